Background: an optimization exercise with open tools, aiming at small area, a short achievable clock period and few clock cycles per item. Do not read the settings as production practice.
In this exercise RTL edits were held to simulation tests only and were not proved equivalent to the original.
Runs are listed by start time; runs that overlapped did not see each other's results, and the first one shown may already differ from the original design.
Some runs may be left out. An edit can pass the tests and still lose a function that they never use.

==> design/flow/design.v <==
`timescale 1ns / 10ps
module flex_counter #(
    parameter SIZE = 8
) (
    input logic clk,
    input logic n_rst,
    input logic clear,
    input logic count_enable,
    input logic [SIZE-1:0] rollover_val,
    output logic [SIZE-1:0] count_out,
    output logic rollover_flag
);
    logic [SIZE-1:0] count_next;
    logic rollover_next;
    always_comb begin
        if (clear) begin
            count_next = '0;
        end else if (count_enable) begin
            if (count_out >= rollover_val) begin
                count_next = '0; count_next[0] = 1'b1;
            end else begin
                count_next = count_out + 1;
            end
        end else begin
            count_next = count_out;
        end
    end
    always_comb begin
        rollover_next = 1'b0;
        if (!clear) begin
            rollover_next = (count_next >= rollover_val);
        end
    end
    always_ff @(posedge clk or negedge n_rst) begin
        if (!n_rst) begin
            count_out <= '0;
            rollover_flag <= 1'b0;
        end else begin
            count_out <= count_next;
            rollover_flag <= rollover_next;
        end
    end
endmodule
`timescale 1ns / 10ps
module sync #(
    parameter logic RST_VAL = 1'b0
) (
    input logic clk,
    input logic n_rst,
    input logic async_in,
    output logic sync_out
);
    logic stage1;
    always_ff @( posedge clk, negedge n_rst ) begin : sync_ff
        if(!n_rst) begin
            stage1 <= RST_VAL;
            sync_out <= RST_VAL;
        end
        else begin
            stage1 <= async_in;
            sync_out <= stage1;
        end
    end
endmodule
`timescale 1ns / 10ps
module counter (
    input logic clk,
    input logic n_rst,
    input logic cnt_up,
    input logic clear,
    output logic one_k_samples
);
    logic [9:0] count_out;
    logic [9:0] unused;
    flex_counter #(.SIZE(10)) counter (
        .clk(clk),
        .n_rst(n_rst),
        .clear(clear),
        .count_enable(cnt_up),
        .rollover_val(10'd1000),
        .count_out(count_out),
        .rollover_flag(one_k_samples)
    );
    assign unused = count_out;
endmodule
`timescale 1ns / 10ps
module magnitude (
  input  logic [16:0] in,
  output logic [15:0] out
);
  logic [16:0] in_temp;
  always_comb begin
    if (in[16] == 1'b1) begin
      in_temp = (~in) + 1'b1;
    end else begin
      in_temp = in;
    end
    out = in_temp[15:0];
  end
endmodule
`timescale 1ns / 10ps
module datapath (
    input  logic        clk,
    input  logic        n_reset,
    input  logic [2:0]  op,
    input  logic [3:0]  src1,
    input  logic [3:0]  src2,
    input  logic [3:0]  dest,
    input  logic [15:0] ext_data1,
    input  logic [15:0] ext_data2,
    output logic [16:0] outreg_data,
    output logic        overflow
);
    logic [16*17-1:0] regs;
    logic [16:0] src1_data;
    logic [16:0] src2_data;
    logic [16:0] wdata;
    logic        wen;
    logic [17:0] sum;
    logic [33:0] prod;
    assign src1_data = regs[src1*17 +: 17];
    assign src2_data = regs[src2*17 +: 17];
    assign outreg_data = regs[16:0];
    always_comb begin
        wen = 1'b1;
        wdata = '0;
        overflow = 1'b0;
        sum = '0;
        prod = '0;
        case (op)
            3'd1: wdata = src1_data;
            3'd2: wdata = {1'b0, ext_data1};
            3'd3: wdata = {1'b0, ext_data2};
            3'd4: begin
                sum = {src1_data[16], src1_data} + {src2_data[16], src2_data};
                wdata = sum[16:0];
                overflow = sum[17] ^ sum[16];
            end
            3'd5: begin
                sum = {src1_data[16], src1_data} - {src2_data[16], src2_data};
                wdata = sum[16:0];
                overflow = sum[17] ^ sum[16];
            end
            3'd6: begin
                prod = $signed(src1_data) * $signed(src2_data);
                wdata = prod[31:15];
                overflow = !((prod[33:31] == 3'b000) || (prod[33:31] == 3'b111));
            end
            default: wen = 1'b0;
        endcase
    end
    genvar i;
    generate
        for (i = 0; i < 16; i++) begin : g_reg
            always_ff @(posedge clk or negedge n_reset) begin
                if (!n_reset) begin
                    regs[i*17 +: 17] <= '0;
                end else if (wen && (dest == i)) begin
                    regs[i*17 +: 17] <= wdata;
                end
            end
        end
    endgenerate
endmodule
`timescale 1ns / 10ps
module controller (
    input logic clk,
    input logic n_rst,
    input logic dr,
    input logic lc,
    input logic overflow,
    output logic cnt_up,
    output logic clear,
    output logic modwait,
    output logic [2:0] op,
    output logic [3:0] src1,
    output logic [3:0] src2,
    output logic [3:0] dest,
    output logic err
);
    logic busy_modwait_next;
    typedef enum logic [4:0] {
        IDLE = 5'd0,
        CHECK_DR = 5'd1,
        SHIFT4_3 = 5'd2,
        SHIFT3_2 = 5'd3,
        SHIFT2_1 = 5'd4,
        SHIFT1_0 = 5'd5,
        CLR_ACC = 5'd6,
        MUL_0 = 5'd7,
        ACC_0 = 5'd8,
        MUL_1 = 5'd9,
        ACC_1 = 5'd10,
        MUL_2 = 5'd11,
        ACC_2 = 5'd12,
        MUL_3 = 5'd13,
        ACC_3 = 5'd14,
        DONE = 5'd15,
        LOAD_F0 = 5'd16,
        LOAD_F1 = 5'd17,
        LOAD_F2 = 5'd18,
        LOAD_F3 = 5'd19,
        DR_ERROR = 5'd20,
        OVERFLOW = 5'd21,
        LOAD_F0_WAIT = 5'd22,
        LOAD_F1_WAIT = 5'd23,
        LOAD_F2_WAIT = 5'd24,
        LOAD_F3_WAIT = 5'd25,
        CHECK_DR_ERR = 5'd26
    } state_t;
    state_t state, state_next;
    always_ff @(posedge clk or negedge n_rst) begin
        if (!n_rst) begin
            state <= IDLE;
        end else begin
            state <= state_next;
        end
    end
    always_comb begin
        busy_modwait_next = !(state_next == IDLE || 
                              state_next == LOAD_F0_WAIT || 
                              state_next == LOAD_F1_WAIT || 
                              state_next == LOAD_F2_WAIT || 
                              state_next == LOAD_F3_WAIT || 
                              state_next == DONE || 
                              state_next == DR_ERROR || 
                              state_next == CHECK_DR_ERR ||
                              state_next == OVERFLOW);
    end
    always_ff @(posedge clk or negedge n_rst) begin
        if (!n_rst) begin
            modwait <= 1'b0;
        end else begin
            modwait <= busy_modwait_next;
        end
    end
    always_comb begin
        state_next = state;
        unique case (state)
            IDLE: begin
                if (lc) begin
                    state_next = LOAD_F0;
                end
                else if (dr) begin
                    state_next = CHECK_DR;
                end
            end
            CHECK_DR: begin
                if (!dr) begin
                    state_next = DR_ERROR;
                end else begin
                    state_next = SHIFT4_3;
                end
            end
            DR_ERROR: begin
                if (lc) begin
                    state_next = LOAD_F0;
                end
                else if (dr) begin
                    state_next = CHECK_DR;
                end
            end
            CHECK_DR_ERR: begin
                if (dr) begin
                    state_next = SHIFT4_3;
                end
            end
            SHIFT4_3: begin
                state_next = SHIFT3_2;
            end
            SHIFT3_2: begin
                state_next = SHIFT2_1;
            end
            SHIFT2_1: begin
                state_next = SHIFT1_0;
            end
            SHIFT1_0: begin
                state_next = CLR_ACC;
            end
            CLR_ACC: begin
                state_next = MUL_0;
            end
            MUL_0: begin
                if (!overflow) begin
                    state_next = ACC_0;
                end else begin
                    state_next = OVERFLOW;
                end
            end
            ACC_0: begin
                if (!overflow) begin
                    state_next = MUL_1;
                end else begin
                    state_next = OVERFLOW;
                end
            end
            MUL_1: begin
                if (!overflow) begin
                    state_next = ACC_1;
                end else begin
                    state_next = OVERFLOW;
                end
            end
            ACC_1: begin
                if (!overflow) begin
                    state_next = MUL_2;
                end else begin
                    state_next = OVERFLOW;
                end
            end
            MUL_2: begin
                if (!overflow) begin
                    state_next = ACC_2;
                end else begin
                    state_next = OVERFLOW;
                end
            end
            ACC_2: begin
                if (!overflow) begin
                    state_next = MUL_3;
                end else begin
                    state_next = OVERFLOW;
                end
            end
            MUL_3: begin
                if (!overflow) begin
                    state_next = ACC_3;
                end else begin
                    state_next = OVERFLOW;
                end
            end
            ACC_3: begin
                if (!overflow) begin
                    state_next = DONE;
                end else begin
                    state_next = OVERFLOW;
                end
            end
            DONE: begin
                state_next = IDLE;
            end
            LOAD_F0: begin
                state_next = LOAD_F0_WAIT;
            end
            LOAD_F0_WAIT: begin
                if (lc) begin
                    state_next = LOAD_F1;
                end
            end
            LOAD_F1: begin
                state_next = LOAD_F1_WAIT;
            end
            LOAD_F1_WAIT: begin
                if (lc) begin
                state_next = LOAD_F2;
                end
            end
            LOAD_F2: begin
                state_next = LOAD_F2_WAIT;
            end
            LOAD_F2_WAIT: begin
                if (lc) begin
                state_next = LOAD_F3;
                end
            end
            LOAD_F3: begin
                state_next = LOAD_F3_WAIT;
            end
            LOAD_F3_WAIT: begin
                state_next = IDLE;
            end
            OVERFLOW: begin
                if (lc) begin
                    state_next = LOAD_F0;
                end else if (dr) begin
                    state_next = CHECK_DR;
                end
            end
            default: state_next = IDLE;
        endcase
    end
    always_comb begin
        clear = 1'd0;
        cnt_up = 1'd0;
        op = 3'd0;
        src1 = 4'd0;
        src2 = 4'd0;
        dest = 4'd0;
        err = 1'd0;
        unique case (state)
            IDLE: begin
            end
            CHECK_DR: begin
                err = 1'd0;
            end
            DR_ERROR: begin
                err = 1'd1;
            end
            CHECK_DR_ERR: begin
                err = 1'd1;
            end
            SHIFT4_3: begin
                op = 3'd1;
                src1 = 4'd3;
                dest = 4'd4;
            end
            SHIFT3_2: begin
                op = 3'd1;
                src1 = 4'd2;
                dest = 4'd3;
            end
            SHIFT2_1: begin 
                op = 3'd1;
                src1 = 4'd1;
                dest = 4'd2;
            end
            SHIFT1_0: begin
                op = 3'd2;
                src1 = 4'd0;
                dest = 4'd1;
            end
            CLR_ACC: begin
                op   = 3'd5;  
                src1 = 4'd0;
                src2 = 4'd0;
                dest = 4'd0;
            end
            MUL_0: begin
                op = 3'd6;
                src1 = 4'd1;
                src2 = 4'd5;
                dest = 4'd9;
                cnt_up = 1'd1;
            end
            ACC_0: begin
                op = 3'd4;
                src1 = 4'd0;
                src2 = 4'd9;
                dest = 4'd0;
            end
            MUL_1: begin
                op = 3'd6;
                src1 = 4'd2;
                src2 = 4'd6;
                dest = 4'd9;
            end
            ACC_1: begin
                op = 3'd5;
                src1 = 4'd0;
                src2 = 4'd9;
                dest = 4'd0;
            end
            MUL_2: begin
                op = 3'd6;
                src1 = 4'd3;
                src2 = 4'd7;
                dest = 4'd9;
            end
            ACC_2: begin
                op = 3'd4;
                src1 = 4'd0;
                src2 = 4'd9;
                dest = 4'd0;
            end
            MUL_3: begin
                op = 3'd6;
                src1 = 4'd4;
                src2 = 4'd8;
                dest = 4'd9;
            end
            ACC_3: begin
                op = 3'd5;
                src1 = 4'd0;
                src2 = 4'd9;
                dest = 4'd0;
            end
            DONE: begin
            end
            LOAD_F0: begin
                op = 3'd3;
                dest = 4'd5;
                clear = 1'd1;
            end
            LOAD_F0_WAIT: begin
            end
            LOAD_F1: begin
                op = 3'd3;
                dest = 4'd6;
            end
            LOAD_F1_WAIT: begin
            end
            LOAD_F2: begin
                op = 3'd3;
                dest = 4'd7;
            end
            LOAD_F2_WAIT: begin
            end
            LOAD_F3: begin
                op = 3'd3;
                dest = 4'd8;
            end
            LOAD_F3_WAIT: begin
            end
            OVERFLOW: begin
                err = 1'd1;
            end
        endcase
    end
endmodule
`timescale 1ns / 10ps
module fir_filter (
    input logic clk,
    input logic n_rst,
    input logic [15:0] sample_data,
    input logic [15:0] fir_coefficient,
    input logic load_coeff,
    input logic data_ready,
    output logic one_k_samples,
    output logic modwait,
    output logic [15:0] fir_out,
    output logic err
);
    logic cnt_up;
    logic clear;
    logic overflow;
    logic [2:0] op;
    logic [3:0] src1;
    logic [3:0] src2;
    logic [3:0] dest;
    logic [16:0] outreg_data;
    logic lc;
    logic dr;
    counter counter (
        .clk(clk),
        .n_rst(n_rst),
        .cnt_up(cnt_up),
        .clear(clear),
        .one_k_samples(one_k_samples)
    );
    controller FIR_controller (
        .clk(clk),
        .n_rst(n_rst),
        .dr(dr),
        .lc(lc),
        .overflow(overflow),
        .cnt_up(cnt_up),
        .clear(clear),
        .modwait(modwait),
        .op(op),
        .src1(src1),
        .src2(src2),
        .dest(dest),
        .err(err)
    );
    datapath datapath (
        .clk(clk),
        .n_reset(n_rst),
        .op(op),
        .src1(src1),
        .src2(src2),
        .dest(dest),
        .ext_data1(sample_data),
        .ext_data2(fir_coefficient),
        .outreg_data(outreg_data),
        .overflow(overflow)
    );
    magnitude magnitude (
        .in(outreg_data),
        .out(fir_out)
    );
    sync sync_lc (
        .clk(clk),
        .n_rst(n_rst),
        .async_in(load_coeff),
        .sync_out(lc)
    );
    sync sync_dr (
        .clk(clk),
        .n_rst(n_rst),
        .async_in(data_ready),
        .sync_out(dr)
    );
endmodule
==> design/flow/run.sh <==
#!/bin/bash
# synth_recipe.tcl (not shown) runs the flow's synth.tcl, then flattens the netlist and writes it again
# the make line also repeats each setting of config.mk as NAME=value (left out here)
make -C /OpenROAD-flow-scripts/flow DESIGN_CONFIG=/design/flow/config.mk WORK_HOME=/design/flow/orfs CLKGATE_MAP_FILE= SYNTH_SCRIPT=/design/flow/synth_recipe.tcl finish
==> design/flow/config.mk <==
export PLATFORM = sky130hd
export DESIGN_NAME = fir_filter
export DESIGN_NICKNAME = fir_filter
export VERILOG_FILES = /design/flow/design.v
export SDC_FILE = /design/flow/constraint.sdc
export NUM_CORES = 4
export LEC_CHECK = 0
export CAP_MARGIN = 20
export CORE_MARGIN = 2
export CORE_UTILIZATION = 40
export SLEW_MARGIN = 20
==> design/flow/constraint.sdc <==
create_clock -name core_clock -period 11.0 [get_ports {clk}]
set_input_delay 2.2000 -clock core_clock [delete_from_list [all_inputs] [get_ports {clk}]]
set_output_delay 2.2000 -clock core_clock [all_outputs]
set_load 0.01 [all_outputs]
==> flow_metrics.py, run 1 <==
metrics = {
    "logic_synthesis": {
        "synth_ff_type": "dfrtp_1",
        "syn_inst": 3084,
        "ys_ff_latch": 257,
        "synth_cell_types": 75,
        "syn_nets": 3542,
        "synth.avg_cell_area_sq_um": 8.392,
        "yosys_warnings": 5,
        "async_flop_share_pct": 100.0,
        "seq_area_frac_synth_pct": 24.85,
        "synth_area_sq_mm": 0.02588,
        "synth_edf_count": 0,
    },
    "sta": {
        "worst_slew_pin_slew_ns": 1.166,
        "timing.final.ws_setup_ns": 0.5524,
        "rsz0062_at_grt": "no",
        "setup_viol": 0,
        "fmax_mhz": 95.72,
        "period_minus_slack_ns": 10.45,
        "tns_ns": 0,
        "period_share_pct": 94.98,
        "maxSlewViolCount": 0,
        "hold_viol_final": 0,
        "slew_headroom_pct": 22.25,
        "clock_skew_ns": 0.01373,
    },
    "worst_setup_path": {
        "startpoint_type": "flip-flop",
        "crit_path_frequent_cell": "fa_1",
        "critPathTopFamily": "adder cells",
        "cpMaxStageDelayCell": "fa_1",
        "required_ns": 11.43,
        "worstSetupPathType": "reg2reg",
        "crit_arrival_ns": 10.88,
        "rrSetupSlack_ns": 0.55,
        "max_stage_delay_ns": 0.56,
        "worst-path-buf-inv": 9,
        "cp-end-kind": "flip-flop",
        "cp_max_fo": 17,
    },
    "clocking": {
        "clock-sinks": 257,
        "numCtsBuffers": 27,
        "h-tree-depth": 1,
        "cts.clk_slew.worst_paths_ns": 0.07,
        "ctsLongestPathBuffers": 3,
        "holdBufCountCts": 0,
        "root_buffer": "clkbuf_16",
        "post_cts_buffers": 0,
        "cts_tree": "built",
        "clk_latency_ns": 0.56,
    },
    "place": {
        "place_hpwl_um": 59990,
        "place_congestion": 0.9436,
        "place_worst_setup_slack_ns": 0.4841,
        "io_buffers": 54,
    },
    "run_status": {
        "status": "no timing/DRC/antenna violations",
    },
    "final_layout": {
        "reg_top3": "datapath.regs (236), counter.counter.count_out (10), FIR_controller.state (5)",
        "fin_util_pct": 45.15,
        "final_common_cell": "nand2_1",
        "nets": 3568,
        "diodes": 0,
        "drive_gt1_share_pct": 8.623,
        "top_register": "datapath.regs",
        "area_growth_syn_to_layout_pct": 12.05,
        "largest_register_ffs": 236,
        "final_cell_mix": "nand2_1, inv_1, nor2_1",
        "n_fill_cell": 6422,
    },
    "drt": {
        "drc_errors": 0,
        "num_vias": 21640,
        "wl_per_cell_um": 20.09,
        "dr.pass1.iters": 5,
        "drt_iter0_drc": 1776,
        "drt-total-wl_um": 80070,
        "viasPerCell": 5.429,
        "postRouteAntennaNets": 0,
    },
    "floorplan": {
        "die_h_um": 258.4,
        "die-area_sq_mm": 0.06675,
        "ios": 55,
        "die_w_um": 258.4,
        "coreArea_sq_mm": 0.06423,
        "initial_core_util_pct": 40.29,
        "rows": 93,
    },
    "grt": {
        "grt_pass1_vias": 21180,
        "grt_use_met3_pct": 3.678,
        "track_usage_pct": 24.34,
        "gr-total-overflow": 0,
        "grt_use_met2_pct": 37.85,
        "grt_max_degree": 130,
        "grt.busiest_layer": "met2",
        "grt.met1_usage_pct": 35.32,
        "antenna_found_initial": 1,
        "grt_pass1_wl_um": 125700,
    },
    "job": {
        "maxCapViolCount": 0,
    },
    "min_path": {
        "min_path_type": "reg2reg",
    },
}
final cells by class:
type	instances	area, sq um	share of cell area [%]
Inverter	365	1370	4.724
Timing Repair Buffer	177	1518	5.234
Clock inverter	15	286.5	0.9880
Clock buffer	35	745.7	2.572
Sequential cell	257	6432	22.18
Tap cell	855	1070	3.689
Multi-Input combinational cell	2282	17580	60.61
stage by stage:
stage | cells | hold slack [ns] | area [sq um]
after floorplan | 3084 | 0.3312 | 25880
after global placement | 3935 | 0.3445 | 27900
after detailed placement | 3935 | 0.3372 | 27910
after CTS | 3985 | 0.3628 | 28940
after global routing | 3986 | 0.3679 | 29000
final | 3986 | 0.3605 | 29000
final timing paths:
kind	cells past startpoint	startpoint	to
worst max-delay path	37	FIR_controller.state[0]	FIR_controller.modwait
worst min-delay path	0	sync_dr.stage1	sync_dr.sync_out
worst max register to register	37	FIR_controller.state[0]	FIR_controller.modwait
worst min register to register	0	sync_dr.stage1	sync_dr.sync_out
max in group asynchronous	3	n_rst	datapath.regs[37]
min in group asynchronous	1	n_rst	datapath.regs[268]
metal layers:
metal	vias up	share of wire (%)
li1	10090	-
met1	10720	45
met2	724	45
met3	115	7.3
met4	0	3.2
met5	-	0
repair_timing:
action	4_1_cts	5_1_grt
endpoints found under the hold margin	0	0
endpoints found under the setup margin	0	1
gates resized for setup	0	7
cell usage after synthesis (10+ instances only):
master,n,share of area (%)
inv_1,365,5.3
nor2b_1,25,0.60
o31ai_1,10,0.29
a211oi_1,11,0.32
a221o_1,18,0.70
or3_1,12,0.29
nand2b_1,14,0.34
a21oi_1,271,5.2
dfrtp_1,257,25
o21ai_0,120,2.3
o211ai_1,19,0.55
mux2i_1,27,1.0
a31oi_1,27,0.65
fa_1,297,23
mux2_2,30,1.3
ha_1,125,6.0
xor2_1,15,0.51
and3_1,25,0.60
a21o_1,28,0.81
xnor2_1,34,1.2
nand3_1,98,1.9
o221ai_1,14,0.47
nor2_1,329,4.8
nor3_1,20,0.39
a311oi_1,17,0.58
buf_1,12,0.17
o21a_1,11,0.32
clkbuf_1,161,2.3
or2_2,10,0.24
nand2_1,467,6.8
and2_1,114,2.8
logic make-up after synthesis:
group | Yosys count | share of synthesized area (%)
AND/OR/NAND/NOR | 1147 | 19.59
AO/OA/AOI/OAI | 606 | 14.47
buffers and inverters | 545 | 7.972
adder cells (fa/ha/maj) | 422 | 29.02
flip-flops | 257 | 24.85
multiplexers | 57 | 2.350
XOR/XNOR | 50 | 1.745
Testbench counts, summed over its fixed seeds: cycles 136,808, samples 8,040.
Power of run 1 is not shown: default switching activity piles up to over one toggle a cycle in this logic, so the estimate is an artifact.
==> run 2, diff against run 1 <==
==> design/flow/design.v (replaced) <==
`timescale 1ns / 10ps
module flex_counter #(
    parameter SIZE = 8
) (
    input logic clk,
    input logic n_rst,
    input logic clear,
    input logic count_enable,
    input logic [SIZE-1:0] rollover_val,
    output logic [SIZE-1:0] count_out,
    output logic rollover_flag
);
    logic [SIZE-1:0] count_next;
    logic rollover_next;
    always_comb begin
        if (clear) begin
            count_next = '0;
        end else if (count_enable) begin
            if (count_out >= rollover_val) begin
                count_next = '0; count_next[0] = 1'b1;
            end else begin
                count_next = count_out + 1;
            end
        end else begin
            count_next = count_out;
        end
    end
    always_comb begin
        rollover_next = 1'b0;
        if (!clear) begin
            rollover_next = (count_next >= rollover_val);
        end
    end
    always_ff @(posedge clk or negedge n_rst) begin
        if (!n_rst) begin
            count_out <= '0;
            rollover_flag <= 1'b0;
        end else begin
            count_out <= count_next;
            rollover_flag <= rollover_next;
        end
    end
endmodule
`timescale 1ns / 10ps
module sync #(
    parameter logic RST_VAL = 1'b0
) (
    input logic clk,
    input logic n_rst,
    input logic async_in,
    output logic sync_out
);
    logic stage1;
    always_ff @( posedge clk, negedge n_rst ) begin : sync_ff
        if(!n_rst) begin
            stage1 <= RST_VAL;
            sync_out <= RST_VAL;
        end
        else begin
            stage1 <= async_in;
            sync_out <= stage1;
        end
    end
endmodule
`timescale 1ns / 10ps
module counter (
    input logic clk,
    input logic n_rst,
    input logic cnt_up,
    input logic clear,
    output logic one_k_samples
);
    logic [9:0] count_out;
    logic [9:0] unused;
    flex_counter #(.SIZE(10)) counter (
        .clk(clk),
        .n_rst(n_rst),
        .clear(clear),
        .count_enable(cnt_up),
        .rollover_val(10'd1000),
        .count_out(count_out),
        .rollover_flag(one_k_samples)
    );
    assign unused = count_out;
endmodule
`timescale 1ns / 10ps
module magnitude (
  input  logic [16:0] in,
  output logic [15:0] out
);
  logic [16:0] in_temp;
  always_comb begin
    if (in[16] == 1'b1) begin
      in_temp = (~in) + 1'b1;
    end else begin
      in_temp = in;
    end
    out = in_temp[15:0];
  end
endmodule
`timescale 1ns / 10ps
module datapath (
    input  logic        clk,
    input  logic        n_reset,
    input  logic [15:0] sample_data,
    input  logic [15:0] fir_coefficient,
    input  logic [3:0]  f_we,         
    input  logic        shift,        
    input  logic        out_we,       
    input  logic        use_alt,      
    input  logic [1:0]  alt_a_sel,    
    input  logic [1:0]  alt_f_sel,    
    input  logic [2:0]  st2_op,       
    input  logic        st2_init,     
    input  logic        st2_neg_a,    
    input  logic        st2_neg_b,    
    output logic        ovf,          
    output logic [15:0] fir_out
);
    logic [15:0] f0, f1, f2, f3;
    logic [15:0] x0, x1, x2;
    always_ff @(posedge clk or negedge n_reset) begin
        if (!n_reset) begin
            f0 <= '0; f1 <= '0; f2 <= '0; f3 <= '0;
        end else begin
            if (f_we[0]) f0 <= fir_coefficient;
            if (f_we[1]) f1 <= fir_coefficient;
            if (f_we[2]) f2 <= fir_coefficient;
            if (f_we[3]) f3 <= fir_coefficient;
        end
    end
    always_ff @(posedge clk or negedge n_reset) begin
        if (!n_reset) begin
            x0 <= '0; x1 <= '0; x2 <= '0;
        end else if (shift) begin
            x0 <= sample_data;
            x1 <= x0;
            x2 <= x1;
        end
    end
    logic [15:0] xalt, falt;
    logic [17:0] f0x3, faltx3;
    logic [15:0] a_next;
    always_comb begin
        case (alt_a_sel)
            2'd1: xalt = x0;
            2'd2: xalt = x1;
            default: xalt = x2;
        endcase
        case (alt_f_sel)
            2'd0: falt = f0;
            2'd1: falt = f1;
            2'd2: falt = f2;
            default: falt = f3;
        endcase
    end
    assign f0x3   = {2'b0, f0} + {1'b0, f0, 1'b0};
    assign faltx3 = {2'b0, falt} + {1'b0, falt, 1'b0};
    assign a_next = use_alt ? xalt : sample_data;
    logic [7:0]  op_s1, op_s2, op_s3;
    logic [15:0] op_f;
    logic [17:0] op_f3;
    always_ff @(posedge clk) begin
        for (int j = 0; j < 8; j++) begin
            op_s1[j] <= a_next[2*j] & ~a_next[2*j+1];
            op_s2[j] <= ~a_next[2*j] & a_next[2*j+1];
            op_s3[j] <= a_next[2*j] & a_next[2*j+1];
        end
        op_f  <= use_alt ? falt : f0;
        op_f3 <= use_alt ? faltx3 : f0x3;
    end
    logic [31:0] rs, rc;
    mul_tree tree (.s1(op_s1), .s2(op_s2), .s3(op_s3), .f(op_f), .f3(op_f3), .rs(rs), .rc(rc));
    logic [31:0] ps, pc;
    always_ff @(posedge clk) begin
        ps <= rs;
        pc <= rc;
    end
    logic [15:0] lo;
    logic        c15;
    logic [31:0] full;
    logic        pov;                  
    logic [18:0] ph, qh;
    assign lo   = {1'b0, ps[14:0]} + {1'b0, pc[14:0]};
    assign c15  = lo[15];
    assign full = ps + pc;
    assign pov  = full[31];
    assign ph   = {2'b0, ps[31:15]};
    assign qh   = {2'b0, pc[31:15]};
    logic [18:0] bank_a, bank_b;       
    logic        bank_ov;
    logic        neg_a, neg_b, is_t3;
    assign neg_a = st2_neg_a;
    assign neg_b = st2_neg_b;
    assign is_t3 = (st2_op == 3'd3);
    logic [18:0] base_a, base_b, in_a, in_b, sa, ca, sb, cb;
    logic [18:0] sum_a, sum_b0, sum_b1, new_a, new_b;
    assign base_a = st2_init ? 19'd0 : bank_a;
    assign base_b = st2_init ? {19{1'b1}} : bank_b;
    assign in_a = base_a ^ {19{neg_a}};
    assign in_b = base_b ^ {19{neg_b}};
    assign sa = in_a ^ ph ^ qh;
    assign ca = (in_a & ph) | (in_a & qh) | (ph & qh);
    assign sb = in_b ^ ph ^ qh;
    assign cb = (in_b & ph) | (in_b & qh) | (ph & qh);
    assign sum_a  = sa + {ca[17:0], c15};
    assign sum_b0 = sb + {cb[17:0], c15};
    assign sum_b1 = sb + {cb[17:0], c15} + 19'd1;
    assign new_a = is_t3 ? base_a : (sum_a ^ {19{neg_a}});
    assign new_b = sum_b0 ^ {19{neg_b}};
    logic [18:0] acc2, acc3, acc3m1;
    assign acc2   = sum_a;
    assign acc3   = sum_b1;
    assign acc3m1 = sum_b0;
    assign ovf = pov | bank_ov
               | (!acc2[18] && (acc2[17] || acc2[16]))
               | (acc3[18] && !(acc3[17] && acc3[16]));
    always_ff @(posedge clk or negedge n_reset) begin
        if (!n_reset) fir_out <= '0;
        else if (out_we) fir_out <= acc3[18] ? ~acc3m1[15:0] : acc3[15:0];
    end
    always_ff @(posedge clk or negedge n_reset) begin
        if (!n_reset) begin
            bank_a <= '0;
            bank_b <= {19{1'b1}};
            bank_ov <= 1'b0;
        end else if (st2_op != 3'd0) begin
            bank_a <= new_a;
            bank_b <= new_b;
            bank_ov <= (st2_init ? 1'b0 : bank_ov) | pov;
        end
    end
endmodule
module mul_tree (
    input  logic [7:0]  s1,    
    input  logic [7:0]  s2,    
    input  logic [7:0]  s3,    
    input  logic [15:0] f,     
    input  logic [17:0] f3,    
    output logic [31:0] rs,    
    output logic [31:0] rc
);
    logic pp0_0, pp0_1, pp0_2, pp0_3, pp0_4, pp0_5, pp0_6, pp0_7, pp0_8, pp0_9, pp0_10, pp0_11, pp0_12, pp0_13, pp0_14, pp0_15, pp0_16, pp0_17, pp1_0, pp1_1, pp1_2, pp1_3, pp1_4, pp1_5, pp1_6, pp1_7, pp1_8, pp1_9, pp1_10, pp1_11, pp1_12, pp1_13, pp1_14, pp1_15, pp1_16, pp1_17, pp2_0, pp2_1, pp2_2, pp2_3, pp2_4, pp2_5, pp2_6, pp2_7, pp2_8, pp2_9, pp2_10, pp2_11, pp2_12, pp2_13, pp2_14, pp2_15, pp2_16, pp2_17, pp3_0, pp3_1, pp3_2, pp3_3, pp3_4, pp3_5, pp3_6, pp3_7, pp3_8, pp3_9, pp3_10, pp3_11, pp3_12, pp3_13, pp3_14, pp3_15, pp3_16, pp3_17, pp4_0, pp4_1, pp4_2, pp4_3, pp4_4, pp4_5, pp4_6, pp4_7, pp4_8, pp4_9, pp4_10, pp4_11, pp4_12, pp4_13, pp4_14, pp4_15, pp4_16, pp4_17, pp5_0, pp5_1, pp5_2, pp5_3, pp5_4, pp5_5, pp5_6, pp5_7, pp5_8, pp5_9, pp5_10, pp5_11, pp5_12, pp5_13, pp5_14, pp5_15, pp5_16, pp5_17, pp6_0, pp6_1, pp6_2, pp6_3, pp6_4, pp6_5, pp6_6, pp6_7, pp6_8, pp6_9, pp6_10, pp6_11, pp6_12, pp6_13, pp6_14, pp6_15, pp6_16, pp6_17, pp7_0, pp7_1, pp7_2, pp7_3, pp7_4, pp7_5, pp7_6, pp7_7, pp7_8, pp7_9, pp7_10, pp7_11, pp7_12, pp7_13, pp7_14, pp7_15, pp7_16, pp7_17, hs0, hc0, fs0, fc0, fs1, fc1, hs1, hc1, fs2, fc2, fs3, fc3, fs4, fc4, fs5, fc5, fs6, fc6, fs7, fc7, fs8, fc8, hs2, hc2, fs9, fc9, hs3, hc3, fs10, fc10, hs4, hc4, hs5, hc5, fs11, fc11, fs12, fc12, hs6, hc6, fs13, fc13, fs14, fc14, fs15, fc15, fs16, fc16, fs17, fc17, fs18, fc18, fs19, fc19, fs20, fc20, fs21, fc21, fs22, fc22, fs23, fc23, fs24, fc24, fs25, fc25, fs26, fc26, fs27, fc27, fs28, fc28, fs29, fc29, fs30, fc30, fs31, fc31, fs32, fc32, fs33, fc33, fs34, fc34, fs35, fc35, fs36, fc36, fs37, fc37, hs7, hc7, fs38, fc38, hs8, hc8, hs9, hc9, fs39, fc39, fs40, fc40, fs41, fc41, fs42, fc42, fs43, fc43, fs44, fc44, fs45, fc45, fs46, fc46, fs47, fc47, fs48, fc48, fs49, fc49, fs50, fc50, fs51, fc51, fs52, fc52, fs53, fc53, fs54, fc54, fs55, fc55, fs56, fc56, fs57, fc57, fs58, fc58, hs10, hc10, hs11, hc11, fs59, fc59, fs60, fc60, fs61, fc61, fs62, fc62, fs63, fc63, fs64, fc64, fs65, fc65, fs66, fc66, fs67, fc67, fs68, fc68, fs69, fc69, fs70, fc70, fs71, fc71, fs72, fc72, fs73, fc73, fs74, fc74, fs75, fc75, fs76, fc76, fs77, fc77, fs78, fc78, fs79, fc79, fs80, fc80, fs81, fc81, fs82, fc82, hs12, hc12;
    assign pp0_0 = (s1[0] & f[0]) | (s3[0] & f3[0]);
    assign pp0_1 = (s1[0] & f[1]) | (s2[0] & f[0]) | (s3[0] & f3[1]);
    assign pp0_2 = (s1[0] & f[2]) | (s2[0] & f[1]) | (s3[0] & f3[2]);
    assign pp0_3 = (s1[0] & f[3]) | (s2[0] & f[2]) | (s3[0] & f3[3]);
    assign pp0_4 = (s1[0] & f[4]) | (s2[0] & f[3]) | (s3[0] & f3[4]);
    assign pp0_5 = (s1[0] & f[5]) | (s2[0] & f[4]) | (s3[0] & f3[5]);
    assign pp0_6 = (s1[0] & f[6]) | (s2[0] & f[5]) | (s3[0] & f3[6]);
    assign pp0_7 = (s1[0] & f[7]) | (s2[0] & f[6]) | (s3[0] & f3[7]);
    assign pp0_8 = (s1[0] & f[8]) | (s2[0] & f[7]) | (s3[0] & f3[8]);
    assign pp0_9 = (s1[0] & f[9]) | (s2[0] & f[8]) | (s3[0] & f3[9]);
    assign pp0_10 = (s1[0] & f[10]) | (s2[0] & f[9]) | (s3[0] & f3[10]);
    assign pp0_11 = (s1[0] & f[11]) | (s2[0] & f[10]) | (s3[0] & f3[11]);
    assign pp0_12 = (s1[0] & f[12]) | (s2[0] & f[11]) | (s3[0] & f3[12]);
    assign pp0_13 = (s1[0] & f[13]) | (s2[0] & f[12]) | (s3[0] & f3[13]);
    assign pp0_14 = (s1[0] & f[14]) | (s2[0] & f[13]) | (s3[0] & f3[14]);
    assign pp0_15 = (s1[0] & f[15]) | (s2[0] & f[14]) | (s3[0] & f3[15]);
    assign pp0_16 = (s2[0] & f[15]) | (s3[0] & f3[16]);
    assign pp0_17 = (s3[0] & f3[17]);
    assign pp1_0 = (s1[1] & f[0]) | (s3[1] & f3[0]);
    assign pp1_1 = (s1[1] & f[1]) | (s2[1] & f[0]) | (s3[1] & f3[1]);
    assign pp1_2 = (s1[1] & f[2]) | (s2[1] & f[1]) | (s3[1] & f3[2]);
    assign pp1_3 = (s1[1] & f[3]) | (s2[1] & f[2]) | (s3[1] & f3[3]);
    assign pp1_4 = (s1[1] & f[4]) | (s2[1] & f[3]) | (s3[1] & f3[4]);
    assign pp1_5 = (s1[1] & f[5]) | (s2[1] & f[4]) | (s3[1] & f3[5]);
    assign pp1_6 = (s1[1] & f[6]) | (s2[1] & f[5]) | (s3[1] & f3[6]);
    assign pp1_7 = (s1[1] & f[7]) | (s2[1] & f[6]) | (s3[1] & f3[7]);
    assign pp1_8 = (s1[1] & f[8]) | (s2[1] & f[7]) | (s3[1] & f3[8]);
    assign pp1_9 = (s1[1] & f[9]) | (s2[1] & f[8]) | (s3[1] & f3[9]);
    assign pp1_10 = (s1[1] & f[10]) | (s2[1] & f[9]) | (s3[1] & f3[10]);
    assign pp1_11 = (s1[1] & f[11]) | (s2[1] & f[10]) | (s3[1] & f3[11]);
    assign pp1_12 = (s1[1] & f[12]) | (s2[1] & f[11]) | (s3[1] & f3[12]);
    assign pp1_13 = (s1[1] & f[13]) | (s2[1] & f[12]) | (s3[1] & f3[13]);
    assign pp1_14 = (s1[1] & f[14]) | (s2[1] & f[13]) | (s3[1] & f3[14]);
    assign pp1_15 = (s1[1] & f[15]) | (s2[1] & f[14]) | (s3[1] & f3[15]);
    assign pp1_16 = (s2[1] & f[15]) | (s3[1] & f3[16]);
    assign pp1_17 = (s3[1] & f3[17]);
    assign pp2_0 = (s1[2] & f[0]) | (s3[2] & f3[0]);
    assign pp2_1 = (s1[2] & f[1]) | (s2[2] & f[0]) | (s3[2] & f3[1]);
    assign pp2_2 = (s1[2] & f[2]) | (s2[2] & f[1]) | (s3[2] & f3[2]);
    assign pp2_3 = (s1[2] & f[3]) | (s2[2] & f[2]) | (s3[2] & f3[3]);
    assign pp2_4 = (s1[2] & f[4]) | (s2[2] & f[3]) | (s3[2] & f3[4]);
    assign pp2_5 = (s1[2] & f[5]) | (s2[2] & f[4]) | (s3[2] & f3[5]);
    assign pp2_6 = (s1[2] & f[6]) | (s2[2] & f[5]) | (s3[2] & f3[6]);
    assign pp2_7 = (s1[2] & f[7]) | (s2[2] & f[6]) | (s3[2] & f3[7]);
    assign pp2_8 = (s1[2] & f[8]) | (s2[2] & f[7]) | (s3[2] & f3[8]);
    assign pp2_9 = (s1[2] & f[9]) | (s2[2] & f[8]) | (s3[2] & f3[9]);
    assign pp2_10 = (s1[2] & f[10]) | (s2[2] & f[9]) | (s3[2] & f3[10]);
    assign pp2_11 = (s1[2] & f[11]) | (s2[2] & f[10]) | (s3[2] & f3[11]);
    assign pp2_12 = (s1[2] & f[12]) | (s2[2] & f[11]) | (s3[2] & f3[12]);
    assign pp2_13 = (s1[2] & f[13]) | (s2[2] & f[12]) | (s3[2] & f3[13]);
    assign pp2_14 = (s1[2] & f[14]) | (s2[2] & f[13]) | (s3[2] & f3[14]);
    assign pp2_15 = (s1[2] & f[15]) | (s2[2] & f[14]) | (s3[2] & f3[15]);
    assign pp2_16 = (s2[2] & f[15]) | (s3[2] & f3[16]);
    assign pp2_17 = (s3[2] & f3[17]);
    assign pp3_0 = (s1[3] & f[0]) | (s3[3] & f3[0]);
    assign pp3_1 = (s1[3] & f[1]) | (s2[3] & f[0]) | (s3[3] & f3[1]);
    assign pp3_2 = (s1[3] & f[2]) | (s2[3] & f[1]) | (s3[3] & f3[2]);
    assign pp3_3 = (s1[3] & f[3]) | (s2[3] & f[2]) | (s3[3] & f3[3]);
    assign pp3_4 = (s1[3] & f[4]) | (s2[3] & f[3]) | (s3[3] & f3[4]);
    assign pp3_5 = (s1[3] & f[5]) | (s2[3] & f[4]) | (s3[3] & f3[5]);
    assign pp3_6 = (s1[3] & f[6]) | (s2[3] & f[5]) | (s3[3] & f3[6]);
    assign pp3_7 = (s1[3] & f[7]) | (s2[3] & f[6]) | (s3[3] & f3[7]);
    assign pp3_8 = (s1[3] & f[8]) | (s2[3] & f[7]) | (s3[3] & f3[8]);
    assign pp3_9 = (s1[3] & f[9]) | (s2[3] & f[8]) | (s3[3] & f3[9]);
    assign pp3_10 = (s1[3] & f[10]) | (s2[3] & f[9]) | (s3[3] & f3[10]);
    assign pp3_11 = (s1[3] & f[11]) | (s2[3] & f[10]) | (s3[3] & f3[11]);
    assign pp3_12 = (s1[3] & f[12]) | (s2[3] & f[11]) | (s3[3] & f3[12]);
    assign pp3_13 = (s1[3] & f[13]) | (s2[3] & f[12]) | (s3[3] & f3[13]);
    assign pp3_14 = (s1[3] & f[14]) | (s2[3] & f[13]) | (s3[3] & f3[14]);
    assign pp3_15 = (s1[3] & f[15]) | (s2[3] & f[14]) | (s3[3] & f3[15]);
    assign pp3_16 = (s2[3] & f[15]) | (s3[3] & f3[16]);
    assign pp3_17 = (s3[3] & f3[17]);
    assign pp4_0 = (s1[4] & f[0]) | (s3[4] & f3[0]);
    assign pp4_1 = (s1[4] & f[1]) | (s2[4] & f[0]) | (s3[4] & f3[1]);
    assign pp4_2 = (s1[4] & f[2]) | (s2[4] & f[1]) | (s3[4] & f3[2]);
    assign pp4_3 = (s1[4] & f[3]) | (s2[4] & f[2]) | (s3[4] & f3[3]);
    assign pp4_4 = (s1[4] & f[4]) | (s2[4] & f[3]) | (s3[4] & f3[4]);
    assign pp4_5 = (s1[4] & f[5]) | (s2[4] & f[4]) | (s3[4] & f3[5]);
    assign pp4_6 = (s1[4] & f[6]) | (s2[4] & f[5]) | (s3[4] & f3[6]);
    assign pp4_7 = (s1[4] & f[7]) | (s2[4] & f[6]) | (s3[4] & f3[7]);
    assign pp4_8 = (s1[4] & f[8]) | (s2[4] & f[7]) | (s3[4] & f3[8]);
    assign pp4_9 = (s1[4] & f[9]) | (s2[4] & f[8]) | (s3[4] & f3[9]);
    assign pp4_10 = (s1[4] & f[10]) | (s2[4] & f[9]) | (s3[4] & f3[10]);
    assign pp4_11 = (s1[4] & f[11]) | (s2[4] & f[10]) | (s3[4] & f3[11]);
    assign pp4_12 = (s1[4] & f[12]) | (s2[4] & f[11]) | (s3[4] & f3[12]);
    assign pp4_13 = (s1[4] & f[13]) | (s2[4] & f[12]) | (s3[4] & f3[13]);
    assign pp4_14 = (s1[4] & f[14]) | (s2[4] & f[13]) | (s3[4] & f3[14]);
    assign pp4_15 = (s1[4] & f[15]) | (s2[4] & f[14]) | (s3[4] & f3[15]);
    assign pp4_16 = (s2[4] & f[15]) | (s3[4] & f3[16]);
    assign pp4_17 = (s3[4] & f3[17]);
    assign pp5_0 = (s1[5] & f[0]) | (s3[5] & f3[0]);
    assign pp5_1 = (s1[5] & f[1]) | (s2[5] & f[0]) | (s3[5] & f3[1]);
    assign pp5_2 = (s1[5] & f[2]) | (s2[5] & f[1]) | (s3[5] & f3[2]);
    assign pp5_3 = (s1[5] & f[3]) | (s2[5] & f[2]) | (s3[5] & f3[3]);
    assign pp5_4 = (s1[5] & f[4]) | (s2[5] & f[3]) | (s3[5] & f3[4]);
    assign pp5_5 = (s1[5] & f[5]) | (s2[5] & f[4]) | (s3[5] & f3[5]);
    assign pp5_6 = (s1[5] & f[6]) | (s2[5] & f[5]) | (s3[5] & f3[6]);
    assign pp5_7 = (s1[5] & f[7]) | (s2[5] & f[6]) | (s3[5] & f3[7]);
    assign pp5_8 = (s1[5] & f[8]) | (s2[5] & f[7]) | (s3[5] & f3[8]);
    assign pp5_9 = (s1[5] & f[9]) | (s2[5] & f[8]) | (s3[5] & f3[9]);
    assign pp5_10 = (s1[5] & f[10]) | (s2[5] & f[9]) | (s3[5] & f3[10]);
    assign pp5_11 = (s1[5] & f[11]) | (s2[5] & f[10]) | (s3[5] & f3[11]);
    assign pp5_12 = (s1[5] & f[12]) | (s2[5] & f[11]) | (s3[5] & f3[12]);
    assign pp5_13 = (s1[5] & f[13]) | (s2[5] & f[12]) | (s3[5] & f3[13]);
    assign pp5_14 = (s1[5] & f[14]) | (s2[5] & f[13]) | (s3[5] & f3[14]);
    assign pp5_15 = (s1[5] & f[15]) | (s2[5] & f[14]) | (s3[5] & f3[15]);
    assign pp5_16 = (s2[5] & f[15]) | (s3[5] & f3[16]);
    assign pp5_17 = (s3[5] & f3[17]);
    assign pp6_0 = (s1[6] & f[0]) | (s3[6] & f3[0]);
    assign pp6_1 = (s1[6] & f[1]) | (s2[6] & f[0]) | (s3[6] & f3[1]);
    assign pp6_2 = (s1[6] & f[2]) | (s2[6] & f[1]) | (s3[6] & f3[2]);
    assign pp6_3 = (s1[6] & f[3]) | (s2[6] & f[2]) | (s3[6] & f3[3]);
    assign pp6_4 = (s1[6] & f[4]) | (s2[6] & f[3]) | (s3[6] & f3[4]);
    assign pp6_5 = (s1[6] & f[5]) | (s2[6] & f[4]) | (s3[6] & f3[5]);
    assign pp6_6 = (s1[6] & f[6]) | (s2[6] & f[5]) | (s3[6] & f3[6]);
    assign pp6_7 = (s1[6] & f[7]) | (s2[6] & f[6]) | (s3[6] & f3[7]);
    assign pp6_8 = (s1[6] & f[8]) | (s2[6] & f[7]) | (s3[6] & f3[8]);
    assign pp6_9 = (s1[6] & f[9]) | (s2[6] & f[8]) | (s3[6] & f3[9]);
    assign pp6_10 = (s1[6] & f[10]) | (s2[6] & f[9]) | (s3[6] & f3[10]);
    assign pp6_11 = (s1[6] & f[11]) | (s2[6] & f[10]) | (s3[6] & f3[11]);
    assign pp6_12 = (s1[6] & f[12]) | (s2[6] & f[11]) | (s3[6] & f3[12]);
    assign pp6_13 = (s1[6] & f[13]) | (s2[6] & f[12]) | (s3[6] & f3[13]);
    assign pp6_14 = (s1[6] & f[14]) | (s2[6] & f[13]) | (s3[6] & f3[14]);
    assign pp6_15 = (s1[6] & f[15]) | (s2[6] & f[14]) | (s3[6] & f3[15]);
    assign pp6_16 = (s2[6] & f[15]) | (s3[6] & f3[16]);
    assign pp6_17 = (s3[6] & f3[17]);
    assign pp7_0 = (s1[7] & f[0]) | (s3[7] & f3[0]);
    assign pp7_1 = (s1[7] & f[1]) | (s2[7] & f[0]) | (s3[7] & f3[1]);
    assign pp7_2 = (s1[7] & f[2]) | (s2[7] & f[1]) | (s3[7] & f3[2]);
    assign pp7_3 = (s1[7] & f[3]) | (s2[7] & f[2]) | (s3[7] & f3[3]);
    assign pp7_4 = (s1[7] & f[4]) | (s2[7] & f[3]) | (s3[7] & f3[4]);
    assign pp7_5 = (s1[7] & f[5]) | (s2[7] & f[4]) | (s3[7] & f3[5]);
    assign pp7_6 = (s1[7] & f[6]) | (s2[7] & f[5]) | (s3[7] & f3[6]);
    assign pp7_7 = (s1[7] & f[7]) | (s2[7] & f[6]) | (s3[7] & f3[7]);
    assign pp7_8 = (s1[7] & f[8]) | (s2[7] & f[7]) | (s3[7] & f3[8]);
    assign pp7_9 = (s1[7] & f[9]) | (s2[7] & f[8]) | (s3[7] & f3[9]);
    assign pp7_10 = (s1[7] & f[10]) | (s2[7] & f[9]) | (s3[7] & f3[10]);
    assign pp7_11 = (s1[7] & f[11]) | (s2[7] & f[10]) | (s3[7] & f3[11]);
    assign pp7_12 = (s1[7] & f[12]) | (s2[7] & f[11]) | (s3[7] & f3[12]);
    assign pp7_13 = (s1[7] & f[13]) | (s2[7] & f[12]) | (s3[7] & f3[13]);
    assign pp7_14 = (s1[7] & f[14]) | (s2[7] & f[13]) | (s3[7] & f3[14]);
    assign pp7_15 = (s1[7] & f[15]) | (s2[7] & f[14]) | (s3[7] & f3[15]);
    assign pp7_16 = (s2[7] & f[15]) | (s3[7] & f3[16]);
    assign pp7_17 = (s3[7] & f3[17]);
    assign hs0 = pp0_12 ^ pp1_10;
    assign hc0 = pp0_12 & pp1_10;
    assign fs0 = pp0_13 ^ pp1_11 ^ pp2_9;
    assign fc0 = (pp0_13 & pp1_11) | (pp0_13 & pp2_9) | (pp1_11 & pp2_9);
    assign fs1 = pp0_14 ^ pp1_12 ^ pp2_10;
    assign fc1 = (pp0_14 & pp1_12) | (pp0_14 & pp2_10) | (pp1_12 & pp2_10);
    assign hs1 = pp3_8 ^ pp4_6;
    assign hc1 = pp3_8 & pp4_6;
    assign fs2 = pp0_15 ^ pp1_13 ^ pp2_11;
    assign fc2 = (pp0_15 & pp1_13) | (pp0_15 & pp2_11) | (pp1_13 & pp2_11);
    assign fs3 = pp3_9 ^ pp4_7 ^ pp5_5;
    assign fc3 = (pp3_9 & pp4_7) | (pp3_9 & pp5_5) | (pp4_7 & pp5_5);
    assign fs4 = pp0_16 ^ pp1_14 ^ pp2_12;
    assign fc4 = (pp0_16 & pp1_14) | (pp0_16 & pp2_12) | (pp1_14 & pp2_12);
    assign fs5 = pp3_10 ^ pp4_8 ^ pp5_6;
    assign fc5 = (pp3_10 & pp4_8) | (pp3_10 & pp5_6) | (pp4_8 & pp5_6);
    assign fs6 = pp0_17 ^ pp1_15 ^ pp2_13;
    assign fc6 = (pp0_17 & pp1_15) | (pp0_17 & pp2_13) | (pp1_15 & pp2_13);
    assign fs7 = pp3_11 ^ pp4_9 ^ pp5_7;
    assign fc7 = (pp3_11 & pp4_9) | (pp3_11 & pp5_7) | (pp4_9 & pp5_7);
    assign fs8 = pp1_16 ^ pp2_14 ^ pp3_12;
    assign fc8 = (pp1_16 & pp2_14) | (pp1_16 & pp3_12) | (pp2_14 & pp3_12);
    assign hs2 = pp4_10 ^ pp5_8;
    assign hc2 = pp4_10 & pp5_8;
    assign fs9 = pp1_17 ^ pp2_15 ^ pp3_13;
    assign fc9 = (pp1_17 & pp2_15) | (pp1_17 & pp3_13) | (pp2_15 & pp3_13);
    assign hs3 = pp4_11 ^ pp5_9;
    assign hc3 = pp4_11 & pp5_9;
    assign fs10 = pp2_16 ^ pp3_14 ^ pp4_12;
    assign fc10 = (pp2_16 & pp3_14) | (pp2_16 & pp4_12) | (pp3_14 & pp4_12);
    assign hs4 = pp2_17 ^ pp3_15;
    assign hc4 = pp2_17 & pp3_15;
    assign hs5 = pp0_8 ^ pp1_6;
    assign hc5 = pp0_8 & pp1_6;
    assign fs11 = pp0_9 ^ pp1_7 ^ pp2_5;
    assign fc11 = (pp0_9 & pp1_7) | (pp0_9 & pp2_5) | (pp1_7 & pp2_5);
    assign fs12 = pp0_10 ^ pp1_8 ^ pp2_6;
    assign fc12 = (pp0_10 & pp1_8) | (pp0_10 & pp2_6) | (pp1_8 & pp2_6);
    assign hs6 = pp3_4 ^ pp4_2;
    assign hc6 = pp3_4 & pp4_2;
    assign fs13 = pp0_11 ^ pp1_9 ^ pp2_7;
    assign fc13 = (pp0_11 & pp1_9) | (pp0_11 & pp2_7) | (pp1_9 & pp2_7);
    assign fs14 = pp3_5 ^ pp4_3 ^ pp5_1;
    assign fc14 = (pp3_5 & pp4_3) | (pp3_5 & pp5_1) | (pp4_3 & pp5_1);
    assign fs15 = hs0 ^ pp2_8 ^ pp3_6;
    assign fc15 = (hs0 & pp2_8) | (hs0 & pp3_6) | (pp2_8 & pp3_6);
    assign fs16 = pp4_4 ^ pp5_2 ^ pp6_0;
    assign fc16 = (pp4_4 & pp5_2) | (pp4_4 & pp6_0) | (pp5_2 & pp6_0);
    assign fs17 = hc0 ^ fs0 ^ pp3_7;
    assign fc17 = (hc0 & fs0) | (hc0 & pp3_7) | (fs0 & pp3_7);
    assign fs18 = pp4_5 ^ pp5_3 ^ pp6_1;
    assign fc18 = (pp4_5 & pp5_3) | (pp4_5 & pp6_1) | (pp5_3 & pp6_1);
    assign fs19 = fc0 ^ fs1 ^ hs1;
    assign fc19 = (fc0 & fs1) | (fc0 & hs1) | (fs1 & hs1);
    assign fs20 = pp5_4 ^ pp6_2 ^ pp7_0;
    assign fc20 = (pp5_4 & pp6_2) | (pp5_4 & pp7_0) | (pp6_2 & pp7_0);
    assign fs21 = fc1 ^ hc1 ^ fs2;
    assign fc21 = (fc1 & hc1) | (fc1 & fs2) | (hc1 & fs2);
    assign fs22 = fs3 ^ pp6_3 ^ pp7_1;
    assign fc22 = (fs3 & pp6_3) | (fs3 & pp7_1) | (pp6_3 & pp7_1);
    assign fs23 = fc2 ^ fc3 ^ fs4;
    assign fc23 = (fc2 & fc3) | (fc2 & fs4) | (fc3 & fs4);
    assign fs24 = fs5 ^ pp6_4 ^ pp7_2;
    assign fc24 = (fs5 & pp6_4) | (fs5 & pp7_2) | (pp6_4 & pp7_2);
    assign fs25 = fc4 ^ fc5 ^ fs6;
    assign fc25 = (fc4 & fc5) | (fc4 & fs6) | (fc5 & fs6);
    assign fs26 = fs7 ^ pp6_5 ^ pp7_3;
    assign fc26 = (fs7 & pp6_5) | (fs7 & pp7_3) | (pp6_5 & pp7_3);
    assign fs27 = fc6 ^ fc7 ^ fs8;
    assign fc27 = (fc6 & fc7) | (fc6 & fs8) | (fc7 & fs8);
    assign fs28 = hs2 ^ pp6_6 ^ pp7_4;
    assign fc28 = (hs2 & pp6_6) | (hs2 & pp7_4) | (pp6_6 & pp7_4);
    assign fs29 = fc8 ^ hc2 ^ fs9;
    assign fc29 = (fc8 & hc2) | (fc8 & fs9) | (hc2 & fs9);
    assign fs30 = hs3 ^ pp6_7 ^ pp7_5;
    assign fc30 = (hs3 & pp6_7) | (hs3 & pp7_5) | (pp6_7 & pp7_5);
    assign fs31 = fc9 ^ hc3 ^ fs10;
    assign fc31 = (fc9 & hc3) | (fc9 & fs10) | (hc3 & fs10);
    assign fs32 = pp5_10 ^ pp6_8 ^ pp7_6;
    assign fc32 = (pp5_10 & pp6_8) | (pp5_10 & pp7_6) | (pp6_8 & pp7_6);
    assign fs33 = fc10 ^ hs4 ^ pp4_13;
    assign fc33 = (fc10 & hs4) | (fc10 & pp4_13) | (hs4 & pp4_13);
    assign fs34 = pp5_11 ^ pp6_9 ^ pp7_7;
    assign fc34 = (pp5_11 & pp6_9) | (pp5_11 & pp7_7) | (pp6_9 & pp7_7);
    assign fs35 = hc4 ^ pp3_16 ^ pp4_14;
    assign fc35 = (hc4 & pp3_16) | (hc4 & pp4_14) | (pp3_16 & pp4_14);
    assign fs36 = pp5_12 ^ pp6_10 ^ pp7_8;
    assign fc36 = (pp5_12 & pp6_10) | (pp5_12 & pp7_8) | (pp6_10 & pp7_8);
    assign fs37 = pp3_17 ^ pp4_15 ^ pp5_13;
    assign fc37 = (pp3_17 & pp4_15) | (pp3_17 & pp5_13) | (pp4_15 & pp5_13);
    assign hs7 = pp6_11 ^ pp7_9;
    assign hc7 = pp6_11 & pp7_9;
    assign fs38 = pp4_16 ^ pp5_14 ^ pp6_12;
    assign fc38 = (pp4_16 & pp5_14) | (pp4_16 & pp6_12) | (pp5_14 & pp6_12);
    assign hs8 = pp4_17 ^ pp5_15;
    assign hc8 = pp4_17 & pp5_15;
    assign hs9 = pp0_6 ^ pp1_4;
    assign hc9 = pp0_6 & pp1_4;
    assign fs39 = pp0_7 ^ pp1_5 ^ pp2_3;
    assign fc39 = (pp0_7 & pp1_5) | (pp0_7 & pp2_3) | (pp1_5 & pp2_3);
    assign fs40 = hs5 ^ pp2_4 ^ pp3_2;
    assign fc40 = (hs5 & pp2_4) | (hs5 & pp3_2) | (pp2_4 & pp3_2);
    assign fs41 = hc5 ^ fs11 ^ pp3_3;
    assign fc41 = (hc5 & fs11) | (hc5 & pp3_3) | (fs11 & pp3_3);
    assign fs42 = fc11 ^ fs12 ^ hs6;
    assign fc42 = (fc11 & fs12) | (fc11 & hs6) | (fs12 & hs6);
    assign fs43 = fc12 ^ hc6 ^ fs13;
    assign fc43 = (fc12 & hc6) | (fc12 & fs13) | (hc6 & fs13);
    assign fs44 = fc13 ^ fc14 ^ fs15;
    assign fc44 = (fc13 & fc14) | (fc13 & fs15) | (fc14 & fs15);
    assign fs45 = fc15 ^ fc16 ^ fs17;
    assign fc45 = (fc15 & fc16) | (fc15 & fs17) | (fc16 & fs17);
    assign fs46 = fc17 ^ fc18 ^ fs19;
    assign fc46 = (fc17 & fc18) | (fc17 & fs19) | (fc18 & fs19);
    assign fs47 = fc19 ^ fc20 ^ fs21;
    assign fc47 = (fc19 & fc20) | (fc19 & fs21) | (fc20 & fs21);
    assign fs48 = fc21 ^ fc22 ^ fs23;
    assign fc48 = (fc21 & fc22) | (fc21 & fs23) | (fc22 & fs23);
    assign fs49 = fc23 ^ fc24 ^ fs25;
    assign fc49 = (fc23 & fc24) | (fc23 & fs25) | (fc24 & fs25);
    assign fs50 = fc25 ^ fc26 ^ fs27;
    assign fc50 = (fc25 & fc26) | (fc25 & fs27) | (fc26 & fs27);
    assign fs51 = fc27 ^ fc28 ^ fs29;
    assign fc51 = (fc27 & fc28) | (fc27 & fs29) | (fc28 & fs29);
    assign fs52 = fc29 ^ fc30 ^ fs31;
    assign fc52 = (fc29 & fc30) | (fc29 & fs31) | (fc30 & fs31);
    assign fs53 = fc31 ^ fc32 ^ fs33;
    assign fc53 = (fc31 & fc32) | (fc31 & fs33) | (fc32 & fs33);
    assign fs54 = fc33 ^ fc34 ^ fs35;
    assign fc54 = (fc33 & fc34) | (fc33 & fs35) | (fc34 & fs35);
    assign fs55 = fc35 ^ fc36 ^ fs37;
    assign fc55 = (fc35 & fc36) | (fc35 & fs37) | (fc36 & fs37);
    assign fs56 = fc37 ^ hc7 ^ fs38;
    assign fc56 = (fc37 & hc7) | (fc37 & fs38) | (hc7 & fs38);
    assign fs57 = fc38 ^ hs8 ^ pp6_13;
    assign fc57 = (fc38 & hs8) | (fc38 & pp6_13) | (hs8 & pp6_13);
    assign fs58 = hc8 ^ pp5_16 ^ pp6_14;
    assign fc58 = (hc8 & pp5_16) | (hc8 & pp6_14) | (pp5_16 & pp6_14);
    assign hs10 = pp5_17 ^ pp6_15;
    assign hc10 = pp5_17 & pp6_15;
    assign hs11 = pp0_4 ^ pp1_2;
    assign hc11 = pp0_4 & pp1_2;
    assign fs59 = pp0_5 ^ pp1_3 ^ pp2_1;
    assign fc59 = (pp0_5 & pp1_3) | (pp0_5 & pp2_1) | (pp1_3 & pp2_1);
    assign fs60 = hs9 ^ pp2_2 ^ pp3_0;
    assign fc60 = (hs9 & pp2_2) | (hs9 & pp3_0) | (pp2_2 & pp3_0);
    assign fs61 = hc9 ^ fs39 ^ pp3_1;
    assign fc61 = (hc9 & fs39) | (hc9 & pp3_1) | (fs39 & pp3_1);
    assign fs62 = fc39 ^ fs40 ^ pp4_0;
    assign fc62 = (fc39 & fs40) | (fc39 & pp4_0) | (fs40 & pp4_0);
    assign fs63 = fc40 ^ fs41 ^ pp4_1;
    assign fc63 = (fc40 & fs41) | (fc40 & pp4_1) | (fs41 & pp4_1);
    assign fs64 = fc41 ^ fs42 ^ pp5_0;
    assign fc64 = (fc41 & fs42) | (fc41 & pp5_0) | (fs42 & pp5_0);
    assign fs65 = fc42 ^ fs43 ^ fs14;
    assign fc65 = (fc42 & fs43) | (fc42 & fs14) | (fs43 & fs14);
    assign fs66 = fc43 ^ fs44 ^ fs16;
    assign fc66 = (fc43 & fs44) | (fc43 & fs16) | (fs44 & fs16);
    assign fs67 = fc44 ^ fs45 ^ fs18;
    assign fc67 = (fc44 & fs45) | (fc44 & fs18) | (fs45 & fs18);
    assign fs68 = fc45 ^ fs46 ^ fs20;
    assign fc68 = (fc45 & fs46) | (fc45 & fs20) | (fs46 & fs20);
    assign fs69 = fc46 ^ fs47 ^ fs22;
    assign fc69 = (fc46 & fs47) | (fc46 & fs22) | (fs47 & fs22);
    assign fs70 = fc47 ^ fs48 ^ fs24;
    assign fc70 = (fc47 & fs48) | (fc47 & fs24) | (fs48 & fs24);
    assign fs71 = fc48 ^ fs49 ^ fs26;
    assign fc71 = (fc48 & fs49) | (fc48 & fs26) | (fs49 & fs26);
    assign fs72 = fc49 ^ fs50 ^ fs28;
    assign fc72 = (fc49 & fs50) | (fc49 & fs28) | (fs50 & fs28);
    assign fs73 = fc50 ^ fs51 ^ fs30;
    assign fc73 = (fc50 & fs51) | (fc50 & fs30) | (fs51 & fs30);
    assign fs74 = fc51 ^ fs52 ^ fs32;
    assign fc74 = (fc51 & fs52) | (fc51 & fs32) | (fs52 & fs32);
    assign fs75 = fc52 ^ fs53 ^ fs34;
    assign fc75 = (fc52 & fs53) | (fc52 & fs34) | (fs53 & fs34);
    assign fs76 = fc53 ^ fs54 ^ fs36;
    assign fc76 = (fc53 & fs54) | (fc53 & fs36) | (fs54 & fs36);
    assign fs77 = fc54 ^ fs55 ^ hs7;
    assign fc77 = (fc54 & fs55) | (fc54 & hs7) | (fs55 & hs7);
    assign fs78 = fc55 ^ fs56 ^ pp7_10;
    assign fc78 = (fc55 & fs56) | (fc55 & pp7_10) | (fs56 & pp7_10);
    assign fs79 = fc56 ^ fs57 ^ pp7_11;
    assign fc79 = (fc56 & fs57) | (fc56 & pp7_11) | (fs57 & pp7_11);
    assign fs80 = fc57 ^ fs58 ^ pp7_12;
    assign fc80 = (fc57 & fs58) | (fc57 & pp7_12) | (fs58 & pp7_12);
    assign fs81 = fc58 ^ hs10 ^ pp7_13;
    assign fc81 = (fc58 & hs10) | (fc58 & pp7_13) | (hs10 & pp7_13);
    assign fs82 = hc10 ^ pp6_16 ^ pp7_14;
    assign fc82 = (hc10 & pp6_16) | (hc10 & pp7_14) | (pp6_16 & pp7_14);
    assign hs12 = pp6_17 ^ pp7_15;
    assign hc12 = pp6_17 & pp7_15;
    assign rs[0] = pp0_0;
    assign rc[0] = 1'b0;
    assign rs[1] = pp0_1;
    assign rc[1] = 1'b0;
    assign rs[2] = pp0_2;
    assign rc[2] = pp1_0;
    assign rs[3] = pp0_3;
    assign rc[3] = pp1_1;
    assign rs[4] = hs11;
    assign rc[4] = pp2_0;
    assign rs[5] = hc11;
    assign rc[5] = fs59;
    assign rs[6] = fc59;
    assign rc[6] = fs60;
    assign rs[7] = fc60;
    assign rc[7] = fs61;
    assign rs[8] = fc61;
    assign rc[8] = fs62;
    assign rs[9] = fc62;
    assign rc[9] = fs63;
    assign rs[10] = fc63;
    assign rc[10] = fs64;
    assign rs[11] = fc64;
    assign rc[11] = fs65;
    assign rs[12] = fc65;
    assign rc[12] = fs66;
    assign rs[13] = fc66;
    assign rc[13] = fs67;
    assign rs[14] = fc67;
    assign rc[14] = fs68;
    assign rs[15] = fc68;
    assign rc[15] = fs69;
    assign rs[16] = fc69;
    assign rc[16] = fs70;
    assign rs[17] = fc70;
    assign rc[17] = fs71;
    assign rs[18] = fc71;
    assign rc[18] = fs72;
    assign rs[19] = fc72;
    assign rc[19] = fs73;
    assign rs[20] = fc73;
    assign rc[20] = fs74;
    assign rs[21] = fc74;
    assign rc[21] = fs75;
    assign rs[22] = fc75;
    assign rc[22] = fs76;
    assign rs[23] = fc76;
    assign rc[23] = fs77;
    assign rs[24] = fc77;
    assign rc[24] = fs78;
    assign rs[25] = fc78;
    assign rc[25] = fs79;
    assign rs[26] = fc79;
    assign rc[26] = fs80;
    assign rs[27] = fc80;
    assign rc[27] = fs81;
    assign rs[28] = fc81;
    assign rc[28] = fs82;
    assign rs[29] = fc82;
    assign rc[29] = hs12;
    assign rs[30] = hc12;
    assign rc[30] = pp7_16;
    assign rs[31] = pp7_17;
    assign rc[31] = 1'b0;
endmodule
`timescale 1ns / 10ps
module controller (
    input  logic       clk,
    input  logic       n_rst,
    input  logic       dr,
    input  logic       lc,
    input  logic       ovf,
    output logic       cnt_up,
    output logic       clear,
    output logic       modwait,
    output logic       err,
    output logic [3:0] f_we,
    output logic       shift,
    output logic       out_we,
    output logic       use_alt,
    output logic [1:0] alt_a_sel,
    output logic [1:0] alt_f_sel,
    output logic [2:0] st2_op,
    output logic       st2_init,
    output logic       st2_neg_a,
    output logic       st2_neg_b
);
    typedef enum logic [1:0] {
        IDLE  = 2'd0,
        SAMP  = 2'd1,    
        LOAD  = 2'd2,    
        LWAIT = 2'd3     
    } state_t;
    state_t state, state_next;
    logic [1:0] k, k_next;           
    logic seen_samp, seen_load;
    logic post_commit, post_load;    
    logic [2:0] tag_op, tag_op_next, tag_st2_next;
    logic init_op, init_op_next, init_st2_next;
    always_comb begin
        state_next = state;
        k_next = k;
        seen_samp = 1'b0;
        seen_load = 1'b0;
        case (state)
            IDLE: begin
                if (lc) begin
                    state_next = LOAD;
                    k_next = 2'd0;
                    seen_load = 1'b1;
                end else if (dr) begin
                    state_next = SAMP;
                    seen_samp = 1'b1;
                end
            end
            SAMP: state_next = IDLE;
            LOAD: state_next = LWAIT;
            LWAIT: begin
                if (k == 2'd3) begin
                    state_next = IDLE;
                end else if (lc) begin
                    state_next = LOAD;
                    k_next = k + 2'd1;
                    seen_load = 1'b1;
                end
            end
            default: state_next = IDLE;
        endcase
    end
    assign shift  = (state == SAMP) && dr;
    assign out_we = shift;
    assign cnt_up = shift;
    assign clear  = (state == LOAD) && (k == 2'd0);
    always_comb begin
        f_we = 4'd0;
        if (seen_load) f_we[k_next] = 1'b1;
        if (state == LOAD) f_we[k] = 1'b1;
    end
    logic lw_load;                   
    logic [1:0] alt_a_next, alt_f_next;
    assign lw_load = (state == LWAIT) && lc && (k != 2'd3);
    always_comb begin
        use_alt = 1'b0;
        tag_op_next = 3'd0;
        init_op_next = 1'b0;
        if (seen_samp) begin
            use_alt = 1'b1; tag_op_next = 3'd3; init_op_next = 1'b1;
        end else if (lw_load) begin
            use_alt = 1'b1; init_op_next = 1'b1;
            tag_op_next = (k == 2'd2) ? 3'd1 : 3'd3;
        end else if (state == SAMP) begin
            use_alt = 1'b1;
            if (dr) tag_op_next = 3'd2;
        end else if ((state == LOAD) && (k != 2'd0)) begin
            use_alt = 1'b1;
            tag_op_next = (k == 2'd2) ? 3'd1 : 3'd2;
        end else if (post_commit) begin
            use_alt = 1'b1; tag_op_next = 3'd1;
        end else if (post_load && (k != 2'd0)) begin
            use_alt = 1'b1;
            tag_op_next = (k == 2'd2) ? 3'd2 : (k == 2'd3) ? 3'd3 : 3'd1;
        end
    end
    always_comb begin
        if (state == SAMP) begin
            alt_a_next = 2'd1; alt_f_next = 2'd1;                        
        end else if (state == LOAD) begin                                
            if (k == 2'd2) begin alt_a_next = 2'd2; alt_f_next = 2'd2; end
            else if (k == 2'd3) begin alt_a_next = 2'd3; alt_f_next = 2'd3; end
            else begin alt_a_next = 2'd1; alt_f_next = 2'd1; end
        end else if (state_next == SAMP) begin
            alt_a_next = 2'd1; alt_f_next = 2'd2;
        end else if (state_next == LOAD) begin
            if (k_next == 2'd2) begin alt_a_next = 2'd1; alt_f_next = 2'd1; end
            else begin alt_a_next = 2'd2; alt_f_next = 2'd2; end
        end else if (state_next == LWAIT) begin                          
            if (k_next == 2'd2) begin alt_a_next = 2'd1; alt_f_next = 2'd1; end
            else begin alt_a_next = 2'd3; alt_f_next = 2'd3; end
        end else begin                                                   
            alt_a_next = 2'd2; alt_f_next = 2'd3;
        end
    end
    always_comb begin
        tag_st2_next = tag_op;
        init_st2_next = init_op;
        if (seen_samp || ((state == SAMP) && !dr)) begin
            tag_st2_next = 3'd0;
        end
    end
    always_ff @(posedge clk or negedge n_rst) begin
        if (!n_rst) begin
            state <= IDLE;
            k <= 2'd0;
            modwait <= 1'b0;
            err <= 1'b0;
            post_commit <= 1'b0;
            post_load <= 1'b0;
            tag_op <= 3'd0;
            init_op <= 1'b0;
            st2_op <= 3'd0;
            st2_init <= 1'b0;
            st2_neg_a <= 1'b0;
            st2_neg_b <= 1'b0;
            alt_a_sel <= 2'd1;
            alt_f_sel <= 2'd1;
        end else begin
            state <= state_next;
            k <= k_next;
            modwait <= (state_next == SAMP) || (state_next == LOAD);
            if (state == SAMP) err <= dr ? ovf : 1'b1;
            else if (seen_load) err <= 1'b0;
            post_commit <= shift;
            post_load <= (state == LOAD);
            tag_op <= tag_op_next;
            init_op <= init_op_next;
            st2_op <= tag_st2_next;
            st2_init <= init_st2_next;
            st2_neg_a <= (tag_st2_next == 3'd1);
            st2_neg_b <= (tag_st2_next == 3'd1) || (tag_st2_next == 3'd3);
            alt_a_sel <= alt_a_next;
            alt_f_sel <= alt_f_next;
        end
    end
endmodule
`timescale 1ns / 10ps
module fir_filter (
    input logic clk,
    input logic n_rst,
    input logic [15:0] sample_data,
    input logic [15:0] fir_coefficient,
    input logic load_coeff,
    input logic data_ready,
    output logic one_k_samples,
    output logic modwait,
    output logic [15:0] fir_out,
    output logic err
);
    logic cnt_up;
    logic clear;
    logic ovf;
    logic lc;
    logic dr;
    logic [3:0] f_we;
    logic shift;
    logic out_we;
    logic use_alt;
    logic [1:0] alt_a_sel;
    logic [1:0] alt_f_sel;
    logic [2:0] st2_op;
    logic st2_init;
    logic st2_neg_a;
    logic st2_neg_b;
    counter counter (
        .clk(clk),
        .n_rst(n_rst),
        .cnt_up(cnt_up),
        .clear(clear),
        .one_k_samples(one_k_samples)
    );
    controller FIR_controller (
        .clk(clk),
        .n_rst(n_rst),
        .dr(dr),
        .lc(lc),
        .ovf(ovf),
        .cnt_up(cnt_up),
        .clear(clear),
        .modwait(modwait),
        .err(err),
        .f_we(f_we),
        .shift(shift),
        .out_we(out_we),
        .use_alt(use_alt),
        .alt_a_sel(alt_a_sel),
        .alt_f_sel(alt_f_sel),
        .st2_op(st2_op),
        .st2_init(st2_init),
        .st2_neg_a(st2_neg_a),
        .st2_neg_b(st2_neg_b)
    );
    datapath datapath (
        .clk(clk),
        .n_reset(n_rst),
        .sample_data(sample_data),
        .fir_coefficient(fir_coefficient),
        .f_we(f_we),
        .shift(shift),
        .out_we(out_we),
        .use_alt(use_alt),
        .alt_a_sel(alt_a_sel),
        .alt_f_sel(alt_f_sel),
        .st2_op(st2_op),
        .st2_init(st2_init),
        .st2_neg_a(st2_neg_a),
        .st2_neg_b(st2_neg_b),
        .ovf(ovf),
        .fir_out(fir_out)
    );
    sync sync_lc (
        .clk(clk),
        .n_rst(n_rst),
        .async_in(load_coeff),
        .sync_out(lc)
    );
    sync sync_dr (
        .clk(clk),
        .n_rst(n_rst),
        .async_in(data_ready),
        .sync_out(dr)
    );
endmodule
==> run 2 against run 1 <==
  * Still clean
  * Worst setup slack better by 5.2 ns
  * Register-to-register slack better by 5.2 ns
  * Via count is 24% lower
  * Largest cell class unchanged
  * Highest routed layer unchanged
==> flow_metrics.py, run 2 <==
metrics = {
    "run_status": {
        "status": "no timing/DRC/antenna violations",
    },
    "final_layout": {
        "area_growth_syn_to_layout_pct": 11.10,
        "n_fill_cell": 5013,
        "nets": 2505,
        "final_cell_mix": "inv_1, nand2_1, dfrtp_1",
        "diodes": 0,
        "seqCellArea_sq_mm": 0.007381,
        "multi_input_area_sq_mm": 0.01254,
        "reg_top3": "datapath.ps (30), datapath.pc (29)",
        "top_register": "datapath.ps",
        "drive_gt1_share_pct": 9.733,
        "final_common_cell": "inv_1",
        "largest_register_ffs": 30,
    },
    "floorplan": {
        "die-area_sq_mm": 0.05556,
        "ios": 55,
        "initial_core_util_pct": 40.62,
        "die_w_um": 235.7,
        "coreArea_sq_mm": 0.05287,
        "die_h_um": 235.7,
        "rows": 84,
    },
    "sta": {
        "rsz0062_at_grt": "no",
        "maxSlewViolCount": 0,
        "timing.final.ws_setup_ns": 5.705,
        "hold_viol_final": 0,
        "setup_viol": 0,
        "period_minus_slack_ns": 5.295,
        "tns_ns": 0,
        "clock_skew_ns": 0.02563,
        "worst_slew_pin_slew_ns": 1.077,
        "slew_headroom_pct": 28.23,
        "fmax_mhz": 188.9,
        "period_share_pct": 48.14,
    },
    "grt": {
        "grt_max_degree": 83,
        "track_usage_pct": 19.78,
        "gr-total-overflow": 0,
        "grt_pass1_wl_um": 89640,
        "antenna_found_initial": 0,
        "grt_pass1_vias": 16600,
    },
    "clocking": {
        "h-tree-depth": 2,
        "cts.clk_slew.worst_paths_ns": 0.06,
        "cts_resized": 0,
        "cts_tree": "built",
        "numCtsBuffers": 38,
        "root_buffer": "clkbuf_16",
        "clock-sinks": 317,
        "holdBufCountCts": 0,
        "clk_latency_ns": 0.57,
        "post_cts_buffers": 0,
        "ctsLongestPathBuffers": 3,
    },
    "logic_synthesis": {
        "synth.avg_cell_area_sq_um": 9.574,
        "synth_cell_types": 80,
        "yosys.area.top_type_share_pct": 20.97,
        "syn_nets": 2528,
        "yosysMostFrequentCell": "inv_1",
        "ys_top_cells_by_area": "dfrtp_1, fa_1, dfxtp_1",
        "synth_ff_type": "dfrtp_1",
        "syn_inst": 2243,
        "ys_ff_latch": 317,
        "seq_area_frac_synth_pct": 34.36,
        "yosys.area.top_type": "dfrtp_1",
        "synth_edf_count": 0,
        "synth_area_sq_mm": 0.02148,
        "async_flop_share_pct": 63.41,
        "ys_top_cells_by_count": "inv_1, nand2_1, dfrtp_1, ha_1, a21oi_1",
        "yosys_warnings": 4,
    },
    "place": {
        "io_buffers": 54,
        "place_hpwl_um": 39400,
        "place_worst_setup_slack_ns": 5.639,
        "place_congestion": 0.9116,
    },
    "drt": {
        "drt-total-wl_um": 55100,
        "dr.pass1.iters": 14,
        "num_vias": 16500,
        "drt_iter0_drc": 2048,
        "viasPerCell": 5.616,
        "postRouteAntennaNets": 0,
        "wl_per_cell_um": 18.76,
        "drc_errors": 0,
    },
    "worst_setup_path": {
        "cpMaxStageDelayCell": "fa_1",
        "worstSetupPathType": "reg2reg",
        "cp_cell_sequence": "buf_4 -> nor2_1 -> xor2_1 -> fa_1 -> inv_1 -> ha_1 -> fa_1 -> a211oi_2 -> o21bai_4 -> a2111o_1 -> o21ai_1 -> xnor2_1 -> nand3_1 -> nor4b_4 -> xnor2_2 -> or4_1 -> nand3_1",
        "startpoint_type": "flip-flop",
        "crit_arrival_ns": 5.79,
        "rr_endpoint": "datapath.fir_out[13]",
        "cp-end-kind": "flip-flop",
        "r2r_cells": 17,
        "critPathTopFamily": "simple AND/OR/NAND/NOR gates",
        "rr_startpoint": "FIR_controller.st2_init",
        "rrSetupSlack_ns": 5.71,
        "cp_max_fo": 39,
        "worst-path-buf-inv": 2,
        "required_ns": 11.49,
        "max_stage_delay_ns": 0.55,
    },
    "min_path": {
        "min_path_type": "reg2reg",
        "hold_depth": 0,
        "min_to": "sync_dr.sync_out",
        "hp-start": "sync_dr.stage1",
    },
    "job": {
        "maxCapViolCount": 0,
    },
}
## run 2: changes by cell type in the layout (fill, tap and decap cells not counted), moves of 116 or more
cell,change
a222oi_1,+119
dfxtp_1,+116
a21oi_1,-135
nand2_1,-240
fa_1,-178
nor2_1,-197
## run 2: through the flow
stage	hold WS [ns]	area [sq um]	util, %	instances
floorplan	0.3312	21480	-	2243
global placement	0.3402	22520	42.59	2868
detailed placement	0.3387	22520	42.59	2868
CTS	0.3525	23850	45.11	2938
global route	0.3561	23860	45.13	2938
finish	0.3509	23860	45.13	2938
## run 2: cell type report
type                            count  area share, %
Multi-Input combinational cell   1503          52.56
Sequential cell                   317          30.94
Clock buffer                       51          4.620
Inverter                          292          4.594
Tap cell                          688          3.608
Timing Repair Buffer               68          2.722
Clock inverter                     19         0.9597
## run 2: kinds of logic after synthesis
family	count (synthesis)	synth area share (%)
AO/OA/AOI/OAI	514	17.50
XOR/XNOR	124	5.092
adder cells (fa/ha/maj)	249	18.67
buffers and inverters	423	7.405
AND/OR/NAND/NOR	522	11.23
multiplexers	94	5.756
flip-flops	317	34.36
## run 2: metal layers
metal,global-route usage [%],share of wire [%],up-vias
met2,32.36,46,645
met1,26.50,44,7976
met5,0,0,-
met4,6.871,3.1,0
li1,-,-,7758
met3,3.342,6.7,122
## run 2: worst max-delay path by stage
stage | from | to | slack (ns) | depth (start not counted)
6_report | FIR_controller.st2_init | datapath.fir_out[13] | 5.71 | 17
3_5_place_dp | FIR_controller.st2_init | datapath.fir_out[13] | 5.64 | 17
5_1_grt | FIR_controller.st2_init | datapath.fir_out[13] | 5.36 | 17
2_1_floorplan | FIR_controller.st2_op[0] | datapath.fir_out[3] | 5.94 | 18
3_3_place_gp | FIR_controller.st2_init | datapath.fir_out[13] | 5.71 | 17
4_1_cts | FIR_controller.st2_init | datapath.fir_out[13] | 5.59 | 17
Testbench counts for the RTL of run 2, summed over its fixed seeds: cycles 32,288, samples 8,040.
Power of run 2 is left out for the same reason.
==> run 3, diff against run 2 <==
==> design/flow/flow/run.sh (new file) <==
#!/bin/bash
# The standard layout, with repair_timing asked to reach more setup slack
# than the design's clock period needs. Make's output goes to flow_make.log;
# each ORFS step keeps its own log under orfs/logs/.
set -euo pipefail
bash standard.sh SETUP_SLACK_MARGIN=7 finish > flow_make.log 2>&1
==> design/flow/standard.sh (new file) <==
#!/bin/bash
# synth_recipe.tcl (not shown) runs the flow's synth.tcl, then flattens the netlist and writes it again
# the make line also repeats each setting of config.mk as NAME=value (left out here)
make -C /OpenROAD-flow-scripts/flow DESIGN_CONFIG=/design/flow/config.mk WORK_HOME=/design/flow/orfs CLKGATE_MAP_FILE= SYNTH_SCRIPT=/design/flow/synth_recipe.tcl "${@:-finish}"
removed: design/flow/run.sh
==> run 3 against run 2 <==
  * Still clean on timing, DRC and antenna
  * Final cell count rose by 1.5%
  * Register-to-register slack improved by 0.97 ns
  * Final area rose by 4.3%
  * Synthesized cell count did not move
  * Clock skew rose by 0.019 ns
  * Count of clock-buffer cells in the layout rose by 5
  * Worst hold slack improved by 0.014 ns
  * Routed wire length rose by 3.8%
  * Die area did not move
  * Maximum frequency rose by 22%
  * Global-route usage rose by 0.96 points
  * Non-clock buffer count rose by 41
  * Critical path type unchanged
  * Largest cell class unchanged
  * Highest routed layer unchanged
==> flow_metrics.py, run 3 <==
metrics = {
    "run_status": {
        "status": "no timing/DRC/antenna violations",
    },
    "worst_setup_path": {
        "cp-end-kind": "flip-flop",
        "cp_max_fo": 7,
        "rr_endpoint": "datapath.fir_out[13]",
        "required_ns": 11.51,
        "critPathTopFamily": "simple AND/OR/NAND/NOR gates",
        "rr_startpoint": "FIR_controller.st2_op[0]",
        "worstSetupPathType": "reg2reg",
        "crit_arrival_ns": 4.84,
        "worst-path-buf-inv": 3,
        "cp_cell_sequence": "buf_8 -> xor2_1 -> fa_1 -> inv_1 -> ha_4 -> o21a_1 -> and4_1 -> a211oi_2 -> xnor2_2 -> o2111a_2 -> nand4_4 -> nor4b_4 -> buf_6 -> xnor2_4 -> or4_1 -> nand3_1",
        "r2r_cells": 16,
        "startpoint_type": "flip-flop",
        "cpMaxStageDelayCell": "fa_1",
        "rrSetupSlack_ns": 6.67,
        "max_stage_delay_ns": 0.56,
    },
    "final_layout": {
        "fin_util_pct": 47.07,
        "layout.cells.non_filler": 2983,
        "diodes": 0,
        "n_fill_cell": 4893,
        "fin_area_sq_mm": 0.02489,
        "largest_register_ffs": 30,
        "reg_top3": "datapath.ps (30), datapath.pc (29)",
        "drive_gt1_share_pct": 14.55,
        "area_growth_syn_to_layout_pct": 15.88,
        "final_cell_mix": "inv_1, nand2_1, dfrtp_1",
        "top_register": "datapath.ps",
        "final_common_cell": "inv_1",
        "nets": 2549,
    },
    "sta": {
        "worst_slew_pin_slew_ns": 1.076,
        "fmax_mhz": 231.2,
        "period_share_pct": 39.33,
        "clock_skew_ns": 0.04421,
        "rsz0062_at_grt": "yes",
        "tns_ns": 0,
        "setup_viol": 0,
        "period_minus_slack_ns": 4.326,
        "slew_headroom_pct": 28.25,
        "hold_viol_final": 0,
        "maxSlewViolCount": 0,
    },
    "clocking": {
        "h-tree-depth": 2,
        "ctsLongestPathBuffers": 3,
        "holdBufCountCts": 0,
        "cts_tree": "built",
        "clk_latency_ns": 0.59,
        "root_buffer": "clkbuf_16",
        "numCtsBuffers": 40,
        "cts.clk_slew.worst_paths_ns": 0.06,
        "clock-sinks": 317,
    },
    "place": {
        "dp.cells": 2868,
        "place_hpwl_um": 39740,
        "place_congestion": 0.8991,
        "io_buffers": 54,
        "dpl-instance-area_sq_mm": 0.02258,
    },
    "grt": {
        "antenna_found_initial": 0,
        "track_usage_pct": 20.74,
        "grt_pass1_vias": 17010,
        "grt_pass1_wl_um": 93430,
        "grt_max_degree": 100,
        "gr-total-overflow": 0,
    },
    "drt": {
        "wl_per_cell_um": 19.17,
        "dr.pass1.iters": 15,
        "num_vias": 16890,
        "postRouteAntennaNets": 0,
        "drt_iter0_drc": 2246,
        "drt-total-wl_um": 57200,
        "drc_errors": 0,
        "viasPerCell": 5.661,
    },
    "logic_synthesis": {
        "syn_nets": 2528,
        "yosys_warnings": 4,
        "synth_ff_type": "dfrtp_1",
        "synth_area_sq_mm": 0.02148,
        "ys_top_cells_by_count": "inv_1, nand2_1, dfrtp_1, ha_1, a21oi_1",
        "yosysMostFrequentCell": "inv_1",
        "yosys.area.top_type_share_pct": 20.97,
        "syn_inst": 2243,
        "ys_ff_latch": 317,
        "ys_top_cells_by_area": "dfrtp_1, fa_1, dfxtp_1",
        "synth.avg_cell_area_sq_um": 9.574,
        "yosys.area.top_type": "dfrtp_1",
        "seq_area_frac_synth_pct": 34.36,
        "async_flop_share_pct": 63.41,
        "synth_cell_types": 80,
        "synth_edf_count": 0,
    },
    "floorplan": {
        "die_h_um": 235.7,
        "die_w_um": 235.7,
        "rows": 84,
        "die-area_sq_mm": 0.05556,
        "ios": 55,
        "coreArea_sq_mm": 0.05287,
        "initial_core_util_pct": 40.62,
    },
    "min_path": {
        "hp-start": "sync_dr.stage1",
        "hold_depth": 0,
        "min_to": "sync_dr.sync_out",
        "min_path_type": "reg2reg",
    },
    "job": {
        "maxCapViolCount": 0,
    },
}
## run 3: changes by cell type in the layout (fill, tap and decap cells not counted), sizes merged
cell and change:
buf +40, clkbuf +5, inv +5, clkinv -3, bufinv -2, clkinvlp -2, bufbuf +1, xnor2 +1
## run 3: final cells by class
class	count	area (sq um)	area share (%)
timing repair buffer	109	1069	4.294
multi-input combinational	1504	13140	52.79
inverter	292	1100	4.419
clock inverter	17	185.2	0.7441
tap	688	860.8	3.459
sequential	317	7392	29.70
clock buffer	56	1144	4.595
## run 3: cells by family after synthesis
logic type | after synthesis | share of synthesized area [%]
muxes | 94 | 5.756
AOI/OAI and AO/OA | 514 | 17.50
adders and majority gates | 249 | 18.67
xor gates and xnor gates | 124 | 5.092
DFF | 317 | 34.36
and+or+nand+nor | 522 | 11.23
buffers and inverters | 423 | 7.405
## run 3: worst register-to-register path, stage by stage (launching register included)
cell	delay, ns
dfrtp_4	0.52
buf_8	0.16
xor2_1	0.18
fa_1	0.56
inv_1	0.07
ha_4	0.26
o21a_1	0.23
and4_1	0.23
a211oi_2	0.31
xnor2_2	0.17
o2111a_2	0.28
nand4_4	0.12
nor4b_4	0.29
buf_6	0.17
xnor2_4	0.11
or4_1	0.52
nand3_1	0.09
## run 3: what timing repair did
item                       CTS  global route
pin swaps                   45            13
setup endpoints to repair   21            87
buffers inserted            32             8
resized for setup          106            17
cloned                       2             0
## run 3: per-layer routing
layer	GRT usage, %	wire length, um
met1	28.37	25470
met2	33.34	26300
met3	3.389	3722
met4	7.180	1700
met5	0	0
## run 3: worst max-delay path by stage
| stage | end | depth (start not counted) | slack [ns] | start |
|---|---|---|---|---|
| 2_1_floorplan | datapath.fir_out[13] | 17 | 6.62 | FIR_controller.st2_op[0] |
| 3_3_place_gp | datapath.fir_out[13] | 17 | 6.05 | datapath.pc[4] |
| 3_5_place_dp | datapath.fir_out[13] | 17 | 5.85 | datapath.pc[13] |
| 4_1_cts | datapath.fir_out[13] | 17 | 6.74 | FIR_controller.st2_op[0] |
| 5_1_grt | datapath.fir_out[2] | 16 | 6.50 | FIR_controller.st2_op[0] |
| 6_report | datapath.fir_out[13] | 16 | 6.67 | FIR_controller.st2_op[0] |
## run 3: metrics by stage
step                setup slack [ns]  hold slack [ns]
floorplan                      6.623           0.3312
global placement               6.048           0.3603
detailed placement             5.851           0.3595
CTS                            6.744           0.3733
global route                   6.501           0.3704
finish                         6.674           0.3646
Power of run 3 is left out for the same reason.
==> run 4, diff against run 3 <==
--- a/design/flow/design.v
+++ b/design/flow/design.v
@@ -107,10 +107,11 @@
     input  logic [3:0]  f_we,         
     input  logic        shift,        
     input  logic        out_we,       
-    input  logic        use_alt,      
+    input  logic        a_use_x,      
     input  logic [1:0]  alt_a_sel,    
+    input  logic        f_use_alt,    
     input  logic [1:0]  alt_f_sel,    
-    input  logic [2:0]  st2_op,       
+    input  logic [1:0]  st2_op,       
     input  logic        st2_init,     
     input  logic        st2_neg_a,    
     input  logic        st2_neg_b,    
@@ -138,9 +139,8 @@
             x2 <= x1;
         end
     end
-    logic [15:0] xalt, falt;
-    logic [17:0] f0x3, faltx3;
-    logic [15:0] a_next;
+    logic [15:0] xalt, falt, fsel, a_next;
+    logic [17:0] fsel3;
     always_comb begin
         case (alt_a_sel)
             2'd1: xalt = x0;
@@ -148,15 +148,14 @@
             default: xalt = x2;
         endcase
         case (alt_f_sel)
-            2'd0: falt = f0;
             2'd1: falt = f1;
             2'd2: falt = f2;
             default: falt = f3;
         endcase
     end
-    assign f0x3   = {2'b0, f0} + {1'b0, f0, 1'b0};
-    assign faltx3 = {2'b0, falt} + {1'b0, falt, 1'b0};
-    assign a_next = use_alt ? xalt : sample_data;
+    assign fsel   = f_use_alt ? falt : f0;
+    assign fsel3  = {2'b0, fsel} + {1'b0, fsel, 1'b0};
+    assign a_next = a_use_x ? xalt : sample_data;
     logic [7:0]  op_s1, op_s2, op_s3;
     logic [15:0] op_f;
     logic [17:0] op_f3;
@@ -166,8 +165,8 @@
             op_s2[j] <= ~a_next[2*j] & a_next[2*j+1];
             op_s3[j] <= a_next[2*j] & a_next[2*j+1];
         end
-        op_f  <= use_alt ? falt : f0;
-        op_f3 <= use_alt ? faltx3 : f0x3;
+        op_f  <= fsel;
+        op_f3 <= fsel3;
     end
     logic [31:0] rs, rc;
     mul_tree tree (.s1(op_s1), .s2(op_s2), .s3(op_s3), .f(op_f), .f3(op_f3), .rs(rs), .rc(rc));
@@ -176,42 +175,42 @@
         ps <= rs;
         pc <= rc;
     end
-    logic [15:0] lo;
-    logic        c15;
-    logic [31:0] full;
-    logic        pov;                  
-    logic [18:0] ph, qh;
-    assign lo   = {1'b0, ps[14:0]} + {1'b0, pc[14:0]};
-    assign c15  = lo[15];
-    assign full = ps + pc;
-    assign pov  = full[31];
-    assign ph   = {2'b0, ps[31:15]};
-    assign qh   = {2'b0, pc[31:15]};
-    logic [18:0] bank_a, bank_b;       
+    logic [31:0] prod;
+    logic [16:0] p;
+    assign prod = ps + pc;
+    always_ff @(posedge clk) begin
+        p <= prod[31:15];
+    end
+    logic [18:0] pv;
+    logic        pov;
+    assign pv  = {3'b0, p[15:0]};
+    assign pov = p[16];
+    logic [17:0] bank_a, bank_b;       
     logic        bank_ov;
-    logic        neg_a, neg_b, is_t3;
-    assign neg_a = st2_neg_a;
-    assign neg_b = st2_neg_b;
-    assign is_t3 = (st2_op == 3'd3);
-    logic [18:0] base_a, base_b, in_a, in_b, sa, ca, sb, cb;
-    logic [18:0] sum_a, sum_b0, sum_b1, new_a, new_b;
-    assign base_a = st2_init ? 19'd0 : bank_a;
-    assign base_b = st2_init ? {19{1'b1}} : bank_b;
-    assign in_a = base_a ^ {19{neg_a}};
-    assign in_b = base_b ^ {19{neg_b}};
-    assign sa = in_a ^ ph ^ qh;
-    assign ca = (in_a & ph) | (in_a & qh) | (ph & qh);
-    assign sb = in_b ^ ph ^ qh;
-    assign cb = (in_b & ph) | (in_b & qh) | (ph & qh);
-    assign sum_a  = sa + {ca[17:0], c15};
-    assign sum_b0 = sb + {cb[17:0], c15};
-    assign sum_b1 = sb + {cb[17:0], c15} + 19'd1;
-    assign new_a = is_t3 ? base_a : (sum_a ^ {19{neg_a}});
-    assign new_b = sum_b0 ^ {19{neg_b}};
+    logic [18:0] base_a, base_b, sum_a, sum_b, new_a, new_b;
+    logic [19:0] sum_bx;
+    assign base_a = st2_init ? 19'd0 : {bank_a[17], bank_a};
+    assign base_b = st2_init ? {19{1'b1}} : {bank_b[17], bank_b};
+    assign sum_a  = (base_a ^ {19{st2_neg_a}}) + pv;
+    assign sum_b  = (base_b ^ {19{st2_neg_b}}) + pv;
+    assign sum_bx = {base_b, 1'b1} + {pv, 1'b1};    
+    assign new_a = (st2_op == 2'd3) ? base_a : (sum_a ^ {19{st2_neg_a}});
+    assign new_b = sum_b ^ {19{st2_neg_b}};
+    always_ff @(posedge clk or negedge n_reset) begin
+        if (!n_reset) begin
+            bank_a <= '0;
+            bank_b <= {18{1'b1}};
+            bank_ov <= 1'b0;
+        end else if (st2_op != 2'd0) begin
+            bank_a <= new_a[17:0];
+            bank_b <= new_b[17:0];
+            bank_ov <= (st2_init ? 1'b0 : bank_ov) | pov;
+        end
+    end
     logic [18:0] acc2, acc3, acc3m1;
     assign acc2   = sum_a;
-    assign acc3   = sum_b1;
-    assign acc3m1 = sum_b0;
+    assign acc3m1 = sum_b;
+    assign acc3   = sum_bx[19:1];
     assign ovf = pov | bank_ov
                | (!acc2[18] && (acc2[17] || acc2[16]))
                | (acc3[18] && !(acc3[17] && acc3[16]));
@@ -219,17 +218,6 @@
         if (!n_reset) fir_out <= '0;
         else if (out_we) fir_out <= acc3[18] ? ~acc3m1[15:0] : acc3[15:0];
     end
-    always_ff @(posedge clk or negedge n_reset) begin
-        if (!n_reset) begin
-            bank_a <= '0;
-            bank_b <= {19{1'b1}};
-            bank_ov <= 1'b0;
-        end else if (st2_op != 3'd0) begin
-            bank_a <= new_a;
-            bank_b <= new_b;
-            bank_ov <= (st2_init ? 1'b0 : bank_ov) | pov;
-        end
-    end
 endmodule
 module mul_tree (
     input  logic [7:0]  s1,    
@@ -656,30 +644,53 @@
     output logic [3:0] f_we,
     output logic       shift,
     output logic       out_we,
-    output logic       use_alt,
+    output logic       a_use_x,
     output logic [1:0] alt_a_sel,
+    output logic       f_use_alt,
     output logic [1:0] alt_f_sel,
-    output logic [2:0] st2_op,
+    output logic [1:0] st2_op,
     output logic       st2_init,
     output logic       st2_neg_a,
     output logic       st2_neg_b
 );
-    typedef enum logic [1:0] {
-        IDLE  = 2'd0,
-        SAMP  = 2'd1,    
-        LOAD  = 2'd2,    
-        LWAIT = 2'd3     
+    typedef enum logic [2:0] {
+        IDLE  = 3'd0,
+        FAST  = 3'd1,    
+        SLOW  = 3'd2,    
+        LOAD  = 3'd3,    
+        LWAIT = 3'd4     
     } state_t;
+    typedef enum logic [2:0] {
+        K_DEF = 3'd0,    
+        K_R1  = 3'd1,    
+        K_R2  = 3'd2,    
+        K_R3  = 3'd3,    
+        K_B1  = 3'd5,    
+        K_B2  = 3'd6,    
+        K_B3  = 3'd7     
+    } kind_t;
     state_t state, state_next;
-    logic [1:0] k, k_next;           
-    logic seen_samp, seen_load;
-    logic post_commit, post_load;    
-    logic [2:0] tag_op, tag_op_next, tag_st2_next;
-    logic init_op, init_op_next, init_st2_next;
+    logic [1:0] k, k_next;
+    logic [2:0] sc, sc_next;         
+    logic slow_first;                
+    logic [2:0] pw, pw_next;         
+    logic bank_valid, bank_valid_next;
+    logic fast_seen, slow_seen, seen_load;
+    logic abort, slow_commit, event_samp, kill;
+    kind_t kind_next;
+    assign fast_seen = (state == IDLE) && dr && !lc && (pw == 3'd3);
+    assign slow_seen = (state == IDLE) && dr && !lc && (pw != 3'd3);
+    assign abort = (state == SLOW) && slow_first && !dr;
+    assign slow_commit = (state == SLOW) && (sc == 3'd7) && !abort;
+    assign event_samp = (state == FAST) || abort || slow_commit;
+    assign kill = ((pw == 3'd3) && !fast_seen)
+                || ((state == IDLE) && (pw != 3'd0) && (pw != 3'd3) && (dr || lc))
+                || ((state == FAST) && !dr)
+                || abort;
     always_comb begin
         state_next = state;
         k_next = k;
-        seen_samp = 1'b0;
+        sc_next = sc;
         seen_load = 1'b0;
         case (state)
             IDLE: begin
@@ -688,11 +699,19 @@
                     k_next = 2'd0;
                     seen_load = 1'b1;
                 end else if (dr) begin
-                    state_next = SAMP;
-                    seen_samp = 1'b1;
+                    if (pw == 3'd3) begin
+                        state_next = FAST;
+                    end else begin
+                        state_next = SLOW;
+                        sc_next = bank_valid ? 3'd5 : 3'd1;
+                    end
                 end
             end
-            SAMP: state_next = IDLE;
+            FAST: state_next = IDLE;
+            SLOW: begin
+                if (abort || (sc == 3'd7)) state_next = IDLE;
+                else sc_next = sc + 3'd1;
+            end
             LOAD: state_next = LWAIT;
             LWAIT: begin
                 if (k == 2'd3) begin
@@ -706,7 +725,7 @@
             default: state_next = IDLE;
         endcase
     end
-    assign shift  = (state == SAMP) && dr;
+    assign shift  = ((state == FAST) && dr) || slow_commit;
     assign out_we = shift;
     assign cnt_up = shift;
     assign clear  = (state == LOAD) && (k == 2'd0);
@@ -715,89 +734,103 @@
         if (seen_load) f_we[k_next] = 1'b1;
         if (state == LOAD) f_we[k] = 1'b1;
     end
-    logic lw_load;                   
-    logic [1:0] alt_a_next, alt_f_next;
-    assign lw_load = (state == LWAIT) && lc && (k != 2'd3);
     always_comb begin
-        use_alt = 1'b0;
-        tag_op_next = 3'd0;
-        init_op_next = 1'b0;
-        if (seen_samp) begin
-            use_alt = 1'b1; tag_op_next = 3'd3; init_op_next = 1'b1;
-        end else if (lw_load) begin
-            use_alt = 1'b1; init_op_next = 1'b1;
-            tag_op_next = (k == 2'd2) ? 3'd1 : 3'd3;
-        end else if (state == SAMP) begin
-            use_alt = 1'b1;
-            if (dr) tag_op_next = 3'd2;
-        end else if ((state == LOAD) && (k != 2'd0)) begin
-            use_alt = 1'b1;
-            tag_op_next = (k == 2'd2) ? 3'd1 : 3'd2;
-        end else if (post_commit) begin
-            use_alt = 1'b1; tag_op_next = 3'd1;
-        end else if (post_load && (k != 2'd0)) begin
-            use_alt = 1'b1;
-            tag_op_next = (k == 2'd2) ? 3'd2 : (k == 2'd3) ? 3'd3 : 3'd1;
-        end
+        bank_valid_next = bank_valid;
+        if (seen_load && (k_next != 2'd0)) bank_valid_next = 1'b0;
+        if (slow_commit) bank_valid_next = 1'b1;
     end
     always_comb begin
-        if (state == SAMP) begin
-            alt_a_next = 2'd1; alt_f_next = 2'd1;                        
-        end else if (state == LOAD) begin                                
-            if (k == 2'd2) begin alt_a_next = 2'd2; alt_f_next = 2'd2; end
-            else if (k == 2'd3) begin alt_a_next = 2'd3; alt_f_next = 2'd3; end
-            else begin alt_a_next = 2'd1; alt_f_next = 2'd1; end
-        end else if (state_next == SAMP) begin
-            alt_a_next = 2'd1; alt_f_next = 2'd2;
-        end else if (state_next == LOAD) begin
-            if (k_next == 2'd2) begin alt_a_next = 2'd1; alt_f_next = 2'd1; end
-            else begin alt_a_next = 2'd2; alt_f_next = 2'd2; end
-        end else if (state_next == LWAIT) begin                          
-            if (k_next == 2'd2) begin alt_a_next = 2'd1; alt_f_next = 2'd1; end
-            else begin alt_a_next = 2'd3; alt_f_next = 2'd3; end
-        end else begin                                                   
-            alt_a_next = 2'd2; alt_f_next = 2'd3;
-        end
+        pw_next = 3'd0;
+        if (event_samp && bank_valid_next) pw_next = 3'd1;
+        else if (!kill && (pw == 3'd1 || pw == 3'd2 || pw == 3'd3)) pw_next = pw + 3'd1;
     end
     always_comb begin
-        tag_st2_next = tag_op;
-        init_st2_next = init_op;
-        if (seen_samp || ((state == SAMP) && !dr)) begin
-            tag_st2_next = 3'd0;
+        kind_next = K_DEF;
+        if (slow_seen) kind_next = bank_valid ? K_B1 : K_R1;
+        else if (kill) kind_next = K_DEF;
+        else if (pw == 3'd1) kind_next = K_B1;
+        else if (pw == 3'd2) kind_next = K_B2;
+        else if (pw == 3'd3) kind_next = K_B3;
+        else if ((state == SLOW) && (sc != 3'd7)) begin
+            case (sc + 3'd1)
+                3'd2: kind_next = K_R2;
+                3'd3: kind_next = K_R3;
+                3'd4: kind_next = K_DEF;
+                3'd5: kind_next = K_B1;
+                3'd6: kind_next = K_B2;
+                default: kind_next = K_B3;
+            endcase
         end
     end
+    logic a_use_x_n, f_use_alt_n, init_n;
+    logic [1:0] a_sel_n, f_sel_n, op_n;
+    always_comb begin
+        a_use_x_n = 1'b1; a_sel_n = 2'd1; f_use_alt_n = 1'b1; f_sel_n = 2'd1;
+        op_n = 2'd0; init_n = 1'b0;
+        case (kind_next)
+            K_R1, K_B1: begin
+                a_sel_n = (kind_next == K_R1) ? 2'd3 : 2'd2; f_sel_n = 2'd3;
+                op_n = 2'd3; init_n = 1'b1;
+            end
+            K_R2: begin a_sel_n = 2'd2; f_sel_n = 2'd2; op_n = 2'd2; end
+            K_R3: begin a_sel_n = 2'd1; f_sel_n = 2'd1; op_n = 2'd1; end
+            K_B2: begin a_sel_n = 2'd1; f_sel_n = 2'd2; op_n = 2'd2; end
+            K_B3: begin a_use_x_n = 1'b0; f_sel_n = 2'd1; op_n = 2'd1; end
+            default: begin a_use_x_n = 1'b0; f_use_alt_n = 1'b0; end
+        endcase
+    end
+    logic [1:0] ptag_op, tag_op, tag_st1;
+    logic ptag_init, tag_op_init, tag_st1_init;
     always_ff @(posedge clk or negedge n_rst) begin
         if (!n_rst) begin
             state <= IDLE;
             k <= 2'd0;
+            sc <= 3'd0;
+            slow_first <= 1'b0;
+            pw <= 3'd0;
+            bank_valid <= 1'b1;
             modwait <= 1'b0;
             err <= 1'b0;
-            post_commit <= 1'b0;
-            post_load <= 1'b0;
-            tag_op <= 3'd0;
-            init_op <= 1'b0;
-            st2_op <= 3'd0;
+            a_use_x <= 1'b0;
+            alt_a_sel <= 2'd1;
+            f_use_alt <= 1'b0;
+            alt_f_sel <= 2'd1;
+            ptag_op <= 2'd0;
+            ptag_init <= 1'b0;
+            tag_op <= 2'd0;
+            tag_op_init <= 1'b0;
+            tag_st1 <= 2'd0;
+            tag_st1_init <= 1'b0;
+            st2_op <= 2'd0;
             st2_init <= 1'b0;
             st2_neg_a <= 1'b0;
             st2_neg_b <= 1'b0;
-            alt_a_sel <= 2'd1;
-            alt_f_sel <= 2'd1;
         end else begin
             state <= state_next;
             k <= k_next;
-            modwait <= (state_next == SAMP) || (state_next == LOAD);
-            if (state == SAMP) err <= dr ? ovf : 1'b1;
+            sc <= sc_next;
+            slow_first <= slow_seen;
+            pw <= pw_next;
+            bank_valid <= bank_valid_next;
+            modwait <= (state_next == FAST) || (state_next == SLOW) || (state_next == LOAD);
+            if (state == FAST) err <= dr ? ovf : 1'b1;
+            else if (abort) err <= 1'b1;
+            else if (slow_commit) err <= ovf;
             else if (seen_load) err <= 1'b0;
-            post_commit <= shift;
-            post_load <= (state == LOAD);
-            tag_op <= tag_op_next;
-            init_op <= init_op_next;
-            st2_op <= tag_st2_next;
-            st2_init <= init_st2_next;
-            st2_neg_a <= (tag_st2_next == 3'd1);
-            st2_neg_b <= (tag_st2_next == 3'd1) || (tag_st2_next == 3'd3);
-            alt_a_sel <= alt_a_next;
-            alt_f_sel <= alt_f_next;
+            a_use_x <= a_use_x_n;
+            alt_a_sel <= a_sel_n;
+            f_use_alt <= f_use_alt_n;
+            alt_f_sel <= f_sel_n;
+            ptag_op <= op_n;
+            ptag_init <= init_n;
+            tag_op <= kill ? 2'd0 : ptag_op;
+            tag_op_init <= ptag_init;
+            tag_st1 <= kill ? 2'd0 : tag_op;
+            tag_st1_init <= tag_op_init;
+            st2_op <= kill ? 2'd0 : tag_st1;
+            st2_init <= !kill && (tag_st1 != 2'd0) && tag_st1_init;
+            st2_neg_a <= !kill && (tag_st1 == 2'd1);
+            st2_neg_b <= !kill && ((tag_st1 == 2'd1) || (tag_st1 == 2'd3));
         end
     end
 endmodule
@@ -822,10 +855,11 @@
     logic [3:0] f_we;
     logic shift;
     logic out_we;
-    logic use_alt;
+    logic a_use_x;
     logic [1:0] alt_a_sel;
+    logic f_use_alt;
     logic [1:0] alt_f_sel;
-    logic [2:0] st2_op;
+    logic [1:0] st2_op;
     logic st2_init;
     logic st2_neg_a;
     logic st2_neg_b;
@@ -849,8 +883,9 @@
         .f_we(f_we),
         .shift(shift),
         .out_we(out_we),
-        .use_alt(use_alt),
+        .a_use_x(a_use_x),
         .alt_a_sel(alt_a_sel),
+        .f_use_alt(f_use_alt),
         .alt_f_sel(alt_f_sel),
         .st2_op(st2_op),
         .st2_init(st2_init),
@@ -865,8 +900,9 @@
         .f_we(f_we),
         .shift(shift),
         .out_we(out_we),
-        .use_alt(use_alt),
+        .a_use_x(a_use_x),
         .alt_a_sel(alt_a_sel),
+        .f_use_alt(f_use_alt),
         .alt_f_sel(alt_f_sel),
         .st2_op(st2_op),
         .st2_init(st2_init),
==> design/flow/run.sh (new file) <==
#!/bin/bash
# synth_recipe.tcl (not shown) runs the flow's synth.tcl, then flattens the netlist and writes it again
# the make line also repeats each setting of config.mk as NAME=value (left out here)
make -C /OpenROAD-flow-scripts/flow DESIGN_CONFIG=/design/flow/config.mk WORK_HOME=/design/flow/orfs CLKGATE_MAP_FILE= SYNTH_SCRIPT=/design/flow/synth_recipe.tcl finish
removed: design/flow/flow/run.sh
removed: design/flow/standard.sh
==> run 4 against run 3 <==
  * Routed wire length down 6.7%
  * Via count shrank 1.0%
  * Worst hold slack worse by 0.017 ns
  * Highest routed layer unchanged
  * Global-route usage is 2.0 points lower
  * Largest cell class unchanged
  * Count of clock-buffer cells in the layout increased by 2
  * Synthesized cell count up 1.3%
  * Flip-flop and latch count is 30 higher
  * Non-clock buffer count fell by 40
  * Core utilization down 2.1 points
  * Final area fell by 2.8%
  * Final cell count decreased by 0.13%
==> flow_metrics.py, run 4 <==
metrics = {
    "run_status": {
        "status": "no timing/DRC/antenna violations",
    },
    "sta": {
        "setup_viol": 0,
        "hold_viol_final": 0,
        "rsz0062_at_grt": "no",
        "fmax_mhz": 215.7,
        "timing.final.ws_setup_ns": 6.365,
        "tns_ns": 0,
        "period_share_pct": 42.14,
        "maxSlewViolCount": 0,
        "worst_slew_pin_slew_ns": 1.069,
        "slew_headroom_pct": 28.76,
        "period_minus_slack_ns": 4.636,
        "clock_skew_ns": 0.02059,
    },
    "drt": {
        "dr.pass1.iters": 13,
        "viasPerCell": 5.611,
        "drc_errors": 0,
        "wl_per_cell_um": 17.92,
        "drt-total-wl_um": 53380,
        "postRouteAntennaNets": 0,
        "drt_iter0_drc": 2058,
        "num_vias": 16720,
    },
    "logic_synthesis": {
        "syn_nets": 2527,
        "ys_top_cells_by_count": "nand2_1, inv_1, dfrtp_1, dfxtp_1, ha_1",
        "synth_cell_types": 91,
        "synth_fa_ha_area_share_pct": 15.53,
        "synth-compound-area-share_pct": 16.95,
        "synth.avg_cell_area_sq_um": 9.577,
        "yosys.area.top_type": "dfrtp_1",
        "synth_xor_area_share_pct": 5.052,
        "yosys.area.top_type_share_pct": 22.19,
        "yosys_warnings": 4,
        "synth_area_sq_mm": 0.02177,
        "muxShareOfSynthArea_pct": 6.420,
        "async_flop_share_pct": 61.67,
        "synth_top_family_by_area": "compound AO/OA/AOI/OAI gates",
        "syn_inst": 2273,
        "ys_ff_latch": 347,
        "yosysMostFrequentCell": "nand2_1",
        "synth_ff_type": "dfrtp_1",
        "yosys.area_share.simple_pct": 13.00,
        "ys_top_cells_by_area": "dfrtp_1, dfxtp_1, fa_1",
        "synth_edf_count": 0,
        "seq_area_frac_synth_pct": 36.95,
    },
    "clocking": {
        "ctsLongestPathBuffers": 3,
        "clock-sinks": 347,
        "holdBufCountCts": 0,
        "numCtsBuffers": 41,
        "clk_latency_ns": 0.57,
        "cts.clk_slew.worst_paths_ns": 0.06,
        "root_buffer": "clkbuf_16",
        "cts_tree": "built",
        "cts_resized": 0,
        "post_cts_buffers": 0,
        "h-tree-depth": 2,
    },
    "final_layout": {
        "final_common_cell": "nand2_1",
        "largest_register_ffs": 30,
        "fin_util_pct": 44.96,
        "reg_top3": "datapath.ps (30), datapath.pc (29)",
        "top_register": "datapath.ps",
        "area_growth_syn_to_layout_pct": 11.15,
        "nets": 2504,
        "drive_gt1_share_pct": 8.454,
        "diodes": 0,
        "layout.cells.non_filler": 2979,
        "final_cell_mix": "nand2_1, inv_1, dfrtp_1",
    },
    "grt": {
        "grt_max_degree": 82,
        "gr-total-overflow": 0,
        "track_usage_pct": 18.71,
        "grt_pass1_vias": 16130,
        "antenna_found_initial": 0,
        "grt_pass1_wl_um": 85640,
    },
    "place": {
        "io_buffers": 54,
        "place_hpwl_um": 37700,
        "place_congestion": 0.8671,
        "place_worst_setup_slack_ns": 6.337,
        "dp.cells": 2901,
    },
    "floorplan": {
        "ios": 55,
        "die-area_sq_mm": 0.05630,
        "die_w_um": 237.3,
        "rows": 85,
        "initial_core_util_pct": 40.45,
        "coreArea_sq_mm": 0.05381,
        "die_h_um": 237.3,
    },
    "worst_setup_path": {
        "crit_arrival_ns": 5.11,
        "startpoint_type": "flip-flop",
        "worstSetupPathType": "reg2reg",
        "cp_max_fo": 28,
        "required_ns": 11.47,
        "cp-end-kind": "flip-flop",
    },
    "job": {
        "maxCapViolCount": 0,
    },
    "min_path": {
        "min_path_type": "reg2reg",
    },
}
[run 4: cell type report]
type / count / area (sq um)
clock inverters: 18 / 163.9
flip-flops and latches: 347 / 8045
multi-input cells: 1590 / 12410
fillers: 5035 / 29620
repair buffers: 69 / 681.9
inverters: 201 / 754.5
clock buffers: 58 / 1265
well taps: 696 / 870.8
[run 4: worst paths after layout]
kind | from | endpoint | slack (ns) | depth (start not counted)
max | FIR_controller.st2_init | FIR_controller.err | 6.36 | 13
min | sync_dr.stage1 | sync_dr.sync_out | 0.35 | 0
max reg2reg | FIR_controller.st2_init | FIR_controller.err | 6.36 | 13
min reg2reg | sync_dr.stage1 | sync_dr.sync_out | 0.35 | 0
max in group asynchronous | n_rst | datapath.f2[11] | 7.56 | 4
min in group asynchronous | n_rst | datapath.bank_a[16] | 1.63 | 1
[run 4: cell families (layout without fill, tap and decap cells)]
| logic type | after synthesis | after routing |
|---|---|---|
| simple gates | 617 | 617 |
| compound gates | 504 | 504 |
| flops | 347 | 347 |
| buf+inv | 336 | 346 |
| fa+ha+maj | 218 | 218 |
| mux | 127 | 127 |
| xor+xnor | 124 | 124 |
[run 4: critical path, cell delays in order (launching register included)]
cell and delay [ns]:
dfrtp_1 0.91, clkinv_1 0.76, nand2_1 0.23, xnor2_1 0.08, ha_1 0.25, fa_1 0.46, a211oi_1 0.33, o21ai_1 0.15
a41oi_1 0.38, o21a_1 0.22, o211ai_1 0.20, mux2i_1 0.16, or2_1 0.21, a41oi_1 0.18
[run 4: per-layer routing]
| layer | track usage (%) | routed length [um] |
|---|---|---|
| met1 | 24.80 | 23760 |
| met2 | 30.85 | 24850 |
| met3 | 3.391 | 3577 |
| met4 | 6.366 | 1196 |
| met5 | 0 | 0 |
[run 4: stage by stage]
stage               hold slack, ns  instance area, sq um
CTS                         0.3499                 24160
detailed placement          0.3364                 22730
finish                      0.3476                 24190
floorplan                   0.3312                 21770
global route                0.3630                 24190
global placement            0.3365                 22730
Testbench counts for the RTL of run 4, summed over its fixed seeds: cycles 32,336, samples 8,040.
Power of run 4 is left out for the same reason.
==> run 5, diff against run 4 <==
--- a/design/flow/design.v
+++ b/design/flow/design.v
@@ -109,12 +109,12 @@
     input  logic        out_we,       
     input  logic        a_use_x,      
     input  logic [1:0]  alt_a_sel,    
-    input  logic        f_use_alt,    
-    input  logic [1:0]  alt_f_sel,    
-    input  logic [1:0]  st2_op,       
-    input  logic        st2_init,     
-    input  logic        st2_neg_a,    
-    input  logic        st2_neg_b,    
+    input  logic [1:0]  f_sel,        
+    input  logic        f_byp,        
+    input  logic        st2a_neg,     
+    input  logic        st2_we_a,     
+    input  logic        st2_we_b,     
+    input  logic        bank_clear,   
     output logic        ovf,          
     output logic [15:0] fir_out
 );
@@ -139,22 +139,27 @@
             x2 <= x1;
         end
     end
-    logic [15:0] xalt, falt, fsel, a_next;
-    logic [17:0] fsel3;
+    logic [15:0] xalt, fpre, a_next;
+    logic [17:0] fpre3;
     always_comb begin
         case (alt_a_sel)
             2'd1: xalt = x0;
             2'd2: xalt = x1;
             default: xalt = x2;
         endcase
-        case (alt_f_sel)
-            2'd1: falt = f1;
-            2'd2: falt = f2;
-            default: falt = f3;
-        endcase
     end
-    assign fsel   = f_use_alt ? falt : f0;
-    assign fsel3  = {2'b0, fsel} + {1'b0, fsel, 1'b0};
+    always_ff @(posedge clk) begin
+        if (f_byp) fpre <= fir_coefficient;
+        else begin
+            case (f_sel)
+                2'd0: fpre <= f0;
+                2'd1: fpre <= f1;
+                2'd2: fpre <= f2;
+                default: fpre <= f3;
+            endcase
+        end
+    end
+    triple triple (.f(fpre), .f3(fpre3));
     assign a_next = a_use_x ? xalt : sample_data;
     logic [7:0]  op_s1, op_s2, op_s3;
     logic [15:0] op_f;
@@ -165,8 +170,8 @@
             op_s2[j] <= ~a_next[2*j] & a_next[2*j+1];
             op_s3[j] <= a_next[2*j] & a_next[2*j+1];
         end
-        op_f  <= fsel;
-        op_f3 <= fsel3;
+        op_f  <= fpre;
+        op_f3 <= fpre3;
     end
     logic [31:0] rs, rc;
     mul_tree tree (.s1(op_s1), .s2(op_s2), .s3(op_s3), .f(op_f), .f3(op_f3), .rs(rs), .rc(rc));
@@ -176,41 +181,45 @@
         pc <= rc;
     end
     logic [31:0] prod;
-    logic [16:0] p;
+    logic [15:0] p;                    
+    logic        pneg;                 
+    logic        pov;                  
     assign prod = ps + pc;
     always_ff @(posedge clk) begin
-        p <= prod[31:15];
+        p    <= prod[30:15] ^ {16{st2a_neg}};
+        pneg <= st2a_neg;
+        pov  <= prod[31];
     end
-    logic [18:0] pv;
-    logic        pov;
-    assign pv  = {3'b0, p[15:0]};
-    assign pov = p[16];
+    logic [18:0] pe;
+    assign pe = {{3{pneg}}, p};
     logic [17:0] bank_a, bank_b;       
     logic        bank_ov;
-    logic [18:0] base_a, base_b, sum_a, sum_b, new_a, new_b;
-    logic [19:0] sum_bx;
-    assign base_a = st2_init ? 19'd0 : {bank_a[17], bank_a};
-    assign base_b = st2_init ? {19{1'b1}} : {bank_b[17], bank_b};
-    assign sum_a  = (base_a ^ {19{st2_neg_a}}) + pv;
-    assign sum_b  = (base_b ^ {19{st2_neg_b}}) + pv;
-    assign sum_bx = {base_b, 1'b1} + {pv, 1'b1};    
-    assign new_a = (st2_op == 2'd3) ? base_a : (sum_a ^ {19{st2_neg_a}});
-    assign new_b = sum_b ^ {19{st2_neg_b}};
+    logic [19:0] sum_ax, sum_bx, acc3x;
+    logic [18:0] sum_a, sum_b;
+    assign sum_ax = {bank_a[17], bank_a, 1'b1} + {pe, pneg};
+    assign sum_bx = {bank_b[17], bank_b, 1'b1} + {pe, pneg};
+    assign acc3x  = {bank_b[17], bank_b, 1'b1} + {pe, 1'b1};
+    assign sum_a = sum_ax[19:1];
+    assign sum_b = sum_bx[19:1];
     always_ff @(posedge clk or negedge n_reset) begin
         if (!n_reset) begin
             bank_a <= '0;
             bank_b <= {18{1'b1}};
             bank_ov <= 1'b0;
-        end else if (st2_op != 2'd0) begin
-            bank_a <= new_a[17:0];
-            bank_b <= new_b[17:0];
-            bank_ov <= (st2_init ? 1'b0 : bank_ov) | pov;
+        end else if (bank_clear) begin
+            bank_a <= '0;
+            bank_b <= {18{1'b1}};
+            bank_ov <= 1'b0;
+        end else begin
+            if (st2_we_a) bank_a <= sum_a[17:0];
+            if (st2_we_b) bank_b <= sum_b[17:0];
+            if (st2_we_b) bank_ov <= bank_ov | pov;
         end
     end
     logic [18:0] acc2, acc3, acc3m1;
     assign acc2   = sum_a;
     assign acc3m1 = sum_b;
-    assign acc3   = sum_bx[19:1];
+    assign acc3   = acc3x[19:1];
     assign ovf = pov | bank_ov
                | (!acc2[18] && (acc2[17] || acc2[16]))
                | (acc3[18] && !(acc3[17] && acc3[16]));
@@ -219,6 +228,37 @@
         else if (out_we) fir_out <= acc3[18] ? ~acc3m1[15:0] : acc3[15:0];
     end
 endmodule
+module triple (
+    input  logic [15:0] f,
+    output logic [17:0] f3
+);
+    logic [16:0] a, b, g0, p0;
+    logic [16:0] g [0:5];
+    logic [16:0] p [0:5];
+    assign a = {1'b0, f};
+    assign b = {f, 1'b0};
+    assign g0 = a & b;
+    assign p0 = a ^ b;
+    assign g[0] = g0;
+    assign p[0] = p0;
+    genvar l, i;
+    generate
+        for (l = 0; l < 5; l++) begin : g_lvl
+            for (i = 0; i < 17; i++) begin : g_bit
+                if (i >= (1 << l)) begin : g_op
+                    assign g[l+1][i] = g[l][i] | (p[l][i] & g[l][i - (1 << l)]);
+                    assign p[l+1][i] = p[l][i] & p[l][i - (1 << l)];
+                end else begin : g_pass
+                    assign g[l+1][i] = g[l][i];
+                    assign p[l+1][i] = p[l][i];
+                end
+            end
+        end
+    endgenerate
+    assign f3[0] = p0[0];
+    assign f3[16:1] = p0[16:1] ^ g[5][15:0];
+    assign f3[17] = g[5][16];
+endmodule
 module mul_tree (
     input  logic [7:0]  s1,    
     input  logic [7:0]  s2,    
@@ -646,12 +686,12 @@
     output logic       out_we,
     output logic       a_use_x,
     output logic [1:0] alt_a_sel,
-    output logic       f_use_alt,
-    output logic [1:0] alt_f_sel,
-    output logic [1:0] st2_op,
-    output logic       st2_init,
-    output logic       st2_neg_a,
-    output logic       st2_neg_b
+    output logic [1:0] f_sel,
+    output logic       f_byp,
+    output logic       st2a_neg,
+    output logic       st2_we_a,
+    output logic       st2_we_b,
+    output logic       bank_clear
 );
     typedef enum logic [2:0] {
         IDLE  = 3'd0,
@@ -660,28 +700,27 @@
         LOAD  = 3'd3,    
         LWAIT = 3'd4     
     } state_t;
-    typedef enum logic [2:0] {
-        K_DEF = 3'd0,    
-        K_R1  = 3'd1,    
-        K_R2  = 3'd2,    
-        K_R3  = 3'd3,    
-        K_B1  = 3'd5,    
-        K_B2  = 3'd6,    
-        K_B3  = 3'd7     
+    typedef enum logic [3:0] {
+        K_DEF = 4'd0,    
+        K_L3  = 4'd2,    
+        K_L2  = 4'd3,    
+        K_L1  = 4'd4,    
+        K_P0  = 4'd5,    
+        K_B1  = 4'd6,    
+        K_B2  = 4'd7,    
+        K_B3  = 4'd8     
     } kind_t;
     state_t state, state_next;
     logic [1:0] k, k_next;
-    logic [2:0] sc, sc_next;         
+    logic [3:0] sc, sc_next;         
     logic slow_first;                
     logic [2:0] pw, pw_next;         
-    logic bank_valid, bank_valid_next;
     logic fast_seen, slow_seen, seen_load;
-    logic abort, slow_commit, event_samp, kill;
-    kind_t kind_next;
+    logic abort, slow_commit, event_samp, arm, kill;
     assign fast_seen = (state == IDLE) && dr && !lc && (pw == 3'd3);
     assign slow_seen = (state == IDLE) && dr && !lc && (pw != 3'd3);
     assign abort = (state == SLOW) && slow_first && !dr;
-    assign slow_commit = (state == SLOW) && (sc == 3'd7) && !abort;
+    assign slow_commit = (state == SLOW) && (sc == 4'd8) && !abort;
     assign event_samp = (state == FAST) || abort || slow_commit;
     assign kill = ((pw == 3'd3) && !fast_seen)
                 || ((state == IDLE) && (pw != 3'd0) && (pw != 3'd3) && (dr || lc))
@@ -703,14 +742,14 @@
                         state_next = FAST;
                     end else begin
                         state_next = SLOW;
-                        sc_next = bank_valid ? 3'd5 : 3'd1;
+                        sc_next = 4'd4;
                     end
                 end
             end
             FAST: state_next = IDLE;
             SLOW: begin
-                if (abort || (sc == 3'd7)) state_next = IDLE;
-                else sc_next = sc + 3'd1;
+                if (abort || (sc == 4'd8)) state_next = IDLE;
+                else sc_next = sc + 4'd1;
             end
             LOAD: state_next = LWAIT;
             LWAIT: begin
@@ -734,84 +773,78 @@
         if (seen_load) f_we[k_next] = 1'b1;
         if (state == LOAD) f_we[k] = 1'b1;
     end
-    always_comb begin
-        bank_valid_next = bank_valid;
-        if (seen_load && (k_next != 2'd0)) bank_valid_next = 1'b0;
-        if (slow_commit) bank_valid_next = 1'b1;
-    end
+    assign arm = event_samp || ((state == LOAD) && (k == 2'd3));
+    assign f_byp = seen_load && (k_next != 2'd0);
     always_comb begin
         pw_next = 3'd0;
-        if (event_samp && bank_valid_next) pw_next = 3'd1;
+        if (arm) pw_next = 3'd1;
         else if (!kill && (pw == 3'd1 || pw == 3'd2 || pw == 3'd3)) pw_next = pw + 3'd1;
     end
+    logic [3:0] kind1;
     always_comb begin
-        kind_next = K_DEF;
-        if (slow_seen) kind_next = bank_valid ? K_B1 : K_R1;
-        else if (kill) kind_next = K_DEF;
-        else if (pw == 3'd1) kind_next = K_B1;
-        else if (pw == 3'd2) kind_next = K_B2;
-        else if (pw == 3'd3) kind_next = K_B3;
-        else if ((state == SLOW) && (sc != 3'd7)) begin
-            case (sc + 3'd1)
-                3'd2: kind_next = K_R2;
-                3'd3: kind_next = K_R3;
-                3'd4: kind_next = K_DEF;
-                3'd5: kind_next = K_B1;
-                3'd6: kind_next = K_B2;
-                default: kind_next = K_B3;
-            endcase
-        end
+        kind1 = K_DEF;
+        if (f_byp) kind1 = (k_next == 2'd1) ? K_L1 : (k_next == 2'd2) ? K_L2 : K_L3;
+        else if (kill) kind1 = K_DEF;
+        else if (pw == 3'd1) kind1 = K_B1;
+        else if (pw == 3'd2) kind1 = K_B2;
+        else if (pw == 3'd3) kind1 = K_B3;
+        else if ((state == SLOW) && (sc != 4'd8)) kind1 = sc + 4'd1;
     end
-    logic a_use_x_n, f_use_alt_n, init_n;
-    logic [1:0] a_sel_n, f_sel_n, op_n;
+    logic [3:0] kind2;
     always_comb begin
-        a_use_x_n = 1'b1; a_sel_n = 2'd1; f_use_alt_n = 1'b1; f_sel_n = 2'd1;
-        op_n = 2'd0; init_n = 1'b0;
-        case (kind_next)
-            K_R1, K_B1: begin
-                a_sel_n = (kind_next == K_R1) ? 2'd3 : 2'd2; f_sel_n = 2'd3;
-                op_n = 2'd3; init_n = 1'b1;
-            end
-            K_R2: begin a_sel_n = 2'd2; f_sel_n = 2'd2; op_n = 2'd2; end
-            K_R3: begin a_sel_n = 2'd1; f_sel_n = 2'd1; op_n = 2'd1; end
-            K_B2: begin a_sel_n = 2'd1; f_sel_n = 2'd2; op_n = 2'd2; end
-            K_B3: begin a_use_x_n = 1'b0; f_sel_n = 2'd1; op_n = 2'd1; end
-            default: begin a_use_x_n = 1'b0; f_use_alt_n = 1'b0; end
+        kind2 = K_DEF;
+        if (slow_seen) kind2 = K_P0;
+        else if (arm) kind2 = K_B1;
+        else if (pw == 3'd1) kind2 = K_B2;
+        else if (pw == 3'd2) kind2 = K_B3;
+        else if ((state == SLOW) && !abort && (sc < 4'd7)) kind2 = sc + 4'd2;
+    end
+    logic a_use_x_n;
+    logic [1:0] a_sel_n, op_n, f_sel_n;
+    always_comb begin
+        a_use_x_n = 1'b1; a_sel_n = 2'd1; op_n = 2'd0;
+        case (kind1)
+            K_L3: begin a_sel_n = 2'd3; op_n = 2'd3; end
+            K_L2: begin a_sel_n = 2'd2; op_n = 2'd2; end
+            K_L1: begin a_sel_n = 2'd1; op_n = 2'd1; end
+            K_B1: begin a_sel_n = 2'd2; op_n = 2'd3; end
+            K_B2: begin a_sel_n = 2'd1; op_n = 2'd2; end
+            K_B3: begin a_use_x_n = 1'b0; op_n = 2'd1; end
+            default: a_use_x_n = 1'b0;
+        endcase
+        case (kind2)
+            K_B1: f_sel_n = 2'd3;
+            K_B2: f_sel_n = 2'd2;
+            K_B3: f_sel_n = 2'd1;
+            default: f_sel_n = 2'd0;
         endcase
     end
     logic [1:0] ptag_op, tag_op, tag_st1;
-    logic ptag_init, tag_op_init, tag_st1_init;
+    assign st2a_neg   = (tag_st1 == 2'd1) || (tag_st1 == 2'd3);
+    assign bank_clear = shift || ((state == LOAD) && (k == 2'd0));
     always_ff @(posedge clk or negedge n_rst) begin
         if (!n_rst) begin
             state <= IDLE;
             k <= 2'd0;
-            sc <= 3'd0;
+            sc <= 4'd0;
             slow_first <= 1'b0;
             pw <= 3'd0;
-            bank_valid <= 1'b1;
             modwait <= 1'b0;
             err <= 1'b0;
             a_use_x <= 1'b0;
             alt_a_sel <= 2'd1;
-            f_use_alt <= 1'b0;
-            alt_f_sel <= 2'd1;
+            f_sel <= 2'd0;
             ptag_op <= 2'd0;
-            ptag_init <= 1'b0;
             tag_op <= 2'd0;
-            tag_op_init <= 1'b0;
             tag_st1 <= 2'd0;
-            tag_st1_init <= 1'b0;
-            st2_op <= 2'd0;
-            st2_init <= 1'b0;
-            st2_neg_a <= 1'b0;
-            st2_neg_b <= 1'b0;
+            st2_we_a <= 1'b0;
+            st2_we_b <= 1'b0;
         end else begin
             state <= state_next;
             k <= k_next;
             sc <= sc_next;
             slow_first <= slow_seen;
             pw <= pw_next;
-            bank_valid <= bank_valid_next;
             modwait <= (state_next == FAST) || (state_next == SLOW) || (state_next == LOAD);
             if (state == FAST) err <= dr ? ovf : 1'b1;
             else if (abort) err <= 1'b1;
@@ -819,18 +852,12 @@
             else if (seen_load) err <= 1'b0;
             a_use_x <= a_use_x_n;
             alt_a_sel <= a_sel_n;
-            f_use_alt <= f_use_alt_n;
-            alt_f_sel <= f_sel_n;
+            f_sel <= f_sel_n;
             ptag_op <= op_n;
-            ptag_init <= init_n;
             tag_op <= kill ? 2'd0 : ptag_op;
-            tag_op_init <= ptag_init;
             tag_st1 <= kill ? 2'd0 : tag_op;
-            tag_st1_init <= tag_op_init;
-            st2_op <= kill ? 2'd0 : tag_st1;
-            st2_init <= !kill && (tag_st1 != 2'd0) && tag_st1_init;
-            st2_neg_a <= !kill && (tag_st1 == 2'd1);
-            st2_neg_b <= !kill && ((tag_st1 == 2'd1) || (tag_st1 == 2'd3));
+            st2_we_a <= !kill && ((tag_st1 == 2'd1) || (tag_st1 == 2'd2));
+            st2_we_b <= !kill && (tag_st1 != 2'd0);
         end
     end
 endmodule
@@ -857,12 +884,12 @@
     logic out_we;
     logic a_use_x;
     logic [1:0] alt_a_sel;
-    logic f_use_alt;
-    logic [1:0] alt_f_sel;
-    logic [1:0] st2_op;
-    logic st2_init;
-    logic st2_neg_a;
-    logic st2_neg_b;
+    logic [1:0] f_sel;
+    logic f_byp;
+    logic st2a_neg;
+    logic st2_we_a;
+    logic st2_we_b;
+    logic bank_clear;
     counter counter (
         .clk(clk),
         .n_rst(n_rst),
@@ -885,12 +912,12 @@
         .out_we(out_we),
         .a_use_x(a_use_x),
         .alt_a_sel(alt_a_sel),
-        .f_use_alt(f_use_alt),
-        .alt_f_sel(alt_f_sel),
-        .st2_op(st2_op),
-        .st2_init(st2_init),
-        .st2_neg_a(st2_neg_a),
-        .st2_neg_b(st2_neg_b)
+        .f_sel(f_sel),
+        .f_byp(f_byp),
+        .st2a_neg(st2a_neg),
+        .st2_we_a(st2_we_a),
+        .st2_we_b(st2_we_b),
+        .bank_clear(bank_clear)
     );
     datapath datapath (
         .clk(clk),
@@ -902,12 +929,12 @@
         .out_we(out_we),
         .a_use_x(a_use_x),
         .alt_a_sel(alt_a_sel),
-        .f_use_alt(f_use_alt),
-        .alt_f_sel(alt_f_sel),
-        .st2_op(st2_op),
-        .st2_init(st2_init),
-        .st2_neg_a(st2_neg_a),
-        .st2_neg_b(st2_neg_b),
+        .f_sel(f_sel),
+        .f_byp(f_byp),
+        .st2a_neg(st2a_neg),
+        .st2_we_a(st2_we_a),
+        .st2_we_b(st2_we_b),
+        .bank_clear(bank_clear),
         .ovf(ovf),
         .fir_out(fir_out)
     );
==> design/flow/flow/run.sh (new file) <==
#!/bin/bash
# The standard layout (standard.sh: the standard synthesis, then
# floorplan, place, CTS, route and finish), with repair_timing asked to reach
# more setup slack than the design's clock period needs. Make's output goes
# to flow_make.log; each ORFS step keeps its own log under orfs/logs/.
set -euo pipefail
bash standard.sh SETUP_SLACK_MARGIN=7.7 finish > flow_make.log 2>&1
==> design/flow/standard.sh (new file) <==
#!/bin/bash
# synth_recipe.tcl (not shown) runs the flow's synth.tcl, then flattens the netlist and writes it again
# the make line also repeats each setting of config.mk as NAME=value (left out here)
make -C /OpenROAD-flow-scripts/flow DESIGN_CONFIG=/design/flow/config.mk WORK_HOME=/design/flow/orfs CLKGATE_MAP_FILE= SYNTH_SCRIPT=/design/flow/synth_recipe.tcl "${@:-finish}"
--- a/design/flow/config.mk
+++ b/design/flow/config.mk
@@ -7,5 +7,5 @@
 export LEC_CHECK = 0
 export CAP_MARGIN = 20
 export CORE_MARGIN = 2
-export CORE_UTILIZATION = 40
+export CORE_UTILIZATION = 55
 export SLEW_MARGIN = 20
removed: design/flow/run.sh
==> run 5 against run 4 <==
  * Non-clock buffer count up 12
  * Still clean
  * Routed wire length fell by 11%
  * Register-to-register slack gained 1.4 ns
  * First-iteration DRC count is 7.4% lower
  * Area after synthesis is 4.6% lower
==> flow_metrics.py, run 5 <==
metrics = {
    "worst_setup_path": {
        "cp_max_fo": 2,
        "max_stage_delay_ns": 0.38,
        "rr_startpoint": "datapath.op_s3[0]",
        "crit_arrival_ns": 1.11,
        "worstSetupPathType": "reg2out",
        "required_ns": 8.80,
        "cpMaxStageDelayCell": "dfrtp_1",
        "cp_cell_sequence": "buf_2",
        "cp-end-kind": "primary output",
        "startpoint_type": "flip-flop",
        "worst-path-buf-inv": 1,
        "crit_start": "FIR_controller.err",
        "critPathTopFamily": "flip-flops",
    },
    "logic_synthesis": {
        "seq_area_frac_synth_pct": 39.65,
        "async_flop_share_pct": 58.10,
        "syn_nets": 2288,
        "synth_cell_types": 87,
        "synth.avg_cell_area_sq_um": 10.13,
        "syn_inst": 2049,
        "ys_top_cells_by_count": "nand2_1, dfrtp_1, inv_1, dfxtp_1, a222oi_1",
        "ys_top_cells_by_area": "dfrtp_1, dfxtp_1, fa_1",
        "synth_ff_type": "dfrtp_1",
        "yosys_warnings": 7,
        "yosysMostFrequentCell": "nand2_1",
        "synth_area_sq_mm": 0.02076,
        "synth_edf_count": 0,
        "yosys.area.top_type_share_pct": 22.78,
        "ys_ff_latch": 358,
        "yosys.area.top_type": "dfrtp_1",
    },
    "clocking": {
        "clock-sinks": 358,
        "cts_tree": "built",
        "numCtsBuffers": 40,
        "ctsLongestPathBuffers": 3,
        "root_buffer": "clkbuf_16",
        "clk_latency_ns": 0.58,
        "cts.clk_slew.worst_paths_ns": 0.06,
        "h-tree-depth": 2,
    },
    "sta": {
        "period_minus_slack_ns": 3.305,
        "fmax_mhz": 302.6,
        "period_share_pct": 30.05,
        "clock_skew_ns": 0.04284,
        "rsz0062_at_grt": "yes",
        "worst_slew_pin_slew_ns": 1.060,
        "hold_viol_final": 0,
        "setup_viol": 0,
        "maxSlewViolCount": 0,
        "tns_ns": 0,
        "slew_headroom_pct": 29.35,
    },
    "drt": {
        "dr.pass1.iters": 14,
        "num_vias": 15260,
        "postRouteAntennaNets": 0,
        "drt-total-wl_um": 47650,
        "viasPerCell": 5.895,
        "wl_per_cell_um": 18.41,
        "drt_iter0_drc": 1906,
        "drc_errors": 0,
    },
    "run_status": {
        "status": "no timing/DRC/antenna violations",
    },
    "grt": {
        "antenna_found_initial": 0,
        "grt_use_met2_pct": 38.48,
        "grt.met1_usage_pct": 34.95,
        "grt_use_met3_pct": 4.105,
        "grt_pass1_wl_um": 77200,
        "track_usage_pct": 24.60,
        "grt.busiest_layer": "met2",
        "grt_max_degree": 87,
        "grt_pass1_vias": 14800,
        "gr-total-overflow": 0,
    },
    "floorplan": {
        "die_w_um": 198.3,
        "coreArea_sq_mm": 0.03740,
        "die-area_sq_mm": 0.03932,
        "ios": 55,
        "initial_core_util_pct": 55.51,
        "rows": 71,
        "die_h_um": 198.3,
    },
    "final_layout": {
        "drive_gt1_share_pct": 12.28,
        "largest_register_ffs": 30,
        "area_growth_syn_to_layout_pct": 11.36,
        "diodes": 0,
        "fin_area_sq_mm": 0.02312,
        "nets": 2284,
        "top_register": "datapath.ps",
        "reg_top3": "datapath.ps (30), datapath.pc (29)",
        "final_cell_mix": "nand2_1, dfrtp_1, inv_1",
        "n_fill_cell": 3125,
        "final_common_cell": "nand2_1",
        "multi_input_area_sq_mm": 0.01135,
        "seqCellArea_sq_mm": 0.008259,
        "fin_util_pct": 61.82,
    },
    "place": {
        "dpl-instance-area_sq_mm": 0.02152,
        "io_buffers": 54,
        "place_congestion": 0.8810,
        "place_hpwl_um": 33600,
    },
    "job": {
        "maxCapViolCount": 0,
    },
    "min_path": {
        "min_path_type": "reg2reg",
        "hp-start": "sync_lc.stage1",
    },
}
run 5: cell types whose count changed in the layout (fill, tap and decap cells not counted), moves of 16 or more:
| cell | change |
|---|---|
| a22oi_1 | -19 |
| clkdlybuf4s50_1 | -19 |
| dfxtp_2 | +22 |
| mux2_1 | -27 |
| mux2_2 | +19 |
| mux4_2 | +16 |
| nand2_1 | -35 |
| nand3_1 | -17 |
| nor3_1 | -22 |
| o21ai_0 | -39 |
| or2_2 | -18 |
run 5: final timing paths:
path / endpoint / slack [ns] / cells after the start
min reg2reg: sync_lc.sync_out / 0.35 / 0
max in group asynchronous: datapath.f0[13] / 8.16 / 2
max reg2reg: datapath.pc[15] / 7.80 / 8
min: sync_lc.sync_out / 0.35 / 0
max: err / 7.69 / 1
min in group asynchronous: datapath.fir_out[1] / 1.61 / 1
run 5: cell type report:
class,count,area share [%]
clock buffer,62,5.255
clock inverter,12,0.8984
inverter,188,3.052
multi-input combinational,1376,49.09
sequential,358,35.72
tap,511,2.765
timing repair buffer,81,3.215
run 5: worst reg2reg max path: stages (launching register included):
cell and delay [ns]:
dfxtp_1 0.49, a222oi_1 0.35, inv_1 0.11, fa_1 0.53
fa_1 0.55, inv_1 0.06, fa_1 0.47, inv_1 0.05
fa_1 0.43
run 5: per-stage QoR:
stage	hold slack (ns)	setup slack, ns	std cells
floorplan	0.3312	7.872	2049
global placement	0.3326	7.196	2499
finish	0.3482	7.695	2588
global route	0.3610	7.647	2588
CTS	0.3484	7.664	2576
detailed placement	0.3347	7.184	2499
run 5: kinds of logic (layout without fill, tap and decap cells):
| kind of cell | count (synthesis) | count (layout) | synth area share [%] |
|---|---|---|---|
| fa+ha+maj | 203 | 203 | 15.38 |
| compound gates | 438 | 438 | 15.80 |
| simple gates | 489 | 489 | 10.46 |
| xor+xnor | 98 | 98 | 4.134 |
| mux | 148 | 148 | 8.594 |
| flops | 358 | 358 | 39.65 |
| buf+inv | 315 | 343 | 5.991 |
run 5: timing repair:
action | CTS | global route
setup endpoints to repair | 29 | 47
gates cloned | 0 | 2
setup buffers | 3 | 8
pin swaps | 0 | 5
hold buffers | 0 | 0
resized for setup | 80 | 33
run 5: per-layer routing:
| metal | share of wire [%] | routed length (um) |
|---|---|---|
| met1 | 46 | 21850 |
| met2 | 45 | 21510 |
| met3 | 6.7 | 3198 |
| met4 | 2.3 | 1086 |
| met5 | 0 | 0 |
Testbench counts for the RTL of run 5, summed over its fixed seeds: cycles 32,288, samples 8,040.
Power of run 5 is not shown: the default activity estimate is doubtful for this run.
==> run 6, diff against run 5 <==
--- a/design/flow/config.mk
+++ b/design/flow/config.mk
@@ -5,6 +5,7 @@
 export SDC_FILE = /design/flow/constraint.sdc
 export NUM_CORES = 4
 export LEC_CHECK = 0
+export ABC_AREA = 1
 export CAP_MARGIN = 20
 export CORE_MARGIN = 2
 export CORE_UTILIZATION = 55
==> run 6 against run 5 <==
  * Area after synthesis up 6.5%
  * Flip-flop and latch count unchanged
  * Synthesized cell count up 39%
  * Critical path depth unchanged
  * Final area up 4.5%
  * Worst setup slack worse by 0.042 ns
  * Worst hold slack better by 0.0086 ns
  * Count of clock-buffer cells in the layout down 6
  * Routed wire length up 21%
  * Core utilization down 1.0 points
  * Critical endpoint is now fir_out[11]
==> flow_metrics.py, run 6 <==
metrics = {
    "floorplan": {
        "rows": 73,
        "die_h_um": 204.5,
        "coreArea_sq_mm": 0.03973,
        "die-area_sq_mm": 0.04184,
        "initial_core_util_pct": 55.67,
        "die_w_um": 204.5,
        "ios": 55,
    },
    "final_layout": {
        "largest_register_ffs": 30,
        "top_register": "datapath.ps",
        "final_common_cell": "nand2_1",
        "drive_gt1_share_pct": 6.027,
        "nets": 3062,
        "area_growth_syn_to_layout_pct": 9.232,
        "final_cell_mix": "nand2_1, inv_1, o21ai_0",
        "reg_top3": "datapath.ps (30), datapath.pc (29)",
        "diodes": 0,
        "fin_util_pct": 60.81,
        "n_fill_cell": 3593,
    },
    "clocking": {
        "h-tree-depth": 2,
        "clk_latency_ns": 0.58,
        "root_buffer": "clkbuf_16",
        "numCtsBuffers": 41,
        "ctsLongestPathBuffers": 3,
        "cts_tree": "built",
        "cts.clk_slew.worst_paths_ns": 0.06,
        "clock-sinks": 358,
        "holdBufCountCts": 0,
    },
    "sta": {
        "tns_ns": 0,
        "clock_skew_ns": 0.02479,
        "rsz0062_at_grt": "yes",
        "fmax_mhz": 298.7,
        "maxSlewViolCount": 0,
        "period_share_pct": 30.43,
        "whs_ns": 0.3568,
        "setup_viol": 0,
        "period_minus_slack_ns": 3.347,
        "hold_viol_final": 0,
        "slew_headroom_pct": 32.15,
        "worst_slew_pin_slew_ns": 1.017,
    },
    "drt": {
        "postRouteAntennaNets": 0,
        "num_vias": 18390,
        "drc_errors": 0,
        "viasPerCell": 5.443,
        "wl_per_cell_um": 17.04,
        "drt-total-wl_um": 57590,
        "drt_iter0_drc": 1281,
        "dr.pass1.iters": 6,
    },
    "logic_synthesis": {
        "async_flop_share_pct": 58.10,
        "yosysMostFrequentCell": "nand2_1",
        "synth_ff_type": "dfrtp_1",
        "syn_inst": 2847,
        "synth_cell_types": 51,
        "ys_top_cells_by_count": "nand2_1, inv_1, o21ai_0, nor2_1, dfrtp_1",
        "yosys.area.top_type_share_pct": 21.38,
        "synth_area_sq_mm": 0.02212,
        "yosys_warnings": 7,
        "seq_area_frac_synth_pct": 37.22,
        "yosys.area.top_type": "dfrtp_1",
        "syn_nets": 3086,
        "ys_ff_latch": 358,
        "synth.avg_cell_area_sq_um": 7.769,
        "synth_edf_count": 0,
        "ys_top_cells_by_area": "dfrtp_1, dfxtp_1, nand2_1",
    },
    "worst_setup_path": {
        "crit_start": "datapath.fir_out[11]",
        "crit_cells": 1,
        "startpoint_type": "flip-flop",
        "max_stage_delay_ns": 0.41,
        "rrSetupSlack_ns": 7.80,
        "rr_endpoint": "datapath.pc[13]",
        "rr_startpoint": "datapath.op_f[8]",
        "critPathTopFamily": "flip-flops",
        "endpoint": "fir_out[11]",
        "crit_arrival_ns": 1.15,
        "worstSetupPathType": "reg2out",
        "cp_max_fo": 2,
        "cp_cell_sequence": "buf_2",
        "worst-path-buf-inv": 1,
        "cpMaxStageDelayCell": "dfrtp_1",
        "cp-end-kind": "primary output",
        "required_ns": 8.80,
        "r2r_cells": 7,
    },
    "grt": {
        "grt_pass1_wl_um": 93180,
        "antenna_found_initial": 1,
        "grt_max_degree": 78,
        "gr-total-overflow": 0,
        "grt_pass1_vias": 17810,
        "track_usage_pct": 27.98,
    },
    "min_path": {
        "min_path_type": "reg2reg",
    },
    "run_status": {
        "status": "no timing/DRC/antenna violations",
    },
    "job": {
        "maxCapViolCount": 0,
    },
    "place": {
        "place_hpwl_um": 41970,
        "place_congestion": 0.9300,
        "io_buffers": 54,
    },
}
==> run 6: per-stage QoR <==
stage	cell area, sq um	setup slack, ns	std cells
after floorplan	22120	7.920	2847
after global placement	22820	7.406	3296
after detailed placement	22820	7.376	3296
after CTS	24080	7.635	3373
after global routing	24160	7.638	3379
final	24160	7.653	3379
==> run 6: final cells by class <==
type / count / area (sq um) / area share (%)
Inverter: 392 / 1471 / 6.090
Clock inverter: 18 / 206.4 / 0.8545
Sequential cell: 358 / 8259 / 34.18
Clock buffer: 56 / 1112 / 4.604
Tap cell: 525 / 656.9 / 2.719
Multi-Input combinational cell: 1958 / 11850 / 49.05
Timing Repair Buffer: 72 / 603.1 / 2.496
==> run 6: what timing repair did <==
item                       CTS  global route
setup endpoints to repair   25            35
resized for setup           83            16
cloned                       0             0
setup buffers                3             5
pin swaps                    0             0
==> run 6: layer usage <==
layer,wire (um),GRT usage (%),up-vias
li1,-,-,9115
met1,26580,39.09,8651
met4,1153,8.282,2
met2,26380,44.94,543
met5,12,0,-
met3,3465,4.423,82
==> run 6: worst min path at each step <==
stage / from / end / slack [ns] / cells after the start
2_1_floorplan: sync_dr.stage1 / sync_dr.sync_out / 0.33 / 0
3_3_place_gp: sync_dr.stage1 / sync_dr.sync_out / 0.34 / 0
3_5_place_dp: sync_lc.stage1 / sync_lc.sync_out / 0.34 / 0
4_1_cts: sync_dr.stage1 / sync_dr.sync_out / 0.36 / 0
5_1_grt: sync_dr.stage1 / sync_dr.sync_out / 0.36 / 0
6_report: sync_lc.stage1 / sync_lc.sync_out / 0.36 / 0
==> run 6: logic make-up (layout without fill, tap and decap cells) <==
| group | after synthesis | count (layout) | synth area share (%) |
|---|---|---|---|
| AO/OA/AOI/OAI | 570 | 570 | 15.34 |
| buffers and inverters | 531 | 538 | 9.243 |
| flip-flops | 358 | 358 | 37.22 |
| adder cells (fa/ha/maj) | 203 | 203 | 14.44 |
| AND/OR/NAND/NOR | 1086 | 1086 | 19.77 |
| XOR/XNOR | 92 | 92 | 3.643 |
| multiplexers | 7 | 7 | 0.3563 |
Power of run 6 is not shown: the default activity estimate is doubtful for this run.
==> run 7, diff against run 6 <==
--- a/design/flow/design.v
+++ b/design/flow/design.v
@@ -120,42 +120,47 @@
 );
     logic [15:0] f0, f1, f2, f3;
     logic [15:0] x0, x1, x2;
-    always_ff @(posedge clk or negedge n_reset) begin
-        if (!n_reset) begin
-            f0 <= '0; f1 <= '0; f2 <= '0; f3 <= '0;
-        end else begin
-            if (f_we[0]) f0 <= fir_coefficient;
-            if (f_we[1]) f1 <= fir_coefficient;
-            if (f_we[2]) f2 <= fir_coefficient;
-            if (f_we[3]) f3 <= fir_coefficient;
-        end
+    logic [3:0]  fv;
+    logic [2:0]  xv;
+    always_ff @(posedge clk) begin
+        if (f_we[0]) f0 <= fir_coefficient;
+        if (f_we[1]) f1 <= fir_coefficient;
+        if (f_we[2]) f2 <= fir_coefficient;
+        if (f_we[3]) f3 <= fir_coefficient;
     end
-    always_ff @(posedge clk or negedge n_reset) begin
-        if (!n_reset) begin
-            x0 <= '0; x1 <= '0; x2 <= '0;
-        end else if (shift) begin
+    always_ff @(posedge clk) begin
+        if (shift) begin
             x0 <= sample_data;
             x1 <= x0;
             x2 <= x1;
         end
     end
+    always_ff @(posedge clk or negedge n_reset) begin
+        if (!n_reset) begin
+            fv <= '0;
+            xv <= '0;
+        end else begin
+            fv <= fv | f_we;
+            if (shift) xv <= {xv[1:0], 1'b1};
+        end
+    end
     logic [15:0] xalt, fpre, a_next;
     logic [17:0] fpre3;
     always_comb begin
         case (alt_a_sel)
-            2'd1: xalt = x0;
-            2'd2: xalt = x1;
-            default: xalt = x2;
+            2'd1: xalt = x0 & {16{xv[0]}};
+            2'd2: xalt = x1 & {16{xv[1]}};
+            default: xalt = x2 & {16{xv[2]}};
         endcase
     end
     always_ff @(posedge clk) begin
         if (f_byp) fpre <= fir_coefficient;
         else begin
             case (f_sel)
-                2'd0: fpre <= f0;
-                2'd1: fpre <= f1;
-                2'd2: fpre <= f2;
-                default: fpre <= f3;
+                2'd0: fpre <= f0 & {16{fv[0]}};
+                2'd1: fpre <= f1 & {16{fv[1]}};
+                2'd2: fpre <= f2 & {16{fv[2]}};
+                default: fpre <= f3 & {16{fv[3]}};
             endcase
         end
     end
--- a/design/flow/config.mk
+++ b/design/flow/config.mk
@@ -5,8 +5,9 @@
 export SDC_FILE = /design/flow/constraint.sdc
 export NUM_CORES = 4
 export LEC_CHECK = 0
-export ABC_AREA = 1
 export CAP_MARGIN = 20
 export CORE_MARGIN = 2
-export CORE_UTILIZATION = 55
+export CORE_UTILIZATION = 70
+export CTS_CLUSTER_DIAMETER = 100
+export CTS_CLUSTER_SIZE = 24
 export SLEW_MARGIN = 20
==> run 7 against run 6 <==
  * Still clean
  * Clock skew decreased by 0.0013 ns
  * Worst setup slack better by 0.024 ns
  * Sequential share of layout area grew 7.7 points
  * Area after synthesis shrank 9.4%
  * Critical endpoint is now err
  * Final cell count is 33% lower
  * First-iteration DRC count up 88%
==> flow_metrics.py, run 7 <==
metrics = {
    "logic_synthesis": {
        "synth_fa_ha_area_share_pct": 15.98,
        "yosys.area.top_type_share_pct": 16.77,
        "synth_edf_count": 112,
        "syn_nets": 2135,
        "syn_inst": 1896,
        "ys_top_cells_by_area": "edfxtp_1, dfxtp_1, dfrtp_1",
        "yosys.area_share.simple_pct": 8.568,
        "muxShareOfSynthArea_pct": 1.417,
        "synth_top_family_by_area": "compound AO/OA/AOI/OAI gates",
        "async_flop_share_pct": 28.22,
        "synth-compound-area-share_pct": 19.03,
        "synth_ff_type": "dfxtp_1",
        "synth_xor_area_share_pct": 4.368,
        "synth.avg_cell_area_sq_um": 10.57,
        "ys_top_cells_by_count": "inv_1, dfxtp_1, a222oi_1, ha_1, nand2_1",
        "seq_area_frac_synth_pct": 44.73,
        "yosys_warnings": 7,
        "synth_cell_types": 74,
        "synth_area_sq_mm": 0.02005,
        "yosys.area.top_type": "edfxtp_1",
        "ys_ff_latch": 365,
        "yosysMostFrequentCell": "inv_1",
    },
    "worst_setup_path": {
        "max_stage_delay_ns": 0.46,
        "cp_max_fo": 2,
        "rrSetupSlack_ns": 7.84,
        "cp_cell_sequence": "buf_6",
        "r2r_cells": 8,
        "cp-end-kind": "primary output",
        "crit_arrival_ns": 1.12,
        "rr_endpoint": "datapath.pc[16]",
        "critPathTopFamily": "flip-flops",
        "cpMaxStageDelayCell": "dfrtp_2",
        "rr_startpoint": "datapath.op_f[9]",
        "crit_cells": 1,
        "worst-path-buf-inv": 1,
        "worstSetupPathType": "reg2out",
        "startpoint_type": "flip-flop",
        "required_ns": 8.80,
    },
    "place": {
        "place_worst_setup_slack_ns": 7.413,
        "io_buffers": 54,
        "place_congestion": 0.9333,
        "place_hpwl_um": 30750,
    },
    "floorplan": {
        "rows": 61,
        "ios": 55,
        "initial_core_util_pct": 71.58,
        "die_h_um": 173.2,
        "die-area_sq_mm": 0.03001,
        "die_w_um": 173.2,
        "coreArea_sq_mm": 0.02801,
    },
    "grt": {
        "grt_pass1_wl_um": 71410,
        "grt.met1_usage_pct": 40.85,
        "gr-total-overflow": 0,
        "track_usage_pct": 28.70,
        "grt_use_met3_pct": 4.276,
        "grt.busiest_layer": "met2",
        "grt_pass1_vias": 14230,
        "antenna_found_initial": 0,
        "grt_use_met2_pct": 46.23,
        "grt_max_degree": 71,
    },
    "final_layout": {
        "multi_input_area_sq_mm": 0.01000,
        "seqCellArea_sq_mm": 0.009000,
        "final_common_cell": "inv_1",
        "largest_register_ffs": 30,
        "reg_top3": "datapath.ps (30), datapath.pc (29)",
        "final_cell_mix": "inv_1, dfxtp_1, a222oi_1",
        "nets": 2119,
        "area_growth_syn_to_layout_pct": 7.052,
        "diodes": 0,
        "n_fill_cell": 1952,
        "drive_gt1_share_pct": 8.347,
        "top_register": "datapath.ps",
    },
    "drt": {
        "viasPerCell": 6.477,
        "wl_per_cell_um": 19.37,
        "drt_iter0_drc": 2414,
        "drc_errors": 0,
        "num_vias": 14710,
        "postRouteAntennaNets": 0,
        "drt-total-wl_um": 43990,
        "dr.pass1.iters": 19,
    },
    "clocking": {
        "root_buffer": "clkbuf_16",
        "cts_tree": "built",
        "numCtsBuffers": 19,
        "cts.clk_slew.worst_paths_ns": 0.10,
        "clk_latency_ns": 0.54,
        "ctsLongestPathBuffers": 3,
        "clock-sinks": 365,
        "h-tree-depth": 1,
    },
    "job": {
        "maxCapViolCount": 0,
    },
    "sta": {
        "period_minus_slack_ns": 3.323,
        "fmax_mhz": 300.9,
        "hold_viol_final": 0,
        "rsz0062_at_grt": "yes",
        "maxSlewViolCount": 0,
        "setup_viol": 0,
        "tns_ns": 0,
        "clock_skew_ns": 0.02346,
        "timing.final.ws_setup_ns": 7.677,
        "worst_slew_pin_slew_ns": 0.9838,
        "slew_headroom_pct": 34.41,
        "period_share_pct": 30.21,
    },
    "min_path": {
        "hold_depth": 0,
        "min_to": "sync_dr.sync_out",
        "hp-start": "sync_dr.stage1",
        "min_path_type": "reg2reg",
    },
    "run_status": {
        "status": "no timing/DRC/antenna violations",
    },
}
## run 7: changes by cell type after synthesis, sizes merged, moves of 30 or more
| cell | delta |
|---|---|
| inv | -201 |
| a222oi | +119 |
| a22o | -55 |
| dfrtp | -105 |
| a21oi | -91 |
| o21ai | -126 |
| nand3 | -110 |
| a21o | +30 |
| xnor2 | +32 |
| nor2 | -98 |
| nand2 | -590 |
| edfxtp | +112 |
| a22oi | +37 |
## run 7: cell families (layout without fill, tap and decap cells)
family	Yosys count	count (layout)
multiplexers	28	28
buffers and inverters	308	305
XOR/XNOR	100	100
adder cells (fa/ha/maj)	204	204
flip-flops	365	365
AO/OA/AOI/OAI	524	524
AND/OR/NAND/NOR	367	367
## run 7: area by class of cell
class / count / area share (%)
clock buffer: 30 / 2.454
clock inverter: 4 / 0.2565
inverter: 191 / 3.340
multi-input combinational: 1223 / 46.61
sequential: 365 / 41.93
tap: 378 / 2.204
timing repair buffer: 80 / 3.200
## run 7: timing repair
action,4_1_cts,5_1_grt
hold buffers,0,0
setup endpoints to repair,42,52
pin swaps,3,14
gates cloned,0,1
setup buffers,6,10
gates resized for setup,86,42
## run 7: worst reg2reg max path: stages (launching register included)
cell      delay [ns]
dfxtp_1         0.50
a222oi_1        0.41
inv_1           0.10
fa_1            0.53
inv_1           0.06
fa_1            0.44
fa_1            0.53
inv_1           0.06
fa_1            0.44
## run 7: worst max path at each step
stage | start | to | slack (ns)
final | FIR_controller.err | err | 7.68
after global routing | FIR_controller.sc[0] | counter.counter.rollover_flag | 7.57
after CTS | FIR_controller.err | err | 7.56
after detailed placement | FIR_controller.sc[0] | counter.counter.rollover_flag | 7.41
after global placement | n_rst | sync_lc.sync_out | 7.53
after floorplan | datapath.op_s3[2] | datapath.pc[20] | 7.87
## run 7: metal layers
metal / up-vias / part of all wire [%]
met2: 717 / 46
met1: 7090 / 43
met5: - / 0
met4: 0 / 2.6
met3: 88 / 8.3
li1: 6815 / -
## run 7: per-stage QoR
stage	instances	hold WS [ns]	utilization, %	area (sq um)
finish	2271	0.3561	76.62	21460
global route	2271	0.3781	76.62	21460
CTS	2260	0.3596	75.92	21270
detailed placement	2220	0.3373	73.80	20670
global placement	2220	0.3343	73.80	20670
floorplan	1896	0.3312	-	20050
Testbench counts for the RTL of run 7, summed over its fixed seeds: cycles 32,288, samples 8,040.
Power of run 7 is not shown: the default activity estimate is doubtful for this run.
==> run 8, diff against run 7 <==
--- a/design/flow/design.v
+++ b/design/flow/design.v
@@ -178,18 +178,21 @@
         op_f  <= fpre;
         op_f3 <= fpre3;
     end
-    logic [31:0] rs, rc;
-    mul_tree tree (.s1(op_s1), .s2(op_s2), .s3(op_s3), .f(op_f), .f3(op_f3), .rs(rs), .rc(rc));
-    logic [31:0] ps, pc;
+    logic [31:9] rs, rc;
+    logic        cl;
+    mul_tree tree (.s1(op_s1), .s2(op_s2), .s3(op_s3), .f(op_f), .f3(op_f3), .rs(rs), .rc(rc), .cl(cl));
+    logic [31:9] ps, pc;
+    logic        pcl;
     always_ff @(posedge clk) begin
-        ps <= rs;
-        pc <= rc;
+        ps  <= rs;
+        pc  <= rc;
+        pcl <= cl;
     end
-    logic [31:0] prod;
+    logic [31:9] prod;
     logic [15:0] p;                    
     logic        pneg;                 
     logic        pov;                  
-    assign prod = ps + pc;
+    assign prod = ps + pc + {22'd0, pcl};
     always_ff @(posedge clk) begin
         p    <= prod[30:15] ^ {16{st2a_neg}};
         pneg <= st2a_neg;
@@ -270,8 +273,9 @@
     input  logic [7:0]  s3,    
     input  logic [15:0] f,     
     input  logic [17:0] f3,    
-    output logic [31:0] rs,    
-    output logic [31:0] rc
+    output logic [31:9] rs,    
+    output logic [31:9] rc,
+    output logic        cl     
 );
     logic pp0_0, pp0_1, pp0_2, pp0_3, pp0_4, pp0_5, pp0_6, pp0_7, pp0_8, pp0_9, pp0_10, pp0_11, pp0_12, pp0_13, pp0_14, pp0_15, pp0_16, pp0_17, pp1_0, pp1_1, pp1_2, pp1_3, pp1_4, pp1_5, pp1_6, pp1_7, pp1_8, pp1_9, pp1_10, pp1_11, pp1_12, pp1_13, pp1_14, pp1_15, pp1_16, pp1_17, pp2_0, pp2_1, pp2_2, pp2_3, pp2_4, pp2_5, pp2_6, pp2_7, pp2_8, pp2_9, pp2_10, pp2_11, pp2_12, pp2_13, pp2_14, pp2_15, pp2_16, pp2_17, pp3_0, pp3_1, pp3_2, pp3_3, pp3_4, pp3_5, pp3_6, pp3_7, pp3_8, pp3_9, pp3_10, pp3_11, pp3_12, pp3_13, pp3_14, pp3_15, pp3_16, pp3_17, pp4_0, pp4_1, pp4_2, pp4_3, pp4_4, pp4_5, pp4_6, pp4_7, pp4_8, pp4_9, pp4_10, pp4_11, pp4_12, pp4_13, pp4_14, pp4_15, pp4_16, pp4_17, pp5_0, pp5_1, pp5_2, pp5_3, pp5_4, pp5_5, pp5_6, pp5_7, pp5_8, pp5_9, pp5_10, pp5_11, pp5_12, pp5_13, pp5_14, pp5_15, pp5_16, pp5_17, pp6_0, pp6_1, pp6_2, pp6_3, pp6_4, pp6_5, pp6_6, pp6_7, pp6_8, pp6_9, pp6_10, pp6_11, pp6_12, pp6_13, pp6_14, pp6_15, pp6_16, pp6_17, pp7_0, pp7_1, pp7_2, pp7_3, pp7_4, pp7_5, pp7_6, pp7_7, pp7_8, pp7_9, pp7_10, pp7_11, pp7_12, pp7_13, pp7_14, pp7_15, pp7_16, pp7_17, hs0, hc0, fs0, fc0, fs1, fc1, hs1, hc1, fs2, fc2, fs3, fc3, fs4, fc4, fs5, fc5, fs6, fc6, fs7, fc7, fs8, fc8, hs2, hc2, fs9, fc9, hs3, hc3, fs10, fc10, hs4, hc4, hs5, hc5, fs11, fc11, fs12, fc12, hs6, hc6, fs13, fc13, fs14, fc14, fs15, fc15, fs16, fc16, fs17, fc17, fs18, fc18, fs19, fc19, fs20, fc20, fs21, fc21, fs22, fc22, fs23, fc23, fs24, fc24, fs25, fc25, fs26, fc26, fs27, fc27, fs28, fc28, fs29, fc29, fs30, fc30, fs31, fc31, fs32, fc32, fs33, fc33, fs34, fc34, fs35, fc35, fs36, fc36, fs37, fc37, hs7, hc7, fs38, fc38, hs8, hc8, hs9, hc9, fs39, fc39, fs40, fc40, fs41, fc41, fs42, fc42, fs43, fc43, fs44, fc44, fs45, fc45, fs46, fc46, fs47, fc47, fs48, fc48, fs49, fc49, fs50, fc50, fs51, fc51, fs52, fc52, fs53, fc53, fs54, fc54, fs55, fc55, fs56, fc56, fs57, fc57, fs58, fc58, hs10, hc10, hs11, hc11, fs59, fc59, fs60, fc60, fs61, fc61, fs62, fc62, fs63, fc63, fs64, fc64, fs65, fc65, fs66, fc66, fs67, fc67, fs68, fc68, fs69, fc69, fs70, fc70, fs71, fc71, fs72, fc72, fs73, fc73, fs74, fc74, fs75, fc75, fs76, fc76, fs77, fc77, fs78, fc78, fs79, fc79, fs80, fc80, fs81, fc81, fs82, fc82, hs12, hc12;
     assign pp0_0 = (s1[0] & f[0]) | (s3[0] & f3[0]);
@@ -610,24 +614,18 @@
     assign fc82 = (hc10 & pp6_16) | (hc10 & pp7_14) | (pp6_16 & pp7_14);
     assign hs12 = pp6_17 ^ pp7_15;
     assign hc12 = pp6_17 & pp7_15;
-    assign rs[0] = pp0_0;
-    assign rc[0] = 1'b0;
-    assign rs[1] = pp0_1;
-    assign rc[1] = 1'b0;
-    assign rs[2] = pp0_2;
-    assign rc[2] = pp1_0;
-    assign rs[3] = pp0_3;
-    assign rc[3] = pp1_1;
-    assign rs[4] = hs11;
-    assign rc[4] = pp2_0;
-    assign rs[5] = hc11;
-    assign rc[5] = fs59;
-    assign rs[6] = fc59;
-    assign rc[6] = fs60;
-    assign rs[7] = fc60;
-    assign rc[7] = fs61;
-    assign rs[8] = fc61;
-    assign rc[8] = fs62;
+    logic [9:0] lc;
+    assign lc[0] = 1'b0;
+    assign lc[1] = pp0_0 & lc[0];
+    assign lc[2] = pp0_1 & lc[1];
+    assign lc[3] = (pp0_2 & pp1_0) | ((pp0_2 | pp1_0) & lc[2]);
+    assign lc[4] = (pp0_3 & pp1_1) | ((pp0_3 | pp1_1) & lc[3]);
+    assign lc[5] = (hs11 & pp2_0) | ((hs11 | pp2_0) & lc[4]);
+    assign lc[6] = (hc11 & fs59) | ((hc11 | fs59) & lc[5]);
+    assign lc[7] = (fc59 & fs60) | ((fc59 | fs60) & lc[6]);
+    assign lc[8] = (fc60 & fs61) | ((fc60 | fs61) & lc[7]);
+    assign lc[9] = (fc61 & fs62) | ((fc61 | fs62) & lc[8]);
+    assign cl = lc[9];
     assign rs[9] = fc62;
     assign rc[9] = fs63;
     assign rs[10] = fc63;
--- a/design/flow/flow/run.sh
+++ b/design/flow/flow/run.sh
@@ -4,4 +4,4 @@
 # more setup slack than the design's clock period needs. Make's output goes
 # to flow_make.log; each ORFS step keeps its own log under orfs/logs/.
 set -euo pipefail
-bash standard.sh SETUP_SLACK_MARGIN=7.7 finish > flow_make.log 2>&1
+bash standard.sh SETUP_SLACK_MARGIN=8.0 finish > flow_make.log 2>&1
==> run 8 against run 7 <==
  * Maximum frequency is essentially flat
  * Flip-flop and latch count decreased by 13
  * Count of clock-buffer cells in the layout is the same
  * Die area is 0.59% lower
  * Clock skew down 0.0024 ns
  * Final cell count is 1.8% higher
  * Worst setup slack worse by 0.00063 ns
  * Largest cell class unchanged
==> flow_metrics.py, run 8 <==
metrics = {
    "sta": {
        "rsz0062_at_grt": "yes",
        "tns_ns": 0,
        "hold_viol_final": 0,
        "whs_ns": 0.3850,
        "maxSlewViolCount": 0,
        "period_minus_slack_ns": 3.324,
        "fmax_mhz": 300.8,
        "period_share_pct": 30.22,
        "setup_viol": 0,
        "clock_skew_ns": 0.02107,
        "slew_headroom_pct": 29.56,
        "worst_slew_pin_slew_ns": 1.057,
    },
    "logic_synthesis": {
        "seq_area_frac_synth_pct": 43.69,
        "synth_edf_count": 112,
        "yosys.area.top_type": "edfxtp_1",
        "ys_top_cells_by_count": "inv_1, dfxtp_1, nand2_1, a222oi_1, edfxtp_1",
        "ys_top_cells_by_area": "edfxtp_1, dfxtp_1, dfrtp_1",
        "synth.avg_cell_area_sq_um": 10.59,
        "yosys.area.top_type_share_pct": 16.88,
        "synth_ff_type": "dfxtp_1",
        "synth_cell_types": 80,
        "async_flop_share_pct": 29.26,
        "syn_inst": 1881,
        "yosysMostFrequentCell": "inv_1",
        "ys_ff_latch": 352,
        "yosys_warnings": 7,
        "synth_area_sq_mm": 0.01993,
        "syn_nets": 2114,
    },
    "final_layout": {
        "multi_input_area_sq_mm": 0.01021,
        "largest_register_ffs": 23,
        "nets": 2156,
        "diodes": 0,
        "fin_util_pct": 78.78,
        "area_growth_syn_to_layout_pct": 10.42,
        "drive_gt1_share_pct": 14.16,
        "fin_area_sq_mm": 0.02201,
        "n_fill_cell": 1790,
        "seqCellArea_sq_mm": 0.008816,
        "final_common_cell": "inv_1",
        "reg_top3": "datapath.ps (23), datapath.pc (22)",
        "top_register": "datapath.ps",
        "final_cell_mix": "inv_1, nand2_1, a222oi_1",
    },
    "min_path": {
        "min_path_type": "reg2reg",
        "min_to": "sync_dr.sync_out",
        "hp-start": "sync_dr.stage1",
        "hold_depth": 0,
    },
    "drt": {
        "viasPerCell": 6.654,
        "drt-total-wl_um": 49490,
        "wl_per_cell_um": 21.40,
        "postRouteAntennaNets": 0,
        "num_vias": 15390,
        "dr.pass1.iters": 19,
        "drt_iter0_drc": 2681,
        "drc_errors": 0,
    },
    "run_status": {
        "status": "no timing/DRC/antenna violations",
    },
    "clocking": {
        "numCtsBuffers": 18,
        "clk_latency_ns": 0.54,
        "ctsLongestPathBuffers": 3,
        "cts_tree": "built",
        "h-tree-depth": 1,
        "clock-sinks": 352,
        "root_buffer": "clkbuf_16",
        "cts.clk_slew.worst_paths_ns": 0.09,
    },
    "worst_setup_path": {
        "worst-path-buf-inv": 1,
        "rr_startpoint": "datapath.op_s3[2]",
        "crit_arrival_ns": 1.12,
        "rr_endpoint": "datapath.pc[14]",
        "r2r_cells": 7,
        "worstSetupPathType": "reg2out",
        "rrSetupSlack_ns": 7.77,
        "cpMaxStageDelayCell": "dfrtp_1",
        "startpoint_type": "flip-flop",
        "critPathTopFamily": "flip-flops",
        "required_ns": 8.80,
        "max_stage_delay_ns": 0.43,
        "cp-end-kind": "primary output",
        "cp_max_fo": 2,
        "cp_cell_sequence": "buf_2",
    },
    "place": {
        "io_buffers": 54,
        "dpl-instance-area_sq_mm": 0.02055,
        "place_hpwl_um": 33800,
        "place_congestion": 0.9176,
    },
    "job": {
        "maxCapViolCount": 0,
    },
    "floorplan": {
        "rows": 61,
        "die_w_um": 172.7,
        "coreArea_sq_mm": 0.02793,
        "initial_core_util_pct": 71.34,
        "die_h_um": 172.7,
        "ios": 55,
        "die-area_sq_mm": 0.02984,
    },
    "grt": {
        "track_usage_pct": 32.30,
        "grt_pass1_vias": 14870,
        "gr-total-overflow": 0,
        "grt_max_degree": 60,
        "antenna_found_initial": 0,
        "grt_pass1_wl_um": 78480,
    },
}
==> run 8: cell types whose count changed in the layout (fill, tap and decap cells not counted), moves of 21 or more <==
cell	change
dfxtp_4	+25
dfxtp_1	-26
buf_4	+41
a21oi_1	-21
nand2_1	+21
a22oi_1	-32
nor2_1	-25
==> run 8: kinds of logic after synthesis <==
group                      after synthesis  synth area share [%]
adders and majority gates              200                 15.81
and+or+nand+nor                        382                 9.292
AOI/OAI and AO/OA                      504                 18.95
muxes                                   35                 1.764
DFF                                    352                 43.69
xor gates and xnor gates               103                 4.527
buffers and inverters                  305                 5.958
==> run 8: what timing repair did <==
action                     in CTS  in global routing
cloned                          0                  1
setup buffers                  42                 34
pin swaps                      29                 51
hold buffers                    0                  0
gates resized for setup       146                 78
setup endpoints to repair      61                130
==> run 8: stage by stage <==
step / cells / worst slack [ns]
after floorplan: 1881 / 8.001
after global placement: 2203 / 7.372
after detailed placement: 2204 / 7.492
after CTS: 2278 / 7.669
after global routing: 2313 / 7.667
final: 2313 / 7.676
==> run 8: layout make-up <==
cell class	instances	area share, %
multi-input combinational	1224	46.40
inverter	186	3.184
clock inverter	2	0.2729
clock buffer	30	2.343
tap	378	2.149
timing repair buffer	141	5.589
sequential	352	40.06
==> run 8: worst max path at each step <==
stage                             from                   to  slack (ns)  depth (start not counted)
floorplan            datapath.op_f[14]      datapath.pc[15]        8.00                          9
global placement    datapath.bank_b[0]  datapath.fir_out[3]        7.37                         12
detailed placement               n_rst       datapath.fv[0]        7.49                          2
CTS                 FIR_controller.err                  err        7.67                          1
global route        FIR_controller.err                  err        7.67                          1
finish              FIR_controller.err                  err        7.68                          1
==> run 8: metal layers <==
metal	track usage, %	vias up	part of all wire (%)
li1	-	6892	-
met1	43.47	7420	39
met2	54.17	877	48
met3	5.387	201	9.1
met4	10.06	0	3.9
met5	0	-	0
Testbench counts for the RTL of run 8, summed over its fixed seeds: cycles 32,288, samples 8,040.
Power of run 8 is not shown: the default activity estimate is doubtful for this run.
==> run 9, diff against run 8 <==
--- a/design/flow/flow/run.sh
+++ b/design/flow/flow/run.sh
@@ -4,4 +4,4 @@
 # more setup slack than the design's clock period needs. Make's output goes
 # to flow_make.log; each ORFS step keeps its own log under orfs/logs/.
 set -euo pipefail
-bash standard.sh SETUP_SLACK_MARGIN=8.0 finish > flow_make.log 2>&1
+bash standard.sh SETUP_SLACK_MARGIN=7.7 finish > flow_make.log 2>&1
--- a/design/flow/config.mk
+++ b/design/flow/config.mk
@@ -7,7 +7,7 @@
 export LEC_CHECK = 0
 export CAP_MARGIN = 20
 export CORE_MARGIN = 2
-export CORE_UTILIZATION = 70
+export CORE_UTILIZATION = 55
 export CTS_CLUSTER_DIAMETER = 100
 export CTS_CLUSTER_SIZE = 24
 export SLEW_MARGIN = 20
==> run 9 against run 8 <==
  * Via count decreased by 7.1%
  * Global-route usage decreased by 6.8 points
  * Count of clock-buffer cells in the layout grew 1
  * Die area rose by 27%
  * Critical endpoint is now fir_out[10]
  * Final cell count up 0.91%
  * Flip-flop and latch count did not move
  * Final area decreased by 3.2%
  * Routed wire length fell by 4.1%
  * Critical path depth did not move
==> flow_metrics.py, run 9 <==
metrics = {
    "worst_setup_path": {
        "crit_start": "datapath.fir_out[10]",
        "required_ns": 8.80,
        "crit_arrival_ns": 1.11,
        "rr_startpoint": "datapath.op_s2[5]",
        "worstSetupPathType": "reg2out",
        "rr_endpoint": "datapath.pc[17]",
        "cp-end-kind": "primary output",
        "rrSetupSlack_ns": 7.84,
        "cpMaxStageDelayCell": "dfrtp_1",
        "crit_cells": 1,
        "cp_max_fo": 2,
        "endpoint": "fir_out[10]",
        "startpoint_type": "flip-flop",
        "worst-path-buf-inv": 1,
        "critPathTopFamily": "flip-flops",
        "cp_cell_sequence": "buf_2",
        "max_stage_delay_ns": 0.43,
        "r2r_cells": 8,
    },
    "sta": {
        "setup_viol": 0,
        "period_minus_slack_ns": 3.307,
        "slew_headroom_pct": 31.81,
        "tns_ns": 0,
        "clock_skew_ns": 0.02497,
        "maxSlewViolCount": 0,
        "timing.final.ws_setup_ns": 7.693,
        "hold_viol_final": 0,
        "period_share_pct": 30.06,
        "worst_slew_pin_slew_ns": 1.023,
        "fmax_mhz": 302.4,
        "rsz0062_at_grt": "yes",
    },
    "logic_synthesis": {
        "syn_inst": 1881,
        "syn_nets": 2114,
        "yosysMostFrequentCell": "inv_1",
        "async_flop_share_pct": 29.26,
        "synth_ff_type": "dfxtp_1",
        "synth_area_sq_mm": 0.01993,
        "ys_top_cells_by_area": "edfxtp_1, dfxtp_1, dfrtp_1",
        "ys_top_cells_by_count": "inv_1, dfxtp_1, nand2_1, a222oi_1, edfxtp_1",
        "yosys_warnings": 7,
        "synth_edf_count": 112,
        "ys_ff_latch": 352,
        "yosys.area.top_type_share_pct": 16.88,
        "seq_area_frac_synth_pct": 43.69,
        "synth_cell_types": 80,
        "yosys.area.top_type": "edfxtp_1",
        "synth.avg_cell_area_sq_um": 10.59,
    },
    "drt": {
        "drc_errors": 0,
        "num_vias": 14290,
        "drt-total-wl_um": 47460,
        "wl_per_cell_um": 20.33,
        "dr.pass1.iters": 26,
        "drt_iter0_drc": 2083,
        "postRouteAntennaNets": 0,
        "viasPerCell": 6.123,
    },
    "run_status": {
        "status": "no timing/DRC/antenna violations",
    },
    "min_path": {
        "min_path_type": "reg2reg",
    },
    "clocking": {
        "cts.clk_slew.worst_paths_ns": 0.10,
        "cts_tree": "built",
        "h-tree-depth": 1,
        "holdBufCountCts": 0,
        "numCtsBuffers": 19,
        "ctsLongestPathBuffers": 3,
        "clock-sinks": 352,
        "root_buffer": "clkbuf_16",
        "clk_latency_ns": 0.54,
    },
    "final_layout": {
        "drive_gt1_share_pct": 8.066,
        "top_register": "datapath.ps",
        "reg_top3": "datapath.ps (23), datapath.pc (22)",
        "fin_area_sq_mm": 0.02131,
        "largest_register_ffs": 23,
        "layout.cells.non_filler": 2334,
        "n_fill_cell": 3023,
        "final_common_cell": "inv_1",
        "final_cell_mix": "inv_1, nand2_1, a222oi_1",
        "nets": 2092,
        "area_growth_syn_to_layout_pct": 6.925,
    },
    "floorplan": {
        "coreArea_sq_mm": 0.03566,
        "rows": 69,
        "die-area_sq_mm": 0.03777,
        "die_w_um": 194.4,
        "initial_core_util_pct": 55.89,
        "ios": 55,
        "die_h_um": 194.4,
    },
    "place": {
        "place_hpwl_um": 34810,
        "io_buffers": 54,
        "place_congestion": 0.9123,
        "dpl-instance-area_sq_mm": 0.02066,
        "place_worst_setup_slack_ns": 7.477,
        "dp.cells": 2287,
    },
    "grt": {
        "track_usage_pct": 25.53,
        "antenna_found_initial": 1,
        "grt_pass1_vias": 14290,
        "grt_pass1_wl_um": 78000,
        "gr-total-overflow": 0,
        "grt_max_degree": 59,
    },
    "job": {
        "maxCapViolCount": 0,
    },
}
==> run 9: cell counts after synthesis <==
Identical to the previous run, type by type.
==> run 9: final cells by class <==
class	count	area (sq um)	area share, %
timing repair buffer	76	626.9	2.942
clock inverter	3	36.28	0.1703
sequential	352	8753	41.08
tap	461	576.8	2.707
clock buffer	31	551.8	2.589
antenna	1	2.502	0.01174
inverter	186	700.7	3.288
multi-input combinational	1224	10060	47.21
==> run 9: worst min path at each step <==
stage	start	end	depth (start not counted)
floorplan	sync_dr.stage1	sync_dr.sync_out	0
global placement	sync_lc.stage1	sync_lc.sync_out	0
detailed placement	sync_lc.stage1	sync_lc.sync_out	0
CTS	sync_lc.stage1	sync_lc.sync_out	0
global route	sync_lc.stage1	sync_lc.sync_out	0
finish	sync_dr.stage1	sync_dr.sync_out	0
==> run 9: cells by family after synthesis <==
logic type | synth area share [%]
AO/OA/AOI/OAI | 18.95
flip-flops | 43.69
buffers and inverters | 5.958
adder cells (fa/ha/maj) | 15.81
AND/OR/NAND/NOR | 9.292
multiplexers | 1.764
XOR/XNOR | 4.527
==> run 9: worst register-to-register path, cell delays in order, from the launching register on <==
cell      delay, ns
dfxtp_1        0.55
a222oi_1       0.33
inv_1          0.09
fa_1           0.50
inv_1          0.07
fa_1           0.45
fa_1           0.52
inv_1          0.05
fa_1           0.46
==> run 9: layer usage <==
layer / global-route usage (%) / part of all wire (%) / routed length, um / vias up
met1: 33.43 / 42 / 19770 / 6945
met3: 3.418 / 6.1 / 2894 / 74
met2: 44.52 / 49 / 23450 / 516
met5: 0 / 0 / 0 / -
li1: - / - / - / 6756
met4: 7.265 / 2.8 / 1348 / 0
==> run 9: through the flow <==
| stage | util, % | hold slack, ns |
|---|---|---|
| final | 59.76 | 0.3683 |
| after floorplan | - | 0.3312 |
| after CTS | 59.48 | 0.3686 |
| after global placement | 57.91 | 0.3461 |
| after detailed placement | 57.93 | 0.3472 |
| after global routing | 59.76 | 0.3754 |
==> run 9: what timing repair did <==
| action | 4_1_cts | 5_1_grt |
|---|---|---|
| cloned | 0 | 0 |
| setup endpoints to repair | 39 | 32 |
| pin swaps | 1 | 5 |
| endpoints found under the hold margin | 0 | 0 |
| setup buffers | 5 | 7 |
| resized for setup | 76 | 34 |
Power of run 9 is not shown: the default activity estimate is doubtful for this run.
==> run 10, diff against run 9 <==
--- a/design/flow/config.mk
+++ b/design/flow/config.mk
@@ -5,9 +5,9 @@
 export SDC_FILE = /design/flow/constraint.sdc
 export NUM_CORES = 4
 export LEC_CHECK = 0
-export CAP_MARGIN = 20
+export CAP_MARGIN = 10
 export CORE_MARGIN = 2
 export CORE_UTILIZATION = 55
 export CTS_CLUSTER_DIAMETER = 100
 export CTS_CLUSTER_SIZE = 24
-export SLEW_MARGIN = 20
+export SLEW_MARGIN = 10
==> run 10 against run 9 <==
  * Maximum frequency down 0.35%
  * Clock skew up 0.00085 ns
  * Die area unchanged
  * Still clean on timing, DRC and antenna
  * Final area about the same
  * Critical path depth unchanged
  * Global-route usage up 0.091 points
  * Via count up 0.15%
  * Core utilization up 0.060 points
  * Worst setup slack worse by 0.012 ns
==> flow_metrics.py, run 10 <==
metrics = {
    "run_status": {
        "status": "no timing/DRC/antenna violations",
    },
    "clocking": {
        "holdBufCountCts": 0,
        "clk_latency_ns": 0.54,
        "numCtsBuffers": 19,
        "cts.clk_slew.worst_paths_ns": 0.10,
        "root_buffer": "clkbuf_16",
        "h-tree-depth": 1,
        "clock-sinks": 352,
        "ctsLongestPathBuffers": 3,
        "cts_tree": "built",
    },
    "floorplan": {
        "coreArea_sq_mm": 0.03566,
        "ios": 55,
        "die_h_um": 194.4,
        "initial_core_util_pct": 55.89,
        "die-area_sq_mm": 0.03777,
        "rows": 69,
        "die_w_um": 194.4,
    },
    "worst_setup_path": {
        "cp_cell_sequence": "buf_2",
        "crit_cells": 1,
        "required_ns": 8.80,
        "critPathTopFamily": "flip-flops",
        "cp-end-kind": "primary output",
        "startpoint_type": "flip-flop",
        "worstSetupPathType": "reg2out",
        "crit_arrival_ns": 1.12,
        "r2r_cells": 6,
        "cpMaxStageDelayCell": "dfrtp_1",
        "cp_max_fo": 2,
        "worst-path-buf-inv": 1,
        "max_stage_delay_ns": 0.42,
    },
    "logic_synthesis": {
        "synth_ff_type": "dfxtp_1",
        "synth_area_sq_mm": 0.01993,
        "seq_area_frac_synth_pct": 43.69,
        "syn_inst": 1881,
        "async_flop_share_pct": 29.26,
        "ys_top_cells_by_count": "inv_1, dfxtp_1, nand2_1, a222oi_1, edfxtp_1",
        "ys_ff_latch": 352,
        "yosys_warnings": 7,
        "yosys.area.top_type_share_pct": 16.88,
        "synth_edf_count": 112,
        "yosys.area.top_type": "edfxtp_1",
        "ys_top_cells_by_area": "edfxtp_1, dfxtp_1, dfrtp_1",
        "synth_cell_types": 80,
        "synth.avg_cell_area_sq_um": 10.59,
        "syn_nets": 2114,
        "yosysMostFrequentCell": "inv_1",
    },
    "sta": {
        "setup_viol": 0,
        "worst_slew_pin_slew_ns": 1.120,
        "maxSlewViolCount": 0,
        "tns_ns": 0,
        "period_minus_slack_ns": 3.319,
        "period_share_pct": 30.17,
        "hold_viol_final": 0,
        "clock_skew_ns": 0.02582,
        "rsz0062_at_grt": "yes",
        "fmax_mhz": 301.3,
        "whs_ns": 0.3700,
        "slew_headroom_pct": 25.34,
    },
    "drt": {
        "drt_iter0_drc": 2122,
        "viasPerCell": 6.127,
        "postRouteAntennaNets": 0,
        "num_vias": 14310,
        "drc_errors": 0,
        "wl_per_cell_um": 20.41,
        "drt-total-wl_um": 47670,
        "dr.pass1.iters": 25,
    },
    "grt": {
        "grt_pass1_wl_um": 78070,
        "grt_max_degree": 59,
        "grt_pass1_vias": 14440,
        "antenna_found_initial": 1,
        "track_usage_pct": 25.62,
        "gr-total-overflow": 0,
    },
    "final_layout": {
        "n_fill_cell": 3033,
        "final_cell_mix": "inv_1, nand2_1, a222oi_1",
        "final_common_cell": "inv_1",
        "nets": 2094,
        "largest_register_ffs": 23,
        "drive_gt1_share_pct": 8.218,
        "area_growth_syn_to_layout_pct": 7.032,
        "top_register": "datapath.ps",
        "reg_top3": "datapath.ps (23), datapath.pc (22)",
        "fin_area_sq_mm": 0.02133,
    },
    "min_path": {
        "hold_depth": 0,
        "min_path_type": "reg2reg",
    },
    "place": {
        "dpl-instance-area_sq_mm": 0.02065,
        "place_hpwl_um": 34810,
        "place_congestion": 0.9123,
        "io_buffers": 54,
    },
    "job": {
        "maxCapViolCount": 0,
    },
}
==> run 10: cell counts after synthesis <==
Identical to the previous run, type by type.
==> run 10: cell families (layout without fill, tap and decap cells) <==
| kind of cell | count (synthesis) | count (layout) | synth area share [%] |
|---|---|---|---|
| fa+ha+maj | 200 | 200 | 15.81 |
| flops | 352 | 352 | 43.69 |
| simple gates | 382 | 382 | 9.292 |
| mux | 35 | 35 | 1.764 |
| compound gates | 504 | 504 | 18.95 |
| xor+xnor | 103 | 103 | 4.527 |
| buf+inv | 305 | 298 | 5.958 |
| other cells | 0 | 1 | 0 |
==> run 10: per-layer routing <==
metal / GRT usage [%] / up-vias / share of wire (%)
li1: - / 6772 / -
met1: 33.35 / 6977 / 42
met2: 44.35 / 479 / 49
met3: 3.401 / 84 / 5.7
met4: 8.547 / 0 / 3.3
met5: 0 / - / 0
==> run 10: repair_timing <==
item	in CTS	in global routing
endpoints found under the hold margin	0	0
resized for setup	76	36
endpoints found under the setup margin	41	40
pin swaps	1	5
buffers inserted	7	7
cloned	0	0
==> run 10: area by class of cell <==
type                            count  area [sq um]  share of cell area [%]
Antenna cell                        1         2.502                 0.01173
Clock buffer                       30         526.8                   2.469
Clock inverter                      4         52.55                  0.2464
Inverter                          186         700.7                   3.285
Multi-Input combinational cell   1224         10070                   47.20
Sequential cell                   352          8746                   41.00
Tap cell                          461         576.8                   2.704
Timing Repair Buffer               78         658.1                   3.085
==> run 10: path summary, 6_finish.rpt <==
kind,start,endpoint,slack (ns)
setup / recovery,datapath.fir_out[14],fir_out[14],7.68
hold / removal,sync_dr.stage1,sync_dr.sync_out,0.37
setup reg to reg,datapath.op_f[12],datapath.pc[13],7.83
hold reg to reg,sync_dr.stage1,sync_dr.sync_out,0.37
max in group asynchronous,n_rst,datapath.bank_ov,8.18
min in group asynchronous,n_rst,counter.counter.count_out[2],1.71
==> run 10: stage by stage <==
| step | std cells | util, % | worst slack [ns] |
|---|---|---|---|
| CTS | 2328 | 59.49 | 7.504 |
| global placement | 2287 | 57.91 | 7.396 |
| detailed placement | 2287 | 57.91 | 7.345 |
| floorplan | 1881 | - | 7.767 |
| global route | 2335 | 59.82 | 7.635 |
| finish | 2336 | 59.82 | 7.681 |
==> run 10: worst register-to-register path: cells and delay by family (launching register included) <==
family / cells / cell delay [ns]
flops: 1 / 0.43
buf+inv: 1 / 0.05
fa+ha+maj: 4 / 2.00
compound gates: 1 / 0.55
Power of run 10 is not shown: the default activity estimate is doubtful for this run.
==> run 11, diff against run 10 <==
--- a/design/flow/config.mk
+++ b/design/flow/config.mk
@@ -7,7 +7,7 @@
 export LEC_CHECK = 0
 export CAP_MARGIN = 10
 export CORE_MARGIN = 2
-export CORE_UTILIZATION = 55
+export CORE_UTILIZATION = 62
 export CTS_CLUSTER_DIAMETER = 100
 export CTS_CLUSTER_SIZE = 24
 export SLEW_MARGIN = 10
==> run 11 against run 10 <==
  * Still clean on timing, DRC and antenna
  * Clock skew decreased by 0.00067 ns
  * Worst hold slack improved by 0.0077 ns
  * Final area decreased by 0.87%
  * Flip-flop and latch count unchanged
  * First-iteration DRC count increased by 14%
  * Sequential share of layout area increased by 0.37 points
  * Final cell count decreased by 2.8%
  * Global-route usage increased by 2.2 points
  * Largest cell class unchanged
==> flow_metrics.py, run 11 <==
metrics = {
    "clocking": {
        "ctsLongestPathBuffers": 3,
        "numCtsBuffers": 18,
        "holdBufCountCts": 0,
        "cts.clk_slew.worst_paths_ns": 0.09,
        "root_buffer": "clkbuf_16",
        "clk_latency_ns": 0.53,
        "h-tree-depth": 1,
        "clock-sinks": 352,
        "cts_tree": "built",
    },
    "grt": {
        "antenna_found_initial": 0,
        "gr-total-overflow": 0,
        "grt_max_degree": 61,
        "grt_pass1_vias": 14310,
        "track_usage_pct": 27.83,
        "grt_pass1_wl_um": 74790,
    },
    "logic_synthesis": {
        "synth_cell_types": 80,
        "synth_fa_ha_area_share_pct": 15.81,
        "synth_xor_area_share_pct": 4.527,
        "yosys.area.top_type": "edfxtp_1",
        "syn_nets": 2114,
        "synth-compound-area-share_pct": 18.95,
        "synth_area_sq_mm": 0.01993,
        "ys_top_cells_by_count": "inv_1, dfxtp_1, nand2_1, a222oi_1, edfxtp_1",
        "synth.avg_cell_area_sq_um": 10.59,
        "muxShareOfSynthArea_pct": 1.764,
        "ys_top_cells_by_area": "edfxtp_1, dfxtp_1, dfrtp_1",
        "yosys_warnings": 7,
        "yosysMostFrequentCell": "inv_1",
        "yosys.area_share.simple_pct": 9.292,
        "async_flop_share_pct": 29.26,
        "ys_ff_latch": 352,
        "syn_inst": 1881,
        "yosys.area.top_type_share_pct": 16.88,
        "synth_top_family_by_area": "compound AO/OA/AOI/OAI gates",
        "seq_area_frac_synth_pct": 43.69,
        "synth_ff_type": "dfxtp_1",
        "synth_edf_count": 112,
    },
    "drt": {
        "wl_per_cell_um": 20.42,
        "drt-total-wl_um": 46340,
        "wl_met3_um": 3566,
        "highest_layer": "met4",
        "dr.pass1.iters": 19,
        "drt_iter0_drc": 2413,
        "viasPerCell": 6.381,
        "num_vias": 14490,
        "postRouteAntennaNets": 0,
        "wl_met1_um": 18910,
        "drc_errors": 0,
        "wl_met2_um": 22250,
    },
    "final_layout": {
        "largest_register_ffs": 23,
        "fin_area_sq_mm": 0.02115,
        "diodes": 0,
        "nets": 2089,
        "reg_top3": "datapath.ps (23), datapath.pc (22)",
        "final_common_cell": "inv_1",
        "area_growth_syn_to_layout_pct": 6.103,
        "drive_gt1_share_pct": 7.762,
        "layout.cells.non_filler": 2270,
        "top_register": "datapath.ps",
        "final_cell_mix": "inv_1, nand2_1, a222oi_1",
    },
    "sta": {
        "slew_headroom_pct": 30.46,
        "timing.final.ws_setup_ns": 7.678,
        "tns_ns": 0,
        "rsz0062_at_grt": "yes",
        "fmax_mhz": 301.1,
        "worst_slew_pin_slew_ns": 1.043,
        "clock_skew_ns": 0.02515,
        "period_minus_slack_ns": 3.322,
        "period_share_pct": 30.20,
        "setup_viol": 0,
        "hold_viol_final": 0,
        "maxSlewViolCount": 0,
    },
    "floorplan": {
        "die_w_um": 183.3,
        "initial_core_util_pct": 62.99,
        "coreArea_sq_mm": 0.03164,
        "rows": 65,
        "die_h_um": 183.3,
        "die-area_sq_mm": 0.03359,
        "ios": 55,
    },
    "worst_setup_path": {
        "cp_max_fo": 2,
        "crit_cells": 1,
        "startpoint_type": "flip-flop",
        "rrSetupSlack_ns": 7.79,
        "r2r_cells": 6,
        "worst-path-buf-inv": 1,
        "rr_startpoint": "datapath.op_f[11]",
        "rr_endpoint": "datapath.pc[14]",
        "crit_start": "FIR_controller.err",
        "cp_cell_sequence": "clkbuf_2",
        "crit_arrival_ns": 1.12,
        "cp-end-kind": "primary output",
        "max_stage_delay_ns": 0.43,
        "endpoint": "err",
        "required_ns": 8.80,
        "cpMaxStageDelayCell": "dfrtp_1",
        "critPathTopFamily": "flip-flops",
        "worstSetupPathType": "reg2out",
    },
    "place": {
        "place_worst_setup_slack_ns": 7.494,
        "dp.cells": 2229,
        "place_congestion": 0.9095,
        "dpl-instance-area_sq_mm": 0.02058,
        "io_buffers": 54,
        "place_hpwl_um": 33770,
    },
    "run_status": {
        "status": "no timing/DRC/antenna violations",
    },
    "min_path": {
        "min_path_type": "reg2reg",
    },
    "job": {
        "maxCapViolCount": 0,
    },
}
==> run 11: cell counts after synthesis <==
Identical to the previous run, type by type.
==> run 11: how the worst min path moves through the flow <==
stage / from / to / slack (ns) / cells past startpoint
after floorplan: sync_dr.stage1 / sync_dr.sync_out / 0.33 / 0
final: sync_lc.stage1 / sync_lc.sync_out / 0.38 / 0
after detailed placement: sync_dr.stage1 / sync_dr.sync_out / 0.36 / 0
after global placement: sync_dr.stage1 / sync_dr.sync_out / 0.36 / 0
after global routing: datapath.fpre[10] / datapath.op_f[10] / 0.38 / 0
after CTS: sync_dr.stage1 / sync_dr.sync_out / 0.38 / 0
==> run 11: kinds of logic (layout without fill, tap and decap cells) <==
kind of cell / Yosys count / in the layout
AOI/OAI and AO/OA: 504 / 504
xor gates and xnor gates: 103 / 103
adders and majority gates: 200 / 200
buffers and inverters: 305 / 292
DFF: 352 / 352
muxes: 35 / 35
and+or+nand+nor: 382 / 382
==> run 11: routing by layer <==
layer | GRT usage [%] | up-vias
li1 | - | 6760
met1 | 36.13 | 6954
met2 | 48.08 | 678
met3 | 3.932 | 93
met4 | 9.536 | 0
met5 | 0 | -
==> run 11: stage by stage <==
| stage | hold WS, ns | utilization (%) |
|---|---|---|
| 5_1_grt | 0.3821 | 66.84 |
| 2_1_floorplan | 0.3312 | - |
| 3_5_place_dp | 0.3582 | 65.04 |
| 4_1_cts | 0.3800 | 66.55 |
| 6_report | 0.3777 | 66.84 |
| 3_3_place_gp | 0.3567 | 65.04 |
==> run 11: final cells by class <==
| class | count | area, sq um |
|---|---|---|
| Sequential cell | 352 | 8747 |
| Clock buffer | 29 | 491.7 |
| Clock inverter | 3 | 28.78 |
| Multi-Input combinational cell | 1224 | 10060 |
| Timing Repair Buffer | 74 | 610.6 |
| Inverter | 186 | 700.7 |
| Fill cell | 2507 | 10490 |
| Tap cell | 402 | 503.0 |
==> run 11: timing repair <==
action	CTS	global route
cloned	0	0
buffers inserted	5	4
pin swaps	0	2
resized for setup	77	35
endpoints found under the setup margin	28	44
Power of run 11 is not shown: the default activity estimate is doubtful for this run.

re-timing with driven ports:
Ports are ideal in the flow. The routed layouts listed here were re-timed in OpenROAD.
Step 1 assumes that a clkbuf_16 drives the clock port and a buf_2 every other input.
Step 2 adds t to the input delays and takes it off the output delays; t is the mean of the earliest and latest rising clock arrival at the registers after step 1. Input paths then give back, and output paths get back, about the clock's delay inside the block.
Slacks: ideal ports / drivers / drivers and shift; pairs: ideal ports / drivers.
run | t, ns | slack for setup (ns) | worst hold slack (ns) | clock arrival spread, ns | worst data-port slew with drivers (ns)
run 1 | 0.603 | 0.552 / 0.552 / 0.552 | 0.361 / 0.361 / 0.361 | 0.014 / 0.013 | 0.05
run 2 | 0.613 | 5.705 / 5.705 / 5.705 | 0.351 / 0.351 / 0.351 | 0.027 / 0.027 | 0.04
run 3 | 0.623 | 6.674 / 6.674 / 6.674 | 0.365 / 0.365 / 0.365 | 0.045 / 0.044 | 0.04
run 4 | 0.615 | 6.364 / 6.364 / 6.364 | 0.348 / 0.348 / 0.348 | 0.021 / 0.021 | 0.06
run 5 | 0.621 | 7.695 / 7.637 / 7.555 | 0.348 / 0.348 / 0.348 | 0.043 / 0.043 | 0.07
run 6 | 0.625 | 7.653 / 7.595 / 7.465 | 0.357 / 0.357 / 0.357 | 0.028 / 0.028 | 0.09
run 7 | 0.585 | 7.677 / 7.624 / 7.544 | 0.356 / 0.356 / 0.356 | 0.023 / 0.023 | 0.05
run 8 | 0.584 | 7.676 / 7.623 / 7.562 | 0.385 / 0.385 / 0.385 | 0.023 / 0.024 | 0.07
run 9 | 0.587 | 7.693 / 7.635 / 7.586 | 0.368 / 0.368 / 0.368 | 0.028 / 0.027 | 0.08
run 10 | 0.587 | 7.681 / 7.627 / 7.599 | 0.370 / 0.370 / 0.370 | 0.032 / 0.031 | 0.07
run 11 | 0.573 | 7.678 / 7.628 / 7.615 | 0.378 / 0.378 / 0.378 | 0.026 / 0.026 | 0.06
After both steps setup and hold are still met in every run listed. The setup slack of run 6, which loses most, moves by -0.058 ns with the drivers and by -0.188 ns with both steps. The worst setup slack also covers recovery checks on asynchronous resets.
